Context: an optimization exercise on an open-source flow, tuned for small area. The choices shown serve that exercise and are no tape-out recipe.
The RTL was checked by simulation tests, not by an equivalence proof against the original design.
Runs are listed by start time; runs that overlapped did not see each other's results, and the first one shown may already differ from the original design.
Not every run is shown, and edits may drop behaviour that the tests do not exercise.
No driver is modelled on the clock port, so clock power and skew are understated where the tree is cut down; a real chip needs a root buffer or a tree.
Power and IR drop assume default switching activity.

===== design/flow/config.mk =====
export PLATFORM = sky130hd
export DESIGN_NAME = top
export DESIGN_NICKNAME = top
export VERILOG_FILES = /design/flow/design.v
export SDC_FILE = /design/flow/constraint.sdc
export NUM_CORES = 4
export LEC_CHECK = 0
export CAP_MARGIN = 20
export CORE_MARGIN = 2
export CORE_UTILIZATION = 40
export SLEW_MARGIN = 20

===== design/flow/design.v =====
module ButtonSync
(
	KEY0,
	KEY1,
	KEY2,
	KEY3,
	CLK,
	BTN0,
	BTN1,
	BTN2,
	BTN3
);
input wire KEY0,KEY1,KEY2,KEY3,CLK;
output wire BTN0,BTN1,BTN2,BTN3;
reg [3:0] sync0, sync1, last;
always @(posedge CLK) begin
	sync0 <= {KEY3,KEY2,KEY1,KEY0};
	sync1 <= sync0;
	last  <= sync1;
end
wire [3:0] press = last & ~sync1;
assign BTN0 = ~press[0];
assign BTN1 = ~press[1];
assign BTN2 = ~press[2];
assign BTN3 = ~press[3];
endmodule
module reg_setup
(
	sw_i,
	r_i,
	e_i,
	clk_i,
	setup_o
);
localparam N = 8;
input clk_i,r_i,e_i;
input [N-1:0]sw_i;
output reg [N-1:0]setup_o;
always@(posedge clk_i) begin 
	if(r_i) begin
		setup_o <= 8'b0000000;
	end 
	else if (e_i) begin
		setup_o <= sw_i;
	end
end 
endmodule
module fsm_clock
(
	clk_i,
	r_i,
	c025_o,
	c05_o,
	c1_o,
	c2_o,
	t025_o,
	t05_o,
	t1_o,
	t2_o
);
localparam integer DIV_025 = 199;
localparam integer DIV_05 = 99;
localparam integer DIV_1 = 49;
localparam integer DIV_2 = 24;
input wire clk_i,r_i;
output reg c025_o,c05_o,c1_o,c2_o;
output wire t025_o,t05_o,t1_o,t2_o;
reg [31:0]contador_025;
reg [31:0]contador_05;
reg [31:0]contador_1;
reg [31:0]contador_2;
assign t025_o = (DIV_025 == contador_025) & ~c025_o;
assign t05_o  = (DIV_05  == contador_05)  & ~c05_o;
assign t1_o   = (DIV_1   == contador_1)   & ~c1_o;
assign t2_o   = (DIV_2   == contador_2)   & ~c2_o;
always @(posedge clk_i)begin
	if(r_i == 1'b1)begin
		contador_025 <=0;
		contador_05  <=0;
		contador_1 	 <=0;
		contador_2	 <=0;
		c025_o		 <=0; 
		c05_o			 <=0;
		c1_o         <=0;
		c2_o         <=0;
	end
	else begin
		contador_025 <= contador_025 + 1;
		contador_05 <= contador_05 + 1;
		contador_1 <= contador_1 + 1;	
		contador_2 <= contador_2 + 1;
		if(DIV_025 == contador_025)begin
				contador_025 <= 0;
				c025_o <= ~c025_o;
		end 
		if(DIV_05 == contador_05)begin
				contador_05 <= 0;
				c05_o <= ~c05_o;
		end 
		if(DIV_1 == contador_1)begin
				contador_1 <= 0;
				c1_o <= ~c1_o;
		end 
		if(DIV_2 == contador_2)begin
				contador_2 <= 0;
				c2_o <= ~c2_o;
		end 
	end
end
endmodule
module mux4x1
(
	F1_i,
	F2_i,
	F3_i,
	F4_i,
	SEL_i,
	F_o
);
localparam SEL = 2;
input wire F1_i;
input wire F2_i;
input wire F3_i;
input wire F4_i;
input wire [SEL-1:0]SEL_i;
output reg F_o;
always @(F1_i or F2_i or F3_i or F4_i or SEL_i)
begin
	case (SEL_i)
		2'b00: begin
			F_o <= F1_i;
		end	
		2'b01: begin
			F_o <= F2_i;
		end	
		2'b10: begin
			F_o <= F3_i;
		end	
		2'b11: begin
			F_o <= F4_i;
		end
	endcase
end
endmodule
module counter_time
(
	clk_i,
	ce_i,
	r_i,
	e_i,
	tempo_o,
	end_time
);
localparam N = 4;
input wire clk_i, ce_i, r_i, e_i;
output reg [N-1:0] tempo_o;
output reg end_time;
always @(posedge clk_i)
begin
	if(r_i == 1'b1) begin
		tempo_o <= 4'b0000;
		end_time <= 1'b0;
	end
	else
 begin
	if(ce_i & e_i) begin
		if(tempo_o == 4'b1001) begin
			tempo_o <= 4'b0000;
			end_time <= 1'b1; 
		end
		else begin
			tempo_o <= tempo_o + 1'b1;
			end_time <= 1'b0;
		end
	end
 end 
end
endmodule
module counter_round
(
	clk_i,
	r_i,
	e_i,
	data_i,
	tc_o,
	round_o
);
localparam N = 4;
input wire clk_i,r_i,e_i;
input wire [N-1:0]data_i;
output reg [N-1:0]round_o;
output reg tc_o;
reg [N-1:0] total;
always@(posedge clk_i)begin
	if (r_i==1'b1) begin
		total <= 4'b0000;
		tc_o <= 1'b0;
		round_o <= 4'b0000;
	end
	else if (e_i == 1'b1) begin
		if (total == data_i) begin
			tc_o <= 1'b1;
			round_o <= total;
			total <= 4'b0000;
		end
		else begin
			total <= total + 1;
			round_o <= total + 1;
			tc_o <= 0;
		end
	end
end
endmodule
module counter_fpga
(
	clk_i,
	ce_i,
	r_i,
	e_i,
	data_i,
	tc_o,
	seqfpga_o
);
localparam N = 4;
input wire clk_i,ce_i,r_i,e_i;
input wire [N-1:0]data_i;
output wire [N-1:0]seqfpga_o;
output reg tc_o;
reg [N-1:0] total;
assign seqfpga_o = total;
always@(posedge clk_i)begin
	if (r_i) begin
		total <= 4'b0000;
		tc_o <= 1'b0;
	end
	else if (ce_i & e_i) begin
		if (total == data_i) begin
			tc_o <= 1;
			total <= 4'b0000;
		end
		else begin
			total <= total + 1;
			tc_o <= 0;
		end
	end
end
endmodule
module seq1
(
    address,
    output_reg
);
input [3:0] address;
output reg [3:0] output_reg;
always @(address) begin
    case (address)
        4'b0000: output_reg = 4'b0001;
        4'b0001: output_reg = 4'b0100;
        4'b0010: output_reg = 4'b0010;
        4'b0011: output_reg = 4'b1000;
        4'b0100: output_reg = 4'b0001;
        4'b0101: output_reg = 4'b1000;
        4'b0110: output_reg = 4'b0100;
        4'b0111: output_reg = 4'b1000;
        4'b1000: output_reg = 4'b0010;
        4'b1001: output_reg = 4'b1000;
        4'b1010: output_reg = 4'b0001;
        4'b1011: output_reg = 4'b0010;
        4'b1100: output_reg = 4'b1000;
        4'b1101: output_reg = 4'b0001;
        4'b1110: output_reg = 4'b0100;
        4'b1111: output_reg = 4'b0010;
        default: output_reg = 4'b0000;   
    endcase
end
endmodule
module seq2
(
    address,
    output_reg
);
input [3:0] address;
output reg [3:0] output_reg;
always @(address) begin
    case (address)
        4'b0000: output_reg = 4'b0001;
        4'b0001: output_reg = 4'b0100;
        4'b0010: output_reg = 4'b0001;
        4'b0011: output_reg = 4'b1000;
        4'b0100: output_reg = 4'b0010;
        4'b0101: output_reg = 4'b0001;
        4'b0110: output_reg = 4'b1000;
        4'b0111: output_reg = 4'b1000;
        4'b1000: output_reg = 4'b0001;
        4'b1001: output_reg = 4'b0010;
        4'b1010: output_reg = 4'b0001;
        4'b1011: output_reg = 4'b1000;
        4'b1100: output_reg = 4'b0100;
        4'b1101: output_reg = 4'b0010;
        4'b1110: output_reg = 4'b1000;
        4'b1111: output_reg = 4'b0001;
        default: output_reg = 4'b0000;   
    endcase
end
endmodule
module seq3
(
    address,
    output_reg
);
input [3:0] address;
output reg [3:0] output_reg;
always @(address) begin
    case (address)
        4'b0000: output_reg = 4'b0001;
        4'b0001: output_reg = 4'b0100;
        4'b0010: output_reg = 4'b0010;
        4'b0011: output_reg = 4'b1000;
        4'b0100: output_reg = 4'b0001;
        4'b0101: output_reg = 4'b1000;
        4'b0110: output_reg = 4'b0100;
        4'b0111: output_reg = 4'b1000;
        4'b1000: output_reg = 4'b0010;
        4'b1001: output_reg = 4'b1000;
        4'b1010: output_reg = 4'b0001;
        4'b1011: output_reg = 4'b0010;
        4'b1100: output_reg = 4'b1000;
        4'b1101: output_reg = 4'b0001;
        4'b1110: output_reg = 4'b0100;
        4'b1111: output_reg = 4'b0010;
        default: output_reg = 4'b0000;   
    endcase
end
endmodule
module seq4
(
    address,
    output_reg
);
input [3:0] address;
output reg [3:0] output_reg;
always @(address) begin
    case (address)
        4'b0000: output_reg = 4'b0001;
        4'b0001: output_reg = 4'b1000;
        4'b0010: output_reg = 4'b0100;
        4'b0011: output_reg = 4'b1000;
        4'b0100: output_reg = 4'b0001;
        4'b0101: output_reg = 4'b0010;
        4'b0110: output_reg = 4'b0100;
        4'b0111: output_reg = 4'b1000;
        4'b1000: output_reg = 4'b0001;
        4'b1001: output_reg = 4'b0010;
        4'b1010: output_reg = 4'b1000;
        4'b1011: output_reg = 4'b0010;
        4'b1100: output_reg = 4'b0001;
        4'b1101: output_reg = 4'b1000;
        4'b1110: output_reg = 4'b0100;
        4'b1111: output_reg = 4'b0010;
        default: output_reg = 4'b0000;   
    endcase
end
endmodule
module mux4x1_4bits
(
	F1_i,
	F2_i,
	F3_i,
	F4_i,
	SEL_i,
	F_o
);
localparam WIDTH = 4;
localparam SEL = 2;
input wire  [WIDTH - 1:0] F1_i;
input wire  [WIDTH - 1:0] F2_i;
input wire  [WIDTH - 1:0] F3_i;
input wire  [WIDTH - 1:0] F4_i;
input wire  [SEL   - 1:0] SEL_i;
output reg  [WIDTH - 1:0] F_o;
always @(F1_i or F2_i or F3_i or F4_i or SEL_i)
begin
	case (SEL_i)
		2'b00: F_o <= F1_i;
		2'b01: F_o <= F2_i;
		2'b10: F_o <= F3_i;
		2'b11: F_o <= F4_i;
	endcase
end
endmodule
module reg_fpga
(
	clk_i,
	ce_i,
	r_i,
	e_i,
	data_i,
	q_o,
	q3_o
);
localparam N = 64;
localparam N1 = 4;
input wire clk_i,ce_i,r_i,e_i;
input wire [N-1:0]data_i;
output reg [N-1:0]q_o;
output reg [N1-1:0]q3_o;
always@(posedge clk_i) begin 
	if(r_i) begin
		q_o <= 64'b0;
		q3_o <= 4'b0;
	end 
	else if (ce_i & e_i) begin
		q_o <= data_i;
		q3_o <= data_i[63:60];
	end
end 
endmodule
module counter_user
(
	clk_i,
	r_i,
	e_i,
	data_i,
	tc_o
);
localparam N = 4;
input wire clk_i,r_i,e_i;
input wire [N-1:0]data_i;	
output reg tc_o;
reg [N-1:0] total;
always@(posedge clk_i)begin
	if (r_i) begin
		total <= 4'b0000;
		tc_o <= 0;
	end
	else if (e_i) begin
		if (total == data_i) begin
			tc_o <= 1;
			total <= 4'b0000;
		end
		else begin
			total <= total + 1;
			tc_o <= 0;
		end
	end
end
endmodule
module logica
(
	reg_setupLevel,
	round,
	reg_setupMapa,
	points
);
input wire [1:0]reg_setupLevel;
input wire [1:0]reg_setupMapa;
input wire [3:0]round;
output wire [7:0]points;
assign points = reg_setupLevel * round;
endmodule
module reg_user
(
	clk_i,
	r_i,
	e_i,
	data_i,
	q_o
);
localparam N = 64;
input clk_i,r_i,e_i;
input [N-1:0]data_i;
output reg [N-1:0]q_o;
always@(posedge clk_i)begin
	if(r_i) begin
		q_o <= 64'b0;
	end 
	else if (e_i) begin
		q_o <= data_i;
end
end
endmodule
module mux2x1
(
	a_i,
	b_i,
	sel_i,
	saida_o
);
localparam N = 7;
input wire [N-1:0]a_i;
input wire [N-1:0]b_i;
input wire sel_i;
output reg [N-1:0]saida_o;
always @(a_i or b_i or sel_i)begin
	if(sel_i == 1)
		saida_o <= a_i;
	else
		saida_o <= b_i;
end
endmodule
module dec7seg
(
    bcd_i,
    seg_o
);
   localparam BCD_SIZE = 4;
	localparam SEG_SIZE = 7;
    input  wire [BCD_SIZE - 1:0] bcd_i;
    output reg  [SEG_SIZE - 1:0] seg_o;
    always @(bcd_i) begin
        case (bcd_i)
            4'h0 : seg_o = ~7'b011_1111;   
				4'h1 : seg_o = ~7'b000_0110;   
				4'h2 : seg_o = ~7'b101_1011;
				4'h3 : seg_o = ~7'b100_1111;
				4'h4 : seg_o = ~7'b110_0110;
				4'h5 : seg_o = ~7'b110_1101;
				4'h6 : seg_o = ~7'b111_1101;
				4'h7 : seg_o = ~7'b000_0111;
				4'h8 : seg_o = ~7'b111_1111;
				4'h9 : seg_o = ~7'b110_1111;
				4'hA : seg_o = ~7'b111_0111;
				4'hB : seg_o = ~7'b111_1100;
				4'hC : seg_o = ~7'b011_1001;
				4'hD : seg_o = ~7'b101_1110;
				4'hE : seg_o = ~7'b111_1001;
				4'hF : seg_o = ~7'b111_0001;
         default: seg_o = ~7'b100_0000;
        endcase
    end
endmodule
module datapath
(
	clock_50,
	key_i,
	switch_i,
	r1_i,
	r2_i,
	e1_i,
	e2_i,
	e3_i,
	e4_i,
	sel_i,
	hex0_o,
	hex1_o,
	hex2_o,
	hex3_o,
	hex4_o,
	hex5_o,
	leds_o,
	end_fpga,
	end_user,
	end_time,
	win_o,
	match_o
);
localparam P_KEY = 4;
localparam P_DEC7SEG = 7;
localparam P_SEQOUTPUT = 4;
localparam P_POINTS = 8;
localparam P_NBTN = 4;
localparam P_COUNTER_ROUND = 4;
localparam P_SEQFPGA = 4;
localparam P_COUNTERTIME = 4;
localparam P_SW = 8;
localparam P_SETUP = 8;
localparam P_Q = 64;
localparam P_Q3 = 4;
localparam P_LED = 10;
localparam P_HEX = 7;	
input wire clock_50,r1_i,r2_i,e1_i,e2_i,e3_i,e4_i,sel_i;
input wire [P_KEY-1:0]key_i;
input wire [P_SW-1:0]switch_i;
output wire [P_LED-1:0]leds_o;
output wire [P_HEX-1:0]hex0_o,hex1_o,hex2_o,hex3_o,hex4_o,hex5_o;
output wire	end_fpga,end_user,end_time,win_o,match_o;
wire [P_SETUP-1:0]w_setup;
wire [P_NBTN-1 :0]w_btn;
ButtonSync BUTTON
(
	.KEY0(key_i[0]), 
	.KEY1(key_i[1]), 
	.KEY2(key_i[2]), 
	.KEY3(key_i[3]),
	.CLK(clock_50),
	.BTN0(w_btn[0]), 
	.BTN1(w_btn[1]), 
	.BTN2(w_btn[2]), 
	.BTN3(w_btn[3])
);
wire [P_NBTN-1:0]w_nbtn = ~w_btn;
reg_setup U04
(
	.sw_i(switch_i),
	.r_i(r1_i),
	.e_i(e1_i),
	.clk_i(clock_50),
	.setup_o(w_setup)
);
wire w_c025,w_c05,w_c1,w_c2; 
wire w_t025,w_t05,w_t1,w_t2;
fsm_clock U03
(
	.clk_i(clock_50),
	.r_i(r1_i),
	.c025_o(w_c025),
	.c05_o(w_c05),
	.c1_o(w_c1),
	.c2_o(w_c2),
	.t025_o(w_t025),
	.t05_o(w_t05),
	.t1_o(w_t1),
	.t2_o(w_t2)
);
wire w_clkhz;
mux4x1 U05
(
	.F1_i(w_t025),
	.F2_i(w_t05),
	.F3_i(w_t1),
	.F4_i(w_t2),
	.SEL_i({w_setup[7],w_setup[6]}),
	.F_o(w_clkhz)
);
wire [P_COUNTERTIME-1:0]w_tempo;
counter_time U02
(
	.clk_i(clock_50),
	.ce_i(w_t1),
	.r_i(r2_i),
	.e_i(e2_i),
	.tempo_o(w_tempo),
	.end_time(end_time)
);
wire [P_COUNTER_ROUND-1:0]w_round;
counter_round U06
(
	.clk_i(clock_50),
	.r_i(r1_i),
	.e_i(e4_i & match_o),
	.data_i(w_setup[3:0]),
	.tc_o(win_o),
	.round_o(w_round)
);
wire [P_SEQFPGA-1:0]w_seqfpga;
counter_fpga U07
(
	.clk_i(clock_50),
	.ce_i(w_clkhz),
	.r_i(r2_i),
	.e_i(e3_i),
	.data_i(w_round),
	.tc_o(end_fpga),
	.seqfpga_o(w_seqfpga)
);
wire [P_SEQOUTPUT-1:0]w_seq1_o;
seq1 U08
(
    .address(w_seqfpga),
    .output_reg(w_seq1_o)
);
wire [P_SEQOUTPUT-1:0]w_seq2_o;
seq2 U09
(
    .address(w_seqfpga),
    .output_reg(w_seq2_o)
);
wire [P_SEQOUTPUT-1:0]w_seq3_o;
seq3 U10
(
    .address(w_seqfpga),
    .output_reg(w_seq3_o)
);
wire [P_SEQOUTPUT-1:0]w_seq4_o;
seq4 U11
(
    .address(w_seqfpga),
    .output_reg(w_seq4_o)
);
wire [P_SEQOUTPUT-1:0]w_seq_fpga;
mux4x1_4bits U12
(
	.F1_i(w_seq1_o),
	.F2_i(w_seq2_o),
	.F3_i(w_seq3_o),
	.F4_i(w_seq4_o),
	.SEL_i({w_setup[5],w_setup[4]}),
	.F_o(w_seq_fpga)
);
wire [P_Q-1:0]w_out_fpga;
wire [P_Q3-1:0]w_q3_o;
reg_fpga U15
(
	.clk_i(clock_50),
	.ce_i(w_clkhz),
	.r_i(r2_i),
	.e_i(e3_i),
	.data_i({w_seq_fpga,w_out_fpga[63:4]}),
	.q_o(w_out_fpga),
	.q3_o(w_q3_o)
);
wire or12and1;
wire and12conteruser;
wire orbtn = w_nbtn[3] |w_nbtn[2] | w_nbtn[1] | w_nbtn[0];
and(and12conteruser,orbtn,e2_i);
counter_user U13
(
	.clk_i(clock_50),
	.r_i(r2_i),
	.e_i(and12conteruser),
	.data_i(w_round),
	.tc_o(end_user)
);
wire [P_POINTS-1:0]w_points;
logica U14
(
	.reg_setupLevel({w_setup[7],w_setup[6]}),
	.round(w_round),
	.reg_setupMapa({w_setup[5],w_setup[4]}),
	.points(w_points)
);
wire [P_Q-1:0]w_out_user;
wire or22and2;
wire and22reg_user;
wire orbtn1 = w_nbtn[3] |w_nbtn[2] | w_nbtn[1] | w_nbtn[0];
and(and22reg_user,orbtn1,e2_i);
reg_user U16
(
	.clk_i(clock_50),	
	.r_i(r2_i),
	.e_i(and22reg_user),
	.data_i({w_nbtn,w_out_user[63:4]}),
	.q_o(w_out_user)
);
wire w_win;
assign w_win = win_o;
wire [6:0]w_mux02_mux1;
mux2x1 MUX0
(
	.a_i(~7'b011_1110),  
	.b_i(~7'b111_0001),  
	.sel_i(w_win),
	.saida_o(w_mux02_mux1)
);
mux2x1 MUX1
(
	.a_i(w_mux02_mux1),
	.b_i(~7'b011_1000),  
	.sel_i(sel_i),
	.saida_o(hex5_o)	
);	
wire [P_DEC7SEG-1:0]w_dec0_mux2;
dec7seg DEC0
(
	 .bcd_i({2'b00,w_setup[7:6]}),
	 .seg_o(w_dec0_mux2)
);
wire [6:0]w_mux2_mux3;
mux2x1 MUX2
(
	.a_i(~7'b110_1101),  
	.b_i(~7'b111_0011),  
	.sel_i(w_win),
	.saida_o(w_mux2_mux3)	
);	
mux2x1 MUX3
(
	.a_i(w_mux2_mux3),
	.b_i(w_dec0_mux2),
	.sel_i(sel_i),
	.saida_o(hex4_o)	
);	
wire [6:0]w_mux4_mux5;
mux2x1 MUX4
(
	.a_i(~7'b111_1101),  
	.b_i(~7'b111_1001),  
	.sel_i(w_win),
	.saida_o(w_mux4_mux5)
);
mux2x1 MUX5
(
	.a_i(~7'b111_0001),  
	.b_i(w_mux4_mux5),
	.sel_i(sel_i),
	.saida_o(hex3_o)	
);
wire [P_DEC7SEG-1:0]w_dec1_mux6;
dec7seg DEC1
(
    .bcd_i(w_tempo),
    .seg_o(w_dec1_mux6)
);
wire [6:0]w_mux6_mux7;
mux2x1 MUX6
(
	.a_i(~7'b101_0000),  
	.b_i(~7'b111_0111),  
	.sel_i(w_win),
	.saida_o(w_mux6_mux7)	
);	
mux2x1 MUX7
(
	.a_i(w_mux6_mux7),
	.b_i(w_dec1_mux6),
	.sel_i(sel_i),
	.saida_o(hex2_o)	
);	
wire [P_DEC7SEG-1:0]w_dec2_mux8;
dec7seg DEC2
(
    .bcd_i(w_points[7:4]),
    .seg_o(w_dec2_mux8)
);
mux2x1 MUX8
(
	.a_i(w_dec2_mux8),
	.b_i(~7'b101_0000),  
	.sel_i(sel_i),
	.saida_o(hex1_o)	
);
wire [P_DEC7SEG-1:0]w_dec3_mux9;
wire [P_DEC7SEG-1:0]w_dec4_mux9;
dec7seg DEC3
(
    .bcd_i(w_round),
    .seg_o(w_dec3_mux9)
);
dec7seg DEC4
(
    .bcd_i(w_points[3:0]),
    .seg_o(w_dec4_mux9)
);
mux2x1 MUX9
(
	.a_i(w_dec4_mux9),
	.b_i(w_dec3_mux9),
	.sel_i(sel_i),
	.saida_o(hex0_o)	
);
wire [3:0] w_ledr;
not(w_ledr[0], key_i[0]);
not(w_ledr[1], key_i[1]);
not(w_ledr[2], key_i[2]);
not(w_ledr[3], key_i[3]);
assign leds_o[9:6] = w_ledr;
assign leds_o[5:4] = 2'b11;
assign leds_o[3:0] = w_q3_o;
assign match_o = (w_out_fpga == w_out_user) && end_user ? 1'b1 : 1'b0;
endmodule
module controle
(
	clock_50,
	enter,
	reset,
	end_fpga,
	end_user,
	end_time,
	win,
	match,
	r1,
	r2,
	e1,
	e2,
	e3,
	e4,
	sel
);
input wire clock_50,enter,reset,end_fpga,end_user,end_time,win,match;
output reg r1,r2,e1,e2,e3,e4,sel;
reg [2:0] EA, PE;
localparam[2:0]INIT = 3'b000,
					SETUP = 3'b001,
					PLAY_FPGA = 3'b010,
					PLAY_USER = 3'b011,
					CHECK = 3'b100,
					NEXT_ROUND = 3'b101,
					RESULT = 3'b110;
always @(posedge clock_50 or posedge reset) begin
	if (reset) begin
		EA <= INIT;
	end else begin
		EA <= PE;
	end
end
always @(EA or enter or end_fpga or end_user or end_time or win or match) begin
	case (EA)
		INIT: begin
         PE = SETUP;
      end
		SETUP: begin
         if (enter == 1'b1) PE = PLAY_FPGA;
         else PE = SETUP;
      end
		PLAY_FPGA: begin
			if (end_fpga == 1'b1) PE = PLAY_USER;
			else PE = PLAY_FPGA;
      end
      PLAY_USER: begin
			if (end_user == 1'b1) PE = CHECK;	
         else if (end_time == 1'b1) PE = RESULT;
			else PE = PLAY_USER;
      end
		CHECK: begin
         if (match == 1'b1) PE = NEXT_ROUND;
         else PE = RESULT;
		end
      NEXT_ROUND: begin
			if (win == 1'b1) PE = RESULT;
         else PE = PLAY_FPGA;
      end
      RESULT: begin
			PE = RESULT;
      end
      default: PE = INIT;
	endcase
end
always @(EA) begin
	r1 = 0; r2 = 0; e1 = 0; e2 = 0; e3 = 0; e4 = 0; sel = 0;
		case (EA)
			INIT: begin
            r1 = 1;
				r2 = 1;
         end
         SETUP: begin
            e1 = 1;
         end
			PLAY_FPGA: begin
            e3 = 1;
         end
         PLAY_USER: begin
            e2 = 1;
         end
			CHECK: begin
            e4 = 1;
         end
         NEXT_ROUND: begin
            r2 = 1;
         end
         RESULT: begin
            sel = 1;
         end
       endcase
    end
endmodule
module top
(
	CLOCK_50,
	KEY,
	SW,
	LEDR,
	HEX0,
	HEX1,
	HEX2,
	HEX3,
	HEX4,
	HEX5
);
localparam P_KEY = 4;
localparam P_SW = 10;
localparam P_LDR = 10;
localparam P_HEX = 7;
input wire CLOCK_50;
input wire [P_KEY-1:0]KEY;
input wire [P_SW-1:0]SW;
output wire [P_LDR-1:0]LEDR;
output wire [P_HEX-1:0]HEX0,HEX1,HEX2,HEX3,HEX4,HEX5;
wire w_r1, w_r2, w_e1, w_e2, w_e3, w_e4;
wire w_end_fpga,w_end_user,w_end_time;
wire w_win,w_match;
wire w_sel;
datapath U00
(
	.clock_50 (CLOCK_50),
	.key_i(KEY),
	.switch_i(SW[9:2]),
	.r1_i(w_r1),
	.r2_i(w_r2),
	.e1_i(w_e1),
	.e2_i(w_e2),
	.e3_i(w_e3),
	.e4_i(w_e4),
	.sel_i(w_sel),
	.hex0_o(HEX0),
	.hex1_o(HEX1),
	.hex2_o(HEX2),
	.hex3_o(HEX3),
	.hex4_o(HEX4),
	.hex5_o(HEX5),
	.leds_o(LEDR),
	.end_fpga(w_end_fpga),
	.end_user(w_end_user),
	.end_time(w_end_time),
	.win_o(w_win),
	.match_o(w_match)
);
controle U01
(
	.clock_50(CLOCK_50),
	.enter(SW[0]),
	.reset(SW[1]),
	.end_fpga(w_end_fpga),
	.end_user(w_end_user),
	.end_time(w_end_time),
	.win(w_win),
	.match(w_match),
	.r1(w_r1),
	.r2(w_r2),
	.e1(w_e1),
	.e2(w_e2),
	.e3(w_e3),
	.e4(w_e4),
	.sel(w_sel)	
);
endmodule

===== design/flow/constraint.sdc =====
create_clock -name core_clock -period 10.0 [get_ports {CLOCK_50}]
set_input_delay 2.0000 -clock core_clock [delete_from_list [all_inputs] [get_ports {CLOCK_50}]]
set_output_delay 2.0000 -clock core_clock [all_outputs]
set_load 0.01 [all_outputs]

===== design/flow/run.sh =====
#!/bin/bash
# synth_recipe.tcl (not shown) runs the flow's synth.tcl, then flattens the netlist and writes it again
# the make line also repeats each setting of config.mk as NAME=value (left out here)
make -C /OpenROAD-flow-scripts/flow DESIGN_CONFIG=/design/flow/config.mk WORK_HOME=/design/flow/orfs CLKGATE_MAP_FILE= SYNTH_SCRIPT=/design/flow/synth_recipe.tcl finish

==> results of run 1 <==
==> per-stage QoR <==
stage	instances	util, %	cell area, sq um
floorplan	1875	-	15400
global placement	2356	43.1	16300
detailed placement	2356	43.1	16300
CTS	2425	46.5	17600
global route	2425	46.5	17600
finish	2425	46.5	17600
==> cells by family (layout without fill, tap and decap cells) <==
family | count (synthesis) | count (layout) | share of synthesized area (%)
buf+inv | 153 | 192 | 4.25
mux | 29 | 29 | 2.10
other cells | 2 | 9 | 0.0489
flops | 338 | 338 | 44.2
fa+ha+maj | 36 | 36 | 2.98
compound gates | 268 | 268 | 9.82
xor+xnor | 190 | 190 | 10.8
simple gates | 852 | 852 | 25.8
==> cells in the final DEF (no fill, tap or decap), types with 5 or more instances in the layout <==
| cell | count |
|---|---|
| nor4_1 | 32 |
| nor3b_1 | 6 |
| nor4_2 | 6 |
| and3_1 | 20 |
| and4_1 | 7 |
| clkbuf_1 | 8 |
| mux2i_1 | 21 |
| nand3_1 | 51 |
| or3_1 | 19 |
| clkbuf_16 | 42 |
| xnor2_1 | 100 |
| clkbuf_8 | 6 |
| clkdlybuf4s50_1 | 57 |
| or2_2 | 5 |
| buf_4 | 10 |
| nor2_1 | 194 |
| inv_1 | 53 |
| nor3_1 | 20 |
| dfxtp_1 | 335 |
| nand4_1 | 41 |
| o211ai_1 | 7 |
| and2_1 | 17 |
| ha_1 | 35 |
| o21ai_1 | 7 |
| nand2_1 | 378 |
| o21ai_2 | 6 |
| conb_1 | 9 |
| nor4b_1 | 5 |
| o21ai_0 | 42 |
| clkinv_2 | 7 |
| a21oi_1 | 166 |
| nor2b_1 | 9 |
| xor2_1 | 90 |
| nand2b_1 | 18 |
==> final timing paths <==
check | startpoint | endpoint | slack, ns | depth (start not counted)
min | U00.BUTTON.sync0[2]$_DFF_P_ | U00.BUTTON.sync1[2]$_DFF_P_ | 0.33 | 0
max reg2reg | U00.U03.contador_05[0]$_SDFF_PP0_ | U00.U12.F3_i[3]$_DFF_P_ | 5.89 | 12
min in group asynchronous | SW[1] | U01.EA[2]$_DFF_PP0_ | 1.66 | 2
min reg2reg | U00.BUTTON.sync0[2]$_DFF_P_ | U00.BUTTON.sync1[2]$_DFF_P_ | 0.33 | 0
max | U00.U04.setup_o[7]$_SDFFE_PP0N_ | HEX0[4] | 4.51 | 9
max in group asynchronous | SW[1] | U01.EA[1]$_DFF_PP0_ | 8.19 | 2
==> final cells by class <==
class | instances | share of cell area [%]
Clock buffer | 56 | 6.63
Sequential cell | 338 | 38.6
Tap cell | 511 | 3.64
Timing Repair Buffer | 67 | 3.68
Clock inverter | 13 | 0.720
Multi-Input combinational cell | 1384 | 45.5
Inverter | 56 | 1.23
==> worst max-delay path, cell delays in order (launching register included) <==
cell             delay, ns
dfxtp_1               0.41
and2_1                0.21
ha_1                  0.21
fa_1                  0.44
xor2_1                0.52
nand2_1               0.19
a21oi_1               0.18
a21oi_1               0.07
o21ai_0               0.16
clkdlybuf4s50_1       0.57
==> layer usage <==
metal	part of all wire, %	vias to the layer above
li1	-	6262
met1	48	5664
met2	46	197
met3	4.1	50
met4	2.2	0
met5	0	-
==> sequential cells by signal, indices dropped and copies added, names as in the netlist, 5 cells and up <==
| name | cells |
|---|---|
| U00.U03.contador_2 | 32 |
| U00.U03.contador_025 | 32 |
| U00.U03.contador_1 | 32 |
| U00.MUX9.b_i | 7 |
| U00.U16.q_o | 64 |
| U00.U15.q_o | 63 |
| U00.MUX3.b_i | 5 |
| U00.U04.setup_o | 8 |
| U00.U03.contador_05 | 32 |
| U00.MUX7.b_i | 7 |
==> reports/metrics.cfg, run 1 <==
[status]
status=complete, no violations

[floorplanning]
io-pin-count=67
fp.dieH_um=200
die-area_sq_um=40000
fp-row-count=71
fp.dieW_um=200
core-area_sq_um=37800
start_util_pct=40.7

[global_route]
grt_usage_pct=17.2
grt_util_met2_pct=28.6
grt_max_degree=96
grt_pass1_vias=11500
grt_util_met1_pct=23.1
grt_antenna_before_repair=0
grt_overflow_total=0
grt_util_met3_pct=2.64
grt_first_pass_wirelength_um=56700
grt-busiest-layer=met2

[critical_path]
start_kind=flip-flop
cp_max_fo=9
required_ns=8.00
worstSetupPathType=flip-flop to output pin
cp.arrival_ns=3.49
end_kind=output pin

[run]
cap_violations=0

[finish]
syn2layout_area_growth_pct=14.4
ff_latch_area_sq_um=6780
multi_input_area_sq_um=7990
nets=1936
num-fill-cells=3708
layout-drive-gt1-share_pct=5.80
antenna_cells=0

[clocking]
worstSkewPairLatency_ns=0.53
clk_pin_slew_worst_paths_ns=0.06
cts.sinks=338
cts_inserted_buffers=38
cts-root-buf=clkbuf_16
cts_tree=done
htreeDepth=2
clockBufferDepth=3
hold_buffers=0
post_cts_resized=0
postCtsSetupRepairBufs=0

[route]
routed_wl_um=34100
viasPerCell=5.02
vias=12200
post_drt_wl_per_cell_um=14.0
initialDrtViolationCount=807
ant_nets=0
drc=0
drt_pass1_iterations=5

[worst_hold_path]
min_path_type=flip-flop to flip-flop

[timing]
max_freq_ghz=0.182
slew_headroom_pct=29.5
min_period_over_period_pct=54.9
finalHoldViolCount=0
rsz0062_at_grt=false
setup_tns_ns=0
drv_slew=0
skew_ns=0.00874
setup_ws_ns=4.51
finalSetupViolCount=0
hold-worst-slack_ns=0.327
period_minus_slack_ns=5.49
tightest_slew_ns=1.06

[placement]
hpwl_um=22800
place.gp.congestion=0.802
place.port_buffers=57
post-place-ws_ns=5.00

[logic_synthesis]
synth_ff_type=dfxtp_1
syn_area_sq_um=15400
synth_cell_types=74
synth_edf_count=0
synth.top_cells.by_area=dfxtp_1 44%, nand2_1 9.3%, xnor2_1 5.7%
synth.yosys.seq_area_share_pct=44.2
synth_cells=1868
synthArstFlopShare_pct=0.888
synth_top_area_share_pct=43.7
yosys_warnings=18
synth_top_cell_by_area=dfxtp_1
synth_seq_cells=338
synth_common_cells=379 x nand2_1, 335 x dfxtp_1, 196 x nor2_1, 166 x a21oi_1, 100 x xnor2_1
post-synth-top-count-cell=nand2_1
synth.avg_cell_area_sq_um=8.22

Power of run 1 is not shown: the default activity estimate is doubtful for this run.
==> run 2, diff against run 1 <==
==> design/flow/design.v (replaced) <==
module top
(
	CLOCK_50,
	KEY,
	SW,
	LEDR,
	HEX0,
	HEX1,
	HEX2,
	HEX3,
	HEX4,
	HEX5
);
input wire CLOCK_50;
input wire [3:0] KEY;
input wire [9:0] SW;
output wire [9:0] LEDR;
output wire [6:0] HEX0, HEX1, HEX2, HEX3, HEX4, HEX5;
localparam [3:0] S_INIT  = 4'd0,
                 S_SETUP = 4'd1,
                 S_FPGA  = 4'd2,    
                 S_FDONE = 4'd3,    
                 S_UOK   = 4'd4,    
                 S_UBAD  = 4'd5,    
                 S_DOK   = 4'd6,    
                 S_DBAD  = 4'd7,
                 S_COK   = 4'd8,    
                 S_CBAD  = 4'd9,
                 S_NEXT  = 4'd10,
                 S_NEXTW = 4'd11,   
                 S_RES   = 4'd12,
                 S_RESW  = 4'd13;
reg [3:0] st, nst;
reg [3:0] sync0, sync1, last;
always @(posedge CLOCK_50) begin
	sync0 <= KEY;
	sync1 <= sync0;
	last  <= sync1;
end
wire [3:0] press = last & ~sync1;
wire       any   = |press;
wire rst1 = SW[1] | (st == S_INIT);
wire rst2 = rst1 | (st == S_NEXT) | (st == S_NEXTW);
reg [7:0] setup;
always @(posedge CLOCK_50) begin
	if (rst1) setup <= 8'd0;
	else if (st == S_SETUP) setup <= SW[9:2];
end
wire [1:0] level = setup[7:6];
wire [1:0] map   = setup[5:4];
wire [3:0] lastr = setup[3:0];
reg [4:0] diva;
reg [3:0] divb;
wire wrap = (diva == 5'd24);
always @(posedge CLOCK_50) begin
	if (rst1) begin
		diva <= 5'd0;
		divb <= 4'd0;
	end else begin
		diva <= wrap ? 5'd0 : diva + 5'd1;
		if (wrap) divb <= divb + 4'd1;
	end
end
wire t2   = wrap & ~divb[0];
wire t1   = wrap & (divb[1:0] == 2'b01);
wire t05  = wrap & (divb[2:0] == 3'b011);
wire t025 = wrap & (divb == 4'b0111);
reg  thz;
always @(*) begin
	case (level)
		2'd0: thz = t025;
		2'd1: thz = t05;
		2'd2: thz = t1;
		default: thz = t2;
	endcase
end
reg [3:0] cnt;
reg [1:0] item;    
always @(*) begin
	case ({map[0], cnt})
		5'h00: item = 2'd0; 5'h01: item = 2'd2; 5'h02: item = 2'd1; 5'h03: item = 2'd3;
		5'h04: item = 2'd0; 5'h05: item = 2'd3; 5'h06: item = 2'd2; 5'h07: item = 2'd3;
		5'h08: item = 2'd1; 5'h09: item = 2'd3; 5'h0A: item = 2'd0; 5'h0B: item = 2'd1;
		5'h0C: item = 2'd3; 5'h0D: item = 2'd0; 5'h0E: item = 2'd2; 5'h0F: item = 2'd1;
		default: item = 2'd0;
	endcase
	if (map == 2'd1) begin
		case (cnt)
			4'h0: item = 2'd0; 4'h1: item = 2'd2; 4'h2: item = 2'd0; 4'h3: item = 2'd3;
			4'h4: item = 2'd1; 4'h5: item = 2'd0; 4'h6: item = 2'd3; 4'h7: item = 2'd3;
			4'h8: item = 2'd0; 4'h9: item = 2'd1; 4'hA: item = 2'd0; 4'hB: item = 2'd3;
			4'hC: item = 2'd2; 4'hD: item = 2'd1; 4'hE: item = 2'd3; default: item = 2'd0;
		endcase
	end else if (map == 2'd3) begin
		case (cnt)
			4'h0: item = 2'd0; 4'h1: item = 2'd3; 4'h2: item = 2'd2; 4'h3: item = 2'd3;
			4'h4: item = 2'd0; 4'h5: item = 2'd1; 4'h6: item = 2'd2; 4'h7: item = 2'd3;
			4'h8: item = 2'd0; 4'h9: item = 2'd1; 4'hA: item = 2'd3; 4'hB: item = 2'd1;
			4'hC: item = 2'd0; 4'hD: item = 2'd3; 4'hE: item = 2'd2; default: item = 2'd1;
		endcase
	end
end
wire [3:0] item_oh = 4'b0001 << item;
reg  [3:0] round;
wire       cnt_end = (cnt == round);
always @(posedge CLOCK_50) begin
	if (rst1) round <= 4'd0;
	else if (st == S_COK && round != lastr) round <= round + 4'd1;
end
reg  [3:0] tempo;    
wire       tout = tempo[3] & tempo[1];
wire       uturn = (st == S_UOK) | (st == S_UBAD) | (st == S_DOK) | (st == S_DBAD);
always @(posedge CLOCK_50) begin
	if (rst2) tempo <= 4'd0;
	else if (uturn & t1) tempo <= tempo + 4'd1;
end
reg [2:0] led;    
wire ustep = ((st == S_UOK) | (st == S_UBAD)) & any;
wire fstep = (st == S_FPGA) & thz;
always @(posedge CLOCK_50) begin
	if (rst2) cnt <= 4'd0;
	else if (ustep | fstep) cnt <= cnt_end ? 4'd0 : cnt + 4'd1;
end
always @(posedge CLOCK_50) begin
	if (rst2) led <= 3'd0;
	else if (fstep) led <= {1'b1, item};
end
wire pok = (press == item_oh);
always @(*) begin
	case (st)
		S_INIT:  nst = S_SETUP;
		S_SETUP: nst = SW[0] ? S_FPGA : S_SETUP;
		S_FPGA:  nst = (thz & cnt_end) ? S_FDONE : S_FPGA;
		S_FDONE: nst = S_UOK;
		S_UOK:   nst = tout ? S_RES :
		               any ? (cnt_end ? (pok ? S_DOK : S_DBAD) : (pok ? S_UOK : S_UBAD)) : S_UOK;
		S_UBAD:  nst = tout ? S_RES : (any & cnt_end) ? S_DBAD : S_UBAD;
		S_DOK:   nst = any ? S_CBAD : S_COK;
		S_DBAD:  nst = S_CBAD;
		S_COK:   nst = (round == lastr) ? S_NEXTW : S_NEXT;
		S_CBAD:  nst = S_RES;
		S_NEXT:  nst = S_FPGA;
		S_NEXTW: nst = S_RESW;
		S_RES:   nst = S_RES;
		S_RESW:  nst = S_RESW;
		default: nst = S_INIT;
	endcase
end
always @(posedge CLOCK_50) begin
	if (SW[1]) st <= S_INIT;
	else st <= nst;
end
wire sel = (st == S_RES) | (st == S_RESW);
wire win = (st == S_NEXTW) | (st == S_RESW);
function [6:0] dec7;
	input [3:0] v;
	case (v)
		4'h0: dec7 = ~7'b011_1111;
		4'h1: dec7 = ~7'b000_0110;
		4'h2: dec7 = ~7'b101_1011;
		4'h3: dec7 = ~7'b100_1111;
		4'h4: dec7 = ~7'b110_0110;
		4'h5: dec7 = ~7'b110_1101;
		4'h6: dec7 = ~7'b111_1101;
		4'h7: dec7 = ~7'b000_0111;
		4'h8: dec7 = ~7'b111_1111;
		4'h9: dec7 = ~7'b110_1111;
		4'hA: dec7 = ~7'b111_0111;
		4'hB: dec7 = ~7'b111_1100;
		4'hC: dec7 = ~7'b011_1001;
		4'hD: dec7 = ~7'b101_1110;
		4'hE: dec7 = ~7'b111_1001;
		default: dec7 = ~7'b111_0001;
	endcase
endfunction
wire [5:0] points = level * round;
wire [3:0] tshow  = tout ? 4'd0 : tempo;
assign HEX5 = sel ? (win ? ~7'b011_1110 : ~7'b111_0001) : ~7'b011_1000;
assign HEX4 = sel ? (win ? ~7'b110_1101 : ~7'b111_0011) : dec7({2'b00, level});
assign HEX3 = sel ? ~7'b111_0001 : (win ? ~7'b111_1101 : ~7'b111_1001);
assign HEX2 = sel ? (win ? ~7'b101_0000 : ~7'b111_0111) : dec7(tshow);
assign HEX1 = sel ? dec7({2'b00, points[5:4]}) : ~7'b101_0000;
assign HEX0 = dec7(sel ? points[3:0] : round);
assign LEDR[9:6] = ~KEY;
assign LEDR[5:4] = 2'b11;
assign LEDR[3:0] = led[2] ? (4'b0001 << led[1:0]) : 4'b0000;
endmodule
==> run 2 against run 1 <==
  * Still clean
  * Cell count is 76% lower
  * Hold slack better by 0.011 ns
  * Fmax is 8.5% lower
  * Global-route usage is 1.5 points lower
  * Final area is 76% lower
  * Via count is 75% lower
  * Synthesized area is 77% lower
  * Core utilization is 1.6 points higher
  * Non-clock buffer count is 9 lower
  * Synthesized cell count is 76% lower
  * Worst setup slack worse by 0.51 ns
  * Highest routed layer unchanged
==> reports/metrics.cfg, run 2 <==
[status]
status=complete, no violations

[logic_synthesis]
synth_edf_count=0
synth.top_cells.by_area=dfxtp_1 31%, ha_1 9.3%, nor2_1 6.2%
synth-compound-area-share_pct=17.0
synth_ff_type=dfxtp_1
synth.avg_cell_area_sq_um=7.88
synth_top_cell_by_area=dfxtp_1
synth_common_cells=58 x nor2_1, 54 x dfxtp_1, 52 x nand2_1, 26 x ha_1
synth_top_family_by_area=simple AND/OR/NAND/NOR gates
synth_cells=443
synth_fa_ha_area_share_pct=9.90
synth_xor_area_share_pct=6.02
syn_area_sq_um=3490
post-synth-top-count-cell=nor2_1
synth_seq_cells=54
synth_top_area_share_pct=31.0
yosys_warnings=1
synth.yosys.seq_area_share_pct=31.0
synth_cell_types=63
muxShareOfSynthArea_pct=2.90
synthArstFlopShare_pct=0
synth_simple_gate_area_share_pct=24.1

[critical_path]
required_ns=8.00
cp_max_fo=14
worstSetupPathType=flip-flop to output pin
start_kind=flip-flop
cp.arrival_ns=4.00
end_kind=output pin
r2r_setup_slack_ns=6.78

[floorplanning]
core-area_sq_um=8590
fp.dieW_um=97.4
io-pin-count=67
start_util_pct=40.6
fp.dieH_um=97.4
fp-row-count=34
die-area_sq_um=9490

[route]
ant_nets=0
post_drt_wl_per_cell_um=12.8
drc=0
routed_wl_um=7510
initialDrtViolationCount=90
drt_pass1_iterations=4
viasPerCell=5.11
vias=2998

[finish]
syn2layout_area_growth_pct=18.5
num-fill-cells=857
layout_commonest_cell=nor2_1
postLayoutCoreUtil_pct=48.1
antenna_cells=0
layout-drive-gt1-share_pct=4.18
final_cell_mix=58 x nor2_1, 57 x clkdlybuf4s50_1, 54 x dfxtp_1, 52 x nand2_1, 26 x ha_1
nets=520

[timing]
period_minus_slack_ns=6.00
tightest_slew_ns=0.898
rsz0062_at_grt=false
min_period_over_period_pct=60.0
finalHoldViolCount=0
finalSetupViolCount=0
max_freq_ghz=0.167
setup_tns_ns=0
drv_slew=0
slew_headroom_pct=40.1
skew_ns=0.00713

[worst_hold_path]
min_path_type=flip-flop to flip-flop

[placement]
place.port_buffers=57
place.gp.congestion=0.798
hpwl_um=5820

[global_route]
grt_pass1_vias=2716
grt_antenna_before_repair=0
grt_usage_pct=15.8
grt_overflow_total=0
grt_first_pass_wirelength_um=12600
grt_max_degree=20

[clocking]
cts_inserted_buffers=5
htreeDepth=2
clockBufferDepth=2
clk_pin_slew_worst_paths_ns=0.10
worstSkewPairLatency_ns=0.31
cts_tree=done
postCtsSetupRepairBufs=0
hold_buffers=0
cts-root-buf=clkbuf_8
cts.sinks=54
post_cts_resized=0

[run]
cap_violations=0

[pwr]
p_leak_uw=0.00177
powerDensity_nw_per_um2=113
irDropWorstVdd_mv=0.0792

run 2: cell types whose count changed after synthesis, moves of 16 or more:
cell | previous run | this run
o21ai_0 | 42 | 18
nand2_1 | 379 | 52
a21oi_1 | 166 | 25
nand4_1 | 41 | 2
and3_1 | 20 | 4
xnor2_1 | 100 | 9
nor2_1 | 196 | 58
clkbuf_1 | 75 | 16
or3_1 | 19 | 1
dfxtp_1 | 335 | 54
inv_1 | 53 | 25
xor2_1 | 90 | 15
nand3_1 | 51 | 6
nor4_1 | 32 | 3
run 2: cell type report:
cell class	count	area (sq um)	share of cell area [%]
Clock buffer	5	68.8	1.66
Clock inverter	3	47.5	1.15
Inverter	27	101	2.45
Multi-Input combinational cell	332	2120	51.3
Sequential cell	54	1080	26.1
Tap cell	108	135	3.27
Timing Repair Buffer	58	578	14.0
run 2: report_power, final:
part / internal (uW) / switching, uW
clock: 76.0 / 74.1
sequential: 225 / 15.0
combinational: 32.4 / 43.5
total: 333 / 133
run 2: kinds of logic after synthesis:
logic type	Yosys count
fa+ha+maj	27
buf+inv	64
compound gates	89
xor+xnor	24
flops	54
mux	10
simple gates	173
other cells	2
run 2: worst paths after layout:
kind	start	to	cells past startpoint
worst max-delay path	st[3]$_SDFF_PP0_	HEX0[5]	10
worst min-delay path	sync0[3]$_DFF_P_	sync1[3]$_DFF_P_	0
worst max register to register	st[1]$_SDFF_PP0_	flip-flop	9
worst min register to register	sync0[3]$_DFF_P_	sync1[3]$_DFF_P_	0
run 2: critical path, stage by stage (launching register included):
cell             delay, ns
dfxtp_1               0.56
nand2_1               0.08
nor2_1                0.65
inv_1                 0.41
o21ai_0               0.69
inv_1                 0.15
ha_1                  0.24
nand2_1               0.11
o21ai_0               0.12
a22o_1                0.21
clkdlybuf4s50_1       0.47
run 2: per-stage QoR:
step	worst slack, ns	power [uW]	std cells	instance area [sq um]	hold slack (ns)
after global routing	3.57	490	587	4140	0.352
after floorplan	5.67	296	450	3520	0.310
after CTS	3.97	471	587	4140	0.341
after global placement	4.51	320	579	4020	0.317
final	4.00	466	587	4140	0.337
after detailed placement	4.34	321	579	4020	0.316
run 2: routing by layer:
layer | global-route usage (%) | wire length, um | up-vias | part of all wire (%)
met5 | 0 | 0 | - | 0
met4 | 4.06 | 64 | 0 | 0.85
li1 | - | - | 1550 | -
met1 | 21.2 | 3650 | 1353 | 49
met2 | 25.9 | 3400 | 88 | 45
met3 | 3.17 | 393 | 7 | 5.2
==> run 3, diff against run 2 <==
--- a/design/flow/design.v
+++ b/design/flow/design.v
@@ -76,29 +76,8 @@
 end
 reg [3:0] cnt;
-reg [1:0] item;    
-always @(*) begin
-	case ({map[0], cnt})
-		5'h00: item = 2'd0; 5'h01: item = 2'd2; 5'h02: item = 2'd1; 5'h03: item = 2'd3;
-		5'h04: item = 2'd0; 5'h05: item = 2'd3; 5'h06: item = 2'd2; 5'h07: item = 2'd3;
-		5'h08: item = 2'd1; 5'h09: item = 2'd3; 5'h0A: item = 2'd0; 5'h0B: item = 2'd1;
-		5'h0C: item = 2'd3; 5'h0D: item = 2'd0; 5'h0E: item = 2'd2; 5'h0F: item = 2'd1;
-		default: item = 2'd0;
-	endcase
-	if (map == 2'd1) begin
-		case (cnt)
-			4'h0: item = 2'd0; 4'h1: item = 2'd2; 4'h2: item = 2'd0; 4'h3: item = 2'd3;
-			4'h4: item = 2'd1; 4'h5: item = 2'd0; 4'h6: item = 2'd3; 4'h7: item = 2'd3;
-			4'h8: item = 2'd0; 4'h9: item = 2'd1; 4'hA: item = 2'd0; 4'hB: item = 2'd3;
-			4'hC: item = 2'd2; 4'hD: item = 2'd1; 4'hE: item = 2'd3; default: item = 2'd0;
-		endcase
-	end else if (map == 2'd3) begin
-		case (cnt)
-			4'h0: item = 2'd0; 4'h1: item = 2'd3; 4'h2: item = 2'd2; 4'h3: item = 2'd3;
-			4'h4: item = 2'd0; 4'h5: item = 2'd1; 4'h6: item = 2'd2; 4'h7: item = 2'd3;
-			4'h8: item = 2'd0; 4'h9: item = 2'd1; 4'hA: item = 2'd3; 4'hB: item = 2'd1;
-			4'hC: item = 2'd0; 4'hD: item = 2'd3; 4'hE: item = 2'd2; default: item = 2'd1;
-		endcase
-	end
-end
+localparam [63:0] ITEM0 = 64'hAEAA9BAC6AD89BAC;
+localparam [63:0] ITEM1 = 64'h64CE52EA58CA52EA;
+wire [5:0] iaddr = {map, cnt};
+wire [1:0] item  = {ITEM1[iaddr], ITEM0[iaddr]};
 wire [3:0] item_oh = 4'b0001 << item;
 reg  [3:0] round;
==> design/flow/flow/run.sh (new file) <==
#!/bin/bash
# Layout flow: the standard synthesis, then the combinational logic is
# re-mapped for area (registers, their names and cell types are kept), then
# the standard layout with 1x port buffers and a leaner clock tree.
set -euo pipefail
W=$PWD
R=$W/orfs/results/${FLOW_PLATFORM:-sky130hd}/top/base
F=$W/flow
LIB=${FLOW_HOME}/platforms/sky130hd/lib/sky130_fd_sc_hd__tt_025C_1v80.lib

# 1. standard synthesis
bash standard.sh "$R/1_2_yosys.v" > synth.log 2>&1

# 2. re-map the combinational logic for area
cp "$R/1_2_yosys.v" "$W/1_2_yosys_standard.v"
DU=$(grep -o 'sky130_fd_sc_hd__[a-z0-9_]*' "$F/dont_use.txt" | sed 's/^/-dont_use /' | tr '\n' ' ')
sed -e "s#@LIB@#$LIB#g" -e "s#@IN@#$W/1_2_yosys_standard.v#g" -e "s#@OUT@#$R/1_2_yosys.v#g" \
    -e "s#@DU@#$DU#g" -e "s#@ABC@#$F/area.abc#g" "$F/reopt.ys" > "$W/reopt.ys"
yosys -l "$W/reopt.log" -s "$W/reopt.ys" > /dev/null 2>&1
sed -e "s#@LIB@#$LIB#g" -e "s#@OUT@#$R/1_2_yosys.v#g" "$F/check.ys" > "$W/check.ys"
yosys -l "$W/check.log" -s "$W/check.ys" > /dev/null 2>&1

# 3. the rest of the standard layout
export BUFFER_PORTS_ARGS="-buffer_cell sky130_fd_sc_hd__buf_1"
export CTS_ARGS="${CTS_ARGS_OVERRIDE:--sink_clustering_enable -repair_clock_nets -dont_use_dummy_load}"
bash standard.sh finish > layout.log 2>&1
==> design/flow/flow/area.abc (new file) <==
strash
&get -n
&deepsyn -T 20
&put
dch -f
map -a
==> design/flow/flow/check.ys (new file) <==
read_liberty -lib @LIB@
read_verilog @OUT@
hierarchy -check -top top
check -assert -mapped
tee -o reopt_stat.txt stat -liberty @LIB@
==> design/flow/flow/dont_use.txt (new file) <==
sky130_fd_sc_hd__probe_p_8 sky130_fd_sc_hd__probec_p_8 sky130_fd_sc_hd__lpflow_bleeder_1 sky130_fd_sc_hd__lpflow_clkbufkapwr_1 sky130_fd_sc_hd__lpflow_clkbufkapwr_16 sky130_fd_sc_hd__lpflow_clkbufkapwr_2 sky130_fd_sc_hd__lpflow_clkbufkapwr_4 sky130_fd_sc_hd__lpflow_clkbufkapwr_8 sky130_fd_sc_hd__lpflow_clkinvkapwr_1 sky130_fd_sc_hd__lpflow_clkinvkapwr_16 sky130_fd_sc_hd__lpflow_clkinvkapwr_2 sky130_fd_sc_hd__lpflow_clkinvkapwr_4 sky130_fd_sc_hd__lpflow_clkinvkapwr_8 sky130_fd_sc_hd__lpflow_decapkapwr_12 sky130_fd_sc_hd__lpflow_decapkapwr_3 sky130_fd_sc_hd__lpflow_decapkapwr_4 sky130_fd_sc_hd__lpflow_decapkapwr_6 sky130_fd_sc_hd__lpflow_decapkapwr_8 sky130_fd_sc_hd__lpflow_inputiso0n_1 sky130_fd_sc_hd__lpflow_inputiso0p_1 sky130_fd_sc_hd__lpflow_inputiso1n_1 sky130_fd_sc_hd__lpflow_inputiso1p_1 sky130_fd_sc_hd__lpflow_inputisolatch_1 sky130_fd_sc_hd__lpflow_isobufsrc_1 sky130_fd_sc_hd__lpflow_isobufsrc_16 sky130_fd_sc_hd__lpflow_isobufsrc_2 sky130_fd_sc_hd__lpflow_isobufsrc_4 sky130_fd_sc_hd__lpflow_isobufsrc_8 sky130_fd_sc_hd__lpflow_isobufsrckapwr_16 sky130_fd_sc_hd__lpflow_lsbuf_lh_hl_isowell_tap_1 sky130_fd_sc_hd__lpflow_lsbuf_lh_hl_isowell_tap_2 sky130_fd_sc_hd__lpflow_lsbuf_lh_hl_isowell_tap_4 sky130_fd_sc_hd__lpflow_lsbuf_lh_isowell_4 sky130_fd_sc_hd__lpflow_lsbuf_lh_isowell_tap_1 sky130_fd_sc_hd__lpflow_lsbuf_lh_isowell_tap_2 sky130_fd_sc_hd__lpflow_lsbuf_lh_isowell_tap_4 
==> design/flow/flow/reopt.ys (new file) <==
read_liberty -ignore_miss_func @LIB@
read_verilog @IN@
hierarchy -top top
blackbox sky130_fd_sc_hd__dfxtp_1 sky130_fd_sc_hd__dfrtp_1 sky130_fd_sc_hd__dfstp_1 sky130_fd_sc_hd__dfrtn_1 sky130_fd_sc_hd__edfxtp_1 sky130_fd_sc_hd__conb_1
flatten
opt_clean -purge
abc -liberty @LIB@ @DU@ -script @ABC@
opt_clean -purge
hilomap -singleton -hicell sky130_fd_sc_hd__conb_1 HI -locell sky130_fd_sc_hd__conb_1 LO
insbuf -buf sky130_fd_sc_hd__buf_1 A X
opt_clean -purge
write_verilog -noattr -noexpr -nohex -nodec @OUT@
==> design/flow/standard.sh (new file) <==
#!/bin/bash
# synth_recipe.tcl (not shown) runs the flow's synth.tcl, then flattens the netlist and writes it again
# the make line also repeats each setting of config.mk as NAME=value (left out here)
make -C /OpenROAD-flow-scripts/flow DESIGN_CONFIG=/design/flow/config.mk WORK_HOME=/design/flow/orfs CLKGATE_MAP_FILE= SYNTH_SCRIPT=/design/flow/synth_recipe.tcl "${@:-finish}"
removed: design/flow/run.sh
==> run 3 against run 2 <==
  * Register-to-register slack got worse by 0.09 ns
  * Largest cell class unchanged
  * Largest power group unchanged
  * Flip-flop and latch count fell by 6
  * Hold slack got worse by 0.0034 ns
  * Highest routed layer unchanged
==> reports/metrics.cfg, run 3 <==
[worst_hold_path]
whs_path_depth=0
worstHoldStart=sync0[3]$_DFF_P_
min_path_type=flip-flop to flip-flop
whs_endpoint=sync1[3]$_DFF_P_

[route]
post_drt_wl_per_cell_um=11.7
drc=0
drt_pass1_iterations=4
vias=2589
routed_wl_um=5970
ant_nets=0
initialDrtViolationCount=110
viasPerCell=5.07

[critical_path]
worstSetupPathType=flip-flop to output pin
cp.arrival_ns=3.09
worstReg2RegStart=st[1]$_SDFF_PP0_
rr_worst_depth=14
required_ns=8.00
end_kind=output pin
r2r-end=cnt[3]$_SDFFE_PP0P_
cp_max_fo=12
r2r_setup_slack_ns=6.69
start_kind=flip-flop

[placement]
place.gp.congestion=0.832
hpwl_um=4740
place.port_buffers=57
post-place-ws_ns=4.71

[finish]
syn2layout_area_growth_pct=14.7
top_regs=setup x8, diva x5
layout-drive-gt1-share_pct=2.29
nets=453
final_cell_mix=64 x nand2_1, 61 x nor2_1, 60 x clkinv_1, 57 x buf_1, 48 x dfxtp_1
layout_commonest_cell=nand2_1
top_register=setup
antenna_cells=0
largest_reg_flops=8

[global_route]
grt_pass1_vias=2229
grt_max_degree=16
grt_first_pass_wirelength_um=9760
grt_antenna_before_repair=0
grt_overflow_total=0
grt_usage_pct=18.5

[timing]
hold-worst-slack_ns=0.334
max_freq_ghz=0.197
finalHoldViolCount=0
min_period_over_period_pct=50.9
slew_headroom_pct=43.1
setup_tns_ns=0
drv_slew=0
rsz0062_at_grt=false
tightest_slew_ns=0.851
skew_ns=0.0232
period_minus_slack_ns=5.09
finalSetupViolCount=0
setup_ws_ns=4.91

[clocking]
hold_buffers=0
worstSkewPairLatency_ns=0.29
clockBufferDepth=2
clk_pin_slew_worst_paths_ns=0.09
post_cts_resized=0
postCtsSetupRepairBufs=0
cts-root-buf=clkbuf_8
cts.sinks=48
cts_tree=done
htreeDepth=2
cts_inserted_buffers=5

[floorplanning]
fp.dieH_um=82.6
fp.dieW_um=82.6
die-area_sq_um=6820
io-pin-count=67
fp-row-count=28
core-area_sq_um=5960
start_util_pct=41.5

[logic_synthesis]
yosys_warnings=1
synth_cells=379
syn_area_sq_um=2470
synth.avg_cell_area_sq_um=6.52

[pwr]
p_sw_uw=129
sequentialPowerShare_pct=53.6
combPwrFrac_pct=21.4
irDropWorstVdd_mv=0.103
p_sw_share_pct=31.8
powerDensity_nw_per_um2=143
p_leak_uw=0.00101
clockPowerShare_pct=25.0
p_int_uw=277

[status]
status=complete, no violations

[run]
cap_violations=0

## run 3: critical path: stages (launching register included)
cell,delay [ns]
dfxtp_1,0.39
clkinv_1,0.15
nor2_1,0.19
nand2_1,0.29
clkinv_1,0.26
nand3_1,0.12
xnor2_1,0.31
clkinv_1,0.10
nor2_1,0.22
clkinv_1,0.18
a21oi_1,0.21
nand2_1,0.09
o21ai_0,0.10
buf_1,0.18
## run 3: worst max path at each step
stage / startpoint / slack [ns] / cells after the start / end
after floorplan: SW[1] / 5.69 / 12 / cnt[3]$_SDFFE_PP0P_
after global placement: SW[1] / 4.86 / 13 / cnt[3]$_SDFFE_PP0P_
after detailed placement: SW[1] / 4.71 / 13 / cnt[3]$_SDFFE_PP0P_
after CTS: st[1]$_SDFF_PP0_ / 4.96 / 13 / HEX0[0]
after global routing: st[1]$_SDFF_PP0_ / 4.58 / 13 / HEX0[0]
final: st[2]$_SDFF_PP0_ / 4.91 / 13 / HEX0[0]
## run 3: layout make-up
class | count | area, sq um
sequential | 48 | 961
multi-input combinational | 266 | 1270
fill | 653 | 3120
tap | 75 | 93.8
timing repair buffer | 57 | 214
inverter | 60 | 225
clock buffer | 5 | 68.8
## run 3: layer usage
| metal | up-vias | wire [um] | share of wire (%) | global-route usage (%) |
|---|---|---|---|---|
| met4 | 0 | 68 | 1.1 | 5.41 |
| met5 | - | 0 | 0 | 0 |
| met3 | 5 | 356 | 6.0 | 3.59 |
| met2 | 82 | 2780 | 46 | 32.0 |
| li1 | 1358 | - | - | - |
| met1 | 1144 | 2770 | 46 | 23.3 |
## run 3: per-stage QoR
step | power (uW) | utilization [%] | area [sq um] | std cells
floorplan | 282 | - | 2500 | 386
global placement | 307 | 46.3 | 2760 | 506
detailed placement | 308 | 46.3 | 2760 | 506
CTS | 411 | 47.5 | 2830 | 511
global route | 434 | 47.6 | 2830 | 511
finish | 405 | 47.6 | 2830 | 511
## run 3: power by group through the flow
| stage | clock network [uW] | logic (uW) | registers (uW) |
|---|---|---|---|
| final | 101 | 86.8 | 217 |
| after global routing | 114 | 101 | 220 |
| after CTS | 107 | 87.0 | 217 |
| after detailed placement | 0 | 86.6 | 221 |
| after global placement | 0 | 85.4 | 221 |
| after floorplan | 0 | 64.8 | 217 |
==> run 4, diff against run 3 <==
--- a/design/flow/design.v
+++ b/design/flow/design.v
@@ -28,5 +28,5 @@
                  S_CBAD  = 4'd9,
                  S_NEXT  = 4'd10,
-                 S_NEXTW = 4'd11,   
+                 S_NEXTW = 4'd11,    
                  S_RES   = 4'd12,
                  S_RESW  = 4'd13;
@@ -40,10 +40,15 @@
 wire [3:0] press = last & ~sync1;
 wire       any   = |press;
-wire rst1 = SW[1] | (st == S_INIT);
-wire rst2 = rst1 | (st == S_NEXT) | (st == S_NEXTW);
+wire s_init = (st == S_INIT);
+wire s_next = (st == S_NEXT) | (st == S_NEXTW);
+wire rst_v  = SW[1] | s_next;      
+wire rst_c  = s_init | s_next;     
 reg [7:0] setup;
 always @(posedge CLOCK_50) begin
-	if (rst1) setup <= 8'd0;
-	else if (st == S_SETUP) setup <= SW[9:2];
+	if (SW[1]) setup[7:6] <= 2'd0;
+	else if (st == S_SETUP) setup[7:6] <= SW[9:8];
+end
+always @(posedge CLOCK_50) begin
+	if (st == S_SETUP) setup[5:0] <= SW[7:2];
 end
 wire [1:0] level = setup[7:6];
@@ -52,7 +57,7 @@
 reg [4:0] diva;
 reg [3:0] divb;
-wire wrap = (diva == 5'd24);
+wire wrap = diva[4] & diva[3];    
 always @(posedge CLOCK_50) begin
-	if (rst1) begin
+	if (s_init) begin
 		diva <= 5'd0;
 		divb <= 4'd0;
@@ -84,5 +89,5 @@
 wire       cnt_end = (cnt == round);
 always @(posedge CLOCK_50) begin
-	if (rst1) round <= 4'd0;
+	if (SW[1]) round <= 4'd0;
 	else if (st == S_COK && round != lastr) round <= round + 4'd1;
 end
@@ -91,5 +96,5 @@
 wire       uturn = (st == S_UOK) | (st == S_UBAD) | (st == S_DOK) | (st == S_DBAD);
 always @(posedge CLOCK_50) begin
-	if (rst2) tempo <= 4'd0;
+	if (rst_v) tempo <= 4'd0;
 	else if (uturn & t1) tempo <= tempo + 4'd1;
 end
@@ -98,9 +103,9 @@
 wire fstep = (st == S_FPGA) & thz;
 always @(posedge CLOCK_50) begin
-	if (rst2) cnt <= 4'd0;
+	if (rst_c) cnt <= 4'd0;
 	else if (ustep | fstep) cnt <= cnt_end ? 4'd0 : cnt + 4'd1;
 end
 always @(posedge CLOCK_50) begin
-	if (rst2) led <= 3'd0;
+	if (rst_v) led <= 3'd0;
 	else if (fstep) led <= {1'b1, item};
 end
@@ -154,13 +159,14 @@
 endfunction
 wire [5:0] points = level * round;
-wire [3:0] tshow  = tout ? 4'd0 : tempo;
+localparam [111:0] TSEG = 112'b1111000100001000100100011001111000010000000010000000000011110000000010001001000110010110000010010011110011000000;
+wire [6:0] tseg = TSEG[tempo*7 +: 7];
 assign HEX5 = sel ? (win ? ~7'b011_1110 : ~7'b111_0001) : ~7'b011_1000;
 assign HEX4 = sel ? (win ? ~7'b110_1101 : ~7'b111_0011) : dec7({2'b00, level});
 assign HEX3 = sel ? ~7'b111_0001 : (win ? ~7'b111_1101 : ~7'b111_1001);
-assign HEX2 = sel ? (win ? ~7'b101_0000 : ~7'b111_0111) : dec7(tshow);
+assign HEX2 = sel ? (win ? ~7'b101_0000 : ~7'b111_0111) : tseg;
 assign HEX1 = sel ? dec7({2'b00, points[5:4]}) : ~7'b101_0000;
 assign HEX0 = dec7(sel ? points[3:0] : round);
 assign LEDR[9:6] = ~KEY;
 assign LEDR[5:4] = 2'b11;
-assign LEDR[3:0] = led[2] ? (4'b0001 << led[1:0]) : 4'b0000;
+assign LEDR[3:0] = {led[1] & led[0], led[1] & ~led[0], ~led[1] & led[0], led[2] & ~led[1] & ~led[0]};
 endmodule
==> design/flow/flow/run.sh (replaced) <==
#!/bin/bash
# Layout flow: the standard synthesis; the combinational logic re-mapped
# for area (registers, their names and cell types kept; the smallest of a few
# ABC runs is used); then the standard layout with 1x port buffers and
# clock tree buffers sized down to what the flip-flop clock slews allow.
set -euo pipefail
W=$PWD
R=$W/orfs/results/${FLOW_PLATFORM:-sky130hd}/top/base
F=$W/flow
LIB=${FLOW_HOME}/platforms/sky130hd/lib/sky130_fd_sc_hd__tt_025C_1v80.lib

# 1. standard synthesis
bash standard.sh "$R/1_2_yosys.v" > synth.log 2>&1

# 2. re-map the combinational logic for area, a few seeds in parallel
cp "$R/1_2_yosys.v" "$W/1_2_yosys_standard.v"
DU=$(grep -o 'sky130_fd_sc_hd__[a-z0-9_]*' "$F/dont_use.txt" | sed 's/^/-dont_use /' | tr '\n' ' ')
for S in 1 2 3 4; do
  if [ $((S % 2)) = 1 ]; then MAP="amap"; else MAP="map -a"; fi
  sed -e "s#@SEED@#$S#g" -e "s#@MAP@#$MAP#g" "$F/area.abc" > "$W/area_$S.abc"
  sed -e "s#@LIB@#$LIB#g" -e "s#@IN@#$W/1_2_yosys_standard.v#g" -e "s#@OUT@#$W/reopt_$S.v#g" \
      -e "s#@DU@#$DU#g" -e "s#@ABC@#$W/area_$S.abc#g" "$F/reopt.ys" > "$W/reopt_$S.ys"
  yosys -l "$W/reopt_$S.log" -s "$W/reopt_$S.ys" > /dev/null 2>&1 &
done
wait
best=""; besta=""
for S in 1 2 3 4; do
  sed -e "s#@LIB@#$LIB#g" -e "s#@OUT@#$W/reopt_$S.v#g" -e "s#@STAT@#$W/reopt_stat_$S.txt#g" "$F/check.ys" > "$W/check_$S.ys"
  if yosys -l "$W/check_$S.log" -s "$W/check_$S.ys" > /dev/null 2>&1; then
    a=$(grep "Chip area" "$W/reopt_stat_$S.txt" | awk '{print $NF}')
    echo "seed $S area $a" >> "$W/reopt_choice.txt"
    if [ -z "$besta" ] || awk -v a="$a" -v b="$besta" 'BEGIN{exit !(a<b)}'; then best=$S; besta=$a; fi
  fi
done
if [ -n "$best" ]; then
  echo "chosen seed $best" >> "$W/reopt_choice.txt"
  cp "$W/reopt_$best.v" "$R/1_2_yosys.v"
else
  echo "no re-mapped netlist passed its check; keeping the standard one" >> "$W/reopt_choice.txt"
fi

# 3. the rest of the standard layout
export BUFFER_PORTS_ARGS="-buffer_cell sky130_fd_sc_hd__buf_1"
export CTS_ARGS="-sink_clustering_enable -repair_clock_nets -dont_use_dummy_load"
export POST_CTS_TCL="$F/post_cts.tcl"
bash standard.sh finish > layout.log 2>&1
==> design/flow/flow/area.abc (replaced) <==
strash
&get -n
&deepsyn -S @SEED@ -I 2 -T 30
&put
dch -f
@MAP@
==> design/flow/flow/check.ys (replaced) <==
read_liberty -lib @LIB@
read_verilog @OUT@
hierarchy -check -top top
check -assert -mapped
tee -o @STAT@ stat -liberty @LIB@
==> design/flow/flow/post_cts.tcl (new file) <==
# Size each clock tree buffer down to the smallest clkbuf whose output
# slew at its loads stays under a target, then re-legalize.
set_propagated_clock [all_clocks]
set clk_sizes {sky130_fd_sc_hd__clkbuf_1 sky130_fd_sc_hd__clkbuf_2 sky130_fd_sc_hd__clkbuf_4 sky130_fd_sc_hd__buf_6 sky130_fd_sc_hd__clkbuf_8 sky130_fd_sc_hd__clkbuf_16}
set leaf_target 0.105
set root_target 0.250
proc load_slew {inst} {
  set mx 0
  foreach op [get_pins -of_objects $inst -filter "direction==output"] {
    set net [get_nets -of_objects $op]
    foreach p [get_pins -of_objects $net -filter "direction==input"] {
      set s [get_property $p slew_max]
      if {$s > $mx} {set mx $s}
    }
  }
  return $mx
}
proc is_leaf {inst} {
  foreach op [get_pins -of_objects $inst -filter "direction==output"] {
    set net [get_nets -of_objects $op]
    foreach p [get_pins -of_objects $net -filter "direction==input"] {
      if {[get_property $p name] == "CLK"} { return 1 }
    }
  }
  return 0
}
set bufs [get_cells clkbuf_*]
# the root first, then the leaves, which set the flip-flop clock slews
set leaves {}
set others {}
foreach b $bufs { if {[is_leaf $b]} { lappend leaves $b } else { lappend others $b } }
foreach b [concat $others $leaves] {
  if {[lsearch $leaves $b] >= 0} { set slew_target $leaf_target } else { set slew_target $root_target }
  set name [get_property $b name]
  set orig [get_property [get_property $b liberty_cell] name]
  set chosen $orig
  foreach sz $clk_sizes {
    replace_cell $b $sz
    estimate_parasitics -placement
    set s [load_slew $b]
    if {$s < $slew_target} { set chosen $sz; break }
    set chosen $sz
  }
  replace_cell $b $chosen
  estimate_parasitics -placement
  puts "clock buffer $name: $orig -> $chosen (load slew [format %.3f [load_slew $b]])"
}
detailed_placement
check_placement -verbose
estimate_parasitics -placement
==> run 4 against run 3 <==
  * Hold slack barely moved
  * Final area fell by 5.1%
  * Clock skew fell by 0.0090 ns
  * Die area fell by 4.5%
  * Critical path type unchanged
  * Power rose by 21%
  * Count of clock-buffer cells in the layout did not move
  * Still clean
  * Register-to-register slack improved by 0.10 ns
  * Cell count fell by 11%
  * Global-route usage fell by 0.41 points
  * Non-clock buffer count did not move
  * Sequential power rose by 16%
==> reports/metrics.cfg, run 4 <==
[timing]
finalHoldViolCount=0
slew_headroom_pct=32.0
period_minus_slack_ns=6.02
hold-worst-slack_ns=0.334
drv_slew=0
max_freq_ghz=0.166
setup_tns_ns=0
finalSetupViolCount=0
skew_ns=0.0141
rsz0062_at_grt=false
tightest_slew_ns=0.994
min_period_over_period_pct=60.2

[global_route]
grt_max_degree=16
grt_antenna_before_repair=0
grt_first_pass_wirelength_um=9340
grt_usage_pct=18.1
grt_overflow_total=0
grt_pass1_vias=2083

[finish]
layout-drive-gt1-share_pct=1.30
final_cell_mix=72 x nor2_1, 57 x buf_1, 54 x clkinv_1, 42 x dfxtp_1, 26 x nand2_1
syn2layout_area_growth_pct=14.3
layout_commonest_cell=nor2_1
top_regs=setup x8, diva x5
antenna_cells=0
top_register=setup
largest_reg_flops=8
nets=402

[critical_path]
slowest_stage=nor2_1
required_ns=8.00
cp.arrival_ns=4.02
max_stage_delay_ns=0.68
end_kind=output pin
crit_start=st[2]$_SDFF_PP0_
worstReg2RegStart=cnt[3]$_SDFFE_PP0P_
crit_chain=clkinv_1, nor2_1, clkinv_1, nor2_1, nor2_1, nor3_1, o21ai_0, o31ai_1, clkinv_1, o211ai_1, a21oi_1, or3_1, a31oi_1, buf_1
worstSetupPathType=flip-flop to output pin
cp_max_fo=13
cp_top_family=simple AND/OR/NAND/NOR gates
start_kind=flip-flop
path_buf_inv=4

[route]
post_drt_wl_per_cell_um=12.1
drc=0
initialDrtViolationCount=104
vias=2311
ant_nets=0
drt_pass1_iterations=4
viasPerCell=5.06
routed_wl_um=5510

[clocking]
worstSkewPairLatency_ns=0.35
cts.sinks=48
cts_tree=done
clk_pin_slew_worst_paths_ns=0.09

[floorplanning]
die-area_sq_um=6510
io-pin-count=67
fp.dieW_um=80.7
start_util_pct=41.9
fp.dieH_um=80.7
core-area_sq_um=5610
fp-row-count=27

[logic_synthesis]
synth_cells=328
syn_area_sq_um=2350
yosys_warnings=1
synth.avg_cell_area_sq_um=7.17

[pwr]
clockPowerShare_pct=18.8
p_sw_uw=184
p_int_uw=306
p_leak_uw=0.000925
p_sw_share_pct=37.6
irDropWorstVdd_mv=0.0877
sequentialPowerShare_pct=51.4
powerDensity_nw_per_um2=182
combPwrFrac_pct=29.7

[placement]
place.gp.congestion=0.819
hpwl_um=4350
place.port_buffers=57

[run]
cap_violations=0

[worst_hold_path]
worstHoldStart=sync0[2]$_DFF_P_
min_path_type=flip-flop to flip-flop

[status]
status=complete, no violations

## run 4: worst reg2reg max path: stages (launching register included)
cell and delay, ns:
dfxtp_1 0.43, clkinv_1 0.18, nor2_1 0.23, nor3_1 0.10
nor2_1 0.09, nor3_1 0.05, a2111oi_0 0.79, clkinv_1 0.27
a31oi_1 0.38, nand2_1 0.09, a31oi_1 0.23, o2111ai_1 0.13
a31oi_1 0.17
## run 4: per-layer routing
metal | up-vias | GRT usage (%) | wire (um)
met2 | 59 | 30.1 | 2550
met5 | - | 0 | 0
li1 | 1233 | - | -
met3 | 2 | 3.26 | 238
met4 | 0 | 4.75 | 14
met1 | 1017 | 24.0 | 2710
## run 4: path summary, 6_finish.rpt
kind	endpoint	slack, ns	depth (start not counted)
max	HEX0[6]	3.98	14
min	sync1[2]$_DFF_P_	0.33	0
min reg2reg	sync1[2]$_DFF_P_	0.33	0
max reg2reg	st[0]$_SDFF_PP0_	6.79	12
## run 4: per-stage QoR
step                      total power, uW  util (%)  setup WS [ns]  instances  area, sq um
after floorplan                       355         -           4.72        335         2380
after global placement                400      47.0           4.57        452         2640
after detailed placement              402      47.0           4.41        452         2640
after global routing                  525      47.9           3.26        457         2690
final                                 490      47.9           3.98        457         2690
## run 4: cell type report
type | count | area (sq um)
tap | 72 | 90.1
inverter | 54 | 203
multi-input combinational | 221 | 1110
sequential | 48 | 1020
timing repair buffer | 57 | 214
fill | 584 | 2920
clock buffer | 5 | 50.0
## run 4: power by group through the flow
stage	Combinational, uW	Sequential [uW]	Clock, uW
after floorplan	107	247	0
after global placement	145	255	0
after detailed placement	146	256	0
after global routing	165	257	103
final	146	252	92.2
==> run 5, diff against run 4 <==
--- a/design/flow/design.v
+++ b/design/flow/design.v
@@ -57,5 +57,5 @@
 reg [4:0] diva;
 reg [3:0] divb;
-wire wrap = diva[4] & diva[3];    
+wire wrap = diva[4] & ~diva[3] & ~diva[1] & ~diva[0];
 always @(posedge CLOCK_50) begin
 	if (s_init) begin
@@ -63,5 +63,5 @@
 		divb <= 4'd0;
 	end else begin
-		diva <= wrap ? 5'd0 : diva + 5'd1;
+		diva <= wrap ? 5'd0 : {diva[3:0], ~(diva[4] ^ diva[2])};
 		if (wrap) divb <= divb + 4'd1;
 	end
--- a/design/flow/flow/run.sh
+++ b/design/flow/flow/run.sh
@@ -16,14 +16,15 @@
 cp "$R/1_2_yosys.v" "$W/1_2_yosys_standard.v"
 DU=$(grep -o 'sky130_fd_sc_hd__[a-z0-9_]*' "$F/dont_use.txt" | sed 's/^/-dont_use /' | tr '\n' ' ')
-for S in 1 2 3 4; do
-  if [ $((S % 2)) = 1 ]; then MAP="amap"; else MAP="map -a"; fi
+for S in 1 2 3 4 5 6 7 8; do
+  if [ $((S % 2)) = 1 ]; then MAP="amap"; else MAP="amap -m"; fi
   sed -e "s#@SEED@#$S#g" -e "s#@MAP@#$MAP#g" "$F/area.abc" > "$W/area_$S.abc"
   sed -e "s#@LIB@#$LIB#g" -e "s#@IN@#$W/1_2_yosys_standard.v#g" -e "s#@OUT@#$W/reopt_$S.v#g" \
       -e "s#@DU@#$DU#g" -e "s#@ABC@#$W/area_$S.abc#g" "$F/reopt.ys" > "$W/reopt_$S.ys"
   yosys -l "$W/reopt_$S.log" -s "$W/reopt_$S.ys" > /dev/null 2>&1 &
+  if [ $((S % 4)) = 0 ]; then wait; fi
 done
 wait
 best=""; besta=""
-for S in 1 2 3 4; do
+for S in 1 2 3 4 5 6 7 8; do
   sed -e "s#@LIB@#$LIB#g" -e "s#@OUT@#$W/reopt_$S.v#g" -e "s#@STAT@#$W/reopt_stat_$S.txt#g" "$F/check.ys" > "$W/check_$S.ys"
   if yosys -l "$W/check_$S.log" -s "$W/check_$S.ys" > /dev/null 2>&1; then
@@ -44,3 +45,5 @@
 export CTS_ARGS="-sink_clustering_enable -repair_clock_nets -dont_use_dummy_load"
 export POST_CTS_TCL="$F/post_cts.tcl"
+# one tie cell per constant value instead of one per constant output
+export SKIP_REPAIR_TIE_FANOUT=1
 bash standard.sh finish > layout.log 2>&1
==> run 5 against run 4 <==
  * Core utilization decreased by 0.41 points
  * Cell count decreased by 4.2%
  * Combinational power decreased by about 60%
  * Critical path depth decreased by 2
  * Final area decreased by 2.0%
  * Global-route usage decreased by 0.59 points
  * Die area decreased by 1.6%
  * Synthesized area decreased by 1.7%
  * Via count decreased by 3.9%
  * Count of clock-buffer cells in the layout unchanged
  * Hold slack got worse by 0.0021 ns
==> reports/metrics.cfg, run 5 <==
[status]
status=complete, no violations

[global_route]
grt_usage_pct=17.5
grt_max_degree=16
grt_overflow_total=0
grt_first_pass_wirelength_um=8930
grt_antenna_before_repair=0
grt_pass1_vias=2039

[timing]
setup_ws_ns=4.15
max_freq_ghz=0.171
skew_ns=0.0521
drv_slew=0
tightest_slew_ns=0.834
finalHoldViolCount=0
min_period_over_period_pct=58.5
period_minus_slack_ns=5.85
slew_headroom_pct=44.3
finalSetupViolCount=0
rsz0062_at_grt=false
setup_tns_ns=0

[finish]
top_regs=setup x8, diva x5
layout_commonest_cell=nor2_1
layout-drive-gt1-share_pct=1.64
antenna_cells=0
fin_area_sq_um=2630
final_cell_mix=61 x nor2_1, 58 x clkinv_1, 57 x buf_1, 42 x dfxtp_1, 27 x nand2_1
largest_reg_flops=8
syn2layout_area_growth_pct=13.9
nets=383
num-fill-cells=580
top_register=setup

[critical_path]
start_kind=flip-flop
crit_top_cell=clkinv_1
cp_max_fo=11
r2r_setup_slack_ns=7.68
slowest_stage=a222oi_1
max_stage_delay_ns=0.70
worstSetupPathType=flip-flop to output pin
cp.arrival_ns=3.85
path_buf_inv=6
crit_chain=clkinv_1, nor3_1, buf_4, clkinv_1, nor2_1, clkinv_1, a222oi_1, clkinv_1, o211ai_1, o21ai_0, o311ai_0, buf_1
required_ns=8.00
end_kind=output pin
cp_top_family=compound AO/OA/AOI/OAI gates

[placement]
post-place-ws_ns=4.62
place.gp.congestion=0.891
place.port_buffers=57
post_dp_cell_area_sq_um=2580
hpwl_um=4250

[route]
viasPerCell=5.07
post_drt_wl_per_cell_um=12.1
drc=0
vias=2220
routed_wl_um=5310
initialDrtViolationCount=86
drt_pass1_iterations=4
ant_nets=0

[clocking]
worstSkewPairLatency_ns=0.37
cts_tree=done
clk_pin_slew_worst_paths_ns=0.09
cts.sinks=48

[floorplanning]
die-area_sq_um=6400
start_util_pct=41.7
core-area_sq_um=5540
fp.dieW_um=80.0
fp.dieH_um=80.0
fp-row-count=27
io-pin-count=67

[logic_synthesis]
yosys_warnings=1
synth_cells=315
synth.avg_cell_area_sq_um=7.34
syn_area_sq_um=2310

[pwr]
combPwrFrac_pct=15.8
irDropWorstVdd_mv=0.0894
p_sw_uw=106
sequentialPowerShare_pct=59.2
p_sw_share_pct=28.9
p_leak_uw=0.000878
p_int_uw=262
clockPowerShare_pct=25.0
powerDensity_nw_per_um2=140

[worst_hold_path]
min_path_type=flip-flop to flip-flop

[run]
cap_violations=0

run 5: worst paths after layout:
path | from | end | depth (start not counted)
setup / recovery | st[3]$_SDFF_PP0_ | HEX0[0] | 12
hold / removal | sync0[0]$_DFF_P_ | sync1[0]$_DFF_P_ | 0
setup reg to reg | cnt[3]$_SDFFE_PP0P_ | st[0]$_SDFF_PP0_ | 7
hold reg to reg | sync0[0]$_DFF_P_ | sync1[0]$_DFF_P_ | 0
run 5: through the flow:
step                util, %  power, uW  hold slack, ns  cells
finish                 47.5        368           0.332    438
global route           47.5        390           0.342    438
detailed placement     46.5        280           0.312    433
global placement       46.5        279           0.311    433
floorplan                 -        261           0.310    315
run 5: area by class of cell:
type	count	area, sq um	share of cell area, %
Tap cell	72	90.1	3.42
Inverter	58	218	8.27
Timing Repair Buffer	58	221	8.41
Multi-Input combinational cell	197	1030	39.1
Sequential cell	48	1020	38.8
Clock buffer	5	52.6	2.00
run 5: power by group through the flow:
stage          Sequential [uW]  Combinational [uW]  Clock [uW]
2_1_floorplan              219                42.0           0
3_3_place_gp               222                57.7           0
3_5_place_dp               222                58.1           0
5_1_grt                    219                66.1         105
6_report                   218                57.9        92.0
run 5: routing by layer:
layer  global-route usage, %  vias to the layer above  wire length [um]
met4                    4.58                        0                24
met2                    29.6                       39              2560
li1                        -                     1188                 -
met5                       0                        -                 0
met1                    21.8                      991              2510
met3                    4.86                        2               219
==> run 6, diff against run 5 <==
--- a/design/flow/design.v
+++ b/design/flow/design.v
@@ -43,5 +43,5 @@
 wire s_next = (st == S_NEXT) | (st == S_NEXTW);
 wire rst_v  = SW[1] | s_next;      
-wire rst_c  = s_init | s_next;     
+wire rst_c  = s_init | s_next | (st == S_FDONE);     
 reg [7:0] setup;
 always @(posedge CLOCK_50) begin
@@ -104,5 +104,5 @@
 always @(posedge CLOCK_50) begin
 	if (rst_c) cnt <= 4'd0;
-	else if (ustep | fstep) cnt <= cnt_end ? 4'd0 : cnt + 4'd1;
+	else if (ustep | fstep) cnt <= cnt + 4'd1;
 end
 always @(posedge CLOCK_50) begin
@@ -165,5 +165,6 @@
 assign HEX3 = sel ? ~7'b111_0001 : (win ? ~7'b111_1101 : ~7'b111_1001);
 assign HEX2 = sel ? (win ? ~7'b101_0000 : ~7'b111_0111) : tseg;
-assign HEX1 = sel ? dec7({2'b00, points[5:4]}) : ~7'b101_0000;
+wire [6:0] phseg = points[5] ? 7'b0100100 : (points[4] ? 7'b1111001 : 7'b1000000);
+assign HEX1 = sel ? phseg : ~7'b101_0000;
 assign HEX0 = dec7(sel ? points[3:0] : round);
 assign LEDR[9:6] = ~KEY;
--- a/design/flow/flow/run.sh
+++ b/design/flow/flow/run.sh
@@ -16,5 +16,5 @@
 cp "$R/1_2_yosys.v" "$W/1_2_yosys_standard.v"
 DU=$(grep -o 'sky130_fd_sc_hd__[a-z0-9_]*' "$F/dont_use.txt" | sed 's/^/-dont_use /' | tr '\n' ' ')
-for S in 1 2 3 4 5 6 7 8; do
+for S in 1 2 3 4 5 6 7 8 9 10 11 12 13 14 15 16; do
   if [ $((S % 2)) = 1 ]; then MAP="amap"; else MAP="amap -m"; fi
   sed -e "s#@SEED@#$S#g" -e "s#@MAP@#$MAP#g" "$F/area.abc" > "$W/area_$S.abc"
@@ -26,5 +26,5 @@
 wait
 best=""; besta=""
-for S in 1 2 3 4 5 6 7 8; do
+for S in 1 2 3 4 5 6 7 8 9 10 11 12 13 14 15 16; do
   sed -e "s#@LIB@#$LIB#g" -e "s#@OUT@#$W/reopt_$S.v#g" -e "s#@STAT@#$W/reopt_stat_$S.txt#g" "$F/check.ys" > "$W/check_$S.ys"
   if yosys -l "$W/check_$S.log" -s "$W/check_$S.ys" > /dev/null 2>&1; then
==> run 6 against run 5 <==
  * Cell count is 0.68% higher
  * Sequential power is 17% higher
  * Critical endpoint is now HEX0[5]
  * Combinational power grew to 2.6 times the previous value
  * First-iteration DRC count is 45% higher
  * Count of clock-buffer cells in the layout stayed put
  * Core utilization is 0.31 points lower
  * Synthesized cell count is 1.3% higher
  * Synthesized area is 0.60% higher
  * Non-clock buffer count is 1 lower
  * Flip-flop and latch count stayed put
  * Still clean on timing, DRC and antenna
==> reports/metrics.cfg, run 6 <==
[route]
post_drt_wl_per_cell_um=12.3
initialDrtViolationCount=125
ant_nets=0
routed_wl_um=5440
viasPerCell=5.12
drc=0
vias=2259
drt_pass1_iterations=4

[pwr]
p_sw_uw=186
p_int_uw=309
irDropWorstVdd_mv=0.102
p_sw_share_pct=37.6
combPwrFrac_pct=30.9
clockPowerShare_pct=17.5
p_leak_uw=0.000880
sequentialPowerShare_pct=51.7
powerDensity_nw_per_um2=188

[critical_path]
start_kind=flip-flop
crit_start=st[2]$_SDFF_PP0_
worstSetupPathType=flip-flop to output pin
worstReg2RegStart=diva[4]$_SDFF_PP0_
cp.arrival_ns=4.01
end_kind=output pin
cp_num_cells=15
r2r-end=cnt[3]$_SDFFE_PP0P_
crit_top_cell=nor2_1
path_buf_inv=3
cp_max_fo=12
endpoint=HEX0[5]
required_ns=8.00
cp_top_family=simple AND/OR/NAND/NOR gates
slowest_stage=nor2_1
crit_chain=clkinv_1, nor2_1, clkinv_1, nor2_1, nor2_1, nor3_1, nand2_1, o21ai_0, nor2_1, o21ai_0, nor2_1, o21a_1, o22ai_1, o21a_1, buf_1
r2r_setup_slack_ns=6.91
max_stage_delay_ns=0.65
rr_worst_depth=8

[placement]
post_dp_cell_area_sq_um=2580
hpwl_um=4320
place.port_buffers=57
place.gp.congestion=0.939

[timing]
period_minus_slack_ns=6.01
slew_headroom_pct=40.0
finalHoldViolCount=0
tightest_slew_ns=0.878
drv_slew=0
max_freq_ghz=0.166
finalSetupViolCount=0
min_period_over_period_pct=60.1
rsz0062_at_grt=false
skew_ns=0.0586
setup_tns_ns=0

[run]
cap_violations=0

[status]
status=complete, no violations

[floorplanning]
fp-row-count=27
start_util_pct=41.7
io-pin-count=67
fp.dieH_um=80.3
die-area_sq_um=6440
core-area_sq_um=5570
fp.dieW_um=80.3

[global_route]
grt_pass1_vias=2055
grt_overflow_total=0
grt_first_pass_wirelength_um=9130
grt_max_degree=16
grt_antenna_before_repair=0
grt_usage_pct=17.9

[finish]
final_cell_mix=73 x nor2_1, 57 x buf_1, 46 x clkinv_1, 42 x dfxtp_1, 25 x o21ai_0
nets=386
antenna_cells=0
largest_reg_flops=8
top_register=setup
layout-drive-gt1-share_pct=1.36
ff_latch_area_sq_um=1020
num-fill-cells=593
fin_area_sq_um=2630
postLayoutCoreUtil_pct=47.2
top_regs=setup x8, diva x5
layout_commonest_cell=nor2_1
syn2layout_area_growth_pct=13.1
multi_input_area_sq_um=1090

[logic_synthesis]
yosys_warnings=1
syn_area_sq_um=2330
synth_cells=319
synth.avg_cell_area_sq_um=7.29

[clocking]
clk_pin_slew_worst_paths_ns=0.10
worstSkewPairLatency_ns=0.39
cts_tree=done
cts.sinks=48

[worst_hold_path]
worstHoldStart=sync0[2]$_DFF_P_
min_path_type=flip-flop to flip-flop

==> run 6: worst reg2reg max path, cell delays in order, from the launching register on <==
cell and delay [ns]:
dfxtp_1 0.32, clkinv_1 0.08, nor4_1 0.64, clkinv_1 0.24, a2111oi_0 0.83, nor2_1 0.21
nor3_1 0.33, nor2_1 0.11, a211oi_1 0.24
==> run 6: final cells by class <==
class / instances / share of cell area, %
multi-input cells: 213 / 41.3
flip-flops and latches: 48 / 38.8
repair buffers: 57 / 8.13
inverters: 46 / 6.56
well taps: 72 / 3.42
clock buffers: 5 / 1.76
==> run 6: layer usage <==
metal,global-route usage (%),part of all wire (%),wire (um),up-vias
li1,-,-,-,1196
met1,23.6,48,2590,1002
met2,29.3,46,2500,57
met3,4.38,6.0,324,4
met4,4.41,0.50,27,0
met5,0,0,0,-
==> run 6: worst min path at each step <==
stage	depth (start not counted)	slack, ns	endpoint
finish	0	0.34	sync1[2]$_DFF_P_
floorplan	0	0.31	sync1[0]$_DFF_P_
global route	0	0.34	sync1[0]$_DFF_P_
global placement	0	0.31	sync1[0]$_DFF_P_
detailed placement	0	0.31	sync1[2]$_DFF_P_
==> run 6: per-stage QoR <==
step | hold WS, ns | setup WS (ns) | total power, uW | std cells
finish | 0.335 | 3.99 | 496 | 441
global route | 0.342 | 3.49 | 533 | 441
detailed placement | 0.312 | 4.46 | 412 | 436
global placement | 0.311 | 4.67 | 413 | 436
floorplan | 0.310 | 4.71 | 365 | 319
==> run 6: power by group through the flow <==
stage / sequential, uW / clock, uW / combinational [uW]
2_1_floorplan: 252 / 0 / 113
3_3_place_gp: 260 / 0 / 153
3_5_place_dp: 260 / 0 / 152
6_report: 256 / 86.6 / 153
5_1_grt: 262 / 96.9 / 175
==> run 7, diff against run 6 <==
--- a/design/flow/design.v
+++ b/design/flow/design.v
@@ -23,11 +23,11 @@
                  S_UOK   = 4'd4,    
                  S_UBAD  = 4'd5,    
-                 S_DOK   = 4'd6,    
-                 S_DBAD  = 4'd7,
+                 S_DOK   = 4'd7,    
+                 S_DBAD  = 4'd6,
                  S_COK   = 4'd8,    
-                 S_CBAD  = 4'd9,
+                 S_CBAD  = 4'd12,
                  S_NEXT  = 4'd10,
                  S_NEXTW = 4'd11,    
-                 S_RES   = 4'd12,
+                 S_RES   = 4'd9,
                  S_RESW  = 4'd13;
 reg [3:0] st, nst;
==> run 7 against run 6 <==
  * Still clean
  * Worst setup slack improved by 0.071 ns
  * Routed wire length decreased by 3.6%
  * Power is 15% higher
  * Clock power is 1% higher
  * Critical path depth down 1
  * Core utilization is 0.22 points higher
  * Synthesized cell count down 0.63%
  * Combinational power rose by 46%
  * Via count is 1.3% lower
  * Die area rose by 0.15%
  * Critical endpoint is now HEX0[6]
==> reports/metrics.cfg, run 7 <==
[logic_synthesis]
syn_area_sq_um=2330
synth.avg_cell_area_sq_um=7.35
yosys_warnings=1
synth_cells=317

[finish]
num-fill-cells=588
fin_area_sq_um=2640
largest_reg_flops=8
layout-drive-gt1-share_pct=1.63
top_regs=setup x8, diva x5
syn2layout_area_growth_pct=13.5
antenna_cells=0
nets=385
final_cell_mix=63 x nor2_1, 57 x buf_1, 50 x clkinv_1, 42 x dfxtp_1, 29 x nand2_1
top_register=setup
layout_commonest_cell=nor2_1

[floorplanning]
io-pin-count=67
fp-row-count=27
fp.dieW_um=80.3
fp.dieH_um=80.3
core-area_sq_um=5570
die-area_sq_um=6450
start_util_pct=41.8

[pwr]
p_leak_uw=0.000894
powerDensity_nw_per_um2=216
irDropWorstVdd_mv=0.146

[timing]
setup_ws_ns=4.06
rsz0062_at_grt=false
max_freq_ghz=0.168
setup_tns_ns=0
period_minus_slack_ns=5.94
skew_ns=0.0535
min_period_over_period_pct=59.4
finalSetupViolCount=0
finalHoldViolCount=0
drv_slew=0
tightest_slew_ns=0.815
slew_headroom_pct=45.5

[critical_path]
rr_worst_depth=14
end_kind=output pin
start_kind=flip-flop
required_ns=8.00
cp.arrival_ns=3.94
worstSetupPathType=flip-flop to output pin
cp_max_fo=12

[global_route]
grt_max_degree=16
grt_antenna_before_repair=0
grt_usage_pct=17.1
grt_pass1_vias=2010
grt_overflow_total=0
grt_first_pass_wirelength_um=8690

[route]
viasPerCell=5.07
drt_pass1_iterations=4
vias=2229
post_drt_wl_per_cell_um=11.9
drc=0
wl_met3_um=303
top_layer_used=met4
ant_nets=0
routed_wl_um=5240
drt-met1-wl_um=2670
initialDrtViolationCount=120
wl_met2_um=2210

[worst_hold_path]
min_path_type=flip-flop to flip-flop
whs_path_depth=0

[clocking]
cts.sinks=48
cts_tree=done
clk_pin_slew_worst_paths_ns=0.10
worstSkewPairLatency_ns=0.38

[placement]
post_dp_cell_area_sq_um=2600
place.gp.congestion=0.891
place.port_buffers=57
post-place-ws_ns=4.53
hpwl_um=4080

[status]
status=complete, no violations

[run]
cap_violations=0

[run 7: power by group]
part           total (uW)  internal [uW]  switching (uW)  leakage (uW)
sequential            262            234            28.0      0.000402
clock                87.7           30.4            57.3     0.0000269
combinational         223           73.6             149      0.000466
[run 7: layout make-up]
class                           instances  area (sq um)  share of cell area (%)
Clock buffer                            5          46.3                    1.75
Inverter                               50           188                    7.10
Sequential cell                        48          1020                    38.6
Tap cell                               72          90.1                    3.41
Multi-Input combinational cell        207          1080                    40.7
Timing Repair Buffer                   58           221                    8.38
[run 7: path summary, 6_finish.rpt]
kind                                     startpoint                to  slack, ns
worst max-delay path               st[0]$_SDFF_PP0_           HEX0[6]       4.06
worst min-delay path               sync0[3]$_DFF_P_  sync1[3]$_DFF_P_       0.33
worst max register to register  cnt[3]$_SDFFE_PP0P_  st[0]$_SDFF_PP0_       6.59
worst min register to register     sync0[3]$_DFF_P_  sync1[3]$_DFF_P_       0.33
[run 7: stage by stage]
stage / std cells / total power [uW] / hold slack [ns] / utilization, %
5_1_grt: 440 / 620 / 0.337 / 47.4
6_report: 440 / 572 / 0.332 / 47.4
2_1_floorplan: 317 / 419 / 0.310 / -
3_5_place_dp: 435 / 488 / 0.312 / 46.6
3_3_place_gp: 435 / 489 / 0.311 / 46.6
[run 7: layer usage]
layer / global-route usage, % / vias up
li1: - / 1201
met1: 22.8 / 967
met2: 27.1 / 55
met3: 3.37 / 6
met4: 6.61 / 0
met5: 0 / -
[run 7: worst max-delay path: stages (launching register included)]
cell      delay, ns
dfxtp_1        0.40
clkinv_1       0.15
nor2_1         0.66
clkinv_1       0.41
nor2_1         0.26
nor2_1         0.13
nor4_1         0.25
xor2_1         0.29
nand2_1        0.13
nor2_1         0.14
o21ai_0        0.15
o221ai_1       0.17
o21ai_0        0.12
a21oi_1        0.14
buf_1          0.16
==> run 8, diff against run 7 <==
--- a/design/flow/design.v
+++ b/design/flow/design.v
@@ -23,11 +23,11 @@
                  S_UOK   = 4'd4,    
                  S_UBAD  = 4'd5,    
-                 S_DOK   = 4'd7,    
-                 S_DBAD  = 4'd6,
+                 S_DOK   = 4'd6,    
+                 S_DBAD  = 4'd7,
                  S_COK   = 4'd8,    
-                 S_CBAD  = 4'd12,
+                 S_CBAD  = 4'd9,
                  S_NEXT  = 4'd10,
                  S_NEXTW = 4'd11,    
-                 S_RES   = 4'd9,
+                 S_RES   = 4'd12,
                  S_RESW  = 4'd13;
 reg [3:0] st, nst;
--- a/design/flow/flow/run.sh
+++ b/design/flow/flow/run.sh
@@ -18,5 +18,6 @@
 for S in 1 2 3 4 5 6 7 8 9 10 11 12 13 14 15 16; do
   if [ $((S % 2)) = 1 ]; then MAP="amap"; else MAP="amap -m"; fi
-  sed -e "s#@SEED@#$S#g" -e "s#@MAP@#$MAP#g" "$F/area.abc" > "$W/area_$S.abc"
+  if [ $S -le 8 ]; then DS="-I 1 -T 10"; else DS="-I 2 -T 30"; fi
+  sed -e "s#@SEED@#$S#g" -e "s#@MAP@#$MAP#g" -e "s#@DS@#$DS#g" "$F/area.abc" > "$W/area_$S.abc"
   sed -e "s#@LIB@#$LIB#g" -e "s#@IN@#$W/1_2_yosys_standard.v#g" -e "s#@OUT@#$W/reopt_$S.v#g" \
       -e "s#@DU@#$DU#g" -e "s#@ABC@#$W/area_$S.abc#g" "$F/reopt.ys" > "$W/reopt_$S.ys"
==> design/flow/flow/area.abc (replaced) <==
strash
&get -n
&deepsyn -S @SEED@ @DS@
&put
dch -f
@MAP@
--- a/design/flow/flow/post_cts.tcl
+++ b/design/flow/flow/post_cts.tcl
@@ -25,4 +25,23 @@
   return 0
 }
+set root_loads {}
+foreach b [get_cells clkbuf_*] {
+  if {[is_leaf $b]} { continue }
+  set ok 1
+  set loads {}
+  foreach op [get_pins -of_objects $b -filter "direction==output"] {
+    foreach p [get_pins -of_objects [get_nets -of_objects $op] -filter "direction==input"] {
+      lappend loads $p
+      if {![string match "clkbuf_*" [get_full_name $p]]} { set ok 0 }
+    }
+  }
+  set inet [get_nets -of_objects [get_pins -of_objects $b -filter "direction==input"]]
+  set drv_is_port [llength [get_ports -quiet [get_property $inet name]]]
+  if {$ok && [llength $loads] <= 4 && $drv_is_port} {
+    puts "removing root clock buffer [get_property $b name] ([llength $loads] loads)"
+    remove_buffers $b
+  }
+}
+estimate_parasitics -placement
 set bufs [get_cells clkbuf_*]
 # the root first, then the leaves, which set the flip-flop clock slews
==> run 8 against run 7 <==
  * Critical path depth unchanged
  * Synthesized area down 0.11%
  * Core utilization down 0.22 points
  * Critical path type unchanged
  * Critical endpoint is now HEX0[3]
  * Flip-flop and latch count unchanged
  * Still clean on timing, DRC and antenna
  * Worst setup slack better by 0.40 ns
  * Via count up 2.0%
  * Sequential power down 7.6%
  * Count of clock-buffer cells in the layout down 1
  * Synthesized cell count up 0.63%
  * Sequential share of layout area up 0.18 points
  * Register-to-register slack better by 0.39 ns
==> reports/metrics.cfg, run 8 <==
[critical_path]
worstReg2RegStart=diva[4]$_SDFF_PP0_
r2r-end=cnt[3]$_SDFFE_PP0P_
cp_max_fo=11
worstSetupPathType=flip-flop to output pin
cp.arrival_ns=3.54
required_ns=8.00
start_kind=flip-flop
rr_worst_depth=10
end_kind=output pin
r2r_setup_slack_ns=6.98

[timing]
slew_headroom_pct=42.6
drv_slew=0
finalHoldViolCount=0
skew_ns=0.0139
max_freq_ghz=0.180
min_period_over_period_pct=55.4
finalSetupViolCount=0
setup_ws_ns=4.46
setup_tns_ns=0
tightest_slew_ns=0.853
period_minus_slack_ns=5.54
rsz0062_at_grt=false

[pwr]
irDropWorstVdd_mv=0.127
powerDensity_nw_per_um2=167
p_leak_uw=0.000873

[floorplanning]
fp.dieW_um=80.3
fp.dieH_um=80.3
fp-row-count=27
start_util_pct=41.8
io-pin-count=67
die-area_sq_um=6440
core-area_sq_um=5570

[route]
ant_nets=0
drt_pass1_iterations=4
viasPerCell=5.17
drc=0
vias=2274
routed_wl_um=5480
post_drt_wl_per_cell_um=12.4
initialDrtViolationCount=162

[worst_hold_path]
min_path_type=flip-flop to flip-flop
whs_path_depth=0
worstHoldStart=sync0[1]$_DFF_P_
whs_endpoint=sync1[1]$_DFF_P_

[global_route]
grt_antenna_before_repair=0
grt_usage_pct=17.2
grt_overflow_total=0
grt_first_pass_wirelength_um=8700
grt_max_degree=16
grt_pass1_vias=1926

[finish]
final_cell_mix=66 x nor2_1, 57 x buf_1, 47 x clkinv_1, 42 x dfxtp_1, 29 x nand2_1
layout-drive-gt1-share_pct=1.09
top_register=setup
postLayoutCoreUtil_pct=47.2
largest_reg_flops=8
nets=385
top_regs=setup x8, diva x5
fin_area_sq_um=2630
antenna_cells=0
syn2layout_area_growth_pct=13.1
num-fill-cells=587
layout_commonest_cell=nor2_1

[placement]
place.gp.congestion=0.934
post-place-ws_ns=4.63
place.port_buffers=57
hpwl_um=4210
post_dp_cell_area_sq_um=2590

[logic_synthesis]
synth_cells=319
syn_area_sq_um=2330
synth.avg_cell_area_sq_um=7.30
yosys_warnings=1

[status]
status=complete, no violations

[clocking]
cts.sinks=48
worstSkewPairLatency_ns=0.12
clk_pin_slew_worst_paths_ns=0.09

[run]
cap_violations=0

==> run 8: through the flow <==
step	power, uW	std cells	hold slack (ns)
floorplan	327	319	0.310
global route	467	440	0.345
finish	440	440	0.333
detailed placement	363	436	0.313
global placement	362	436	0.310
==> run 8: layout make-up <==
cell class              count  area, sq um  share of cell area (%)
well taps                  72         90.1                    3.42
multi-input cells         212         1080                    41.2
inverters                  47          176                    6.70
clock buffers               4         45.0                    1.71
flip-flops and latches     48         1020                    38.8
repair buffers             57          214                    8.13
==> run 8: worst max-delay path by stage <==
| stage | start | end | cells after the start |
|---|---|---|---|
| after global routing | st[1]$_SDFF_PP0_ | HEX0[3] | 14 |
| after global placement | st[2]$_SDFF_PP0_ | HEX0[3] | 13 |
| after floorplan | st[2]$_SDFF_PP0_ | HEX0[3] | 12 |
| final | st[1]$_SDFF_PP0_ | HEX0[3] | 14 |
| after detailed placement | st[1]$_SDFF_PP0_ | HEX0[3] | 14 |
==> run 8: per-layer routing <==
layer	GRT usage (%)	vias up	part of all wire (%)
li1	-	1187	-
met1	23.9	1011	49
met2	26.9	69	44
met3	3.82	7	5.4
met4	4.58	0	1.4
met5	0	-	0
==> run 8: power breakdown <==
group / switching (uW) / total [uW] / leakage, uW / internal [uW]
logic: 79.9 / 118 / 0.000447 / 37.9
clock network: 48.6 / 80.6 / 0.0000242 / 32.0
registers: 20.0 / 242 / 0.000401 / 222
==> run 8: critical path: stages, from the launching register on <==
cell and delay [ns]:
dfxtp_1 0.36, clkinv_1 0.12, nand2_1 0.08, nor2_1 0.55, clkinv_1 0.46, nor2_1 0.39
a31oi_1 0.10, a21oi_1 0.38, clkinv_1 0.15, nor2_1 0.21, nor3_1 0.10, nor3_1 0.21
nor2_1 0.06, o21ai_0 0.07, buf_1 0.17
==> run 9, diff against run 8 <==
--- a/design/flow/design.v
+++ b/design/flow/design.v
@@ -81,9 +81,9 @@
 end
 reg [3:0] cnt;
-localparam [63:0] ITEM0 = 64'hAEAA9BAC6AD89BAC;
-localparam [63:0] ITEM1 = 64'h64CE52EA58CA52EA;
+localparam [63:0] ITEM0 = 64'h64CE52EA58CA52EA;
+localparam [63:0] ITEM1 = 64'h359B36B9CDED36B9;
 wire [5:0] iaddr = {map, cnt};
 wire [1:0] item  = {ITEM1[iaddr], ITEM0[iaddr]};
-wire [3:0] item_oh = 4'b0001 << item;
+wire [3:0] item_oh = {item == 2'd3, item == 2'd1, item == 2'd0, item == 2'd2};
 reg  [3:0] round;
 wire       cnt_end = (cnt == round);
@@ -170,4 +170,4 @@
 assign LEDR[9:6] = ~KEY;
 assign LEDR[5:4] = 2'b11;
-assign LEDR[3:0] = {led[1] & led[0], led[1] & ~led[0], ~led[1] & led[0], led[2] & ~led[1] & ~led[0]};
+assign LEDR[3:0] = {(led[1:0] == 2'd3), (led[1:0] == 2'd1), (led[2] & (led[1:0] == 2'd0)), (led[1:0] == 2'd2)};
 endmodule
==> run 9 against run 8 <==
  * Sequential power is 3% higher
  * Clock power hardly changed
  * Largest cell class unchanged
  * Critical endpoint is now HEX0[5]
  * Synthesized cell count is 0.94% lower
  * Routed wire length is 0.27% lower
  * Hold slack worse by 0.0014 ns
==> reports/metrics.cfg, run 9 <==
[global_route]
grt_usage_pct=17.5
grt_overflow_total=0
grt_antenna_before_repair=0
grt_max_degree=16
grt_pass1_vias=2042
grt_first_pass_wirelength_um=9020

[floorplanning]
fp.dieW_um=80.2
io-pin-count=67
die-area_sq_um=6420
core-area_sq_um=5540
start_util_pct=41.9
fp-row-count=27
fp.dieH_um=80.2

[placement]
place.gp.congestion=0.907
dp_cells=433
place.port_buffers=57
hpwl_um=4240

[timing]
period_minus_slack_ns=4.94
skew_ns=0.0150
drv_slew=0
tightest_slew_ns=0.779
setup_tns_ns=0
finalSetupViolCount=0
max_freq_ghz=0.202
slew_headroom_pct=47.6
rsz0062_at_grt=false
finalHoldViolCount=0
min_period_over_period_pct=49.4

[route]
drt_pass1_iterations=4
post_drt_wl_per_cell_um=12.5
ant_nets=0
viasPerCell=5.29
vias=2312
routed_wl_um=5460
drc=0
initialDrtViolationCount=105

[critical_path]
required_ns=8.00
cp.arrival_ns=2.94
end_kind=output pin
worstSetupPathType=flip-flop to output pin
start_kind=flip-flop
cp_max_fo=12

[pwr]
p_int_uw=306
p_sw_uw=173
irDropWorstVdd_mv=0.115
powerDensity_nw_per_um2=182
sequentialPowerShare_pct=52.2
p_leak_uw=0.000887
clockPowerShare_pct=16.9
p_sw_share_pct=36.1
combPwrFrac_pct=31.0

[clocking]
worstSkewPairLatency_ns=0.12
cts.sinks=48
clk_pin_slew_worst_paths_ns=0.10

[finish]
final_cell_mix=57 x nor2_1, 57 x buf_1, 48 x clkinv_1, 42 x dfxtp_1, 30 x nand2_1
layout-drive-gt1-share_pct=1.10
nets=382
num-fill-cells=578
top_regs=setup x8, diva x5
finalNonFillerCells=437
ff_latch_area_sq_um=1020
multi_input_area_sq_um=1070
antenna_cells=0
syn2layout_area_growth_pct=13.1
top_register=setup
largest_reg_flops=8

[run]
cap_violations=0

[logic_synthesis]
yosys_warnings=1
syn_area_sq_um=2320
synth_cells=316
synth.avg_cell_area_sq_um=7.34

[worst_hold_path]
min_path_type=flip-flop to flip-flop

[status]
status=complete, no violations

run 9: area by class of cell:
cell class / count / share of cell area [%]
inverter: 48 / 6.87
tap: 72 / 3.43
multi-input combinational: 208 / 40.9
sequential: 48 / 38.9
clock buffer: 4 / 1.72
timing repair buffer: 57 / 8.15
run 9: per-stage QoR:
stage | power (uW) | area (sq um) | worst slack (ns) | hold slack [ns] | util (%)
detailed placement | 401 | 2580 | 5.21 | 0.312 | 46.5
finish | 478 | 2620 | 5.06 | 0.331 | 47.4
global placement | 401 | 2580 | 5.37 | 0.312 | 46.5
global route | 514 | 2620 | 4.59 | 0.341 | 47.4
floorplan | 356 | 2320 | 5.37 | 0.310 | -
run 9: final timing paths:
kind | startpoint | end | slack [ns] | cells past startpoint
worst max-delay path | st[2]$_SDFF_PP0_ | HEX0[5] | 5.06 | 13
worst min-delay path | sync0[1]$_DFF_P_ | sync1[1]$_DFF_P_ | 0.33 | 0
worst max register to register | st[0]$_SDFF_PP0_ | cnt[3]$_SDFFE_PP0P_ | 7.37 | 14
worst min register to register | sync0[1]$_DFF_P_ | sync1[1]$_DFF_P_ | 0.33 | 0
run 9: routing by layer:
metal	vias to the layer above	track usage (%)	share of wire [%]
li1	1185	-	-
met1	1053	23.1	48
met2	67	29.3	46
met3	7	3.48	5.3
met4	0	4.58	1.0
met5	-	0	0
run 9: worst max-delay path: stages, from the launching register on:
cell and delay, ns:
dfxtp_1 0.39, nor2b_1 0.19, nand2_1 0.25, clkinv_1 0.26, o21ai_0 0.24, o22ai_1 0.40, clkinv_1 0.15, nor2_1 0.18
o21ai_0 0.11, nand2_1 0.12, nand2_1 0.07, o22ai_1 0.17, o21a_1 0.13, buf_1 0.14
run 9: power groups by stage:
stage | sequential, uW | clock, uW | combinational, uW
after detailed placement | 253 | 0 | 148
after floorplan | 246 | 0 | 110
after global routing | 253 | 91.8 | 169
after global placement | 253 | 0 | 148
final | 249 | 80.8 | 148
==> run 10, diff against run 9 <==
--- a/design/flow/flow/run.sh
+++ b/design/flow/flow/run.sh
@@ -18,5 +18,7 @@
 for S in 1 2 3 4 5 6 7 8 9 10 11 12 13 14 15 16; do
   if [ $((S % 2)) = 1 ]; then MAP="amap"; else MAP="amap -m"; fi
-  if [ $S -le 8 ]; then DS="-I 1 -T 10"; else DS="-I 2 -T 30"; fi
+  # stop on steps without improvement rather than on time, so the result
+  # does not depend on how busy the machine is
+  if [ $S -le 8 ]; then DS="-I 1 -J 200 -T 900"; else DS="-I 1 -J 500 -T 900"; fi
   sed -e "s#@SEED@#$S#g" -e "s#@MAP@#$MAP#g" -e "s#@DS@#$DS#g" "$F/area.abc" > "$W/area_$S.abc"
   sed -e "s#@LIB@#$LIB#g" -e "s#@IN@#$W/1_2_yosys_standard.v#g" -e "s#@OUT@#$W/reopt_$S.v#g" \
--- a/design/flow/flow/post_cts.tcl
+++ b/design/flow/flow/post_cts.tcl
@@ -3,5 +3,5 @@
 set_propagated_clock [all_clocks]
 set clk_sizes {sky130_fd_sc_hd__clkbuf_1 sky130_fd_sc_hd__clkbuf_2 sky130_fd_sc_hd__clkbuf_4 sky130_fd_sc_hd__buf_6 sky130_fd_sc_hd__clkbuf_8 sky130_fd_sc_hd__clkbuf_16}
-set leaf_target 0.105
+set leaf_target 0.115
 set root_target 0.250
 proc load_slew {inst} {
==> run 10 against run 9 <==
  * Still clean
  * Hold slack improved by 0.0036 ns
  * Critical path depth rose by 1
  * Die area rose by 0.15%
  * Register-to-register slack improved by 0.17 ns
  * Count of clock-buffer cells in the layout did not move
  * Global-route usage fell by 0.83 points
  * Clock power fell by 6.7%
  * Synthesized cell count rose by 1.3%
  * Final area did not move
  * Cell count rose by 0.92%
  * Largest power group unchanged
==> reports/metrics.cfg, run 10 <==
[placement]
place.port_buffers=57
hpwl_um=4250
post-place-ws_ns=5.36
dp_cells=437
place.gp.congestion=0.924
post_dp_cell_area_sq_um=2580

[critical_path]
crit_start=st[2]$_SDFF_PP0_
worstSetupPathType=flip-flop to output pin
worstReg2RegStart=st[1]$_SDFF_PP0_
end_kind=output pin
required_ns=8.00
r2r-end=cnt[3]$_SDFFE_PP0P_
endpoint=HEX0[0]
cp_max_fo=13
slowest_stage=dfxtp_1
cp_num_cells=14
max_stage_delay_ns=0.38
start_kind=flip-flop
crit_chain=clkinv_1, nor2_1, nand2_1, clkinv_1, nand2_1, nor2_1, nand2_1, o21ai_0, nor2_1, a21oi_1, o21bai_1, or2_0, o31ai_1, buf_1
cp.arrival_ns=2.81
cp_top_family=simple AND/OR/NAND/NOR gates
rr_worst_depth=11
path_buf_inv=3
r2r_setup_slack_ns=7.54

[logic_synthesis]
synth_cells=320
synth.avg_cell_area_sq_um=7.26
yosys_warnings=1
syn_area_sq_um=2320

[pwr]
powerDensity_nw_per_um2=218
clockPowerShare_pct=13.2
combPwrFrac_pct=40.1
irDropWorstVdd_mv=0.118
p_leak_uw=0.000895
p_sw_share_pct=40.8
p_sw_uw=234
p_int_uw=339
sequentialPowerShare_pct=46.7

[floorplanning]
fp.dieH_um=80.2
fp-row-count=27
fp.dieW_um=80.2
die-area_sq_um=6430
io-pin-count=67
core-area_sq_um=5570
start_util_pct=41.7

[timing]
slew_headroom_pct=45.3
finalHoldViolCount=0
skew_ns=0.0379
rsz0062_at_grt=false
max_freq_ghz=0.208
hold-worst-slack_ns=0.335
period_minus_slack_ns=4.81
min_period_over_period_pct=48.1
drv_slew=0
setup_tns_ns=0
setup_ws_ns=5.19
tightest_slew_ns=0.818
finalSetupViolCount=0

[route]
drt_pass1_iterations=4
initialDrtViolationCount=68
drc=0
vias=2249
routed_wl_um=5250
ant_nets=0
post_drt_wl_per_cell_um=11.9
viasPerCell=5.10

[global_route]
grt_util_met3_pct=3.60
grt_util_met1_pct=19.7
grt_usage_pct=16.7
grt_first_pass_wirelength_um=8670
grt_antenna_before_repair=0
grt_util_met2_pct=30.4
grt_max_degree=17
grt-busiest-layer=met2
grt_overflow_total=0
grt_pass1_vias=2050

[finish]
final_cell_mix=68 x nor2_1, 57 x buf_1, 53 x clkinv_1, 42 x dfxtp_1, 26 x nand2_1
layout_commonest_cell=nor2_1
top_regs=setup x8, diva x5
finalNonFillerCells=441
top_register=setup
nets=386
layout-drive-gt1-share_pct=1.08
antenna_cells=0
fin_area_sq_um=2620
syn2layout_area_growth_pct=12.9
largest_reg_flops=8

[run]
cap_violations=0

[status]
status=complete, no violations

[worst_hold_path]
min_path_type=flip-flop to flip-flop

[clocking]
worstSkewPairLatency_ns=0.15
clk_pin_slew_worst_paths_ns=0.09
cts.sinks=48

-- run 10: through the flow --
step	util (%)	power, uW
final	47.1	572
after global routing	47.1	621
after detailed placement	46.3	501
after global placement	46.3	502
after floorplan	-	432
-- run 10: worst min-delay path by stage --
stage	cells past startpoint	endpoint	slack (ns)	from
2_1_floorplan	0	sync1[0]$_DFF_P_	0.31	sync0[0]$_DFF_P_
3_3_place_gp	0	sync1[1]$_DFF_P_	0.31	sync0[1]$_DFF_P_
3_5_place_dp	0	sync1[0]$_DFF_P_	0.31	sync0[0]$_DFF_P_
5_1_grt	0	sync1[1]$_DFF_P_	0.35	sync0[1]$_DFF_P_
6_report	0	sync1[2]$_DFF_P_	0.33	sync0[2]$_DFF_P_
-- run 10: per-layer routing --
layer  up-vias  routed length [um]
met5         -                   0
met4         0                  26
met3         2                 256
met2        44                2620
met1      1016                2340
li1       1187                   -
-- run 10: power by group through the flow --
stage                     sequential, uW  combinational [uW]  clock, uW
after global routing                 273                 262       85.7
after floorplan                      262                 170          0
after detailed placement             272                 229          0
after global placement               272                 230          0
final                                268                 229       75.4
-- run 10: area by class of cell --
class	instances	area [sq um]
inverter	53	199
timing repair buffer	57	214
sequential	48	1020
multi-input combinational	207	1060
clock buffer	4	41.3
fill	583	2950
tap	72	90.1
==> run 11, diff against run 10 <==
==> design/flow/flow/run.sh (replaced) <==
#!/bin/bash
# Layout flow: the standard synthesis; the combinational logic re-mapped
# for area (registers, their names and cell types kept; the smallest of a few
# ABC runs is used); then the standard layout with 1x port buffers and
# clock tree buffers sized down to what the flip-flop clock slews allow.
set -euo pipefail
W=$PWD
R=$W/orfs/results/${FLOW_PLATFORM:-sky130hd}/top/base
F=$W/flow
LIB=${FLOW_HOME}/platforms/sky130hd/lib/sky130_fd_sc_hd__tt_025C_1v80.lib

# 1. standard synthesis
bash standard.sh "$R/1_2_yosys.v" > synth.log 2>&1

# 2. re-map the combinational logic for area: 16 ABC runs (deepsyn with
# different seeds, then area mapping), 4 at a time; the smallest result that
# passes its check is kept, and used as the start of the next round.
cp "$R/1_2_yosys.v" "$W/1_2_yosys_standard.v"
DU=$(grep -o 'sky130_fd_sc_hd__[a-z0-9_]*' "$F/dont_use.txt" | sed 's/^/-dont_use /' | tr '\n' ' ')
reopt_round() {
  local IN=$1 RD=$2 S MAP DS a best="" besta=""
  for S in $(seq 1 16); do
    if [ $((S % 2)) = 1 ]; then MAP="amap"; else MAP="amap -m"; fi
    # stop on steps without improvement rather than on time, so the result
    # does not depend on how busy the machine is
    if [ $S -le 8 ]; then DS="-I 1 -J 200 -T 900"; else DS="-I 1 -J 500 -T 900"; fi
    sed -e "s#@SEED@#$S#g" -e "s#@MAP@#$MAP#g" -e "s#@DS@#$DS#g" "$F/area.abc" > "$W/area_${RD}_$S.abc"
    sed -e "s#@LIB@#$LIB#g" -e "s#@IN@#$IN#g" -e "s#@OUT@#$W/reopt_${RD}_$S.v#g" \
        -e "s#@DU@#$DU#g" -e "s#@ABC@#$W/area_${RD}_$S.abc#g" "$F/reopt.ys" > "$W/reopt_${RD}_$S.ys"
    yosys -l "$W/reopt_${RD}_$S.log" -s "$W/reopt_${RD}_$S.ys" > /dev/null 2>&1 &
    if [ $((S % 4)) = 0 ]; then wait; fi
  done
  wait
  for S in $(seq 1 16); do
    sed -e "s#@LIB@#$LIB#g" -e "s#@OUT@#$W/reopt_${RD}_$S.v#g" -e "s#@STAT@#$W/reopt_stat_${RD}_$S.txt#g" "$F/check.ys" > "$W/check_${RD}_$S.ys"
    if yosys -l "$W/check_${RD}_$S.log" -s "$W/check_${RD}_$S.ys" > /dev/null 2>&1; then
      a=$(grep "Chip area" "$W/reopt_stat_${RD}_$S.txt" | awk '{print $NF}')
      echo "round $RD seed $S area $a" >> "$W/reopt_choice.txt"
      if [ -z "$besta" ] || awk -v a="$a" -v b="$besta" 'BEGIN{exit !(a<b)}'; then best=$S; besta=$a; fi
    fi
  done
  if [ -n "$best" ]; then
    echo "round $RD chosen seed $best area $besta" >> "$W/reopt_choice.txt"
    cp "$W/reopt_${RD}_$best.v" "$W/reopt_round_$RD.v"
    return 0
  fi
  return 1
}
CUR="$W/1_2_yosys_standard.v"
for RD in 1 2 3; do
  if reopt_round "$CUR" $RD; then CUR="$W/reopt_round_$RD.v"; else break; fi
done
if [ "$CUR" != "$W/1_2_yosys_standard.v" ]; then
  cp "$CUR" "$R/1_2_yosys.v"
else
  echo "no re-mapped netlist passed its check; keeping the standard one" >> "$W/reopt_choice.txt"
fi

# 3. the rest of the standard layout
export BUFFER_PORTS_ARGS="-buffer_cell sky130_fd_sc_hd__buf_1"
export CTS_ARGS="-sink_clustering_enable -repair_clock_nets -dont_use_dummy_load"
export POST_CTS_TCL="$F/post_cts.tcl"
# one tie cell per constant value instead of one per constant output
export SKIP_REPAIR_TIE_FANOUT=1
bash standard.sh finish > layout.log 2>&1
==> run 11 against run 10 <==
  * Count of clock-buffer cells in the layout did not move
  * Clock power up 2%
  * Synthesized cell count fell by 1.9%
  * Still clean on timing, DRC and antenna
  * Cell count fell by 0.91%
==> reports/metrics.cfg, run 11 <==
[worst_hold_path]
whs_endpoint=sync1[1]$_DFF_P_
min_path_type=flip-flop to flip-flop
worstHoldStart=sync0[1]$_DFF_P_
whs_path_depth=0

[global_route]
grt_overflow_total=0
grt_antenna_before_repair=0
grt_max_degree=16
grt_first_pass_wirelength_um=9140
grt_pass1_vias=2131
grt_usage_pct=17.9

[finish]
final_cell_mix=65 x nor2_1, 57 x buf_1, 48 x clkinv_1, 42 x dfxtp_1, 29 x nand2_1
num-fill-cells=567
nets=382
antenna_cells=0
largest_reg_flops=8
layout_commonest_cell=nor2_1
multi_input_area_sq_um=1040
layout-drive-gt1-share_pct=1.64
top_register=setup
top_regs=setup x8, diva x5
ff_latch_area_sq_um=1020
syn2layout_area_growth_pct=13.8

[timing]
tightest_slew_ns=0.769
finalHoldViolCount=0
setup_tns_ns=0
drv_slew=0
period_minus_slack_ns=4.71
finalSetupViolCount=0
max_freq_ghz=0.213
skew_ns=0.0581
slew_headroom_pct=48.5
min_period_over_period_pct=47.1
rsz0062_at_grt=false

[logic_synthesis]
synth.avg_cell_area_sq_um=7.29
synth_cells=314
syn_area_sq_um=2290
yosys_warnings=1

[floorplanning]
start_util_pct=41.6
fp.dieW_um=79.6
fp.dieH_um=79.6
io-pin-count=67
fp-row-count=27
die-area_sq_um=6340
core-area_sq_um=5510

[placement]
place.port_buffers=57
hpwl_um=4180
place.gp.congestion=0.833

[critical_path]
max_stage_delay_ns=0.33
required_ns=8.00
r2r_setup_slack_ns=7.26
cp_top_family=simple AND/OR/NAND/NOR gates
cp_max_fo=10
end_kind=output pin
crit_chain=clkinv_1, nor3_1, buf_4, clkinv_1, nor2_1, nor2_1, a21oi_1, clkinv_1, o22ai_1, nand2_1, or2_0, o31ai_1, buf_1
r2r-end=cnt[3]$_SDFFE_PP0P_
rr_worst_depth=13
crit_top_cell=clkinv_1
start_kind=flip-flop
worstSetupPathType=flip-flop to output pin
cp.arrival_ns=2.71
path_buf_inv=5
slowest_stage=dfxtp_1
worstReg2RegStart=st[1]$_SDFF_PP0_

[clocking]
worstSkewPairLatency_ns=0.17
cts.sinks=48
clk_pin_slew_worst_paths_ns=0.09

[route]
vias=2227
viasPerCell=5.10
post_drt_wl_per_cell_um=12.2
initialDrtViolationCount=72
routed_wl_um=5340
drt_pass1_iterations=4
drc=0
ant_nets=0

[run]
cap_violations=0

[pwr]
p_leak_uw=0.000890
powerDensity_nw_per_um2=201
total_power_uw=522
irDropWorstVdd_mv=0.0904

[status]
status=complete, no violations

[run 11: area by class of cell]
type	instances	area share, %
timing repair buffer	59	8.79
sequential	48	39.2
inverter	48	6.92
multi-input combinational	206	40.0
tap	72	3.46
clock buffer	4	1.59
[run 11: worst register-to-register path: cells and delay by family (launching register included)]
family / cells / cell delay, ns
buffers and inverters: 3 / 0.40
flip-flops: 1 / 0.33
AO/OA/AOI/OAI: 2 / 0.51
AND/OR/NAND/NOR: 8 / 1.41
[run 11: stage by stage]
step	worst slack [ns]	util (%)	area [sq um]	hold WS, ns	std cells
2_1_floorplan	4.94	-	2290	0.310	314
3_3_place_gp	5.61	46.5	2560	0.311	433
3_5_place_dp	5.46	46.5	2560	0.312	433
5_1_grt	4.83	47.3	2600	0.344	437
6_report	5.29	47.3	2600	0.328	437
[run 11: worst max-delay path by stage]
| stage | start | to | slack (ns) | cells past startpoint |
|---|---|---|---|---|
| after global placement | st[2]$_SDFF_PP0_ | HEX0[3] | 5.61 | 13 |
| final | st[3]$_SDFF_PP0_ | HEX0[0] | 5.29 | 13 |
| after detailed placement | st[3]$_SDFF_PP0_ | HEX0[0] | 5.46 | 13 |
| after global routing | st[3]$_SDFF_PP0_ | HEX0[3] | 4.83 | 13 |
| after floorplan | st[2]$_SDFF_PP0_ | HEX0[5] | 4.94 | 11 |
[run 11: routing by layer]
layer / up-vias / track usage [%] / part of all wire, %
met5: - / 0 / 0
met4: 0 / 4.83 / 1.3
met3: 10 / 3.39 / 4.4
met2: 60 / 29.5 / 45
met1: 981 / 23.9 / 50
li1: 1176 / - / -
[run 11: power by group]
part / switching, uW / internal, uW / leakage [uW] / total [uW]
registers: 26.8 / 230 / 0.000401 / 257
clock network: 48.1 / 28.8 / 0.0000228 / 76.9
logic: 126 / 62.4 / 0.000466 / 188
==> run 12, diff against run 11 <==
--- a/design/flow/design.v
+++ b/design/flow/design.v
@@ -32,12 +32,16 @@
                  S_RESW  = 4'd13;
 reg [3:0] st, nst;
-reg [3:0] sync0, sync1, last;
+reg [3:0] sync0, sync1;
+reg [2:0] pc;
+wire [3:0] pn = sync1 & ~sync0;
+wire pn_any = |pn;
+wire pn_one = (pn == 4'b0001) | (pn == 4'b0010) | (pn == 4'b0100) | (pn == 4'b1000);
+wire [1:0] pn_key = {pn[3] | pn[0], pn[3] | pn[2]};
 always @(posedge CLOCK_50) begin
 	sync0 <= KEY;
 	sync1 <= sync0;
-	last  <= sync1;
+	pc    <= pn_one ? {1'b1, pn_key} : {2'b00, pn_any};
 end
-wire [3:0] press = last & ~sync1;
-wire       any   = |press;
+wire any = pc[2] | pc[0];
 wire s_init = (st == S_INIT);
 wire s_next = (st == S_NEXT) | (st == S_NEXTW);
@@ -85,5 +89,4 @@
 wire [5:0] iaddr = {map, cnt};
 wire [1:0] item  = {ITEM1[iaddr], ITEM0[iaddr]};
-wire [3:0] item_oh = {item == 2'd3, item == 2'd1, item == 2'd0, item == 2'd2};
 reg  [3:0] round;
 wire       cnt_end = (cnt == round);
@@ -110,5 +113,5 @@
 	else if (fstep) led <= {1'b1, item};
 end
-wire pok = (press == item_oh);
+wire pok = pc[2] & (pc[1:0] == item);
 always @(*) begin
 	case (st)
==> run 12 against run 11 <==
  * Clock skew fell by 0.0075 ns
  * Core utilization shrank 0.36 points
  * Sequential share of layout area is 0.71 points lower
  * Flip-flop and latch count shrank 1
  * Critical path depth up 5
  * Via count shrank 1.6%
  * Power down 21%
  * First-iteration DRC count rose by 71%
  * Highest routed layer unchanged
  * Routed wire length shrank 2.4%
  * Cell count fell by 0.23%
  * Final area decreased by 0.14%
  * Fmax down 31%
  * Still clean on timing, DRC and antenna
  * Critical path type unchanged
==> reports/metrics.cfg, run 12 <==
[route]
drt_pass1_iterations=4
viasPerCell=5.03
routed_wl_um=5220
drc=0
vias=2191
initialDrtViolationCount=123
ant_nets=0
post_drt_wl_per_cell_um=12.0

[worst_hold_path]
min_path_type=flip-flop to flip-flop

[floorplanning]
io-pin-count=67
fp-row-count=27
fp.dieH_um=79.8
die-area_sq_um=6370
start_util_pct=41.5
fp.dieW_um=79.8
core-area_sq_um=5540

[critical_path]
crit_chain=nand2_1, nor2_1, clkinv_1, nor2_1, clkinv_1, or3_1, a21oi_1, nor2_1, a211o_1, o21ai_0, a221oi_1, a21oi_1, nor2_1, or2_0, a31oi_1, clkinv_1, o21ai_0, buf_1
slowest_stage=nor2_1
cp_max_fo=12
required_ns=8.00
start_kind=flip-flop
max_stage_delay_ns=0.64
crit_top_cell=nor2_1
end_kind=output pin
cp.arrival_ns=4.80
r2r_setup_slack_ns=7.25
worstSetupPathType=flip-flop to output pin

[timing]
min_period_over_period_pct=68.0
tightest_slew_ns=0.822
setup_tns_ns=0
max_freq_ghz=0.147
finalSetupViolCount=0
finalHoldViolCount=0
skew_ns=0.0506
period_minus_slack_ns=6.80
drv_slew=0
slew_headroom_pct=45.0
rsz0062_at_grt=false

[logic_synthesis]
yosys_warnings=1
synth_cells=315
syn_area_sq_um=2300
synth.avg_cell_area_sq_um=7.30

[pwr]
p_leak_uw=0.000900
powerDensity_nw_per_um2=159
irDropWorstVdd_mv=0.115

[placement]
place.port_buffers=57
dp_cells=432
post_dp_cell_area_sq_um=2560
place.gp.congestion=0.862
hpwl_um=4160

[clocking]
worstSkewPairLatency_ns=0.16
cts.sinks=47
clk_pin_slew_worst_paths_ns=0.09

[finish]
finalNonFillerCells=436
largest_reg_flops=8
nets=381
layout-drive-gt1-share_pct=1.10
top_register=setup
top_regs=setup x8, diva x5
final_cell_mix=62 x nor2_1, 57 x buf_1, 45 x clkinv_1, 41 x dfxtp_1, 28 x nand2_1
syn2layout_area_growth_pct=13.1
antenna_cells=0
layout_commonest_cell=nor2_1
fin_area_sq_um=2600

[global_route]
grt_first_pass_wirelength_um=8460
grt_antenna_before_repair=0
grt_overflow_total=0
grt_max_degree=15
grt_pass1_vias=1911
grt_usage_pct=16.5

[run]
cap_violations=0

[status]
status=complete, no violations

==> run 12: report_power, final <==
part	switching [uW]	internal [uW]	total (uW)
Sequential	18.9	217	236
Clock	47.0	28.8	75.8
Combinational	66.9	35.3	102
==> run 12: final cells by class <==
cell class                 count  area (sq um)
clock buffer                   4          41.3
fill                         586          2940
tap                           72          90.1
sequential                    47          1000
multi-input combinational    211          1080
timing repair buffer          57           214
inverter                      45           169
==> run 12: stage by stage <==
stage / utilization [%] / total power (uW) / worst slack, ns / hold slack [ns]
2_1_floorplan: - / 312 / 3.21 / 0.331
3_3_place_gp: 46.2 / 343 / 3.70 / 0.341
3_5_place_dp: 46.2 / 342 / 3.40 / 0.344
5_1_grt: 46.9 / 442 / 2.70 / 0.367
6_report: 46.9 / 413 / 3.20 / 0.357
==> run 12: worst paths after layout <==
path,from,to,depth (start not counted)
worst max-delay path,st[3]$_SDFF_PP0_,HEX1[0],18
worst min register to register,sync0[2]$_DFF_P_,sync1[2]$_DFF_P_,0
worst min-delay path,sync0[2]$_DFF_P_,sync1[2]$_DFF_P_,0
worst max register to register,st[3]$_SDFF_PP0_,st[1]$_SDFF_PP0_,10
==> run 12: worst max-delay path: cells and delay by family (launching register included) <==
family | cells | cell delay, ns
AO/OA/AOI/OAI | 7 | 1.55
flip-flops | 1 | 0.46
AND/OR/NAND/NOR | 7 | 1.86
buffers and inverters | 4 | 0.80
==> run 12: layer usage <==
layer	track usage, %	vias to the layer above	wire (um)
li1	-	1181	-
met1	21.5	956	2600
met2	27.5	50	2310
met3	3.73	4	264
met4	4.24	0	44
met5	0	-	0
==> run 13, diff against run 12 <==
--- a/design/flow/design.v
+++ b/design/flow/design.v
@@ -32,16 +32,12 @@
                  S_RESW  = 4'd13;
 reg [3:0] st, nst;
-reg [3:0] sync0, sync1;
-reg [2:0] pc;
-wire [3:0] pn = sync1 & ~sync0;
-wire pn_any = |pn;
-wire pn_one = (pn == 4'b0001) | (pn == 4'b0010) | (pn == 4'b0100) | (pn == 4'b1000);
-wire [1:0] pn_key = {pn[3] | pn[0], pn[3] | pn[2]};
+reg [3:0] sync0, sync1, last;
 always @(posedge CLOCK_50) begin
 	sync0 <= KEY;
 	sync1 <= sync0;
-	pc    <= pn_one ? {1'b1, pn_key} : {2'b00, pn_any};
+	last  <= sync1;
 end
-wire any = pc[2] | pc[0];
+wire [3:0] press = last & ~sync1;
+wire       any   = |press;
 wire s_init = (st == S_INIT);
 wire s_next = (st == S_NEXT) | (st == S_NEXTW);
@@ -89,4 +85,5 @@
 wire [5:0] iaddr = {map, cnt};
 wire [1:0] item  = {ITEM1[iaddr], ITEM0[iaddr]};
+wire [3:0] item_oh = {item == 2'd3, item == 2'd1, item == 2'd0, item == 2'd2};
 reg  [3:0] round;
 wire       cnt_end = (cnt == round);
@@ -113,5 +110,5 @@
 	else if (fstep) led <= {1'b1, item};
 end
-wire pok = pc[2] & (pc[1:0] == item);
+wire pok = (press == item_oh);
 always @(*) begin
 	case (st)
--- a/design/flow/flow/run.sh
+++ b/design/flow/flow/run.sh
@@ -25,5 +25,5 @@
     # does not depend on how busy the machine is
     if [ $S -le 8 ]; then DS="-I 1 -J 200 -T 900"; else DS="-I 1 -J 500 -T 900"; fi
-    sed -e "s#@SEED@#$S#g" -e "s#@MAP@#$MAP#g" -e "s#@DS@#$DS#g" "$F/area.abc" > "$W/area_${RD}_$S.abc"
+    sed -e "s#@SEED@#$((S + 16 * (RD - 1)))#g" -e "s#@MAP@#$MAP#g" -e "s#@DS@#$DS#g" "$F/area.abc" > "$W/area_${RD}_$S.abc"
     sed -e "s#@LIB@#$LIB#g" -e "s#@IN@#$IN#g" -e "s#@OUT@#$W/reopt_${RD}_$S.v#g" \
         -e "s#@DU@#$DU#g" -e "s#@ABC@#$W/area_${RD}_$S.abc#g" "$F/reopt.ys" > "$W/reopt_${RD}_$S.ys"
@@ -40,13 +40,16 @@
     fi
   done
-  if [ -n "$best" ]; then
+  if [ -n "$best" ] && { [ -z "$CUR_AREA" ] || awk -v a="$besta" -v b="$CUR_AREA" 'BEGIN{exit !(a<b)}'; }; then
     echo "round $RD chosen seed $best area $besta" >> "$W/reopt_choice.txt"
     cp "$W/reopt_${RD}_$best.v" "$W/reopt_round_$RD.v"
+    CUR_AREA=$besta
     return 0
   fi
+  echo "round $RD: no improvement" >> "$W/reopt_choice.txt"
   return 1
 }
 CUR="$W/1_2_yosys_standard.v"
-for RD in 1 2 3; do
+CUR_AREA=""
+for RD in 1 2 3 4; do
   if reopt_round "$CUR" $RD; then CUR="$W/reopt_round_$RD.v"; else break; fi
 done
==> run 13 against run 12 <==
  * Register-to-register slack better by 0.09 ns
  * Highest routed layer unchanged
  * Non-clock buffer count is the same
  * Still clean
  * Power is 38% higher
  * Synthesized area up 0.33%
  * Clock power hardly changed
  * Core utilization is 0.23 points higher
  * Fmax rose by 29%
  * Cell count stayed put
  * Count of clock-buffer cells in the layout unchanged
==> reports/metrics.cfg, run 13 <==
[finish]
largest_reg_flops=8
top_regs=setup x8, diva x5
final_cell_mix=61 x nor2_1, 57 x buf_1, 51 x clkinv_1, 42 x dfxtp_1, 29 x o21ai_0
layout_commonest_cell=nor2_1
antenna_cells=0
top_register=setup
nets=381
syn2layout_area_growth_pct=13.2
layout-drive-gt1-share_pct=1.37
num-fill-cells=585

[critical_path]
cp.arrival_ns=3.27
cp_top_family=simple AND/OR/NAND/NOR gates
r2r-end=cnt[3]$_SDFFE_PP0P_
worstReg2RegStart=st[1]$_SDFF_PP0_
worstSetupPathType=flip-flop to output pin
max_stage_delay_ns=0.63
r2r_setup_slack_ns=7.34
end_kind=output pin
slowest_stage=nor3_2
required_ns=8.00
path_buf_inv=5
rr_worst_depth=11
cp_max_fo=11
crit_chain=clkinv_1, nor3_2, clkinv_1, nor2_1, nor2_1, a21oi_1, clkinv_1, nor2_1, nor3_1, nor2_1, clkinv_1, o22ai_1, buf_1
start_kind=flip-flop

[floorplanning]
die-area_sq_um=6390
fp.dieH_um=79.9
fp-row-count=27
io-pin-count=67
start_util_pct=41.6
fp.dieW_um=79.9
core-area_sq_um=5540

[placement]
hpwl_um=4330
place.gp.congestion=0.850
place.port_buffers=57

[clocking]
clk_pin_slew_worst_paths_ns=0.09
cts.sinks=48
worstSkewPairLatency_ns=0.15

[logic_synthesis]
synth.avg_cell_area_sq_um=7.32
synth_cells=315
syn_area_sq_um=2310
yosys_warnings=1

[timing]
max_freq_ghz=0.190
finalSetupViolCount=0
drv_slew=0
skew_ns=0.0321
min_period_over_period_pct=52.7
slew_headroom_pct=49.6
finalHoldViolCount=0
setup_tns_ns=0
period_minus_slack_ns=5.27
tightest_slew_ns=0.753
rsz0062_at_grt=false

[pwr]
p_leak_uw=0.000867
powerDensity_nw_per_um2=219
irDropWorstVdd_mv=0.0977
total_power_uw=572

[worst_hold_path]
whs_path_depth=0
worstHoldStart=sync0[2]$_DFF_P_
min_path_type=flip-flop to flip-flop
whs_endpoint=sync1[2]$_DFF_P_

[global_route]
grt_first_pass_wirelength_um=9070
grt_usage_pct=17.7
grt_overflow_total=0
grt_pass1_vias=2098
grt_antenna_before_repair=0
grt_max_degree=17

[route]
routed_wl_um=5360
viasPerCell=5.15
drt_pass1_iterations=6
vias=2247
post_drt_wl_per_cell_um=12.3
initialDrtViolationCount=117
drc=0
ant_nets=0

[status]
status=complete, no violations

[run]
cap_violations=0

==> run 13: where the power goes <==
group / total [uW] / internal [uW] / switching [uW]
sequential: 263 / 234 / 29.2
combinational: 233 / 73.7 / 159
clock: 76.1 / 28.8 / 47.2
==> run 13: cell type report <==
type                       count  area (sq um)  share of cell area, %
multi-input combinational    204          1050                   40.4
tap                           72          90.1                   3.45
sequential                    48          1020                   39.1
timing repair buffer          57           214                   8.19
inverter                      51           191                   7.33
clock buffer                   4          41.3                   1.58
==> run 13: layer usage <==
layer	global-route usage (%)	wire length (um)
met4	5.25	55
met5	0	0
met2	30.9	2600
met1	21.9	2500
met3	3.39	206
==> run 13: worst register-to-register path, stage by stage, from the launching register on <==
cell and delay, ns:
dfxtp_1 0.37, nor2_1 0.25, clkinv_1 0.22, nor2_1 0.48
nor2_1 0.16, nor3_1 0.33, nor2_1 0.12, nor2_1 0.17
nand2_1 0.11, nor2_1 0.12, or2_0 0.15, o21ai_0 0.08
==> run 13: worst max path at each step <==
| stage | startpoint | end | slack (ns) | cells after the start |
|---|---|---|---|---|
| floorplan | st[2]$_SDFF_PP0_ | HEX0[5] | 4.73 | 12 |
| global placement | st[2]$_SDFF_PP0_ | HEX0[5] | 4.73 | 13 |
| detailed placement | st[2]$_SDFF_PP0_ | HEX0[6] | 4.47 | 13 |
| global route | st[2]$_SDFF_PP0_ | HEX0[6] | 4.26 | 13 |
| finish | st[2]$_SDFF_PP0_ | HEX0[6] | 4.73 | 13 |
==> run 13: per-stage QoR <==
step,std cells,util (%),hold WS [ns],instance area [sq um],setup WS (ns)
after floorplan,315,-,0.310,2310,4.73
after global placement,432,46.3,0.311,2570,4.73
after detailed placement,432,46.3,0.312,2570,4.47
after global routing,436,47.2,0.347,2610,4.26
final,436,47.2,0.335,2610,4.73
==> run 14, diff against run 13 <==
--- a/design/flow/design.v
+++ b/design/flow/design.v
@@ -32,12 +32,16 @@
                  S_RESW  = 4'd13;
 reg [3:0] st, nst;
-reg [3:0] sync0, sync1, last;
+reg [3:0] sync0, sync1;
+reg [2:0] pc;
+wire [3:0] pn = sync1 & ~sync0;
+wire pn_any = |pn;
+wire pn_one = (pn == 4'b0001) | (pn == 4'b0010) | (pn == 4'b0100) | (pn == 4'b1000);
+wire [1:0] pn_key = {pn[3] | pn[0], pn[3] | pn[2]};
 always @(posedge CLOCK_50) begin
 	sync0 <= KEY;
 	sync1 <= sync0;
-	last  <= sync1;
+	pc    <= pn_one ? {1'b1, pn_key} : {2'b00, pn_any};
 end
-wire [3:0] press = last & ~sync1;
-wire       any   = |press;
+wire any = pc[2] | pc[0];
 wire s_init = (st == S_INIT);
 wire s_next = (st == S_NEXT) | (st == S_NEXTW);
@@ -85,5 +89,4 @@
 wire [5:0] iaddr = {map, cnt};
 wire [1:0] item  = {ITEM1[iaddr], ITEM0[iaddr]};
-wire [3:0] item_oh = {item == 2'd3, item == 2'd1, item == 2'd0, item == 2'd2};
 reg  [3:0] round;
 wire       cnt_end = (cnt == round);
@@ -110,5 +113,5 @@
 	else if (fstep) led <= {1'b1, item};
 end
-wire pok = (press == item_oh);
+wire pok = pc[2] & (pc[1:0] == item);
 always @(*) begin
 	case (st)
==> run 14 against run 13 <==
  * Cell count is 0.46% higher
  * Largest cell class unchanged
  * Synthesized area is 0.43% lower
  * Fmax is 21% lower
  * Still clean
==> reports/metrics.cfg, run 14 <==
[global_route]
grt_max_degree=14
grt_usage_pct=17.4
grt_pass1_vias=1993
grt_first_pass_wirelength_um=8830
grt_overflow_total=0
grt_antenna_before_repair=0

[pwr]
powerDensity_nw_per_um2=156
p_leak_uw=0.000868
irDropWorstVdd_mv=0.106

[finish]
syn2layout_area_growth_pct=13.1
layout-drive-gt1-share_pct=1.09
nets=383
postLayoutCoreUtil_pct=46.9
antenna_cells=0
final_cell_mix=69 x nor2_1, 57 x buf_1, 49 x clkinv_1, 41 x dfxtp_1, 26 x o21ai_0
largest_reg_flops=8
top_regs=setup x8, diva x5
multi_input_area_sq_um=1070
ff_latch_area_sq_um=1000
num-fill-cells=587
top_register=setup
layout_commonest_cell=nor2_1

[placement]
place.port_buffers=57
place.gp.congestion=0.820
hpwl_um=4260

[timing]
finalSetupViolCount=0
tightest_slew_ns=0.779
period_minus_slack_ns=6.71
drv_slew=0
finalHoldViolCount=0
skew_ns=0.0459
setup_tns_ns=0
max_freq_ghz=0.149
slew_headroom_pct=47.9
min_period_over_period_pct=67.1
rsz0062_at_grt=false

[critical_path]
worstSetupPathType=flip-flop to output pin
rr_worst_depth=10
crit_chain=clkinv_1, nand2_1, nor2_1, clkinv_1, nor2_1, clkinv_1, or3_1, a21oi_1, nor2_1, a211o_1, o21ai_0, a221oi_1, a21oi_1, nor2_1, or2_0, a31oi_1, clkinv_1, o21ai_0, buf_1
cp_max_fo=13
end_kind=output pin
path_buf_inv=5
cp.arrival_ns=4.71
slowest_stage=nor2_1
cp_top_family=simple AND/OR/NAND/NOR gates
cp_num_cells=19
start_kind=flip-flop
max_stage_delay_ns=0.59
required_ns=8.00

[logic_synthesis]
yosys_warnings=1
synth_cells=317
syn_area_sq_um=2300
synth.avg_cell_area_sq_um=7.25

[worst_hold_path]
min_path_type=flip-flop to flip-flop
whs_path_depth=0

[floorplanning]
fp.dieW_um=79.8
io-pin-count=67
core-area_sq_um=5540
fp-row-count=27
fp.dieH_um=79.8
die-area_sq_um=6360
start_util_pct=41.5

[run]
cap_violations=0

[route]
initialDrtViolationCount=140
ant_nets=0
post_drt_wl_per_cell_um=12.3
drc=0
wl_met2_um=2450
top_layer_used=met4
wl_met3_um=345
vias=2257
routed_wl_um=5390
viasPerCell=5.15
drt-met1-wl_um=2560
drt_pass1_iterations=4

[clocking]
cts.sinks=47
worstSkewPairLatency_ns=0.16
clk_pin_slew_worst_paths_ns=0.09

[status]
status=complete, no violations

## run 14: where the power goes
group / total [uW] / switching [uW] / internal [uW]
Combinational: 95.9 / 64.9 / 31.0
Sequential: 231 / 15.7 / 215
Clock: 77.6 / 48.8 / 28.9
## run 14: stage by stage
step | cell area, sq um | hold slack (ns) | cells | worst slack, ns | total power [uW]
after detailed placement | 2560 | 0.335 | 434 | 3.57 | 331
after global placement | 2560 | 0.328 | 434 | 3.75 | 329
after global routing | 2600 | 0.363 | 438 | 2.80 | 430
after floorplan | 2300 | 0.323 | 317 | 3.26 | 302
final | 2600 | 0.348 | 438 | 3.29 | 404
## run 14: cell type report
cell class,count,area share [%]
clock buffer,4,1.59
inverter,49,7.08
multi-input combinational,209,41.1
sequential,47,38.5
tap,72,3.47
timing repair buffer,57,8.23
## run 14: path summary, 6_finish.rpt
kind	from	to	slack, ns
setup / recovery	st[1]$_SDFF_PP0_	HEX1[0]	3.29
hold / removal	sync0[2]$_DFF_P_	sync1[2]$_DFF_P_	0.35
setup reg to reg	setup[6]$_SDFFE_PP0N_	cnt[3]$_SDFFE_PP0P_	7.33
hold reg to reg	sync0[2]$_DFF_P_	sync1[2]$_DFF_P_	0.35
## run 14: worst reg2reg max path, stage by stage (launching register included)
cell       delay (ns)
dfxtp_1          0.37
clkinv_1         0.25
nor2_1           0.32
nor2_1           0.07
a2111oi_1        0.73
nor2_1           0.13
nor2_1           0.19
nand2_1          0.11
nor2_1           0.19
nor2_1           0.06
a211oi_1         0.19
## run 14: layer usage
metal	global-route usage, %	vias up
li1	-	1188
met1	22.1	983
met2	30.3	80
met3	3.51	6
met4	4.07	0
met5	0	-
==> run 15, diff against run 14 <==
--- a/design/flow/flow/run.sh
+++ b/design/flow/flow/run.sh
@@ -56,4 +56,11 @@
 if [ "$CUR" != "$W/1_2_yosys_standard.v" ]; then
   cp "$CUR" "$R/1_2_yosys.v"
+  # one tie cell for both constants, if the result still passes its check
+  if python3 "$F/merge_ties.py" "$CUR" "$W/reopt_ties.v" > "$W/merge_ties.log" 2>&1; then
+    sed -e "s#@LIB@#$LIB#g" -e "s#@OUT@#$W/reopt_ties.v#g" -e "s#@STAT@#$W/reopt_stat_ties.txt#g" "$F/check.ys" > "$W/check_ties.ys"
+    if yosys -l "$W/check_ties.log" -s "$W/check_ties.ys" > /dev/null 2>&1; then
+      cp "$W/reopt_ties.v" "$R/1_2_yosys.v"
+    fi
+  fi
 else
   echo "no re-mapped netlist passed its check; keeping the standard one" >> "$W/reopt_choice.txt"
==> design/flow/flow/merge_ties.py (new file) <==
"""Pairs tie cells that drive only HI with ones that drive only LO, so that
one sky130_fd_sc_hd__conb_1 drives both a constant 1 and a constant 0.
usage: python3 merge_ties.py IN.v OUT.v"""
import re, sys
src = open(sys.argv[1]).read()
pat = re.compile(r"  sky130_fd_sc_hd__conb_1 (\S+) \(\n    \.(HI|LO)\(([^\n]*)\)\n  \);\n")
his, los = [], []
for m in pat.finditer(src):
    (his if m.group(2) == "HI" else los).append(m)
out, last, drop = [], 0, set()
pairs = list(zip(his, los))
merged = {}
for h, l in pairs:
    merged[h.start()] = "  sky130_fd_sc_hd__conb_1 %s (\n    .HI(%s),\n    .LO(%s)\n  );\n" % (h.group(1), h.group(3), l.group(3))
    drop.add(l.start())
for m in sorted(his + los, key=lambda m: m.start()):
    out.append(src[last:m.start()])
    if m.start() in merged:
        out.append(merged[m.start()])
    elif m.start() not in drop:
        out.append(m.group(0))
    last = m.end()
out.append(src[last:])
open(sys.argv[2], "w").write("".join(out))
print("merged %d tie cell pairs" % len(pairs))
==> run 15 against run 14 <==
  * Sequential power hardly changed
  * Count of clock-buffer cells in the layout stayed put
  * Largest power group unchanged
  * Critical path type unchanged
  * Combinational power fell by 0.8%
  * Critical path depth did not move
  * Non-clock buffer count grew 1
  * Still clean
==> reports/metrics.cfg, run 15 <==
[status]
status=complete, no violations

[route]
post_drt_wl_per_cell_um=12.0
drc=0
ant_nets=0
drt_pass1_iterations=4
vias=2225
viasPerCell=5.08
initialDrtViolationCount=84
routed_wl_um=5250

[logic_synthesis]
synth.avg_cell_area_sq_um=7.26
synth_cells=316
yosys_warnings=1
syn_area_sq_um=2290

[finish]
final_cell_mix=69 x nor2_1, 57 x buf_1, 49 x clkinv_1, 41 x dfxtp_1, 26 x o21ai_0
nets=384
largest_reg_flops=8
num-fill-cells=602
top_register=setup
layout_commonest_cell=nor2_1
syn2layout_area_growth_pct=13.4
top_regs=setup x8, diva x5
postLayoutCoreUtil_pct=47.2
antenna_cells=0
ff_latch_area_sq_um=1000
layout-drive-gt1-share_pct=1.37
multi_input_area_sq_um=1060

[timing]
drv_slew=0
finalHoldViolCount=0
min_period_over_period_pct=67.0
tightest_slew_ns=0.869
max_freq_ghz=0.149
skew_ns=0.0453
setup_tns_ns=0
rsz0062_at_grt=false
finalSetupViolCount=0
period_minus_slack_ns=6.70
slew_headroom_pct=41.9

[global_route]
grt_pass1_vias=1934
grt_usage_pct=17.4
grt_util_met1_pct=24.2
grt_max_degree=15
grt_util_met3_pct=2.83
grt-busiest-layer=met2
grt_antenna_before_repair=0
grt_overflow_total=0
grt_util_met2_pct=27.7
grt_first_pass_wirelength_um=8780

[critical_path]
slowest_stage=nor2_1
cp_max_fo=13
cp.arrival_ns=4.70
required_ns=8.00
end_kind=output pin
start_kind=flip-flop
worstSetupPathType=flip-flop to output pin
crit_chain=clkinv_1, nand2_1, nor2_1, clkinv_1, nor2_1, clkinv_1, or3_1, a21oi_1, nor2_1, a211o_1, o21ai_0, a221oi_1, a21oi_1, nor2_1, or2_0, a31oi_1, clkinv_1, o21ai_0, buf_1
max_stage_delay_ns=0.67

[placement]
hpwl_um=4160
place.gp.congestion=0.914
place.port_buffers=57

[pwr]
powerDensity_nw_per_um2=154
p_leak_uw=0.000870
irDropWorstVdd_mv=0.0868

[floorplanning]
fp-row-count=27
die-area_sq_um=6360
fp.dieH_um=79.7
core-area_sq_um=5510
io-pin-count=67
start_util_pct=41.6
fp.dieW_um=79.7

[clocking]
cts.sinks=47
worstSkewPairLatency_ns=0.16
clk_pin_slew_worst_paths_ns=0.09

[worst_hold_path]
min_path_type=flip-flop to flip-flop

[run]
cap_violations=0

[run 15: power breakdown]
group / internal (uW) / switching (uW) / leakage (uW)
registers: 215 / 15.2 / 0.000392
clock network: 28.8 / 46.6 / 0.0000228
logic: 30.9 / 64.2 / 0.000455
[run 15: final timing paths]
check | start | endpoint | slack, ns | depth (start not counted)
hold reg to reg | sync0[2]$_DFF_P_ | sync1[2]$_DFF_P_ | 0.35 | 0
setup reg to reg | st[1]$_SDFF_PP0_ | st[1]$_SDFF_PP0_ | 7.40 | 9
setup / recovery | st[1]$_SDFF_PP0_ | HEX1[3] | 3.30 | 19
hold / removal | sync0[2]$_DFF_P_ | sync1[2]$_DFF_P_ | 0.35 | 0
[run 15: per-stage QoR]
stage / hold WS, ns / instances / worst slack (ns) / cell area (sq um) / total power [uW]
2_1_floorplan: 0.323 / 316 / 3.26 / 2290 / 302
3_3_place_gp: 0.329 / 434 / 3.71 / 2560 / 331
3_5_place_dp: 0.336 / 434 / 3.48 / 2560 / 330
5_1_grt: 0.363 / 438 / 2.83 / 2600 / 428
6_report: 0.351 / 438 / 3.30 / 2600 / 401
[run 15: worst max-delay path, delay by kind of cell, from the launching register on]
family | cells | cell delay (ns)
AOI/OAI and AO/OA | 7 | 1.51
buffers and inverters | 5 | 0.89
DFF | 1 | 0.36
and+or+nand+nor | 7 | 1.80
[run 15: per-layer routing]
metal,vias to the layer above,part of all wire (%),routed length [um]
li1,1191,-,-
met1,973,50,2640
met2,55,43,2270
met3,6,5.4,285
met4,0,1.1,59
met5,-,0,0
[run 15: layout make-up]
class,instances,share of cell area [%]
Clock buffer,4,1.59
Inverter,49,7.07
Multi-Input combinational cell,208,40.9
Sequential cell,47,38.5
Tap cell,72,3.46
Timing Repair Buffer,58,8.51

## separate check: timing with driven ports
The results above use ideal ports. As a check the final layouts listed here were re-extracted and re-timed, cells and wires unchanged.
Step 1, drivers: a clkbuf_16 drives CLOCK_50 and a buf_2 each remaining input, both assumed.
Step 2 moves the port delays by t, midway between the first and last clock arrival at a register: inputs arrive t later, outputs are due t later. That takes back most of the time a late clock gives input paths.
Slacks: no drivers / after step 1 / after step 2; pairs: no drivers / after step 1.
run | t, ns | slack for setup (ns) | worst setup path after step 2 | worst data-port slew with drivers (ns)
run 1 | 0.573 | 4.509 / 4.459 / 4.981 | input to output | 0.05
run 2 | 0.330 | 4.002 / 3.974 / 4.304 | register to output | 0.03
run 3 | 0.312 | 4.914 / 4.884 / 5.159 | input to register | 0.04
run 4 | 0.366 | 3.975 / 3.952 / 4.318 | register to output | 0.03
run 5 | 0.369 | 4.151 / 4.125 / 4.494 | register to output | 0.03
run 6 | 0.385 | 3.992 / 3.969 / 4.355 | register to output | 0.04
run 7 | 0.382 | 4.064 / 4.036 / 4.418 | register to output | 0.03
run 8 | 0.170 | 4.460 / 4.404 / 4.574 | register to output | 0.03
run 9 | 0.170 | 5.058 / 5.004 / 5.174 | register to output | 0.03
run 10 | 0.183 | 5.192 / 5.141 / 5.324 | register to output | 0.03
run 11 | 0.191 | 5.294 / 5.243 / 5.434 | register to output | 0.04
run 12 | 0.188 | 3.196 / 3.145 / 3.333 | register to output | 0.03
run 13 | 0.183 | 4.730 / 4.678 / 4.861 | register to output | 0.03
run 14 | 0.184 | 3.290 / 3.240 / 3.424 | register to output | 0.04
run 15 | 0.190 | 3.303 / 3.250 / 3.440 | register to output | 0.04
After both steps setup and hold are still met in every run listed.
